This is an optimization exercise on Yosys and OpenROAD, whose aim is small area, a short achievable clock period and few clock cycles, not a production implementation. Where RTL was checked, it was by simulation tests only, not by an equivalence proof against the original. Runs are listed by start time; runs that overlapped did not see each other's results, and the first one shown may already differ from the original design. Not every run is shown, and edits may drop behaviour that the tests do not exercise. Only the layout flow was run in runs 1, 4 to 7 and 12; the RTL was not checked for function there. Power and IR drop assume default switching activity.

File: flow/design.v
`timescale 1ns / 1ps
module ALU32Bit(ALUControl, A, B, ALUResult, Zero);
	input [3:0] ALUControl;  
	input [31:0] A, B;	     
    output reg [31:0] ALUResult;	 
	output reg Zero;	     
	reg [5:0] count; 
    integer i;
    reg flag;
always @ (*)
begin 
    count = 6'd0;
    flag = 1'b1;
    case (ALUControl)
        4'b0000: ALUResult = A+B;
        4'b0001: ALUResult = A-B;
        4'b0010: ALUResult = A*B;
        4'b0011: ALUResult = A&B;
        4'b0100: ALUResult = A|B;
        4'b0101: ALUResult = (A<B);
        4'b0110: ALUResult = (A==B);
        4'b0111: ALUResult = (A!=B);
        4'b1000: ALUResult = A<<B;
        4'b1001: ALUResult = A>>B;
        4'b1010: ALUResult = (A >> B);
        4'b1011: begin  
            for (i = 31; i >= 0; i = i - 1) begin
                if (flag && A[i] == 1'b1)
                    count = count + 6'd1;
                else
                    flag = 1'b0;
            end
            ALUResult = {26'b0, count};
        end
        4'b1100: begin  
            for (i = 31; i >= 0; i = i - 1) begin
                if (flag && A[i] == 1'b0)
                    count = count + 6'd1;
                else
                    flag = 1'b0;
            end
            ALUResult = {26'b0, count};
        end
        default: ALUResult = 32'b0;
     endcase
 if (ALUResult==1&&ALUControl==4'b0111)
    Zero = 1;
 else 
    Zero = 0;
end
endmodule
`timescale 1ns / 1ps
module Mux32Bit2To1(out, inA, inB, sel);
    output reg [31:0] out;
    input [31:0] inA;
    input [31:0] inB;
    input sel;
always @(*) 
begin 
    if (sel==0) 
    out <= inA;
    else 
    out <= inB;
end
endmodule
`timescale 1ns / 1ps
module PCAdder(PCResult, PCAddResult);
    input [31:0] PCResult;
    output reg [31:0] PCAddResult;
    always@(PCResult)
    begin
    PCAddResult <= PCResult + 4 ;
end
endmodule
`timescale 1ns / 1ps
module ProgramCounter(Address, PCResult, Reset, Clk);
	input [31:0] Address;
	input Reset, Clk;
	output reg [31:0] PCResult;
always @ (posedge Clk) 
begin 
    if (Reset==1)
    PCResult <= 32'b0;
    else 
    PCResult <= Address;
end
endmodule
`timescale 1ns / 1ps
module RegisterFile(ReadRegister1, ReadRegister2, WriteRegister, WriteData, RegWrite, Clk, ReadData1, ReadData2,debug_Reg8, debug_Reg16, debug_Reg17, debug_Reg18, 
      debug_Reg19);
input [4:0] ReadRegister1;
input [4:0] ReadRegister2;
input [4:0] WriteRegister;
input  [31:0] WriteData;
input RegWrite, Clk;
output reg [31:0] ReadData1;
output reg [31:0] ReadData2;
 output [31:0] debug_Reg8, debug_Reg16, debug_Reg17,    
   debug_Reg18, debug_Reg19;
  (* mark_debug = "true" *) reg [31:0] RegFile [0:31];
always @ (*)
begin
   ReadData1 <= (ReadRegister1 == 5'd0) ? 32'b0 : RegFile[ReadRegister1]; 
   ReadData2 <= (ReadRegister2 == 5'd0) ? 32'b0 : RegFile[ReadRegister2];
end
always @ (posedge Clk)
begin
    if ( RegWrite == 1 && WriteRegister != 5'd0) begin
        RegFile[WriteRegister] <= WriteData;
                        end
end
assign debug_Reg8 = RegFile[8];
    assign debug_Reg16 = RegFile[16];
    assign debug_Reg17 = RegFile[17];
    assign debug_Reg18 = RegFile[18];
    assign debug_Reg19 = RegFile[19];
endmodule
`timescale 1ns / 1ps
module SignExtension(in, out);
    input [15:0] in;
    output reg [31:0] out;    
always @ (*) 
begin 
    if (in[15]==1)
    begin
    out[15:0] <= in;
    out[31:16] <= 16'hffff;
    end
    else 
    begin
    out[15:0] <= in;
    out[31:16] <= 16'h0000;
    end
end
endmodule
`timescale 1ns / 1ps
module adder(in1,in2,out);
input [31:0] in1,in2;
output reg [31:0] out;
always@(*)begin
out<=in1+in2;
end
endmodule
`timescale 1ns / 1ps
module controller_finalr(Opcode,func,ALUsrc,RegDst,rst,RegWrite,ALUop,MemRead,MemWrite,MemtoReg,PCsrc,sel_a,sel_b);
input [5:0] Opcode;
input [5:0] func;
input rst;
output reg ALUsrc,RegDst,RegWrite,MemRead,MemWrite,MemtoReg,PCsrc,sel_a,sel_b;
output reg [3:0] ALUop;
always @(*)
if ( rst == 1'b1)
begin
ALUsrc <= 1'b0;
RegDst <= 1'b0;
RegWrite <= 1'b0;
ALUop <= 4'b0000;
MemRead <= 1'b0;
MemWrite <= 1'b0;
MemtoReg <= 1'b0;
PCsrc <= 1'b0;
sel_a<=1'b0;
sel_b<=1'b0;
end
else begin
ALUsrc <= 1'b0;
RegDst <= 1'b0;
RegWrite <= 1'b0;
ALUop <= 4'b0000;
MemRead <= 1'b0;
MemWrite <= 1'b0;
MemtoReg <= 1'b0;
PCsrc <= 1'b0;
sel_a<=1'b0;
sel_b<=1'b0;
case(Opcode)
6'b000000: begin 
if (func == 6'b100000 ) 
begin
ALUsrc <= 1'b0;
RegDst <= 1'b1;
RegWrite <= 1'b1;
ALUop <= 4'b0000;
MemRead <= 1'b0;
MemWrite <= 1'b0;
MemtoReg <= 1'b0;
PCsrc <= 1'b0;
sel_a<=1'b0;
sel_b<=1'b0;
end
if (func == 6'b100010 )  
begin
ALUsrc <= 1'b0;
RegDst <= 1'b1;
RegWrite <= 1'b1;
ALUop <= 4'b0001;
MemRead <= 1'b0;
MemWrite <= 1'b0;
MemtoReg <= 1'b0;
PCsrc <= 1'b0;
sel_a<=1'b0;
sel_b<=1'b0;
end
if (func == 6'b100100 )  
begin
ALUsrc <= 1'b0;
RegDst <= 1'b1;
RegWrite <= 1'b1;
ALUop <= 4'b0011;
MemRead <= 1'b0;
MemWrite <= 1'b0;
MemtoReg <= 1'b0;
PCsrc <= 1'b0;
sel_a<=1'b0;
sel_b<=1'b0;
end
if (func == 6'b100101 )  
begin
ALUsrc <= 1'b0;
RegDst <= 1'b1;
RegWrite <= 1'b1;
ALUop <= 4'b0100;
MemRead <= 1'b0;
MemWrite <= 1'b0;
MemtoReg <= 1'b0;
PCsrc <= 1'b0;
sel_a<=1'b0;
sel_b<=1'b0;
end
if (func == 6'b101010 )  
begin
ALUsrc <= 1'b0;
RegDst <= 1'b1;
RegWrite <= 1'b1;
ALUop <= 4'b0101;
MemRead <= 1'b0;
MemWrite <= 1'b0;
MemtoReg <= 1'b0;
PCsrc <= 1'b0;
sel_a<=1'b0;
sel_b<=1'b0;
end
if (func == 6'b000000 )  
begin
ALUsrc <= 1'b1;
RegDst <= 1'b1;
RegWrite <= 1'b1;
ALUop <= 4'b1000;
MemRead <= 1'b0;
MemWrite <= 1'b0;
MemtoReg <= 1'b0;
PCsrc <= 1'b0;
sel_a<=1'b1;
sel_b<=1'b1;
end
if (func == 6'b000010 )  
begin
ALUsrc <= 1'b0;
RegDst <= 1'b1;
RegWrite <= 1'b1;
ALUop <= 4'b1010;
MemRead <= 1'b0;
MemWrite <= 1'b0;
MemtoReg <= 1'b0;
PCsrc <= 1'b0;
sel_a<=1'b1;
sel_b<=1'b1;
end
end
6'b011100: begin 
if (func == 6'b100001 )  
begin
ALUsrc <= 1'b0;
RegDst <= 1'b1;
RegWrite <= 1'b1;
ALUop <= 4'b1011;
MemRead <= 1'b0;
MemWrite <= 1'b0;
MemtoReg <= 1'b0;
PCsrc <= 1'b0;
sel_a<=1'b0;
sel_b<=1'b0;
end
if (func == 6'b100000 )  
begin
ALUsrc <= 1'b0;
RegDst <= 1'b1;
RegWrite <= 1'b1;
ALUop <= 4'b1100;
MemRead <= 1'b0;
MemWrite <= 1'b0;
MemtoReg <= 1'b0;
PCsrc <= 1'b0;
sel_a<=1'b0;
sel_b<=1'b0;
end
if (func == 6'b000010 )  
begin
ALUsrc <= 1'b0;
RegDst <= 1'b1;
RegWrite <= 1'b1;
ALUop <= 4'b0010;
MemRead <= 1'b0;
MemWrite <= 1'b0;
MemtoReg <= 1'b0;
PCsrc <= 1'b0;
sel_a<=1'b0;
sel_b<=1'b0;
end
end
6'b001000: begin 
ALUsrc <= 1'b1;
RegDst <= 1'b0;
RegWrite <= 1'b1;
ALUop <= 4'b0000;
MemRead <= 1'b0;
MemWrite <= 1'b0;
MemtoReg <= 1'b0;
PCsrc <= 1'b0;
sel_a<=1'b0; 
sel_b<=1'b0;
end
6'b001101: begin 
ALUsrc <= 1'b1;
RegDst <= 1'b0;
RegWrite <= 1'b1;
ALUop <= 4'b0100;
MemRead <= 1'b0;
MemWrite <= 1'b0;
MemtoReg <= 1'b0;
PCsrc <= 1'b0; 
sel_a<=1'b0;
sel_b<=1'b0;
end
6'b100011: begin 
ALUsrc <= 1'b1;
RegDst <= 1'b0;
RegWrite <= 1'b1;
ALUop <= 4'b0000;
MemRead <= 1'b1;
MemWrite <= 1'b0;
MemtoReg <= 1'b1;
PCsrc <= 1'b0; 
sel_a<=1'b0;
sel_b<=1'b0;
end
6'b101011: begin 
ALUsrc <= 1'b1;
RegDst <= 1'b1;
RegWrite <= 1'b0;
ALUop <= 4'b0000;
MemRead <= 1'b0;
MemWrite <= 1'b1;
MemtoReg <= 1'b1;
PCsrc <= 1'b1; 
sel_a<=1'b0;
sel_b<=1'b0;
end
6'b000101: begin 
ALUsrc <= 1'b0;
RegDst <= 1'b0;
RegWrite <= 1'b0;
ALUop <= 4'b0111;
MemRead <= 1'b0;
MemWrite <= 1'b0;
MemtoReg <= 1'b0;
PCsrc <= 1'b1; 
sel_a<=1'b0;
sel_b<=1'b0;
end
default: begin
ALUsrc <= 1'b0;
RegDst <= 1'b0;
RegWrite <= 1'b0;
ALUop <= 4'b0000;
MemRead <= 1'b0;
MemWrite <= 1'b0;
MemtoReg <= 1'b0;
PCsrc <= 1'b0;
sel_a<=1'b0;
sel_b<=1'b0;
end
 endcase
 end
endmodule
`timescale 1ns / 1ps
module datapath(Clk,Rst,imem_addr,imem_rdata,dmem_addr,dmem_wdata,dmem_we,dmem_re,dmem_rdata);
input Clk,Rst;
output [31:0] imem_addr;
input  [31:0] imem_rdata;
output [31:0] dmem_addr;
output [31:0] dmem_wdata;
output dmem_we;
output dmem_re;
input  [31:0] dmem_rdata;
wire [31:0] Out;
wire [31:0] PCAddResult,Instruction,ReadData1,ReadData2,ALUIn,SignExtOut,SignExtOut2,ALUResult,ReadData,ALUADDResult,PCMuxResult,PCResult,ALURealIn,addtopOut,readDataMuxOut;
wire RegWrite,RegDstMux,ALUSrc,Zero,MemWrite,MemRead,MemToReg,PCSrc,sel_a,sel_b;
wire [31:0] RegMuxOut;
wire andOut;
wire [3:0] ALUOp;
wire [31:0] debug_Reg8, 	debug_Reg16, debug_Reg17, debug_Reg18, debug_Reg19;
assign imem_addr = PCResult;
assign Instruction = imem_rdata;
controller_finalr my_controller(Instruction[31:26],Instruction[5:0],ALUSrc,RegDstMux,Rst,RegWrite,ALUOp,MemRead,MemWrite,MemToReg,PCSrc,sel_a,sel_b);
ProgramCounter my_programcounter(PCMuxResult,PCResult,Rst,Clk);
PCAdder my_PCAdder(PCResult,PCAddResult);
Mux32Bit2To1 my_RegDst(RegMuxOut,{27'b0,Instruction[20:16]},{27'b0,Instruction[15:11]},RegDstMux);
RegisterFile my_registerFile(Instruction[25:21],Instruction[20:16],RegMuxOut[4:0],Out,RegWrite,Clk,ReadData1,ReadData2,debug_Reg8, debug_Reg16, debug_Reg17, debug_Reg18, 
      debug_Reg19);
SignExtension my_signExt(Instruction[15:0],SignExtOut);
Mux32Bit2To1 my_ALUSrc(ALUIn,ReadData2,SignExtOut,ALUSrc);
ALU32Bit my_ALU(ALUOp,readDataMuxOut,ALURealIn,ALUResult,Zero);
assign dmem_addr = ALUResult;
assign dmem_wdata = ReadData2;
assign dmem_we = MemWrite;
assign dmem_re = MemRead;
assign ReadData = dmem_rdata;
Mux32Bit2To1 my_finalMux(Out,ALUResult,ReadData,MemToReg);
Mux32Bit2To1 my_mux(PCMuxResult,addtopOut,PCAddResult,andOut);
adder addtop(SignExtOut<<2,PCAddResult,addtopOut);
nand andgate(andOut,Zero,PCSrc);
Mux32Bit2To1 my_signExtMux(ALURealIn,ALUIn,{27'b0,Instruction[10:6]},sel_b);
Mux32Bit2To1 my_readdataMux(readDataMuxOut,ReadData1,ReadData2,sel_a);
endmodule
File: flow/run.sh
#!/bin/bash
# synth_recipe.tcl (not shown) runs the flow's synth.tcl, then flattens the netlist and writes it again
# the make line also repeats each setting of config.mk as NAME=value (left out here)
make -C /OpenROAD-flow-scripts/flow DESIGN_CONFIG=/design/flow/config.mk WORK_HOME=/design/flow/orfs CLKGATE_MAP_FILE= SYNTH_SCRIPT=/design/flow/synth_recipe.tcl finish
File: flow/config.mk
export PLATFORM = sky130hd
export DESIGN_NAME = datapath
export DESIGN_NICKNAME = datapath
export VERILOG_FILES = /design/flow/design.v
export SDC_FILE = /design/flow/constraint.sdc
export NUM_CORES = 8
export LEC_CHECK = 0
export CAP_MARGIN = 20
export CORE_MARGIN = 2
export CORE_UTILIZATION = 40
export SETUP_SLACK_MARGIN = 3
export SLEW_MARGIN = 20
File: flow/constraint.sdc
create_clock -name core_clock -period 35.0 [get_ports {Clk}]
set_input_delay 7.0000 -clock core_clock [delete_from_list [all_inputs] [get_ports {Clk}]]
set_output_delay 7.0000 -clock core_clock [all_outputs]
set_load 0.01 [all_outputs]
==> impl_metrics.csv, run 1 <==
group,metric,value,unit
finish,final_nets,8136,
setup_path,crit_fanout,6,
synthesis,ys_types,120,
die,die_x,455,µm
drt,routed_via_density,6.24,
finish,syn2layout_area_growth,12.6,%
status,outcome,"complete, no violations",
placement,place_congestion,0.995,
sta,rsz0062_at_grt,"yes",
setup_path,arrival,25.94,ns
placement,place_area,86900,µm²
setup_path,regToRegEndpoint,"my_registerFile.RegFile[2][1]",
synthesis,netlist_instances,7148,
sta,finClkSkew,0.0417,ns
finish,drive_above_1_share,0.182,
drt,drt_wl_total,309000,µm
synthesis,syn_avg_cell_area,11.4,µm²
hold_path,min-delay-start,"my_programcounter.PCResult[2]",
synthesis,syn-cell-area,81500,µm²
sta,finalSetupViolCount,0,
die,num_io_pins,164,
sta,fin_crit_sh,0.941,
setup_path,r2r_start,"my_registerFile.RegFile[0][31]",
sta,maxSlewViolCount,0,
sta,setup_slack,2.06,ns
sta,fmax,0.0304,GHz
placement,place_inst,9788,
placement,port-buffer-count,161,
grt,grt_pass1_wl,444000,µm
clock_tree,clkTransAtPathRegs,0.09,ns
drt,firstDrtPassIters,6,
die,die_h,455,µm
placement,dp_slack,0.0722,ns
grt,grt_start_max_net_pins,100,
finish,final_cells,10100,
drt,wl_per_cell,30.6,µm
die,die_area,207000,µm²
setup_path,r2r_setup_slack,15.08,ns
finish,design_area,91800,µm²
clock_tree,hold_buffers,0,
setup_path,cpMaxStageDelayCell,"mux4_4",
hold_path,worst_hold_path.num_cells,1,
clock_tree,cts_max_level,3,
clock_tree,cts-buffers-inserted,100,
setup_path,crit_family,"adder cells",
clock_tree,tritoncts,"yes",
hold_path,min_path_type,"flop to flop",
drt,drc,0,
sta,min_period,32.94,ns
setup_path,path_class,"input port to output port",
grt,antenna_found_initial,9,
synthesis,synth_seq_cells,1054,
setup_path,critical_path.max_stage_delay,0.62,ns
clock_tree,cts.sinks,1054,
sta,tightest_slew,1.23,ns
synthesis,synthArstFlopShare,0,
setup_path,crit_top_cell,"ha_1",
hold_path,hold_end,"my_programcounter.PCResult[2]",
sta,hold_violations,0,
synthesis,yosys.area.top_type,"edfxtp_1",
setup_path,cp.required,28.00,ns
placement,post-dp-hpwl,210000,µm
drt,ant_nets,0,
flow_run,cap_violations,0,
die,core.rowCount,165,
grt,grtUsageTotal,0.293,
sta,setup_tns,0,ns
clock_tree,clock_path_buffers,3,
setup_path,end_kind,"output port",
synthesis,yosys_warnings,8,
synthesis,synth-edff-count,1024,
synthesis,synth_most_common_cell,"edfxtp_1",
grt,grt-ovfl-total,0,
synthesis,synth.area.top_cells,"edfxtp_1, mux4_2, fa_1, ha_1, nand2_1",
drt,dr.first_iter.drc_count,7704,
finish,fillers,18500,
synthesis,yosys-top-cells-count,"edfxtp_1, nand2_1, inv_1, nor2_1, mux4_2",
setup_path,cp_num_buf_inv,11,
setup_path,startpoint_type,"input port",
synthesis,synth-seq-area-share,0.385,
clock_tree,ctsRootBufferMaster,"clkbuf_16",
synthesis,synth_flop_cell,"edfxtp_1",
synthesis,synth_top_area_share,0.377,
grt,grt_pass1_vias,62800,
die,start_util,0.403,
drt,vias,63100,
die,core_area,202000,µm²
clock_tree,insertion_delay,0.75,ns
sta,relSlewSlack,0.177,
setup_path,reg2reg_depth,112,
-- area by class of cell --
cell class / count / area, µm² / area share
clock buffers: 115 / 2560 / 0.0279
clock inverters: 67 / 604 / 0.00658
multi-input cells: 4978 / 46800 / 0.509
inverters: 704 / 2650 / 0.0289
flip-flops and latches: 1054 / 31400 / 0.341
diodes: 8 / 20.0 / 0.000218
well taps: 2672 / 3340 / 0.0364
repair buffers: 512 / 4510 / 0.0491
-- cells in the final DEF (no fill, tap or decap), drive strengths merged, types with 36 or more instances in the layout --
cell           Yosys  layout
a211oi            47      47
a21o              39      39
a21oi            326     326
a221oi            37      37
a22oi             71      71
a31oi             43      43
buf              207     358
clkbuf           238     118
clkdlybuf4s50      0     136
clkinv            10      53
edfxtp          1024    1024
fa               411     411
ha               309     309
inv              694     703
mux2              74      74
mux2i            243     243
mux4             483     483
nand2            784     784
nand2b            44      44
nand3            122     122
nand4             37      37
nor2             630     630
nor2b             36      36
nor3             112     112
o211ai            37      37
o21ai            229     229
o21bai            39      39
o221ai            40      40
o22ai             71      71
xnor2            171     171
xor2              75      75
-- worst max path at each step --
stage	from	end	cells after the start
6_report	imem_rdata[21]	dmem_addr[5]	106
3_3_place_gp	imem_rdata[26]	dmem_addr[5]	102
5_1_grt	imem_rdata[21]	dmem_addr[5]	102
2_1_floorplan	imem_rdata[21]	dmem_addr[5]	107
4_1_cts	imem_rdata[21]	dmem_addr[5]	103
3_5_place_dp	imem_rdata[30]	dmem_addr[5]	105
-- routing by layer --
metal	track usage	vias to the layer above	wire, µm
li1	-	26400	-
met1	0.380	32300	116000
met2	0.472	3675	143000
met3	0.0541	728	31600
met4	0.143	12	17700
met5	0	-	126
-- metrics by stage --
step                       util  hold WS (ns)
after global routing      0.454         0.726
after CTS                 0.452         0.661
after floorplan               -         0.606
after detailed placement  0.430         0.637
after global placement    0.430         0.646
final                     0.454         0.663
-- cells by family (layout without fill, tap and decap cells) --
kind of cell / after synthesis / count (layout) / synth area share
other: 1 / 42 / 0.0000460
AND/OR/NAND/NOR: 1973 / 1973 / 0.107
multiplexers: 800 / 800 / 0.174
adder cells (fa/ha/maj): 720 / 720 / 0.148
flip-flops: 1054 / 1054 / 0.385
XOR/XNOR: 262 / 262 / 0.0319
buffers and inverters: 1149 / 1398 / 0.0577
AO/OA/AOI/OAI: 1189 / 1189 / 0.0961
-- flip-flops by register name (all words and copies together), names as in the netlist --
signal	cells
my_registerFile.RegFile	1024
my_programcounter.PCResult	30
-- timing repair --
| action | in CTS | in global routing |
|---|---|---|
| gates resized for setup | 137 | 40 |
| pin swaps | 125 | 95 |
| gates cloned | 7 | 0 |
| hold endpoints to repair | 0 | 0 |
| setup buffers | 95 | 29 |
| endpoints found under the setup margin | 5 | 5 |
Power of run 1 is left out: the tool's default activity adds up to more than one toggle a clock period on the data nets, which glitch-free logic cannot reach.
==> run 2, diff against run 1 <==
==> flow/design.v (replaced) <==
`timescale 1ns / 1ps
module datapath(Clk,Rst,imem_addr,imem_rdata,dmem_addr,dmem_wdata,dmem_we,dmem_re,dmem_rdata);
input Clk,Rst;
output [31:0] imem_addr;
input  [31:0] imem_rdata;
output [31:0] dmem_addr;
output [31:0] dmem_wdata;
output dmem_we;
output dmem_re;
input  [31:0] dmem_rdata;
reg  [9:0]  pc;           
reg  [31:0] ir;           
reg         xv;           
reg         xpred;        
reg  [9:0]  xpc1;         
reg  [1:0]  mstep;        
reg  [31:0] m_res;        
reg  [9:0]  m_addr;       
reg  [4:0]  m_rd;         
reg         m_lw, m_sw;
reg  [31:0] rf [1:31];
assign imem_addr  = {20'b0, pc, 2'b0};
assign dmem_addr  = {20'b0, m_addr, 2'b0};
assign dmem_wdata = m_res;
assign dmem_we    = m_sw;
assign dmem_re    = m_lw;
wire [9:0] pc1      = pc + 10'd1;
wire       f_pred   = (imem_rdata[31:26] == 6'h05) & imem_rdata[15];
wire [9:0] f_target = pc1 + imem_rdata[9:0];
wire [5:0] op = ir[31:26];
wire [5:0] fn = ir[5:0];
wire [4:0] rs = ir[25:21];
wire [4:0] rt = ir[20:16];
wire [4:0] rd = ir[15:11];
wire [4:0] sh = ir[10:6];
wire op_r   = (op == 6'h00);
wire op_s2  = (op == 6'h1c);
wire i_add  = op_r  & (fn == 6'h20);
wire i_sub  = op_r  & (fn == 6'h22);
wire i_and  = op_r  & (fn == 6'h24);
wire i_or   = op_r  & (fn == 6'h25);
wire i_slt  = op_r  & (fn == 6'h2a);
wire i_sll  = op_r  & (fn == 6'h00);
wire i_srl  = op_r  & (fn == 6'h02);
wire i_mul  = op_s2 & (fn == 6'h02);
wire i_clz  = op_s2 & (fn == 6'h20);
wire i_clo  = op_s2 & (fn == 6'h21);
wire i_addi = (op == 6'h08);
wire i_ori  = (op == 6'h0d);
wire i_lw   = (op == 6'h23);
wire i_sw   = (op == 6'h2b);
wire i_bne  = (op == 6'h05);
wire wr_rd  = i_add | i_sub | i_and | i_or | i_slt | i_sll | i_srl | i_mul | i_clz | i_clo;
wire wr_rt  = i_addi | i_ori | i_lw;
wire [4:0] dest = (xv & wr_rd) ? rd : (xv & wr_rt) ? rt : 5'd0;
wire [31:0] rf_a = (rs == 5'd0) ? 32'd0 : rf[rs];
wire [31:0] rf_b = (rt == 5'd0) ? 32'd0 : rf[rt];
wire fwd_a = (m_rd != 5'd0) & (m_rd == rs);
wire fwd_b = (m_rd != 5'd0) & (m_rd == rt);
wire [31:0] a = fwd_a ? m_res : rf_a;
wire [31:0] b = fwd_b ? m_res : rf_b;
wire [31:0] imm = {{16{ir[15]}}, ir[15:0]};
wire use_imm = i_addi | i_ori | i_lw | i_sw;
wire [31:0] bo  = use_imm ? imm : b;
wire        subt = i_sub | i_slt;
wire [32:0] sum  = {1'b0, a} + {1'b0, subt ? ~b : bo} + {32'd0, subt};
wire        ltu  = ~sum[32];
wire [31:0] lz_in = i_clo ? ~a : a;
reg  [5:0]  lz;
integer k;
always @(*) begin
    lz = 6'd32;
    for (k = 0; k < 32; k = k + 1)
        if (lz_in[k]) lz = 6'd31 - k[5:0];
end
wire [7:0]  mchunk = (mstep == 2'd0) ? b[31:24] :
                     (mstep == 2'd1) ? b[23:16] :
                     (mstep == 2'd2) ? b[15:8]  : b[7:0];
wire [31:0] macc   = (mstep == 2'd0) ? 32'd0 : {m_res[23:0], 8'd0};
wire [31:0] mout   = macc + a * mchunk;
reg [31:0] res;
always @(*) begin
    res = sum[31:0];
    if (i_and)         res = a & b;
    if (i_or | i_ori)  res = a | bo;
    if (i_slt)         res = {31'd0, ltu};
    if (i_sll)         res = b << sh;
    if (i_srl)         res = b >> sh;
    if (i_clz | i_clo) res = {26'd0, lz};
    if (i_mul)         res = mout;
    if (i_sw)          res = b;
end
wire ldstall  = xv & m_lw & (m_rd != 5'd0) & ((m_rd == rs) | (m_rd == rt));
wire mul_go   = xv & i_mul & ~ldstall;
wire mulstall = mul_go & (mstep != 2'd3);
wire stall    = ldstall | mulstall;
wire taken    = i_bne & (a != b);
wire redirect = xv & i_bne & ~ldstall & (taken != xpred);
wire [9:0] x_target = xpc1 + ir[9:0];
always @(posedge Clk) begin
    if (Rst) begin
        pc    <= 10'd0;
        xv    <= 1'b0;
        mstep <= 2'd0;
        m_rd  <= 5'd0;
        m_lw  <= 1'b0;
        m_sw  <= 1'b0;
    end else begin
        if (redirect) begin
            pc <= taken ? x_target : xpc1;
            xv <= 1'b0;
        end else if (!stall) begin
            pc    <= f_pred ? f_target : pc1;
            xv    <= 1'b1;
        end
        if (mul_go) mstep <= mstep + 2'd1;
        if (stall) begin
            m_rd <= 5'd0;
            m_lw <= 1'b0;
            m_sw <= 1'b0;
        end else begin
            m_rd <= dest;
            m_lw <= xv & i_lw;
            m_sw <= xv & i_sw;
        end
    end
end
always @(posedge Clk) begin
    if (!stall && !redirect) begin
        ir    <= imem_rdata;
        xpred <= f_pred;
        xpc1  <= pc1;
    end
    m_res  <= res;
    m_addr <= sum[11:2];
    if (m_rd != 5'd0)
        rf[m_rd] <= m_lw ? dmem_rdata : m_res;
end
endmodule
==> run 2 against run 1 <==
  * Die area shrank 17%
  * Final area fell by 18%
  * Flip-flop and latch count increased by 53
  * Global-route usage decreased by 1.4 points
  * Worst setup slack improved by 21 ns
  * Routed wire length down 21%
  * Core utilization fell by 0.35 points
  * Register-to-register slack better by 8.4 ns
  * Largest cell class unchanged
  * Maximum frequency increased to 2.9 times the previous value
  * Area after synthesis down 17%
  * Non-clock buffer count down 208
  * First-iteration DRC count is 18% lower
==> impl_metrics.csv, run 2 <==
group,metric,value,unit
status,outcome,"complete, no violations",
setup_path,end_kind,"flop",
die,num_io_pins,164,
clock_tree,post-cts-setup-buffer-count,0,
pwr,powerDensity,66.3,nW/µm²
grt,grtUsageTotal,0.278,
sta,min_period,11.50,ns
synthesis,syn-cell-area,67700,µm²
drt,vias,47500,
drt,ant_nets,0,
setup_path,critical_path.max_stage_delay,0.82,ns
clock_tree,cts-resized-gates,0,
finish,largestRegisters,"rf: 992 flops, ir: 32 flops, m_res: 32 flops",
die,core_area,168000,µm²
grt,grt_start_max_net_pins,122,
pwr,power_leakage,0.0264,µW
synthesis,yosys-top-cells-count,"edfxtp_1, mux4_2, nand2_1, nor2_1, mux2i_1",
synthesis,yosys_warnings,1,
synthesis,netlist_instances,5007,
sta,setup_tns,0,ns
synthesis,synth_top_area_share,0.459,
setup_path,reg2reg_depth,32,
setup_path,path_class,"flop to flop",
setup_path,cp.required,35.52,ns
synthesis,synth-edff-count,1035,
synthesis,syn_avg_cell_area,13.5,µm²
clock_tree,tritoncts,"yes",
drt,drc,0,
hold_path,min_path_type,"flop to flop",
die,start_util,0.404,
drt,firstDrtPassIters,6,
setup_path,startpoint_type,"flop",
setup_path,crit_family,"buffers and inverters",
sta,finClkSkew,0.0927,ns
pwr,peakVddDrop,0.0908,mV
clock_tree,clock_path_buffers,3,
pwr,combPwrFrac,0.404,
synthesis,synthArstFlopShare,0,
placement,port-buffer-count,119,
drt,routed_via_density,6.44,
finish,final_nets,5453,
drt,drt_wl_total,243000,µm
finish,final_util,0.450,
synthesis,ys_types,96,
grt,grt_pass1_wl,346000,µm
sta,relSlewSlack,0.200,
clock_tree,clkTransAtPathRegs,0.07,ns
placement,place_congestion,1.03,
synthesis,synth-seq-area-share,0.481,
finish,regMostFlops,"rf",
clock_tree,insertion_delay,0.79,ns
grt,grt_pass1_vias,46500,
sta,finalSetupViolCount,0,
finish,final_common_cell,"edfxtp_1",
die,core.rowCount,150,
pwr,intPower,3130,µW
placement,post-dp-hpwl,153000,µm
clock_tree,cts.sinks,1107,
setup_path,arrival,12.02,ns
setup_path,crit_fanout,44,
synthesis,yosys.area.top_type,"edfxtp_1",
drt,wl_per_cell,33.0,µm
pwr,power.switching,1870,µW
sta,hold_violations,0,
synthesis,synth.area.top_cells,"edfxtp_1, mux4_2, fa_1, mux2i_1, ha_1",
drt,dr.first_iter.drc_count,6300,
pwr,p_clk_frac,0.257,
finish,largest_reg_flops,992,
synthesis,synth_seq_cells,1107,
finish,syn2layout_area_growth,11.5,%
finish,layout_common_cells,"edfxtp_1, mux4_2, nand2_1",
hold_path,worst_hold_path.num_cells,2,
clock_tree,cts-buffers-inserted,118,
setup_path,cp_num_buf_inv,7,
clock_tree,hold_buffers,0,
sta,fmax,0.0870,GHz
setup_path,cp.depth,32,
pwr,seqPwrFrac,0.340,
clock_tree,cts_max_level,3,
sta,setup_slack,23.50,ns
grt,antenna_found_initial,7,
setup_path,cpMaxStageDelayCell,"buf_4",
die,die_area,173000,µm²
sta,tightest_slew,1.18,ns
sta,rsz0062_at_grt,"no",
die,die_h,415,µm
sta,maxSlewViolCount,0,
grt,grt-ovfl-total,0,
pwr,swShare,0.375,
placement,dp_slack,23.48,ns
flow_run,cap_violations,0,
synthesis,synth_flop_cell,"edfxtp_1",
finish,drive_above_1_share,0.204,
setup_path,crit_top_cell,"buf_4",
die,die_x,415,µm
clock_tree,ctsRootBufferMaster,"clkbuf_16",
synthesis,synth_most_common_cell,"edfxtp_1",
sta,fin_crit_sh,0.329,
run 2: routing by layer:
metal | share of wire | global-route usage
met5 | 0.00032 | 0
met3 | 0.10 | 0.0608
met4 | 0.060 | 0.142
met1 | 0.38 | 0.366
met2 | 0.46 | 0.435
run 2: logic make-up after synthesis:
kind of cell,share of synthesized area
simple gates,0.0774
flops,0.481
compound gates,0.0868
mux,0.222
buf+inv,0.0430
fa+ha+maj,0.0782
xor+xnor,0.0124
other cells,0.0000554
run 2: stage by stage:
step / std cells / hold slack, ns / instance area (µm²) / power (µW)
6_report: 7385 / 0.540 / 75500 / 5000
4_1_cts: 7382 / 0.540 / 75400 / 4990
3_5_place_dp: 7158 / 0.531 / 71500 / 3710
3_3_place_gp: 7157 / 0.534 / 71500 / 3700
5_1_grt: 7382 / 0.595 / 75400 / 5250
2_1_floorplan: 5050 / 0.489 / 67800 / 3020
run 2: worst register-to-register path: cells and delay by family, from the launching register on:
kind,cells,cell delay (ns)
compound gates,10,1.48
xor+xnor,1,0.16
fa+ha+maj,5,2.28
buf+inv,7,3.09
flops,1,0.63
mux,3,1.76
simple gates,6,1.91
run 2: area by class of cell:
| type | instances | area, µm² |
|---|---|---|
| sequential | 1107 | 32600 |
| clock buffer | 138 | 3050 |
| multi-input combinational | 3319 | 32700 |
| clock inverter | 86 | 890 |
| antenna | 3 | 7.51 |
| fill | 14900 | 92100 |
| tap | 2204 | 2760 |
| inverter | 224 | 841 |
| timing repair buffer | 304 | 2630 |
run 2: final timing paths:
check / startpoint / end / slack, ns
worst max-delay path: flop / m_res[29] / 23.50
worst min-delay path: pc[8] / pc[8] / 0.54
worst max register to register: flop / m_res[29] / 23.50
worst min register to register: pc[8] / pc[8] / 0.54
run 2: power groups by stage:
stage | Combinational [µW] | Clock (µW) | Sequential, µW
finish | 2020 | 1280 | 1700
global route | 2200 | 1350 | 1700
CTS | 2000 | 1300 | 1700
detailed placement | 1990 | 0 | 1730
global placement | 1970 | 0 | 1730
floorplan | 1310 | 0 | 1710
Testbench counts for the RTL of run 2, summed over its fixed seeds: cycles 213,222.
==> run 3, diff against run 2 <==
==> flow/flow/run.sh (new file) <==
#!/bin/bash
# Standard ORFS layout, with repair_timing asked to leave a setup margin so
# that the resizer works on the paths that set the achieved period.
set -euo pipefail
bash standard.sh SETUP_SLACK_MARGIN=26 finish > make_finish.log 2>&1
==> flow/standard.sh (new file) <==
#!/bin/bash
# synth_recipe.tcl (not shown) runs the flow's synth.tcl, then flattens the netlist and writes it again
# the make line also repeats each setting of config.mk as NAME=value (left out here)
make -C /OpenROAD-flow-scripts/flow DESIGN_CONFIG=/design/flow/config.mk WORK_HOME=/design/flow/orfs CLKGATE_MAP_FILE= SYNTH_SCRIPT=/design/flow/synth_recipe.tcl "${@:-finish}"
removed: flow/run.sh
==> run 3 against run 2 <==
  * Combinational power grew 3%
  * Core utilization rose by 0.96 points
  * Critical path depth shrank 30
  * Count of clock-buffer cells in the layout did not move
  * Worst hold slack got worse by 0.0018 ns
  * Critical endpoint is now dmem_wdata[18]
  * Worst setup slack gained 2.5 ns
  * Via count rose by 2.0%
  * Clock power about the same
  * Area after synthesis stayed put
==> impl_metrics.csv, run 3 <==
group,metric,value,unit
die,start_util,0.404,
synthesis,ys_types,96,
clock_tree,clock_path_buffers,3,
synthesis,synth_most_common_cell,"edfxtp_1",
synthesis,synth.area.top_cells,"edfxtp_1, mux4_2, fa_1, mux2i_1, ha_1",
clock_tree,cts_max_level,3,
synthesis,synthArstFlopShare,0,
pwr,power_leakage,0.0271,µW
sta,fmax,0.111,GHz
finish,largestRegisters,"rf: 992 flops, ir: 32 flops, m_res: 32 flops",
synthesis,synth-edff-count,1035,
drt,dr.first_iter.drc_count,6389,
die,die_x,415,µm
finish,regMostFlops,"rf",
synthesis,yosys.area.top_type,"edfxtp_1",
grt,grt_pass1_vias,47000,
clock_tree,clkTransAtPathRegs,0.07,ns
sta,tightest_slew,1.16,ns
sta,finClkSkew,0.0907,ns
finish,fillers,14700,
sta,setup_tns,0,ns
clock_tree,tritoncts,"yes",
setup_path,cp.required,28.00,ns
finish,syn2layout_area_growth,13.9,%
setup_path,path_class,"flop to output port",
drt,drc,0,
finish,layout_common_cells,"edfxtp_1, mux4_2, nand2_1",
sta,relSlewSlack,0.218,
flow_run,cap_violations,0,
die,die_h,415,µm
sta,min_period,8.99,ns
setup_path,reg2reg_depth,29,
synthesis,synth_top_area_share,0.459,
sta,finalSetupViolCount,0,
status,outcome,"complete, no violations",
setup_path,arrival,1.99,ns
sta,hold_violations,0,
sta,fin_crit_sh,0.257,
placement,post-dp-hpwl,153000,µm
drt,drt_wl_total,252000,µm
drt,wl_per_cell,33.8,µm
clock_tree,cts.sinks,1107,
clock_tree,hold_buffers,0,
finish,drive_above_1_share,0.226,
clock_tree,cts-buffers-inserted,118,
setup_path,end_kind,"output port",
drt,routed_via_density,6.50,
sta,maxSlewViolCount,0,
finish,final_common_cell,"edfxtp_1",
synthesis,yosys_warnings,1,
finish,final_nets,5524,
setup_path,crit_fanout,5,
die,num_io_pins,164,
finish,final_util,0.460,
synthesis,syn_avg_cell_area,13.5,µm²
sta,rsz0062_at_grt,"yes",
drt,firstDrtPassIters,7,
setup_path,startpoint_type,"flop",
hold_path,worst_hold_path.num_cells,2,
pwr,peakVddDrop,0.0911,mV
die,die_area,173000,µm²
grt,grtUsageTotal,0.284,
synthesis,synth_seq_cells,1107,
die,core_area,168000,µm²
die,core.rowCount,150,
grt,grt-ovfl-total,0,
placement,place_congestion,1.03,
drt,ant_nets,0,
pwr,powerDensity,65.8,nW/µm²
synthesis,synth_flop_cell,"edfxtp_1",
grt,grt_start_max_net_pins,109,
finish,largest_reg_flops,992,
clock_tree,insertion_delay,0.79,ns
drt,vias,48500,
synthesis,syn-cell-area,67700,µm²
grt,grt_pass1_wl,352000,µm
synthesis,netlist_instances,5007,
clock_tree,ctsRootBufferMaster,"clkbuf_16",
placement,port-buffer-count,119,
hold_path,min_path_type,"flop to flop",
pwr,power.total,5070,µW
synthesis,yosys-top-cells-count,"edfxtp_1, mux4_2, nand2_1, nor2_1, mux2i_1",
grt,antenna_found_initial,11,
synthesis,synth-seq-area-share,0.481,
-- run 3: cell counts after synthesis --
No cell type changed its count.
-- run 3: metal layers --
layer / GRT usage / share of wire / vias to the layer above
li1: - / - / 19600
met1: 0.371 / 0.37 / 25000
met2: 0.444 / 0.46 / 3132
met3: 0.0637 / 0.10 / 706
met4: 0.152 / 0.063 / 8
met5: 0 / 0.00023 / -
-- run 3: final cells by class --
cell class	instances	area [µm²]	area share
clock inverters	86	890	0.0115
flip-flops and latches	1107	32600	0.423
well taps	2204	2760	0.0358
repair buffers	374	3970	0.0515
multi-input cells	3320	33000	0.428
diodes	5	12.5	0.000162
clock buffers	138	3050	0.0395
inverters	224	848	0.0110
-- run 3: kinds of logic (layout without fill, tap and decap cells) --
family / count (synthesis) / in the layout / share of synthesized area
AOI/OAI and AO/OA: 875 / 875 / 0.0868
xor gates and xnor gates: 94 / 94 / 0.0124
adders and majority gates: 313 / 313 / 0.0782
buffers and inverters: 624 / 822 / 0.0430
DFF: 1107 / 1107 / 0.481
muxes: 839 / 839 / 0.222
other: 1 / 49 / 0.0000554
and+or+nand+nor: 1154 / 1155 / 0.0774
-- run 3: where the power goes --
| group | switching (µW) | total [µW] | internal [µW] |
|---|---|---|---|
| logic | 1290 | 2080 | 789 |
| registers | 49.2 | 1700 | 1650 |
| clock network | 559 | 1290 | 727 |
-- run 3: path summary, 6_finish.rpt --
| kind | startpoint | to | slack, ns |
|---|---|---|---|
| max | m_res[18] | dmem_wdata[18] | 26.01 |
| min reg2reg | pc[8] | pc[8] | 0.54 |
| max reg2reg | m_rd[3] | m_res[31] | 26.20 |
| min | pc[8] | pc[8] | 0.54 |
-- run 3: what timing repair did --
item | 4_1_cts | 5_1_grt
pin swaps | 2 | 11
buffers inserted | 20 | 34
gates resized for setup | 124 | 39
gates cloned | 9 | 8
hold endpoints to repair | 0 | 0
endpoints found under the setup margin | 36 | 13
-- run 3: worst max-delay path, cell delays in order (launching register included) --
cell	delay, ns
dfxtp_1	0.47
buf_6	0.22
clkdlybuf4s50_1	0.57
-- run 3: through the flow --
stage / hold WS (ns) / instances / setup slack [ns] / instance area [µm²]
after CTS: 0.540 / 7411 / 25.97 / 76400
after floorplan: 0.489 / 5050 / 26.00 / 67800
after detailed placement: 0.531 / 7158 / 23.48 / 71500
after global placement: 0.534 / 7157 / 23.67 / 71500
after global routing: 0.594 / 7454 / 25.98 / 77100
final: 0.538 / 7458 / 26.01 / 77100
==> run 4, diff against run 3 <==
--- a/flow/design.v
+++ b/flow/design.v
@@ -10,9 +10,11 @@
 input  [31:0] dmem_rdata;
 reg  [9:0]  pc;           
 reg  [31:0] ir;           
+reg  [31:1] oh_rs;        
+reg  [31:1] oh_rt;        
 reg         xv;           
 reg         xpred;        
-reg  [9:0]  xpc1;         
+reg         mbusy;        
 reg  [1:0]  mstep;        
 reg  [31:0] m_res;        
 reg  [9:0]  m_addr;       
@@ -53,8 +55,16 @@
 wire wr_rd  = i_add | i_sub | i_and | i_or | i_slt | i_sll | i_srl | i_mul | i_clz | i_clo;
 wire wr_rt  = i_addi | i_ori | i_lw;
 wire [4:0] dest = (xv & wr_rd) ? rd : (xv & wr_rt) ? rt : 5'd0;
-wire [31:0] rf_a = (rs == 5'd0) ? 32'd0 : rf[rs];
-wire [31:0] rf_b = (rt == 5'd0) ? 32'd0 : rf[rt];
+reg  [31:0] rf_a, rf_b;
+integer q;
+always @(*) begin
+    rf_a = 32'd0;
+    rf_b = 32'd0;
+    for (q = 1; q < 32; q = q + 1) begin
+        rf_a = rf_a | (rf[q] & {32{oh_rs[q]}});
+        rf_b = rf_b | (rf[q] & {32{oh_rt[q]}});
+    end
+end
 wire fwd_a = (m_rd != 5'd0) & (m_rd == rs);
 wire fwd_b = (m_rd != 5'd0) & (m_rd == rt);
 wire [31:0] a = fwd_a ? m_res : rf_a;
@@ -62,9 +72,10 @@
 wire [31:0] imm = {{16{ir[15]}}, ir[15:0]};
 wire use_imm = i_addi | i_ori | i_lw | i_sw;
 wire [31:0] bo  = use_imm ? imm : b;
-wire        subt = i_sub | i_slt;
+wire        subt = i_sub | i_slt | i_bne;
 wire [32:0] sum  = {1'b0, a} + {1'b0, subt ? ~b : bo} + {32'd0, subt};
 wire        ltu  = ~sum[32];
+wire        ne   = |sum[31:0];
 wire [31:0] lz_in = i_clo ? ~a : a;
 reg  [5:0]  lz;
 integer k;
@@ -73,47 +84,82 @@
     for (k = 0; k < 32; k = k + 1)
         if (lz_in[k]) lz = 6'd31 - k[5:0];
 end
-wire [7:0]  mchunk = (mstep == 2'd0) ? b[31:24] :
-                     (mstep == 2'd1) ? b[23:16] :
-                     (mstep == 2'd2) ? b[15:8]  : b[7:0];
-wire [31:0] macc   = (mstep == 2'd0) ? 32'd0 : {m_res[23:0], 8'd0};
-wire [31:0] mout   = macc + a * mchunk;
+wire        i_sh   = i_sll | i_srl;
+wire        m_op   = i_mul | i_sh;
+wire [31:0] b_rev;
+genvar g;
+generate for (g = 0; g < 32; g = g + 1) begin : rev
+    assign b_rev[g]    = b[31-g];
+    assign mout_rev[g] = mout[31-g];
+end endgenerate
+wire [31:0] mx     = i_mul ? a : i_srl ? b_rev : b;
+wire [1:0]  mslice = mbusy ? mstep : (i_mul ? 2'd3 : sh[4:3]);
+wire [8:0]  bc     = (mslice == 2'd3) ? b[31:23] :
+                     (mslice == 2'd2) ? b[23:15] :
+                     (mslice == 2'd1) ? b[15:7]  : {b[7:0], 1'b0};
+wire [31:0] macc   = mbusy ? {m_res[23:0], 8'd0} : 32'd0;
+reg  [31:0] pp [0:3];
+reg  [3:0]  ng;
+reg  [2:0]  bt;
+reg         one, two;
+integer j;
+always @(*) begin
+    for (j = 0; j < 4; j = j + 1) begin
+        bt    = bc[2*j +: 3];
+        if (i_mul) begin
+            ng[j] = bt[2] & ~(bt[1] & bt[0]);
+            one   = bt[0] ^ bt[1];
+            two   = (bt[2] & ~bt[1] & ~bt[0]) | (~bt[2] & bt[1] & bt[0]);
+        end else begin
+            ng[j] = 1'b0;
+            one   = ~mbusy & (sh[2:1] == j) & ~sh[0];
+            two   = ~mbusy & (sh[2:1] == j) &  sh[0];
+        end
+        pp[j] = (({32{one}} & mx) | ({32{two}} & {mx[30:0], 1'b0})) ^ {32{ng[j]}};
+    end
+end
+wire [31:0] mout_rev;
+wire [31:0] mout = macc + pp[0] + {pp[1][29:0], 2'b0} + {pp[2][27:0], 4'b0} + {pp[3][25:0], 6'b0}
+                 + {25'd0, ng[3], 1'b0, ng[2], 1'b0, ng[1], 1'b0, ng[0]};
+wire ldstall  = xv & m_lw & (m_rd != 5'd0) & ((m_rd == rs) | (m_rd == rt));
+wire m_go     = xv & m_op & ~ldstall;
+wire mulstall = m_go & (mslice != 2'd0);
+wire stall    = ldstall | mulstall;
 reg [31:0] res;
 always @(*) begin
     res = sum[31:0];
     if (i_and)         res = a & b;
     if (i_or | i_ori)  res = a | bo;
     if (i_slt)         res = {31'd0, ltu};
-    if (i_sll)         res = b << sh;
-    if (i_srl)         res = b >> sh;
     if (i_clz | i_clo) res = {26'd0, lz};
-    if (i_mul)         res = mout;
+    if (m_op)          res = (i_srl & ~mulstall) ? mout_rev : mout;
     if (i_sw)          res = b;
 end
-wire ldstall  = xv & m_lw & (m_rd != 5'd0) & ((m_rd == rs) | (m_rd == rt));
-wire mul_go   = xv & i_mul & ~ldstall;
-wire mulstall = mul_go & (mstep != 2'd3);
-wire stall    = ldstall | mulstall;
-wire taken    = i_bne & (a != b);
+wire taken    = i_bne & ne;
 wire redirect = xv & i_bne & ~ldstall & (taken != xpred);
-wire [9:0] x_target = xpc1 + ir[9:0];
+wire [9:0] x_redir = pc + (xpred ? (~ir[9:0] + 10'd1) : ir[9:0]);
+wire [4:0] n_rs = stall ? rs : imem_rdata[25:21];
+wire [4:0] n_rt = stall ? rt : imem_rdata[20:16];
 always @(posedge Clk) begin
     if (Rst) begin
         pc    <= 10'd0;
         xv    <= 1'b0;
-        mstep <= 2'd0;
+        mbusy <= 1'b0;
         m_rd  <= 5'd0;
         m_lw  <= 1'b0;
         m_sw  <= 1'b0;
     end else begin
         if (redirect) begin
-            pc <= taken ? x_target : xpc1;
+            pc <= x_redir;
             xv <= 1'b0;
         end else if (!stall) begin
-            pc    <= f_pred ? f_target : pc1;
-            xv    <= 1'b1;
+            pc <= f_pred ? f_target : pc1;
+            xv <= 1'b1;
         end
-        if (mul_go) mstep <= mstep + 2'd1;
+        if (m_go) begin
+            mbusy <= mulstall;
+            mstep <= mslice - 2'd1;
+        end
         if (stall) begin
             m_rd <= 5'd0;
             m_lw <= 1'b0;
@@ -125,11 +171,15 @@
         end
     end
 end
+integer r;
 always @(posedge Clk) begin
-    if (!stall && !redirect) begin
+    if (!stall) begin
         ir    <= imem_rdata;
         xpred <= f_pred;
-        xpc1  <= pc1;
+    end
+    for (r = 1; r < 32; r = r + 1) begin
+        oh_rs[r] <= (n_rs == r);
+        oh_rt[r] <= (n_rt == r);
     end
     m_res  <= res;
     m_addr <= sum[11:2];
==> flow/flow/run.sh (replaced) <==
#!/bin/bash
# Standard ORFS layout, with repair_timing asked to leave a setup margin so
# that the resizer works on the paths that set the achieved period.
set -euo pipefail
bash standard.sh SETUP_SLACK_MARGIN=26.5 finish > make_finish.log 2>&1
==> run 4 against run 3 <==
  * Final cell count shrank 2.4%
  * Area after synthesis shrank 12%
  * Still clean
  * Highest routed layer unchanged
  * Sequential share of layout area grew 5.7 points
  * Critical path type is now flop to flop
  * Synthesized cell count shrank 0.34%
  * Global-route usage grew 11 points
==> impl_metrics.csv, run 4 <==
group,metric,value,unit
status,outcome,"complete, no violations",
clock_tree,clock_path_buffers,3,
synthesis,syn_avg_cell_area,12.0,µm²
sta,relSlewSlack,0.181,
clock_tree,insertion_delay,0.80,ns
clock_tree,tritoncts,"yes",
sta,setup_tns,0,ns
synthesis,synth_flop_cell,"edfxtp_1",
grt,grt_pass1_vias,50100,
pwr,powerDensity,57.8,nW/µm²
finish,final_nets,5460,
sta,finClkSkew,0.0697,ns
grt,antenna_found_initial,21,
synthesis,synth_seq_cells,1150,
clock_tree,ctsRootBufferMaster,"clkbuf_16",
clock_tree,clkTransAtPathRegs,0.07,ns
grt,grt_pass1_wl,411000,µm
finish,final_common_cell,"edfxtp_1",
sta,min_period,8.60,ns
clock_tree,cts.sinks,1150,
synthesis,synth.area.top_cells,"edfxtp_1, a22oi_1, dfxtp_1, a221oi_1, fa_1",
placement,place_congestion,0.980,
finish,regMostFlops,"rf",
finish,layout_common_cells,"edfxtp_1, a22oi_1, nor2_1",
pwr,power_leakage,0.0239,µW
die,core_area,148000,µm²
synthesis,synth_most_common_cell,"edfxtp_1",
drt,wl_per_cell,42.2,µm
die,core.rowCount,141,
drt,drt_wl_total,307000,µm
finish,fillers,13200,
synthesis,netlist_instances,4990,
die,die_area,152000,µm²
synthesis,yosys_warnings,2,
placement,port-buffer-count,119,
drt,vias,54300,
die,num_io_pins,164,
sta,fin_crit_sh,0.246,
sta,rsz0062_at_grt,"yes",
setup_path,arrival,9.25,ns
drt,ant_nets,0,
die,start_util,0.404,
finish,syn2layout_area_growth,17.0,%
setup_path,crit_fanout,17,
synthesis,synth-seq-area-share,0.558,
synthesis,yosys-top-cells-count,"edfxtp_1, a22oi_1, nor2_1, clkbuf_1, nand2_1",
placement,dp_slack,24.94,ns
placement,post-dp-hpwl,175000,µm
drt,drc,0,
clock_tree,cts_max_level,3,
synthesis,syn-cell-area,59700,µm²
finish,final_cells,7277,
synthesis,synth-edff-count,1027,
drt,routed_via_density,7.46,
sta,tightest_slew,1.22,ns
sta,finalSetupViolCount,0,
sta,fmax,0.116,GHz
setup_path,critical_path.max_stage_delay,1.01,ns
finish,largestRegisters,"rf: 992 flops, ir: 32 flops, m_res: 32 flops",
clock_tree,cts-buffers-inserted,115,
drt,firstDrtPassIters,12,
die,die_x,390,µm
synthesis,ys_types,96,
setup_path,cpMaxStageDelayCell,"dfxtp_2",
finish,largest_reg_flops,992,
setup_path,startpoint_type,"flop",
placement,place_inst,6922,
grt,grt_start_max_net_pins,76,
synthesis,synth_top_area_share,0.517,
die,die_h,390,µm
flow_run,cap_violations,0,
hold_path,min_path_type,"flop to flop",
grt,grt-ovfl-total,0,
setup_path,end_kind,"flop",
grt,grtUsageTotal,0.390,
setup_path,cp.required,35.65,ns
synthesis,synthArstFlopShare,0,
sta,hold_violations,0,
sta,setup_slack,26.40,ns
finish,drive_above_1_share,0.155,
sta,maxSlewViolCount,0,
setup_path,path_class,"flop to flop",
synthesis,yosys.area.top_type,"edfxtp_1",
pwr,peakVddDrop,0.0492,mV
drt,dr.first_iter.drc_count,12700,
==> run 4: timing repair <==
item | 4_1_cts | 5_1_grt
buffers inserted | 47 | 52
hold buffers | 0 | 0
pin swaps | 22 | 44
resized for setup | 267 | 125
endpoints found under the setup margin | 97 | 41
cloned | 2 | 5
==> run 4: kinds of logic (layout without fill, tap and decap cells) <==
family | Yosys count | count (layout) | synth area share
AND/OR/NAND/NOR | 1132 | 1133 | 0.0931
adder cells (fa/ha/maj) | 179 | 179 | 0.0477
buffers and inverters | 525 | 803 | 0.0375
AO/OA/AOI/OAI | 1670 | 1671 | 0.210
flip-flops | 1150 | 1150 | 0.558
XOR/XNOR | 212 | 212 | 0.0317
other | 1 | 78 | 0.0000628
multiplexers | 121 | 121 | 0.0215
==> run 4: worst max-delay path: cells and delay by family (launching register included) <==
family | cells | cell delay, ns
AOI/OAI and AO/OA | 16 | 3.43
adders and majority gates | 4 | 1.53
and+or+nand+nor | 6 | 1.39
DFF | 1 | 1.01
buffers and inverters | 2 | 0.64
xor gates and xnor gates | 2 | 0.40
==> run 4: power by group <==
group | total (µW) | switching [µW] | internal [µW]
combinational | 1000 | 692 | 310
sequential | 1750 | 43.6 | 1700
clock | 1290 | 571 | 718
==> run 4: metrics by stage <==
step | area (µm²) | power, µW | util | hold WS (ns)
floorplan | 60100 | 2200 | - | 0.506
global placement | 64000 | 2640 | 0.433 | 0.565
detailed placement | 64000 | 2640 | 0.433 | 0.569
CTS | 68700 | 3970 | 0.465 | 0.554
global route | 69700 | 4120 | 0.472 | 0.585
finish | 69800 | 4040 | 0.472 | 0.551
==> run 4: worst paths after layout <==
kind / startpoint / to / slack (ns) / cells after the start
worst min-delay path: pc[8] / pc[8] / 0.55 / 2
worst min register to register: pc[8] / pc[8] / 0.55 / 2
worst max register to register: oh_rs[22] / m_res[31] / 26.40 / 30
worst max-delay path: oh_rs[22] / m_res[31] / 26.40 / 30
==> run 4: final cells by class <==
class	instances	area, µm²	area share
Multi-Input combinational cell	3360	25300	0.362
Inverter	151	574	0.00822
Antenna cell	34	85.1	0.00122
Tap cell	1930	2410	0.0346
Sequential cell	1150	33500	0.480
Clock buffer	146	3150	0.0451
Clock inverter	69	708	0.0101
Timing Repair Buffer	437	4120	0.0590
==> run 4: layer usage <==
| layer | wire [µm] | vias to the layer above | global-route usage | part of all wire |
|---|---|---|---|---|
| met5 | 254 | - | 0.0108 | 0.00083 |
| met4 | 30300 | 18 | 0.282 | 0.099 |
| met3 | 53200 | 1859 | 0.199 | 0.17 |
| met2 | 123000 | 5830 | 0.548 | 0.40 |
| met1 | 101000 | 26200 | 0.454 | 0.33 |
| li1 | - | 20400 | - | - |
==> run 5, diff against run 4 <==
--- a/flow/design.v
+++ b/flow/design.v
@@ -12,8 +12,11 @@
 reg  [31:0] ir;           
 reg  [31:1] oh_rs;        
 reg  [31:1] oh_rt;        
+reg         fw_rs;        
+reg         fw_rt;        
 reg         xv;           
 reg         xpred;        
+reg  [1:0]  fctr;         
 reg         mbusy;        
 reg  [1:0]  mstep;        
 reg  [31:0] m_res;        
@@ -27,7 +30,7 @@
 assign dmem_we    = m_sw;
 assign dmem_re    = m_lw;
 wire [9:0] pc1      = pc + 10'd1;
-wire       f_pred   = (imem_rdata[31:26] == 6'h05) & imem_rdata[15];
+wire       f_pred   = (imem_rdata[31:26] == 6'h05) & (imem_rdata[15] | fctr[1]);
 wire [9:0] f_target = pc1 + imem_rdata[9:0];
 wire [5:0] op = ir[31:26];
 wire [5:0] fn = ir[5:0];
@@ -65,16 +68,16 @@
         rf_b = rf_b | (rf[q] & {32{oh_rt[q]}});
     end
 end
-wire fwd_a = (m_rd != 5'd0) & (m_rd == rs);
-wire fwd_b = (m_rd != 5'd0) & (m_rd == rt);
-wire [31:0] a = fwd_a ? m_res : rf_a;
-wire [31:0] b = fwd_b ? m_res : rf_b;
+wire [31:0] a = rf_a | (m_res & {32{fw_rs}});
+wire [31:0] b = rf_b | (m_res & {32{fw_rt}});
 wire [31:0] imm = {{16{ir[15]}}, ir[15:0]};
 wire use_imm = i_addi | i_ori | i_lw | i_sw;
 wire [31:0] bo  = use_imm ? imm : b;
 wire        subt = i_sub | i_slt | i_bne;
 wire [32:0] sum  = {1'b0, a} + {1'b0, subt ? ~b : bo} + {32'd0, subt};
-wire        ltu  = ~sum[32];
+wire [31:0] ca = (m_lw & fw_rs) ? dmem_rdata : a;
+wire [31:0] cb = (m_lw & fw_rt) ? dmem_rdata : b;
+wire        ltu  = ca < cb;
 wire        ne   = |sum[31:0];
 wire [31:0] lz_in = i_clo ? ~a : a;
 reg  [5:0]  lz;
@@ -121,7 +124,7 @@
 wire [31:0] mout_rev;
 wire [31:0] mout = macc + pp[0] + {pp[1][29:0], 2'b0} + {pp[2][27:0], 4'b0} + {pp[3][25:0], 6'b0}
                  + {25'd0, ng[3], 1'b0, ng[2], 1'b0, ng[1], 1'b0, ng[0]};
-wire ldstall  = xv & m_lw & (m_rd != 5'd0) & ((m_rd == rs) | (m_rd == rt));
+wire ldstall  = xv & ~i_slt & m_lw & (fw_rs | fw_rt);
 wire m_go     = xv & m_op & ~ldstall;
 wire mulstall = m_go & (mslice != 2'd0);
 wire stall    = ldstall | mulstall;
@@ -140,11 +143,15 @@
 wire [9:0] x_redir = pc + (xpred ? (~ir[9:0] + 10'd1) : ir[9:0]);
 wire [4:0] n_rs = stall ? rs : imem_rdata[25:21];
 wire [4:0] n_rt = stall ? rt : imem_rdata[20:16];
+wire [4:0] n_rd = stall ? 5'd0 : dest;
+wire       n_fs = (n_rd != 5'd0) & (n_rd == n_rs);
+wire       n_ft = (n_rd != 5'd0) & (n_rd == n_rt);
 always @(posedge Clk) begin
     if (Rst) begin
         pc    <= 10'd0;
         xv    <= 1'b0;
         mbusy <= 1'b0;
+        fctr  <= 2'b01;
         m_rd  <= 5'd0;
         m_lw  <= 1'b0;
         m_sw  <= 1'b0;
@@ -156,6 +163,9 @@
             pc <= f_pred ? f_target : pc1;
             xv <= 1'b1;
         end
+        if (xv & i_bne & ~ldstall & ~ir[15])
+            fctr <= taken ? (fctr == 2'b11 ? 2'b11 : fctr + 2'b01)
+                          : (fctr == 2'b00 ? 2'b00 : fctr - 2'b01);
         if (m_go) begin
             mbusy <= mulstall;
             mstep <= mslice - 2'd1;
@@ -165,7 +175,7 @@
             m_lw <= 1'b0;
             m_sw <= 1'b0;
         end else begin
-            m_rd <= dest;
+            m_rd <= n_rd;
             m_lw <= xv & i_lw;
             m_sw <= xv & i_sw;
         end
@@ -178,9 +188,11 @@
         xpred <= f_pred;
     end
     for (r = 1; r < 32; r = r + 1) begin
-        oh_rs[r] <= (n_rs == r);
-        oh_rt[r] <= (n_rt == r);
-    end
+        oh_rs[r] <= (n_rs == r) & ~n_fs;
+        oh_rt[r] <= (n_rt == r) & ~n_ft;
+    end
+    fw_rs <= n_fs;
+    fw_rt <= n_ft;
     m_res  <= res;
     m_addr <= sum[11:2];
     if (m_rd != 5'd0)
==> run 5 against run 4 <==
  * Via count is 4.9% higher
  * Still clean
  * Largest cell class unchanged
  * Critical path depth decreased by 22
  * Clock skew rose by 0.038 ns
  * Final cell count up 4.6%
  * Area after synthesis rose by 2.1%
  * Largest power group unchanged
  * Worst setup slack worse by 0.034 ns
  * Maximum frequency decreased by 0.40%
==> impl_metrics.csv, run 5 <==
group,metric,value,unit
status,outcome,"complete, no violations",
setup_path,cp.depth,8,
drt,ant_nets,0,
pwr,intPower,2730,µW
die,num_io_pins,164,
sta,min_period,8.63,ns
clock_tree,tritoncts,"yes",
synthesis,synth_flop_cell,"edfxtp_1",
setup_path,crit_fanout,3,
drt,vias,56900,
drt,drc,0,
finish,layout_common_cells,"edfxtp_1, a22oi_1, nand2_1",
clock_tree,hold_buffers,0,
sta,fin_crit_sh,0.247,
sta,rsz0062_at_grt,"yes",
drt,firstDrtPassIters,10,
placement,port-buffer-count,119,
finish,syn2layout_area_growth,16.0,%
setup_path,path_cells,"dlygate4sd2_1 > o21ai_0 > ha_1 > nand4_1 > or4_4 > a41oi_2 > a22o_1 > a21oi_2",
synthesis,yosys.area.top_type,"edfxtp_1",
sta,finalSetupViolCount,0,
synthesis,synthArstFlopShare,0,
sta,maxSlewViolCount,0,
pwr,peakVddDrop,0.0426,mV
setup_path,path_class,"input port to flop",
drt,routed_via_density,7.47,
synthesis,ys_types,103,
setup_path,crit_end,"m_res[0]",
finish,final_nets,5732,
setup_path,regToRegEndpoint,"m_res[30]",
synthesis,synth_seq_cells,1154,
grt,grt_start_max_net_pins,69,
finish,ff_latch_area,33600,µm²
grt,grt_pass1_vias,52000,
pwr,p_clk_frac,0.320,
placement,place_congestion,1.02,
sta,tightest_slew,1.20,ns
setup_path,arrival,9.19,ns
pwr,seqPwrFrac,0.434,
synthesis,synth_most_common_cell,"edfxtp_1",
synthesis,netlist_instances,5276,
setup_path,crit_family,"simple AND/OR/NAND/NOR gates",
setup_path,r2r_setup_slack,26.53,ns
die,core.rowCount,143,
hold_path,worst_hold_path.num_cells,2,
clock_tree,clkTransAtPathRegs,0.07,ns
synthesis,synth_top_area_share,0.506,
pwr,combPwrFrac,0.246,
sta,setup_slack,26.37,ns
die,die_area,155000,µm²
synthesis,syn_avg_cell_area,11.5,µm²
grt,grtUsageTotal,0.388,
finish,regMostFlops,"rf",
setup_path,reg2reg_depth,27,
clock_tree,cts.sinks,1154,
die,die_x,394,µm
setup_path,critical_path.max_stage_delay,0.53,ns
grt,antenna_found_initial,30,
placement,dp_slack,24.93,ns
setup_path,startpoint_type,"input port",
finish,final_common_cell,"edfxtp_1",
clock_tree,cts-buffers-inserted,118,
synthesis,synth-edff-count,1027,
drt,highest_layer,"met5",
finish,largest_reg_flops,992,
sta,fmax,0.116,GHz
drt,dr_wl_met2,124000,µm
finish,largestRegisters,"rf: 992 flops, ir: 32 flops, m_res: 32 flops",
drt,drt_wl_total,316000,µm
synthesis,synth.area.top_cells,"edfxtp_1, a22oi_1, dfxtp_1, nand4_1, fa_1",
synthesis,synth-seq-area-share,0.548,
pwr,powerDensity,57.9,nW/µm²
pwr,power.switching,1360,µW
clock_tree,insertion_delay,0.81,ns
die,core_area,152000,µm²
setup_path,end_kind,"flop",
clock_tree,ctsRootBufferMaster,"clkbuf_16",
finish,multiInputGateArea,26200,µm²
sta,hold_violations,0,
synthesis,syn-cell-area,60900,µm²
grt,grt-ovfl-total,0,
sta,relSlewSlack,0.203,
synthesis,yosys_warnings,2,
grt,grt_pass1_wl,420000,µm
setup_path,cp_num_buf_inv,1,
pwr,swShare,0.333,
drt,wl_met1,103000,µm
sta,finClkSkew,0.108,ns
pwr,power_leakage,0.0239,µW
die,start_util,0.402,
flow_run,cap_violations,0,
setup_path,cpMaxStageDelayCell,"dlygate4sd2_1",
sta,setup_tns,0,ns
drt,wl_met3,58100,µm
clock_tree,cts_max_level,3,
synthesis,yosys-top-cells-count,"edfxtp_1, a22oi_1, nand2_1, nor2_1, nand4_1",
setup_path,startpoint,"dmem_rdata[4]",
setup_path,cp.required,35.56,ns
setup_path,r2r_start,"oh_rs[10]",
finish,drive_above_1_share,0.155,
hold_path,min_path_type,"flop to flop",
die,die_h,394,µm
drt,dr.first_iter.drc_count,12800,
placement,post-dp-hpwl,178000,µm
drt,wl_per_cell,41.6,µm
finish,fillers,13700,
clock_tree,clock_path_buffers,3,
[run 5: how the worst min path moves through the flow]
stage / start / endpoint / slack (ns)
finish: fctr[1] / fctr[1] / 0.50
global route: fctr[1] / fctr[1] / 0.51
CTS: fctr[1] / fctr[1] / 0.49
detailed placement: fctr[1] / fctr[1] / 0.48
global placement: fctr[1] / fctr[1] / 0.48
floorplan: fctr[1] / fctr[1] / 0.46
[run 5: logic make-up (layout without fill, tap and decap cells)]
group | count (synthesis) | in the layout | synth area share
adders and majority gates | 209 | 209 | 0.0529
buffers and inverters | 574 | 812 | 0.0421
xor gates and xnor gates | 210 | 210 | 0.0308
muxes | 57 | 57 | 0.0103
AOI/OAI and AO/OA | 1866 | 1866 | 0.212
other | 1 | 70 | 0.0000615
and+or+nand+nor | 1205 | 1205 | 0.104
DFF | 1154 | 1154 | 0.548
[run 5: metal layers]
| layer | vias to the layer above | global-route usage |
|---|---|---|
| li1 | 21300 | - |
| met1 | 27100 | 0.457 |
| met2 | 6355 | 0.537 |
| met3 | 2100 | 0.200 |
| met4 | 48 | 0.279 |
| met5 | - | 0.0142 |
[run 5: power by group through the flow]
stage	clock [µW]	combinational, µW	sequential, µW
2_1_floorplan	0	458	1770
3_5_place_dp	0	868	1810
6_report	1310	1010	1780
5_1_grt	1350	1030	1780
4_1_cts	1300	927	1770
3_3_place_gp	0	860	1810
[run 5: tightest hold or removal path, cell delays in order (launching register included)]
cell,delay (ns)
dfxtp_1,0.34
nand2_1,0.06
a21oi_1,0.05
[run 5: per-stage QoR]
stage / utilization / hold slack [ns] / power (µW) / instance area (µm²) / std cells
6_report: 0.467 / 0.502 / 4100 / 70700 / 7613
5_1_grt: 0.466 / 0.512 / 4160 / 70600 / 7587
4_1_cts: 0.461 / 0.494 / 4010 / 69900 / 7545
3_5_place_dp: 0.429 / 0.481 / 2680 / 65100 / 7280
3_3_place_gp: 0.429 / 0.477 / 2670 / 65100 / 7280
2_1_floorplan: - / 0.460 / 2230 / 61200 / 5319
[run 5: layout make-up]
type | count | area share
clock buffer | 141 | 0.0443
multi-input combinational | 3591 | 0.370
inverter | 184 | 0.00993
antenna | 26 | 0.000920
tap | 2030 | 0.0359
sequential | 1154 | 0.475
timing repair buffer | 408 | 0.0522
clock inverter | 79 | 0.0114
[run 5: what timing repair did]
action                     CTS  global route
pin swaps                   13            74
buffers inserted            45            39
setup endpoints to repair   97            32
gates resized for setup    294           179
cloned                       0             3
==> run 6, diff against run 5 <==
--- a/flow/config.mk
+++ b/flow/config.mk
@@ -7,6 +7,5 @@
 export LEC_CHECK = 0
 export CAP_MARGIN = 20
 export CORE_MARGIN = 2
-export CORE_UTILIZATION = 40
-export SETUP_SLACK_MARGIN = 3
+export CORE_UTILIZATION = 55
 export SLEW_MARGIN = 20
==> run 6 against run 5 <==
  * Still clean on timing, DRC and antenna
  * Count of clock-buffer cells in the layout is the same
  * Die area shrank 27%
  * Power increased by 0.45%
  * First-iteration DRC count rose by 1.8%
  * Worst setup slack improved by 0.11 ns
  * Core utilization increased by 17 points
  * Non-clock buffer count is 5 higher
  * Final area decreased by 0.82%
==> impl_metrics.csv, run 6 <==
group,metric,value,unit
pwr,peakVddDrop,0.0510,mV
sta,rsz0062_at_grt,"no",
sta,finalSetupViolCount,0,
clock_tree,clock_path_buffers,3,
hold_path,hold_end,"fctr[1]",
synthesis,yosys.area.top_type,"edfxtp_1",
setup_path,path_class,"flop to output port",
synthesis,synth_top_area_share,0.506,
clock_tree,cts_max_level,3,
drt,firstDrtPassIters,12,
die,start_util,0.553,
die,core.rowCount,122,
sta,fin_crit_sh,0.243,
finish,final_cells,7074,
drt,vias,56700,
sta,setup_tns,0,ns
drt,wl_per_cell,43.7,µm
placement,post-dp-hpwl,179000,µm
clock_tree,cts.sinks,1154,
setup_path,regToRegEndpoint,"m_res[31]",
setup_path,r2r_setup_slack,26.52,ns
clock_tree,insertion_delay,0.76,ns
synthesis,netlist_instances,5276,
synthesis,syn-cell-area,60900,µm²
sta,hold_violations,0,
hold_path,min_path_type,"flop to flop",
pwr,power_leakage,0.0240,µW
placement,dp_slack,25.04,ns
die,die_x,337,µm
clock_tree,clkTransAtPathRegs,0.07,ns
sta,finClkSkew,0.0430,ns
setup_path,crit_family,"buffers and inverters",
synthesis,synth-seq-area-share,0.548,
sta,setup_slack,26.48,ns
drt,routed_via_density,8.02,
grt,grt_pass1_vias,51700,
hold_path,worst_hold_path.num_cells,2,
drt,drc,0,
synthesis,synth_seq_cells,1154,
status,outcome,"complete, no violations",
sta,maxSlewViolCount,0,
synthesis,ys_types,103,
grt,grt_pass1_wl,413000,µm
setup_path,arrival,1.52,ns
setup_path,path_cells,"buf_8 > clkdlybuf4s15_2",
setup_path,cp_num_buf_inv,2,
flow_run,cap_violations,0,
finish,drive_above_1_share,0.159,
clock_tree,tritoncts,"yes",
sta,whs,0.504,ns
finish,final_nets,5736,
die,core_area,110000,µm²
die,num_io_pins,164,
drt,drt_wl_total,309000,µm
sta,fmax,0.117,GHz
sta,relSlewSlack,0.175,
synthesis,yosys-top-cells-count,"edfxtp_1, a22oi_1, nand2_1, nor2_1, nand4_1",
finish,final_common_cell,"edfxtp_1",
setup_path,end_kind,"output port",
grt,antenna_found_initial,23,
finish,layout_common_cells,"edfxtp_1, a22oi_1, nand2_1",
synthesis,synth.area.top_cells,"edfxtp_1, a22oi_1, dfxtp_1, nand4_1, fa_1",
sta,tightest_slew,1.23,ns
finish,largestRegisters,"rf: 992 flops, ir: 32 flops, m_res: 32 flops",
grt,grtUsageTotal,0.531,
synthesis,yosys_warnings,2,
synthesis,syn_avg_cell_area,11.5,µm²
placement,place_inst,6756,
setup_path,r2r_start,"oh_rt[30]",
setup_path,cp.depth,2,
finish,regMostFlops,"rf",
setup_path,crit_fanout,5,
grt,grt_start_max_net_pins,69,
placement,port-buffer-count,119,
finish,largest_reg_flops,992,
setup_path,critical_path.max_stage_delay,0.37,ns
setup_path,startpoint_type,"flop",
setup_path,cpMaxStageDelayCell,"dfxtp_2",
die,die_h,337,µm
die,die_area,113000,µm²
drt,ant_nets,0,
synthesis,synthArstFlopShare,0,
setup_path,cp.required,28.00,ns
grt,grt-ovfl-total,0,
clock_tree,cts-buffers-inserted,116,
pwr,powerDensity,58.7,nW/µm²
drt,dr.first_iter.drc_count,13000,
synthesis,synth_flop_cell,"edfxtp_1",
clock_tree,ctsRootBufferMaster,"clkbuf_16",
finish,syn2layout_area_growth,15.1,%
synthesis,synth-edff-count,1027,
sta,min_period,8.52,ns
setup_path,reg2reg_depth,32,
synthesis,synth_most_common_cell,"edfxtp_1",
hold_path,min-delay-start,"fctr[1]",
placement,place_congestion,1.03,
## run 6: cell count changes in the layout (fill, tap and decap cells not counted), moves of 8 or more
cell,previous run,this run
dfxtp_4,37,29
bufinv_16,12,20
buf_12,21,11
clkinv_1,32,21
buf_4,237,249
dlygate4sd2_1,42,55
## run 6: logic make-up after synthesis
logic type,after synthesis,synth area share
xor gates and xnor gates,210,0.0308
muxes,57,0.0103
DFF,1154,0.548
AOI/OAI and AO/OA,1866,0.212
and+or+nand+nor,1205,0.104
buffers and inverters,574,0.0421
adders and majority gates,209,0.0529
other,1,0.0000615
## run 6: repair_timing
| item | 4_1_cts | 5_1_grt |
|---|---|---|
| buffers inserted | 36 | 32 |
| pin swaps | 28 | 60 |
| gates cloned | 0 | 5 |
| setup endpoints to repair | 97 | 34 |
| resized for setup | 265 | 171 |
| hold buffers | 0 | 0 |
## run 6: worst max-delay path by stage
stage | startpoint | slack (ns) | endpoint
global route | ir[4] | 26.45 | m_res[31]
floorplan | imem_rdata[0] | 26.12 | pc[8]
global placement | ir[31] | 25.15 | m_res[1]
finish | m_res[31] | 26.48 | dmem_wdata[31]
detailed placement | ir[31] | 25.04 | m_res[1]
CTS | oh_rt[30] | 26.50 | m_res[31]
## run 6: area by class of cell
cell class              count  area, µm²
diodes                     22       55.1
clock buffers             141       3080
clock inverters            80        997
fillers                  8684      40100
inverters                 184        698
multi-input cells        3592      26300
flip-flops and latches   1154      33600
well taps                1488       1860
repair buffers            413       3550
## run 6: per-stage QoR
step	utilization	power (µW)	area [µm²]
2_1_floorplan	-	2230	61200
3_3_place_gp	0.586	2660	64600
3_5_place_dp	0.586	2670	64600
4_1_cts	0.629	4010	69300
5_1_grt	0.636	4180	70100
6_report	0.636	4110	70100
## run 6: where the power goes
part	internal (µW)	switching [µW]
Sequential	1710	60.5
Combinational	279	711
Clock	777	572
## run 6: tightest hold or removal path, cell delays in order (launching register included)
cell and delay (ns):
dfxtp_1 0.34, nand2_1 0.06, a21oi_1 0.06
## run 6: layer usage
layer / share of wire / up-vias / global-route usage / wire length [µm]
li1: - / 21300 / - / -
met1: 0.31 / 26800 / 0.625 / 96900
met2: 0.39 / 6558 / 0.721 / 120000
met3: 0.19 / 2116 / 0.281 / 58000
met4: 0.11 / 45 / 0.406 / 32700
met5: 0.0046 / - / 0.0685 / 1440
==> run 7, diff against run 6 <==
==> flow/flow/run.sh (replaced) <==
#!/bin/bash
# Standard ORFS layout, with repair_timing asked to leave a setup margin so
# that the resizer works on the paths that set the achieved period, and the
# port buffers made with a plain buffer cell.
set -euo pipefail
bash standard.sh SETUP_SLACK_MARGIN=26.5 'BUFFER_PORTS_ARGS=-buffer_cell sky130_fd_sc_hd__buf_2' finish > make_finish.log 2>&1
--- a/flow/config.mk
+++ b/flow/config.mk
@@ -7,5 +7,6 @@
 export LEC_CHECK = 0
 export CAP_MARGIN = 20
 export CORE_MARGIN = 2
-export CORE_UTILIZATION = 55
+export CORE_UTILIZATION = 40
+export SETUP_SLACK_MARGIN = 3
 export SLEW_MARGIN = 20
==> run 7 against run 6 <==
  * Non-clock buffer count fell by 33
  * Global-route usage down 14 points
  * Count of clock-buffer cells in the layout grew 2
  * Largest cell class unchanged
  * Critical path depth increased by 10
  * Largest power group unchanged
  * Combinational power is 6.7% lower
  * Core utilization decreased by 17 points
  * Sequential share of layout area down 0.086 points
  * Critical endpoint is now m_res[0]
  * Synthesized cell count unchanged
  * Worst setup slack lost 0.014 ns
  * Clock power about the same
  * Die area increased by 37%
  * Final area is 0.13% higher
==> impl_metrics.csv, run 7 <==
group,metric,value,unit
status,outcome,"complete, no violations",
finish,regMostFlops,"rf",
synthesis,synth-seq-area-share,0.548,
finish,syn2layout_area_growth,15.2,%
synthesis,synth-edff-count,1027,
synthesis,ys_types,103,
synthesis,synth_compound_area_frac,0.212,
grt,grt_pass1_vias,51500,
sta,fin_crit_sh,0.244,
setup_path,path_class,"input port to flop",
setup_path,crit_fanout,3,
synthesis,synthXorXnorAreaFrac,0.0308,
grt,antenna_found_initial,20,
finish,layout_common_cells,"edfxtp_1, a22oi_1, nand2_1",
die,die_h,394,µm
synthesis,synth_top_area_share,0.506,
clock_tree,insertion_delay,0.80,ns
sta,hold_violations,0,
synthesis,synthSimpleGateAreaFrac,0.104,
sta,relSlewSlack,0.155,
placement,place_inst,7277,
pwr,peakVddDrop,0.0488,mV
sta,setup_tns,0,ns
drt,wl_per_cell,42.0,µm
drt,routed_via_density,7.42,
hold_path,min_path_type,"flop to flop",
sta,finalSetupViolCount,0,
finish,largestRegisters,"rf: 992 flops, ir: 32 flops, m_res: 32 flops",
finish,final_nets,5708,
drt,dr.first_iter.drc_count,12500,
synthesis,synth_fa_ha_area_frac,0.0529,
sta,min_period,8.54,ns
drt,drc,0,
synthesis,synth_mux_area_frac,0.0103,
clock_tree,cts-buffers-inserted,121,
synthesis,synth_top_family_by_area,"compound AO/OA/AOI/OAI gates",
synthesis,syn_avg_cell_area,11.5,µm²
drt,drt_wl_total,319000,µm
setup_path,arrival,9.19,ns
setup_path,cp.required,35.66,ns
drt,ant_nets,0,
grt,grt-ovfl-total,0,
synthesis,synth.area.top_cells,"edfxtp_1, a22oi_1, dfxtp_1, nand4_1, fa_1",
clock_tree,cts.sinks,1154,
placement,port-buffer-count,119,
clock_tree,clock_path_buffers,3,
grt,grtUsageTotal,0.393,
finish,final_util,0.463,
die,start_util,0.402,
sta,maxSlewViolCount,0,
finish,final_common_cell,"edfxtp_1",
synthesis,synth_flop_cell,"edfxtp_1",
synthesis,yosys.area.top_type,"edfxtp_1",
synthesis,synth_seq_cells,1154,
clock_tree,tritoncts,"yes",
pwr,power_leakage,0.0237,µW
clock_tree,clkTransAtPathRegs,0.06,ns
drt,firstDrtPassIters,10,
clock_tree,hold_buffers,0,
grt,grt_start_max_net_pins,69,
drt,vias,56300,
setup_path,end_kind,"flop",
synthesis,netlist_instances,5276,
die,core_area,152000,µm²
grt,grt_pass1_wl,425000,µm
sta,tightest_slew,1.26,ns
finish,final_cells,7586,
sta,finClkSkew,0.0754,ns
synthesis,syn-cell-area,60900,µm²
synthesis,yosys-top-cells-count,"edfxtp_1, a22oi_1, nand2_1, nor2_1, nand4_1",
pwr,powerDensity,58.1,nW/µm²
die,core.rowCount,143,
die,num_io_pins,164,
synthesis,synthArstFlopShare,0,
synthesis,synth_most_common_cell,"edfxtp_1",
sta,rsz0062_at_grt,"yes",
synthesis,yosys_warnings,2,
die,die_x,394,µm
placement,post-dp-hpwl,185000,µm
setup_path,startpoint_type,"input port",
clock_tree,ctsRootBufferMaster,"clkbuf_16",
flow_run,cap_violations,0,
placement,place_congestion,1.00,
die,die_area,155000,µm²
finish,drive_above_1_share,0.168,
clock_tree,cts_max_level,3,
finish,largest_reg_flops,992,
sta,fmax,0.117,GHz
run 7: logic make-up (layout without fill, tap and decap cells):
| logic type | after synthesis | in the layout |
|---|---|---|
| other | 1 | 61 |
| and+or+nand+nor | 1205 | 1205 |
| adders and majority gates | 209 | 209 |
| muxes | 57 | 57 |
| AOI/OAI and AO/OA | 1866 | 1867 |
| buffers and inverters | 574 | 793 |
| DFF | 1154 | 1154 |
| xor gates and xnor gates | 210 | 210 |
run 7: stage by stage:
stage | worst slack (ns) | hold slack (ns) | total power [µW] | area (µm²)
finish | 26.46 | 0.511 | 4080 | 70200
global route | 26.41 | 0.523 | 4160 | 70200
CTS | 26.50 | 0.513 | 4010 | 69200
detailed placement | 25.23 | 0.504 | 2670 | 64500
global placement | 25.32 | 0.480 | 2660 | 64500
floorplan | 26.12 | 0.460 | 2230 | 61200
run 7: cell type report:
class | count | area, µm²
Clock buffer | 143 | 3190
Timing Repair Buffer | 380 | 3080
Tap cell | 2030 | 2540
Clock inverter | 86 | 925
Fill cell | 13700 | 81300
Sequential cell | 1154 | 33600
Inverter | 184 | 699
Antenna cell | 17 | 42.5
Multi-Input combinational cell | 3592 | 26200
run 7: worst max-delay path, cell delays in order:
cell and delay, ns:
buf_2 0.14, mux2_2 0.27, ha_1 0.19, a21o_1 0.19, a21o_1 0.20, a21oi_2 0.13, o211ai_1 0.18, a21oi_2 0.22
buf_4 0.14, a41oi_2 0.12, a22o_1 0.27, a21oi_1 0.14
run 7: final timing paths:
kind                                      from  depth (start not counted)  slack [ns]        to
worst max-delay path            dmem_rdata[24]                         12       26.46  m_res[0]
worst min-delay path                   fctr[1]                          2        0.51   fctr[1]
worst max register to register       oh_rt[30]                         31       26.52  m_res[2]
worst min register to register         fctr[1]                          2        0.51   fctr[1]
run 7: repair_timing:
action                                  in CTS  in global routing
hold endpoints to repair                     0                  0
resized for setup                          140                132
cloned                                       1                  5
endpoints found under the setup margin      69                 31
setup buffers                               17                 39
pin swaps                                   15                 62
run 7: metal layers:
metal / vias up / part of all wire / global-route usage
li1: 21200 / - / -
met2: 6202 / 0.40 / 0.554
met3: 1886 / 0.18 / 0.176
met1: 26900 / 0.33 / 0.477
met4: 22 / 0.095 / 0.277
met5: - / 0.00098 / 0.00616
run 7: power breakdown:
group          internal, µW  switching, µW  total, µW  leakage [µW]
Clock                   752            590       1340       0.00198
Sequential             1710            101       1810        0.0104
Combinational           263            662        925        0.0113
==> run 8, diff against run 7 <==
--- a/flow/design.v
+++ b/flow/design.v
@@ -96,11 +96,19 @@
     assign mout_rev[g] = mout[31-g];
 end endgenerate
 wire [31:0] mx     = i_mul ? a : i_srl ? b_rev : b;
-wire [1:0]  mslice = mbusy ? mstep : (i_mul ? 2'd3 : sh[4:3]);
+wire [1:0]  mslice = mbusy ? mstep : (i_mul ? 2'd0 : sh[4:3]);
+wire [31:0] xs     = (mslice == 2'd0) ? mx :
+                     (mslice == 2'd1) ? {mx[23:0], 8'd0} :
+                     (mslice == 2'd2) ? {mx[15:0], 16'd0} : {mx[7:0], 24'd0};
 wire [8:0]  bc     = (mslice == 2'd3) ? b[31:23] :
                      (mslice == 2'd2) ? b[23:15] :
                      (mslice == 2'd1) ? b[15:7]  : {b[7:0], 1'b0};
-wire [31:0] macc   = mbusy ? {m_res[23:0], 8'd0} : 32'd0;
+wire [31:0] macc   = mbusy ? m_res : 32'd0;
+wire [31:0] b_eq   = ~(b ^ {32{b[31]}});
+wire        m_done = ~i_mul | (mslice == 2'd3) |
+                     ((mslice == 2'd2) & (&b_eq[30:23])) |
+                     ((mslice == 2'd1) & (&b_eq[30:15])) |
+                     ((mslice == 2'd0) & (&b_eq[30:7]));
 reg  [31:0] pp [0:3];
 reg  [3:0]  ng;
 reg  [2:0]  bt;
@@ -118,7 +126,7 @@
             one   = ~mbusy & (sh[2:1] == j) & ~sh[0];
             two   = ~mbusy & (sh[2:1] == j) &  sh[0];
         end
-        pp[j] = (({32{one}} & mx) | ({32{two}} & {mx[30:0], 1'b0})) ^ {32{ng[j]}};
+        pp[j] = (({32{one}} & xs) | ({32{two}} & {xs[30:0], 1'b0})) ^ {32{ng[j]}};
     end
 end
 wire [31:0] mout_rev;
@@ -126,7 +134,7 @@
                  + {25'd0, ng[3], 1'b0, ng[2], 1'b0, ng[1], 1'b0, ng[0]};
 wire ldstall  = xv & ~i_slt & m_lw & (fw_rs | fw_rt);
 wire m_go     = xv & m_op & ~ldstall;
-wire mulstall = m_go & (mslice != 2'd0);
+wire mulstall = m_go & ~m_done;
 wire stall    = ldstall | mulstall;
 reg [31:0] res;
 always @(*) begin
@@ -168,7 +176,7 @@
                           : (fctr == 2'b00 ? 2'b00 : fctr - 2'b01);
         if (m_go) begin
             mbusy <= mulstall;
-            mstep <= mslice - 2'd1;
+            mstep <= mslice + 2'd1;
         end
         if (stall) begin
             m_rd <= 5'd0;
==> run 8 against run 7 <==
  * First-iteration DRC count is 2.9% higher
  * Non-clock buffer count is 29 higher
  * Flip-flop and latch count stayed put
  * Highest routed layer unchanged
==> impl_metrics.csv, run 8 <==
group,metric,value,unit
setup_path,end_kind,"flop",
synthesis,synth-edff-count,1027,
setup_path,crit_family,"compound AO/OA/AOI/OAI gates",
synthesis,synth-seq-area-share,0.537,
synthesis,synth.area.top_cells,"edfxtp_1, a22oi_1, dfxtp_1, ha_1, fa_1",
setup_path,crit_fanout,18,
setup_path,cp.required,35.63,ns
pwr,power_leakage,0.0241,µW
synthesis,syn-cell-area,62100,µm²
synthesis,netlist_instances,5349,
synthesis,synthArstFlopShare,0,
grt,grt_pass1_wl,437000,µm
sta,finalSetupViolCount,0,
die,die_x,398,µm
placement,post-dp-hpwl,195000,µm
pwr,power.total,4070,µW
finish,final_util,0.461,
setup_path,crit_top_cell,"buf_4",
synthesis,synth_top_area_share,0.496,
clock_tree,hold_buffers,0,
synthesis,yosys.area.top_type,"edfxtp_1",
sta,maxSlewViolCount,0,
sta,fmax,0.114,GHz
clock_tree,clkTransAtPathRegs,0.07,ns
finish,largest_reg_flops,992,
drt,routed_via_density,7.50,
die,core_area,154000,µm²
finish,final_cells,7691,
synthesis,ys_types,99,
drt,wl_per_cell,42.6,µm
clock_tree,cts_max_level,3,
clock_tree,cts.sinks,1154,
synthesis,synth_flop_cell,"edfxtp_1",
sta,finClkSkew,0.0971,ns
placement,place_inst,7393,
clock_tree,ctsRootBufferMaster,"clkbuf_16",
placement,place_area,65800,µm²
synthesis,synth_most_common_cell,"a22oi_1",
synthesis,synth_seq_cells,1154,
sta,min_period,8.73,ns
setup_path,cpMaxStageDelayCell,"or4_4",
sta,relSlewSlack,0.0817,
placement,port-buffer-count,119,
die,start_util,0.403,
finish,largestRegisters,"rf: 992 flops, ir: 32 flops, m_res: 32 flops",
drt,vias,57700,
grt,grt_start_max_net_pins,55,
drt,drc,0,
sta,tightest_slew,1.36,ns
finish,drive_above_1_share,0.166,
setup_path,arrival,9.36,ns
drt,drt_wl_total,328000,µm
sta,hold_violations,0,
finish,syn2layout_area_growth,14.4,%
grt,grt_pass1_vias,53100,
clock_tree,tritoncts,"yes",
grt,antenna_found_initial,27,
synthesis,syn_avg_cell_area,11.6,µm²
finish,final_nets,5831,
placement,place_congestion,1.03,
pwr,powerDensity,57.3,nW/µm²
clock_tree,clock_path_buffers,3,
flow_run,cap_violations,0,
drt,dr.first_iter.drc_count,12800,
finish,layout_common_cells,"a22oi_1, edfxtp_1, nand4_1",
sta,rsz0062_at_grt,"yes",
die,core.rowCount,144,
clock_tree,cts-buffers-inserted,116,
setup_path,cp_num_buf_inv,9,
clock_tree,insertion_delay,0.82,ns
setup_path,critical_path.max_stage_delay,0.66,ns
sta,setup_tns,0,ns
status,outcome,"complete, no violations",
finish,design_area,71100,µm²
setup_path,path_class,"flop to flop",
grt,grtUsageTotal,0.399,
die,die_area,159000,µm²
drt,firstDrtPassIters,11,
drt,ant_nets,0,
die,die_h,398,µm
sta,fin_crit_sh,0.250,
finish,regMostFlops,"rf",
finish,final_common_cell,"a22oi_1",
finish,fillers,14000,
synthesis,yosys_warnings,2,
setup_path,startpoint_type,"flop",
hold_path,min_path_type,"flop to flop",
die,num_io_pins,164,
grt,grt-ovfl-total,0,
synthesis,yosys-top-cells-count,"a22oi_1, edfxtp_1, nor2_1, nand4_1, nand2_1",
pwr,peakVddDrop,0.0521,mV
-- run 8: layer usage --
layer	wire [µm]	track usage	vias up
met5	1000	0.0278	-
met4	30600	0.273	38
met3	59700	0.207	2004
met2	129000	0.557	6490
met1	107000	0.473	27500
li1	-	-	21600
-- run 8: final timing paths --
path | startpoint | end | slack, ns | cells past startpoint
worst max-delay path | oh_rs[10] | m_res[31] | 26.27 | 33
worst min register to register | fctr[1] | fctr[1] | 0.50 | 2
worst max register to register | oh_rs[10] | m_res[31] | 26.27 | 33
worst min-delay path | fctr[1] | fctr[1] | 0.50 | 2
-- run 8: layout make-up --
cell class                 instances  area [µm²]  area share
inverter                         236         908      0.0128
tap                             2044        2560      0.0360
sequential                      1154       33600       0.472
timing repair buffer             409        3090      0.0435
antenna                           25        62.6    0.000880
multi-input combinational       3609       26900       0.379
clock inverter                    71         815      0.0115
clock buffer                     143        3160      0.0444
-- run 8: per-stage QoR --
| stage | hold slack [ns] | setup slack [ns] |
|---|---|---|
| after detailed placement | 0.483 | 24.97 |
| final | 0.496 | 26.27 |
| after global placement | 0.476 | 25.17 |
| after floorplan | 0.459 | 25.96 |
| after CTS | 0.493 | 26.31 |
| after global routing | 0.512 | 26.21 |
-- run 8: cell families (layout without fill, tap and decap cells) --
kind of cell,count (synthesis),count (layout),share of synthesized area
compound gates,1900,1900,0.217
other cells,1,69,0.0000604
flops,1154,1154,0.537
simple gates,1155,1155,0.0999
fa+ha+maj,239,239,0.0588
buf+inv,629,859,0.0460
xor+xnor,205,205,0.0294
mux,66,66,0.0115
-- run 8: power by group --
| group | internal (µW) | switching, µW |
|---|---|---|
| Sequential | 1710 | 83.0 |
| Clock | 739 | 586 |
| Combinational | 270 | 684 |
| Total | 2720 | 1350 |
-- run 8: worst min-delay path: stages, from the launching register on --
cell and delay [ns]:
dfxtp_1 0.33, nand2_1 0.06, a21oi_1 0.06
-- run 8: what timing repair did --
| action | in CTS | in global routing |
|---|---|---|
| hold endpoints to repair | 0 | 0 |
| setup endpoints to repair | 69 | 55 |
| setup buffers | 21 | 38 |
| pin swaps | 24 | 17 |
| gates resized for setup | 135 | 66 |
Testbench counts for the RTL of run 8, summed over its fixed seeds: cycles 194,651.
==> run 9, diff against run 8 <==
--- a/flow/design.v
+++ b/flow/design.v
@@ -12,6 +12,8 @@
 reg  [31:0] ir;           
 reg  [31:1] oh_rs;        
 reg  [31:1] oh_rt;        
+reg  [31:1] ol_rs;        
+reg  [31:1] ol_rt;        
 reg         fw_rs;        
 reg         fw_rt;        
 reg         xv;           
@@ -64,12 +66,12 @@
     rf_a = 32'd0;
     rf_b = 32'd0;
     for (q = 1; q < 32; q = q + 1) begin
-        rf_a = rf_a | (rf[q] & {32{oh_rs[q]}});
-        rf_b = rf_b | (rf[q] & {32{oh_rt[q]}});
-    end
-end
-wire [31:0] a = rf_a | (m_res & {32{fw_rs}});
-wire [31:0] b = rf_b | (m_res & {32{fw_rt}});
+        rf_a = rf_a | (rf[q] & {{16{oh_rs[q]}}, {16{ol_rs[q]}}});
+        rf_b = rf_b | (rf[q] & {{16{oh_rt[q]}}, {16{ol_rt[q]}}});
+    end
+end
+wire [31:0] a = {rf_a[31:16] | (m_res[31:16] & {16{fw_rs}}), fw_rs ? m_res[15:0] : rf_a[15:0]};
+wire [31:0] b = {rf_b[31:16] | (m_res[31:16] & {16{fw_rt}}), fw_rt ? m_res[15:0] : rf_b[15:0]};
 wire [31:0] imm = {{16{ir[15]}}, ir[15:0]};
 wire use_imm = i_addi | i_ori | i_lw | i_sw;
 wire [31:0] bo  = use_imm ? imm : b;
@@ -141,7 +143,7 @@
     res = sum[31:0];
     if (i_and)         res = a & b;
     if (i_or | i_ori)  res = a | bo;
-    if (i_slt)         res = {31'd0, ltu};
+    if (i_slt)         res = 32'd0;
     if (i_clz | i_clo) res = {26'd0, lz};
     if (m_op)          res = (i_srl & ~mulstall) ? mout_rev : mout;
     if (i_sw)          res = b;
@@ -198,10 +200,12 @@
     for (r = 1; r < 32; r = r + 1) begin
         oh_rs[r] <= (n_rs == r) & ~n_fs;
         oh_rt[r] <= (n_rt == r) & ~n_ft;
+        ol_rs[r] <= (n_rs == r);
+        ol_rt[r] <= (n_rt == r);
     end
     fw_rs <= n_fs;
     fw_rt <= n_ft;
-    m_res  <= res;
+    m_res  <= {res[31:1], i_slt ? ltu : res[0]};
     m_addr <= sum[11:2];
     if (m_rd != 5'd0)
         rf[m_rd] <= m_lw ? dmem_rdata : m_res;
==> run 9 against run 8 <==
  * Still clean
  * Count of clock-buffer cells in the layout grew 5
  * Critical path depth shrank 32
  * Non-clock buffer count grew 4
  * Critical path type is now flop to output port
  * Critical endpoint is now dmem_wdata[19]
  * Largest cell class unchanged
  * Largest power group unchanged
  * Highest routed layer unchanged
==> impl_metrics.csv, run 9 <==
group,metric,value,unit
status,outcome,"complete, no violations",
setup_path,r2r_setup_slack,26.55,ns
synthesis,yosys.area.top_type,"edfxtp_1",
setup_path,critical_path.max_stage_delay,0.58,ns
hold_path,worst_hold_path.num_cells,2,
synthesis,synth-seq-area-share,0.543,
setup_path,path_cells,"buf_2",
hold_path,min_path_type,"flop to flop",
synthesis,synth_top_area_share,0.484,
drt,routed_via_density,7.38,
placement,post-dp-hpwl,197000,µm
setup_path,cp_num_buf_inv,1,
grt,grtUsageTotal,0.384,
setup_path,r2r_start,"fw_rt",
clock_tree,cts-buffers-inserted,120,
sta,setup_tns,0,ns
finish,final_nets,5950,
grt,grt_pass1_wl,435000,µm
drt,drc,0,
placement,place_inst,7551,
finish,regMostFlops,"rf",
synthesis,synth_most_common_cell,"edfxtp_1",
finish,largest_reg_flops,992,
clock_tree,clkTransAtPathRegs,0.06,ns
synthesis,syn-cell-area,63800,µm²
finish,multiInputGateArea,27600,µm²
sta,maxSlewViolCount,0,
setup_path,cpMaxStageDelayCell,"dfxtp_2",
setup_path,regToRegEndpoint,"pc[9]",
die,die_h,403,µm
setup_path,arrival,1.53,ns
pwr,power_leakage,0.0253,µW
finish,final_cells,7847,
sta,hold_violations,0,
finish,fillers,14400,
finish,final_common_cell,"edfxtp_1",
finish,syn2layout_area_growth,14.1,%
finish,layout_common_cells,"edfxtp_1, a22oi_1, nor2_1",
grt,grt_pass1_vias,53300,
sta,whs,0.552,ns
grt,grtUsageMet1,0.459,
synthesis,synth_flop_cell,"edfxtp_1",
synthesis,syn_avg_cell_area,11.5,µm²
drt,vias,58000,
finish,drive_above_1_share,0.156,
finish,design_area,72700,µm²
die,core.rowCount,146,
synthesis,ys_types,97,
setup_path,crit_fanout,5,
setup_path,reg2reg_depth,27,
die,die_area,163000,µm²
grt,antenna_found_initial,33,
flow_run,cap_violations,0,
synthesis,yosys-top-cells-count,"edfxtp_1, a22oi_1, clkbuf_1, nor2_1, a21oi_1",
placement,place_congestion,1.04,
synthesis,synth-edff-count,1027,
clock_tree,insertion_delay,0.81,ns
sta,min_period,8.53,ns
pwr,peakVddDrop,0.0434,mV
die,start_util,0.403,
clock_tree,ctsRootBufferMaster,"clkbuf_16",
clock_tree,cts_max_level,3,
synthesis,synth.area.top_cells,"edfxtp_1, a22oi_1, dfxtp_1, ha_1, fa_1",
sta,relSlewSlack,0.121,
setup_path,path_class,"flop to output port",
placement,port-buffer-count,119,
setup_path,startpoint_type,"flop",
grt,use_met2,0.545,
synthesis,netlist_instances,5563,
sta,finalSetupViolCount,0,
sta,fin_crit_sh,0.244,
grt,top_usage_layer,"met2",
clock_tree,hold_buffers,0,
placement,dp_slack,25.00,ns
sta,fmax,0.117,GHz
die,num_io_pins,164,
setup_path,end_kind,"output port",
clock_tree,clock_path_buffers,3,
drt,dr.first_iter.drc_count,12400,
grt,use_met3,0.179,
clock_tree,tritoncts,"yes",
die,die_x,403,µm
pwr,powerDensity,56.5,nW/µm²
sta,finClkSkew,0.0881,ns
synthesis,synth_seq_cells,1216,
clock_tree,cts.sinks,1216,
sta,tightest_slew,1.32,ns
synthesis,synthArstFlopShare,0,
hold_path,min-delay-start,"fctr[1]",
finish,largestRegisters,"rf: 992 flops, ir: 32 flops, m_res: 32 flops",
setup_path,crit_family,"flip-flops",
drt,wl_per_cell,41.3,µm
finish,ff_latch_area,34700,µm²
synthesis,yosys_warnings,2,
sta,setup_slack,26.47,ns
hold_path,hold_end,"fctr[1]",
placement,place_area,67500,µm²
grt,grt-ovfl-total,0,
drt,firstDrtPassIters,10,
drt,drt_wl_total,324000,µm
setup_path,cp.required,28.00,ns
die,core_area,158000,µm²
sta,rsz0062_at_grt,"yes",
drt,ant_nets,0,
grt,grt_start_max_net_pins,66,
==> run 9: changes by cell type after synthesis, sizes merged, moves of 45 or more <==
cell,delta
a21oi,+69
a221oi,+169
a22o,+177
a22oi,-395
buf,-138
clkbuf,+243
dfxtp,+62
inv,-48
nand3,+45
nand4,-98
nor2,+58
==> run 9: logic make-up after synthesis <==
logic type                 after synthesis  share of synthesized area
xor gates and xnor gates               217                     0.0302
adders and majority gates              239                     0.0573
muxes                                   98                     0.0166
AOI/OAI and AO/OA                     1890                      0.213
buffers and inverters                  686                     0.0435
other                                    1                  0.0000588
DFF                                   1216                      0.543
and+or+nand+nor                       1216                     0.0962
==> run 9: worst max path at each step <==
stage,from,to,cells after the start
finish,m_res[19],dmem_wdata[19],1
global route,imem_rdata[1],pc[9],15
CTS,ir[31],m_res[2],35
detailed placement,ir[0],m_res[2],33
global placement,ir[28],m_res[2],32
floorplan,imem_rdata[1],pc[9],14
==> run 9: timing repair <==
item                       in CTS  in global routing
resized for setup             103                 90
pin swaps                      24                 33
setup buffers                  23                 14
setup endpoints to repair      70                 47
gates cloned                    3                  3
==> run 9: cell type report <==
cell class | count | share of cell area
well taps | 2072 | 0.0356
multi-input cells | 3706 | 0.379
flip-flops and latches | 1216 | 0.477
diodes | 26 | 0.000894
repair buffers | 413 | 0.0425
inverters | 188 | 0.00999
clock inverters | 78 | 0.0113
clock buffers | 148 | 0.0437
==> run 9: worst register-to-register path: stages, from the launching register on <==
cell,delay [ns]
dfxtp_4,0.69
buf_6,0.42
clkinvlp_4,0.24
buf_12,0.19
nor2_1,0.16
a21o_2,0.32
nor2_1,0.09
a21oi_1,0.26
mux2i_1,0.16
fa_1,0.50
inv_1,0.11
fa_1,0.26
nor2b_4,0.07
o31ai_4,0.29
a211oi_2,0.19
o31ai_1,0.50
a211oi_1,0.16
buf_4,0.22
a21boi_0,0.24
xnor2_1,0.28
or4_1,0.86
nor4b_2,0.32
nand4_1,0.44
or4_4,0.65
a21oi_4,0.16
buf_12,0.17
nor2_2,0.09
a221oi_2,0.31
==> run 9: per-layer routing <==
layer	wire length (µm)	up-vias	share of wire
met5	570	-	0.0018
li1	-	22000	-
met1	107000	27800	0.33
met3	56600	1944	0.17
met2	130000	6249	0.40
met4	29800	28	0.092
==> run 9: metrics by stage <==
stage / utilization / power (µW)
2_1_floorplan: - / 2300
3_3_place_gp: 0.426 / 2700
3_5_place_dp: 0.426 / 2710
4_1_cts: 0.455 / 4030
5_1_grt: 0.459 / 4190
6_report: 0.459 / 4110
==> run 9: power by group <==
group | switching, µW | total, µW | internal (µW)
clock | 610 | 1340 | 732
sequential | 80.8 | 1860 | 1780
combinational | 643 | 902 | 259
Testbench counts for the RTL of run 9, summed over its fixed seeds: cycles 194,651.
==> run 10, diff against run 9 <==
--- a/flow/design.v
+++ b/flow/design.v
@@ -12,8 +12,6 @@
 reg  [31:0] ir;           
 reg  [31:1] oh_rs;        
 reg  [31:1] oh_rt;        
-reg  [31:1] ol_rs;        
-reg  [31:1] ol_rt;        
 reg         fw_rs;        
 reg         fw_rt;        
 reg         xv;           
@@ -66,12 +64,12 @@
     rf_a = 32'd0;
     rf_b = 32'd0;
     for (q = 1; q < 32; q = q + 1) begin
-        rf_a = rf_a | (rf[q] & {{16{oh_rs[q]}}, {16{ol_rs[q]}}});
-        rf_b = rf_b | (rf[q] & {{16{oh_rt[q]}}, {16{ol_rt[q]}}});
-    end
-end
-wire [31:0] a = {rf_a[31:16] | (m_res[31:16] & {16{fw_rs}}), fw_rs ? m_res[15:0] : rf_a[15:0]};
-wire [31:0] b = {rf_b[31:16] | (m_res[31:16] & {16{fw_rt}}), fw_rt ? m_res[15:0] : rf_b[15:0]};
+        rf_a = rf_a | (rf[q] & {32{oh_rs[q]}});
+        rf_b = rf_b | (rf[q] & {32{oh_rt[q]}});
+    end
+end
+wire [31:0] a = rf_a | (m_res & {32{fw_rs}});
+wire [31:0] b = rf_b | (m_res & {32{fw_rt}});
 wire [31:0] imm = {{16{ir[15]}}, ir[15:0]};
 wire use_imm = i_addi | i_ori | i_lw | i_sw;
 wire [31:0] bo  = use_imm ? imm : b;
@@ -143,7 +141,7 @@
     res = sum[31:0];
     if (i_and)         res = a & b;
     if (i_or | i_ori)  res = a | bo;
-    if (i_slt)         res = 32'd0;
+    if (i_slt)         res = {31'd0, ltu};
     if (i_clz | i_clo) res = {26'd0, lz};
     if (m_op)          res = (i_srl & ~mulstall) ? mout_rev : mout;
     if (i_sw)          res = b;
@@ -200,12 +198,10 @@
     for (r = 1; r < 32; r = r + 1) begin
         oh_rs[r] <= (n_rs == r) & ~n_fs;
         oh_rt[r] <= (n_rt == r) & ~n_ft;
-        ol_rs[r] <= (n_rs == r);
-        ol_rt[r] <= (n_rt == r);
     end
     fw_rs <= n_fs;
     fw_rt <= n_ft;
-    m_res  <= {res[31:1], i_slt ? ltu : res[0]};
+    m_res  <= res;
     m_addr <= sum[11:2];
     if (m_rd != 5'd0)
         rf[m_rd] <= m_lw ? dmem_rdata : m_res;
==> flow/flow/run.sh (replaced) <==
#!/bin/bash
# Standard ORFS layout, with repair_timing asked to leave a setup margin so
# that the resizer works on the paths that set the achieved period, and the
# port buffers made with a plain buffer cell.
set -euo pipefail
bash standard.sh SETUP_SLACK_MARGIN=27.5 'BUFFER_PORTS_ARGS=-buffer_cell sky130_fd_sc_hd__buf_2' finish > make_finish.log 2>&1
==> run 10 against run 9 <==
  * Still clean on timing, DRC and antenna
  * Core utilization up 0.47 points
  * Die area decreased by 2.5%
  * Global-route usage up 1.5 points
  * Via count is 0.67% lower
  * Power fell by 1.2%
  * Clock skew shrank 0.025 ns
  * Area after synthesis down 2.6%
  * Sequential power shrank 5%
  * Synthesized cell count fell by 3.8%
  * Worst hold slack lost 0.053 ns
  * Combinational power grew about 10%
  * Highest routed layer unchanged
==> impl_metrics.csv, run 10 <==
group,metric,value,unit
pwr,swShare,0.334,
sta,setup_tns,0,ns
pwr,power.switching,1350,µW
finish,design_area,71600,µm²
setup_path,arrival,9.46,ns
finish,layout_common_cells,"a22oi_1, edfxtp_1, nand4_1",
setup_path,r2r_start,"oh_rs[11]",
sta,tightest_slew,1.29,ns
synthesis,synth_seq_cells,1154,
die,core_area,154000,µm²
sta,finalSetupViolCount,0,
grt,grtUsageTotal,0.399,
finish,syn2layout_area_growth,15.2,%
clock_tree,clock_path_buffers,3,
placement,post-dp-hpwl,189000,µm
synthesis,synthArstFlopShare,0,
synthesis,synth-edff-count,1027,
pwr,peakVddDrop,0.0447,mV
setup_path,end_kind,"flop",
pwr,seqPwrFrac,0.437,
sta,fin_crit_sh,0.251,
synthesis,yosys.area.top_type,"edfxtp_1",
hold_path,hold_end,"fctr[1]",
synthesis,syn_avg_cell_area,11.6,µm²
finish,drive_above_1_share,0.175,
synthesis,synth.area.top_cells,"edfxtp_1, a22oi_1, dfxtp_1, ha_1, fa_1",
sta,finClkSkew,0.0628,ns
clock_tree,tritoncts,"yes",
die,num_io_pins,164,
grt,grt_start_max_net_pins,57,
pwr,combPwrFrac,0.244,
setup_path,reg2reg_depth,31,
finish,fillers,14100,
finish,final_nets,5831,
hold_path,min_path_type,"flop to flop",
sta,fmax,0.114,GHz
clock_tree,insertion_delay,0.80,ns
flow_run,cap_violations,0,
pwr,power_leakage,0.0243,µW
die,core.rowCount,144,
die,die_x,398,µm
finish,largest_reg_flops,992,
placement,port-buffer-count,119,
clock_tree,ctsRootBufferMaster,"clkbuf_16",
grt,grt-ovfl-total,0,
clock_tree,cts-buffers-inserted,117,
sta,rsz0062_at_grt,"yes",
hold_path,min-delay-start,"fctr[1]",
sta,min_period,8.80,ns
hold_path,worst_hold_path.num_cells,2,
drt,firstDrtPassIters,12,
setup_path,r2r_setup_slack,26.55,ns
setup_path,startpoint_type,"input port",
grt,antenna_found_initial,28,
finish,final_common_cell,"a22oi_1",
synthesis,ys_types,99,
clock_tree,hold_buffers,0,
drt,ant_nets,0,
pwr,powerDensity,56.7,nW/µm²
die,start_util,0.403,
synthesis,synth_most_common_cell,"a22oi_1",
clock_tree,clkTransAtPathRegs,0.07,ns
drt,drt_wl_total,327000,µm
setup_path,crit_fanout,3,
pwr,intPower,2710,µW
placement,place_area,65900,µm²
synthesis,synth_top_area_share,0.496,
grt,grt_pass1_wl,436000,µm
drt,dr.first_iter.drc_count,12600,
synthesis,synth-seq-area-share,0.537,
sta,hold_violations,0,
finish,largestRegisters,"rf: 992 flops, ir: 32 flops, m_res: 32 flops",
die,die_area,159000,µm²
setup_path,path_class,"input port to flop",
die,die_h,398,µm
setup_path,regToRegEndpoint,"m_res[22]",
sta,relSlewSlack,0.142,
pwr,p_clk_frac,0.319,
synthesis,yosys-top-cells-count,"a22oi_1, edfxtp_1, nor2_1, nand4_1, nand2_1",
pwr,power.total,4060,µW
drt,drc,0,
setup_path,cp.required,35.66,ns
synthesis,syn-cell-area,62100,µm²
sta,maxSlewViolCount,0,
drt,vias,57600,
status,outcome,"complete, no violations",
clock_tree,cts.sinks,1154,
drt,wl_per_cell,42.4,µm
synthesis,netlist_instances,5349,
clock_tree,cts_max_level,3,
grt,grt_pass1_vias,53000,
synthesis,synth_flop_cell,"edfxtp_1",
synthesis,yosys_warnings,2,
finish,regMostFlops,"rf",
placement,place_congestion,0.984,
drt,routed_via_density,7.47,
[run 10: logic make-up after synthesis]
group,Yosys count,synth area share
compound gates,1900,0.217
simple gates,1155,0.0999
flops,1154,0.537
buf+inv,629,0.0460
fa+ha+maj,239,0.0588
xor+xnor,205,0.0294
mux,66,0.0115
other cells,1,0.0000604
[run 10: worst max-delay path, cell delays in order]
cell and delay (ns):
buf_12 0.12, nor2_4 0.08, a21oi_2 0.04, ha_1 0.32, a21o_1 0.19, a21o_1 0.17, a21o_1 0.16, a21oi_2 0.13
nor2b_1 0.06, o21ai_1 0.11, nand2b_1 0.10, a21oi_2 0.24, o221a_2 0.24, a22oi_2 0.07, o21ai_1 0.13, nand2_1 0.08
o221ai_2 0.20
[run 10: how the worst max path moves through the flow]
stage | end | slack, ns | startpoint
2_1_floorplan | pc[9] | 25.96 | imem_rdata[1]
3_3_place_gp | m_res[0] | 25.38 | dmem_rdata[17]
3_5_place_dp | m_res[0] | 25.33 | dmem_rdata[17]
4_1_cts | m_res[0] | 26.29 | dmem_rdata[17]
5_1_grt | m_res[0] | 26.14 | dmem_rdata[17]
6_report | m_res[0] | 26.20 | dmem_rdata[17]
[run 10: layout make-up]
type                    instances  area (µm²)  share of cell area
flip-flops and latches       1154       33600               0.470
well taps                    2044        2560              0.0357
diodes                         31        77.6             0.00108
multi-input cells            3610       27300               0.381
clock buffers                 140        3130              0.0437
inverters                     236         903              0.0126
repair buffers                407        3280              0.0458
clock inverters                79         744              0.0104
[run 10: stage by stage]
stage | setup slack, ns | cells | util | hold slack (ns)
finish | 26.20 | 7701 | 0.464 | 0.499
global route | 26.14 | 7673 | 0.464 | 0.557
CTS | 26.29 | 7655 | 0.461 | 0.504
detailed placement | 25.33 | 7377 | 0.428 | 0.494
global placement | 25.38 | 7377 | 0.428 | 0.495
floorplan | 25.96 | 5392 | - | 0.456
[run 10: timing repair]
item | CTS | global route
buffers inserted | 56 | 12
cloned | 3 | 0
pin swaps | 34 | 12
endpoints found under the hold margin | 0 | 0
endpoints found under the setup margin | 104 | 144
resized for setup | 238 | 46
[run 10: power groups by stage]
stage / sequential [µW] / clock [µW] / combinational [µW]
4_1_cts: 1770 / 1290 / 928
2_1_floorplan: 1760 / 0 / 453
3_3_place_gp: 1820 / 0 / 820
6_report: 1770 / 1290 / 992
5_1_grt: 1770 / 1340 / 1020
3_5_place_dp: 1820 / 0 / 827
[run 10: per-layer routing]
layer	GRT usage	part of all wire	wire (µm)
met5	0.0245	0.0024	774
met2	0.551	0.39	129000
met1	0.472	0.33	109000
met3	0.208	0.18	57600
met4	0.280	0.093	30400
Testbench counts for the RTL of run 10, summed over its fixed seeds: cycles 194,651.
==> run 11, diff against run 10 <==
--- a/flow/design.v
+++ b/flow/design.v
@@ -12,6 +12,8 @@
 reg  [31:0] ir;           
 reg  [31:1] oh_rs;        
 reg  [31:1] oh_rt;        
+reg  [31:1] ol_rs;        
+reg  [31:1] ol_rt;        
 reg         fw_rs;        
 reg         fw_rt;        
 reg         xv;           
@@ -64,12 +66,12 @@
     rf_a = 32'd0;
     rf_b = 32'd0;
     for (q = 1; q < 32; q = q + 1) begin
-        rf_a = rf_a | (rf[q] & {32{oh_rs[q]}});
-        rf_b = rf_b | (rf[q] & {32{oh_rt[q]}});
-    end
-end
-wire [31:0] a = rf_a | (m_res & {32{fw_rs}});
-wire [31:0] b = rf_b | (m_res & {32{fw_rt}});
+        rf_a = rf_a | (rf[q] & {{16{oh_rs[q]}}, {16{ol_rs[q]}}});
+        rf_b = rf_b | (rf[q] & {{16{oh_rt[q]}}, {16{ol_rt[q]}}});
+    end
+end
+wire [31:0] a = {rf_a[31:16] | (m_res[31:16] & {16{fw_rs}}), fw_rs ? m_res[15:0] : rf_a[15:0]};
+wire [31:0] b = {rf_b[31:16] | (m_res[31:16] & {16{fw_rt}}), fw_rt ? m_res[15:0] : rf_b[15:0]};
 wire [31:0] imm = {{16{ir[15]}}, ir[15:0]};
 wire use_imm = i_addi | i_ori | i_lw | i_sw;
 wire [31:0] bo  = use_imm ? imm : b;
@@ -141,7 +143,7 @@
     res = sum[31:0];
     if (i_and)         res = a & b;
     if (i_or | i_ori)  res = a | bo;
-    if (i_slt)         res = {31'd0, ltu};
+    if (i_slt)         res = 32'd0;
     if (i_clz | i_clo) res = {26'd0, lz};
     if (m_op)          res = (i_srl & ~mulstall) ? mout_rev : mout;
     if (i_sw)          res = b;
@@ -198,10 +200,12 @@
     for (r = 1; r < 32; r = r + 1) begin
         oh_rs[r] <= (n_rs == r) & ~n_fs;
         oh_rt[r] <= (n_rt == r) & ~n_ft;
+        ol_rs[r] <= (n_rs == r);
+        ol_rt[r] <= (n_rt == r);
     end
     fw_rs <= n_fs;
     fw_rt <= n_ft;
-    m_res  <= res;
+    m_res  <= {res[31:1], i_slt ? ltu : res[0]};
     m_addr <= sum[11:2];
     if (m_rd != 5'd0)
         rf[m_rd] <= m_lw ? dmem_rdata : m_res;
==> flow/flow/run.sh (replaced) <==
#!/bin/bash
# Standard ORFS layout, with repair_timing asked to leave a setup margin so
# that the resizer works on the paths that set the achieved period, and the
# port buffers made with a plain buffer cell.
set -euo pipefail
bash standard.sh SETUP_SLACK_MARGIN=26.5 'BUFFER_PORTS_ARGS=-buffer_cell sky130_fd_sc_hd__buf_2' finish > make_finish.log 2>&1
==> flow/config.mk (replaced) <==
export PLATFORM = sky130hd
export DESIGN_NAME = datapath
export DESIGN_NICKNAME = datapath
export VERILOG_FILES = /design/flow/design.v
export SDC_FILE = /design/flow/constraint.sdc
export NUM_CORES = 8
export LEC_CHECK = 0
export CAP_MARGIN = 5
export CORE_MARGIN = 2
export CORE_UTILIZATION = 40
export CTS_BUF_LIST = sky130_fd_sc_hd__clkbuf_8
export CTS_CLUSTER_DIAMETER = 50
export CTS_CLUSTER_SIZE = 16
export SLEW_MARGIN = 5
==> run 11 against run 10 <==
  * Core utilization fell by 1.3 points
  * Critical path depth fell by 15
  * Combinational power fell by 2.5%
  * Critical endpoint is now dmem_wdata[6]
==> impl_metrics.csv, run 11 <==
group,metric,value,unit
drt,dr.first_iter.drc_count,12100,
pwr,p_clk_frac,0.251,
synthesis,syn_avg_cell_area,11.5,µm²
die,core.rowCount,146,
die,core_area,158000,µm²
setup_path,end_kind,"output port",
pwr,power_leakage,0.0248,µW
sta,fmax,0.118,GHz
synthesis,syn-cell-area,63800,µm²
die,start_util,0.403,
placement,post-dp-hpwl,197000,µm
sta,hold_violations,0,
sta,maxSlewViolCount,0,
pwr,intPower,2440,µW
die,num_io_pins,164,
finish,largest_reg_flops,992,
sta,fin_crit_sh,0.243,
clock_tree,hold_buffers,0,
finish,final_cells,7881,
clock_tree,ctsRootBufferMaster,"clkbuf_8",
setup_path,arrival,1.51,ns
clock_tree,cts-buffers-inserted,110,
synthesis,synth.area.top_cells,"edfxtp_1, a22oi_1, dfxtp_1, ha_1, fa_1",
synthesis,synth_top_area_share,0.484,
placement,port-buffer-count,119,
finish,syn2layout_area_growth,12.1,%
finish,layout_common_cells,"edfxtp_1, a22oi_1, buf_4",
sta,tightest_slew,1.39,ns
sta,setup_tns,0,ns
status,outcome,"complete, no violations",
synthesis,synth_flop_cell,"edfxtp_1",
grt,grt_start_max_net_pins,66,
die,die_area,163000,µm²
setup_path,critical_path.max_stage_delay,0.35,ns
sta,finClkSkew,0.0787,ns
sta,finalSetupViolCount,0,
pwr,seqPwrFrac,0.491,
drt,ant_nets,0,
clock_tree,clkTransAtPathRegs,0.10,ns
pwr,power.switching,1300,µW
grt,grt-ovfl-total,0,
synthesis,yosys.area.top_type,"edfxtp_1",
synthesis,yosys_warnings,2,
clock_tree,cts_max_level,3,
synthesis,synth-seq-area-share,0.543,
sta,rsz0062_at_grt,"yes",
die,die_h,403,µm
setup_path,path_cells,"buf_12 > buf_6",
die,die_x,403,µm
clock_tree,cts.sinks,1216,
grt,antenna_found_initial,42,
placement,place_inst,7550,
finish,drive_above_1_share,0.163,
synthesis,synthArstFlopShare,0,
synthesis,synth_most_common_cell,"edfxtp_1",
drt,drt_wl_total,325000,µm
synthesis,ys_types,97,
pwr,combPwrFrac,0.258,
flow_run,cap_violations,0,
synthesis,yosys-top-cells-count,"edfxtp_1, a22oi_1, clkbuf_1, nor2_1, a21oi_1",
sta,min_period,8.51,ns
placement,place_congestion,1.04,
finish,final_nets,5988,
drt,wl_per_cell,41.2,µm
finish,regMostFlops,"rf",
setup_path,path_class,"flop to output port",
clock_tree,insertion_delay,0.93,ns
drt,drc,0,
setup_path,cpMaxStageDelayCell,"dfxtp_2",
pwr,powerDensity,52.4,nW/µm²
grt,grtUsageTotal,0.384,
setup_path,cp.required,28.00,ns
pwr,peakVddDrop,0.0352,mV
hold_path,min_path_type,"flop to flop",
drt,routed_via_density,7.37,
synthesis,netlist_instances,5563,
sta,relSlewSlack,0.0627,
finish,largestRegisters,"rf: 992 flops, ir: 32 flops, m_res: 32 flops",
drt,firstDrtPassIters,10,
synthesis,synth-edff-count,1027,
setup_path,startpoint_type,"flop",
grt,grt_pass1_wl,435000,µm
pwr,swShare,0.348,
setup_path,crit_fanout,3,
finish,final_common_cell,"edfxtp_1",
grt,grt_pass1_vias,52800,
synthesis,synth_seq_cells,1216,
clock_tree,tritoncts,"yes",
clock_tree,clock_path_buffers,3,
drt,vias,58100,
run 11: changes by cell type after synthesis, sizes merged, moves of 69 or more:
cell    delta
a22o     +177
buf      -138
a221oi   +169
clkbuf   +243
a21oi     +69
a22oi    -395
nand4     -98
run 11: kinds of logic after synthesis:
logic type      after synthesis  synth area share
compound gates             1890             0.213
xor+xnor                    217            0.0302
fa+ha+maj                   239            0.0573
buf+inv                     686            0.0435
flops                      1216             0.543
mux                          98            0.0166
other cells                   1         0.0000588
simple gates               1216            0.0962
run 11: worst paths after layout:
check / startpoint / endpoint / slack, ns / cells after the start
worst max-delay path: m_res[6] / dmem_wdata[6] / 26.49 / 2
worst min-delay path: fctr[1] / fctr[1] / 0.54 / 2
worst max register to register: ol_rt[24] / m_res[2] / 26.60 / 29
worst min register to register: fctr[1] / fctr[1] / 0.54 / 2
run 11: power groups by stage:
stage	clock network (µW)	logic [µW]	registers, µW
after floorplan	0	455	1840
after global placement	0	813	1890
after detailed placement	0	820	1890
after CTS	931	906	1840
after global routing	981	999	1840
final	939	967	1840
run 11: metrics by stage:
step                      hold WS [ns]  setup slack (ns)  cell area, µm²  total power (µW)  utilization
after floorplan                  0.486             26.06           64100              2300            -
after global placement           0.509             24.98           67400              2700        0.426
after detailed placement         0.521             24.96           67400              2710        0.426
after CTS                        0.537             26.44           70800              3670        0.447
after global routing             0.574             26.43           71400              3820        0.451
final                            0.537             26.49           71500              3750        0.451
run 11: repair_timing:
item                                   CTS  global route
pin swaps                               14            25
cloned                                   5             2
setup endpoints to repair               84            44
resized for setup                      140            75
endpoints found under the hold margin    0             0
buffers inserted                        51            35
run 11: per-layer routing:
layer	part of all wire	track usage	wire length, µm	vias up
met4	0.092	0.264	29800	48
li1	-	-	-	22000
met2	0.40	0.545	131000	6243
met5	0.0026	0.0199	853	-
met3	0.17	0.183	56400	1869
met1	0.33	0.458	107000	27900
run 11: layout make-up:
class	instances	area (µm²)
antenna	40	100
clock buffer	112	1540
clock inverter	86	832
fill	14400	86900
inverter	188	742
multi-input combinational	3707	27400
sequential	1216	34800
tap	2072	2590
timing repair buffer	460	3460
run 11: critical path: cells and delay by family, from the launching register on:
kind                   cells  cell delay [ns]
buffers and inverters      2             0.25
flip-flops                 1             0.35
Testbench counts for the RTL of run 11, summed over its fixed seeds: cycles 194,651.
==> run 12, diff against run 11 <==
--- a/flow/design.v
+++ b/flow/design.v
@@ -1,3 +1,19 @@
+`timescale 1ns / 1ps
+module add10(in1, in2, out);
+input  [9:0] in1, in2;
+output [9:0] out;
+assign out = in1 + in2;
+endmodule
+module add32(in1, in2, out);
+input  [31:0] in1, in2;
+output [31:0] out;
+assign out = in1 + in2;
+endmodule
+module ltu32(in1, in2, lt);
+input  [31:0] in1, in2;
+output lt;
+assign lt = in1 < in2;
+endmodule
 `timescale 1ns / 1ps
 module datapath(Clk,Rst,imem_addr,imem_rdata,dmem_addr,dmem_wdata,dmem_we,dmem_re,dmem_rdata);
 input Clk,Rst;
@@ -33,7 +49,8 @@
 assign dmem_re    = m_lw;
 wire [9:0] pc1      = pc + 10'd1;
 wire       f_pred   = (imem_rdata[31:26] == 6'h05) & (imem_rdata[15] | fctr[1]);
-wire [9:0] f_target = pc1 + imem_rdata[9:0];
+wire [9:0] f_target;
+add10 u_ftgt(pc1, imem_rdata[9:0], f_target);
 wire [5:0] op = ir[31:26];
 wire [5:0] fn = ir[5:0];
 wire [4:0] rs = ir[25:21];
@@ -79,7 +96,8 @@
 wire [32:0] sum  = {1'b0, a} + {1'b0, subt ? ~b : bo} + {32'd0, subt};
 wire [31:0] ca = (m_lw & fw_rs) ? dmem_rdata : a;
 wire [31:0] cb = (m_lw & fw_rt) ? dmem_rdata : b;
-wire        ltu  = ca < cb;
+wire        ltu;
+ltu32 u_lt(ca, cb, ltu);
 wire        ne   = |sum[31:0];
 wire [31:0] lz_in = i_clo ? ~a : a;
 reg  [5:0]  lz;
@@ -132,8 +150,22 @@
     end
 end
 wire [31:0] mout_rev;
-wire [31:0] mout = macc + pp[0] + {pp[1][29:0], 2'b0} + {pp[2][27:0], 4'b0} + {pp[3][25:0], 6'b0}
-                 + {25'd0, ng[3], 1'b0, ng[2], 1'b0, ng[1], 1'b0, ng[0]};
+wire [31:0] t0 = macc;
+wire [31:0] t1 = pp[0];
+wire [31:0] t2 = {pp[1][29:0], 2'b0};
+wire [31:0] t3 = {pp[2][27:0], 4'b0};
+wire [31:0] t4 = {pp[3][25:0], 6'b0};
+wire [31:0] t5 = {25'd0, ng[3], 1'b0, ng[2], 1'b0, ng[1], 1'b0, ng[0]};
+wire [31:0] s1 = t0 ^ t1 ^ t2;
+wire [31:0] c1 = {(t0[30:0] & t1[30:0]) | (t0[30:0] & t2[30:0]) | (t1[30:0] & t2[30:0]), 1'b0};
+wire [31:0] s2 = t3 ^ t4 ^ t5;
+wire [31:0] c2 = {(t3[30:0] & t4[30:0]) | (t3[30:0] & t5[30:0]) | (t4[30:0] & t5[30:0]), 1'b0};
+wire [31:0] s3 = s1 ^ c1 ^ s2;
+wire [31:0] c3 = {(s1[30:0] & c1[30:0]) | (s1[30:0] & s2[30:0]) | (c1[30:0] & s2[30:0]), 1'b0};
+wire [31:0] s4 = s3 ^ c3 ^ c2;
+wire [31:0] c4 = {(s3[30:0] & c3[30:0]) | (s3[30:0] & c2[30:0]) | (c3[30:0] & c2[30:0]), 1'b0};
+wire [31:0] mout;
+add32 u_madd(s4, c4, mout);
 wire ldstall  = xv & ~i_slt & m_lw & (fw_rs | fw_rt);
 wire m_go     = xv & m_op & ~ldstall;
 wire mulstall = m_go & ~m_done;
--- a/flow/config.mk
+++ b/flow/config.mk
@@ -12,3 +12,4 @@
 export CTS_CLUSTER_DIAMETER = 50
 export CTS_CLUSTER_SIZE = 16
 export SLEW_MARGIN = 5
+export SYNTH_HIERARCHICAL = 1
==> run 12 against run 11 <==
  * Still clean
  * Non-clock buffer count shrank 39
  * Final area increased by 0.59%
  * Clock power grew 6.1%
  * Via count increased by 1.0%
  * Final cell count up 0.66%
  * Largest cell class unchanged
==> impl_metrics.csv, run 12 <==
group,metric,value,unit
setup_path,critical_path.max_stage_delay,0.51,ns
setup_path,crit_fanout,2,
finish,syn2layout_area_growth,11.3,%
synthesis,yosys_warnings,8,
finish,drive_above_1_share,0.171,
flow_run,cap_violations,0,
grt,use_met3,0.194,
drt,wl_per_cell,41.0,µm
sta,hold_violations,0,
clock_tree,ctsRootBufferMaster,"clkbuf_8",
grt,grt_start_max_net_pins,74,
sta,rsz0062_at_grt,"yes",
setup_path,startpoint_type,"flop",
sta,setup_slack,26.44,ns
sta,tightest_slew,1.32,ns
pwr,peakVddDrop,0.0356,mV
grt,top_usage_layer,"met2",
setup_path,path_class,"flop to output port",
sta,relSlewSlack,0.121,
pwr,power.total,3820,µW
placement,place_congestion,1.00,
sta,fmax,0.117,GHz
clock_tree,cts-buffers-inserted,117,
placement,dp_slack,25.38,ns
synthesis,netlist_instances,5586,
grt,grt_pass1_wl,434000,µm
sta,maxSlewViolCount,0,
drt,ant_nets,0,
finish,final_util,0.448,
drt,dr.first_iter.drc_count,12800,
grt,grtUsageMet1,0.455,
synthesis,synth_seq_cells,1216,
die,die_h,406,µm
finish,final_nets,5972,
synthesis,yosys.area.top_type,"edfxtp_1",
synthesis,synth_most_common_cell,"edfxtp_1",
setup_path,cpMaxStageDelayCell,"dfxtp_4",
synthesis,synth_top_area_share,0.477,
die,die_x,406,µm
finish,design_area,71900,µm²
grt,grt_pass1_vias,53500,
synthesis,yosys-top-cells-count,"edfxtp_1, a22oi_1, clkbuf_1, nor2_1, a21oi_1",
synthesis,synth-seq-area-share,0.536,
grt,grt-ovfl-total,0,
pwr,power_leakage,0.0250,µW
synthesis,syn-cell-area,64600,µm²
clock_tree,cts.sinks,1216,
drt,firstDrtPassIters,13,
placement,port-buffer-count,119,
setup_path,end_kind,"output port",
synthesis,synthArstFlopShare,0,
drt,routed_via_density,7.40,
sta,min_period,8.56,ns
finish,largestRegisters,"rf: 992 flops, ir: 32 flops, m_res: 32 flops",
grt,grtUsageTotal,0.382,
synthesis,syn_avg_cell_area,11.6,µm²
grt,antenna_found_initial,28,
die,die_area,165000,µm²
sta,fin_crit_sh,0.245,
die,core_area,160000,µm²
sta,setup_tns,0,ns
setup_path,arrival,1.56,ns
hold_path,min_path_type,"flop to flop",
synthesis,synth.area.top_cells,"edfxtp_1, a22oi_1, dfxtp_1, ha_1, fa_1",
clock_tree,tritoncts,"yes",
setup_path,cp_num_buf_inv,1,
clock_tree,cts_max_level,3,
grt,use_met2,0.537,
die,num_io_pins,164,
clock_tree,clock_path_buffers,3,
sta,finClkSkew,0.114,ns
sta,finalSetupViolCount,0,
synthesis,synth_flop_cell,"edfxtp_1",
status,outcome,"complete, no violations",
placement,post-dp-hpwl,194000,µm
setup_path,crit_family,"flip-flops",
setup_path,cp.required,28.00,ns
finish,layout_common_cells,"edfxtp_1, a22oi_1, buf_4",
synthesis,ys_types,112,
finish,largest_reg_flops,992,
drt,drc,0,
pwr,powerDensity,53.1,nW/µm²
clock_tree,insertion_delay,0.96,ns
drt,vias,58700,
finish,regMostFlops,"rf",
drt,drt_wl_total,325000,µm
setup_path,path_cells,"buf_6",
die,start_util,0.403,
die,core.rowCount,147,
clock_tree,clkTransAtPathRegs,0.10,ns
finish,final_common_cell,"edfxtp_1",
synthesis,synth-edff-count,1027,
placement,place_area,68100,µm²
## run 12: final cells by class
type                    count  area [µm²]
clock inverters            89         953
inverters                 156         606
clock buffers             122        1680
flip-flops and latches   1216       34800
multi-input cells        3750       28000
repair buffers            421        3060
diodes                     19        47.5
well taps                2160        2700
fillers                 14800       88500
## run 12: timing repair
item,in CTS,in global routing
hold buffers,0,0
setup buffers,41,21
resized for setup,140,58
setup endpoints to repair,75,57
pin swaps,2,10
gates cloned,0,0
## run 12: worst reg2reg max path: cells and delay by family (launching register included)
family | cells | cell delay [ns]
compound gates | 12 | 2.80
fa+ha+maj | 4 | 1.79
buf+inv | 6 | 1.13
flops | 1 | 1.09
simple gates | 3 | 0.70
mux | 1 | 0.45
xor+xnor | 2 | 0.28
## run 12: where the power goes
group | internal (µW) | leakage [µW] | total [µW] | switching, µW
clock | 407 | 0.00135 | 996 | 590
combinational | 284 | 0.0128 | 981 | 697
sequential | 1790 | 0.0109 | 1840 | 55.4
total | 2480 | 0.0250 | 3820 | 1340
## run 12: modules after synthesis (local to each module, per instance)
module	area (µm²)	flops+latches
add32	1740	0
ltu32	777	0
datapath	61700	1216
add10	385	0
## run 12: final timing paths
path,depth (start not counted),from,end,slack (ns)
setup / recovery,1,m_res[15],dmem_wdata[15],26.44
setup reg to reg,28,ol_rs[20],m_res[23],26.53
hold / removal,2,fctr[1],fctr[1],0.53
hold reg to reg,2,fctr[1],fctr[1],0.53
## run 12: routing by layer
layer	share of wire	vias to the layer above
met5	0.0030	-
met4	0.089	34
met3	0.18	1881
met2	0.40	6391
met1	0.33	28200
li1	-	22100
## run 12: cells by family (layout without fill, tap and decap cells)
family                   after synthesis  in the layout  share of synthesized area
other                                  1             66                  0.0000581
adder cells (fa/ha/maj)              244            244                     0.0574
flip-flops                          1216           1216                      0.536
XOR/XNOR                             219            219                     0.0297
AND/OR/NAND/NOR                     1167           1167                     0.0930
AO/OA/AOI/OAI                       1939           1939                      0.218
buffers and inverters                666            788                     0.0435
multiplexers                         134            134                     0.0225
## run 12: stage by stage
stage                     instances  hold slack, ns
after floorplan                5632           0.477
after global placement         7640           0.502
after detailed placement       7641           0.524
after CTS                      7893           0.540
after global routing           7919           0.576
final                          7933           0.532
==> run 13, diff against run 12 <==
==> flow/design.v: back to that of run 8 <==
--- a/flow/config.mk
+++ b/flow/config.mk
@@ -12,4 +12,3 @@
 export CTS_CLUSTER_DIAMETER = 50
 export CTS_CLUSTER_SIZE = 16
 export SLEW_MARGIN = 5
-export SYNTH_HIERARCHICAL = 1
==> run 13 against run 12 <==
  * Still clean
  * Clock skew grew 0.0088 ns
  * Final area shrank 2.6%
  * Final cell count shrank 2.7%
  * Register-to-register slack lost 0.35 ns
  * First-iteration DRC count grew 1.5%
  * Critical path depth grew 25
  * Flip-flop and latch count shrank 62
  * Area after synthesis shrank 3.8%
  * Count of clock-buffer cells in the layout shrank 7
  * Die area shrank 3.8%
  * Global-route usage grew 1.9 points
  * Worst setup slack lost 0.26 ns
  * Critical path type is now flop to flop
  * Critical endpoint is now m_res[12]
==> impl_metrics.csv, run 13 <==
group,metric,value,unit
finish,fillers,14200,
synthesis,yosys.area.top_type,"edfxtp_1",
die,num_io_pins,164,
grt,grt_start_max_net_pins,55,
finish,final_common_cell,"a22oi_1",
synthesis,synthArstFlopShare,0,
synthesis,synth.area.top_cells,"edfxtp_1, a22oi_1, dfxtp_1, ha_1, fa_1",
finish,final_cells,7717,
clock_tree,tritoncts,"yes",
sta,setup_slack,26.18,ns
synthesis,yosys-top-cells-count,"a22oi_1, edfxtp_1, nor2_1, nand4_1, nand2_1",
sta,min_period,8.82,ns
clock_tree,clkTransAtPathRegs,0.10,ns
finish,drive_above_1_share,0.172,
clock_tree,cts-buffers-inserted,112,
clock_tree,cts_max_level,3,
synthesis,synth-edff-count,1027,
drt,routed_via_density,7.56,
sta,rsz0062_at_grt,"yes",
synthesis,netlist_instances,5349,
placement,dp_slack,24.99,ns
status,outcome,"complete, no violations",
drt,drt_wl_total,330000,µm
finish,syn2layout_area_growth,12.7,%
die,die_area,159000,µm²
placement,port-buffer-count,119,
grt,grtUsageTotal,0.401,
finish,final_nets,5851,
sta,whs,0.496,ns
finish,final_util,0.454,
finish,largest_reg_flops,992,
sta,hold_violations,0,
synthesis,syn-cell-area,62100,µm²
setup_path,cp.required,35.76,ns
synthesis,synth_top_area_share,0.496,
placement,post-dp-hpwl,195000,µm
hold_path,min_path_type,"flop to flop",
finish,layout_common_cells,"a22oi_1, edfxtp_1, buf_4",
drt,ant_nets,0,
placement,place_congestion,1.03,
synthesis,syn_avg_cell_area,11.6,µm²
drt,drc,0,
grt,grt_pass1_wl,438000,µm
setup_path,startpoint_type,"flop",
clock_tree,clock_path_buffers,3,
sta,relSlewSlack,0.0355,
pwr,power_leakage,0.0237,µW
finish,largestRegisters,"rf: 992 flops, ir: 32 flops, m_res: 32 flops",
clock_tree,ctsRootBufferMaster,"clkbuf_8",
synthesis,synth_flop_cell,"edfxtp_1",
sta,finClkSkew,0.122,ns
sta,fin_crit_sh,0.252,
drt,dr.first_iter.drc_count,13000,
pwr,peakVddDrop,0.0517,mV
setup_path,crit_fanout,23,
sta,tightest_slew,1.44,ns
clock_tree,insertion_delay,0.96,ns
die,core.rowCount,144,
sta,setup_tns,0,ns
placement,place_inst,7392,
die,start_util,0.403,
drt,wl_per_cell,42.8,µm
sta,maxSlewViolCount,0,
flow_run,cap_violations,0,
synthesis,synth-seq-area-share,0.537,
die,die_x,398,µm
clock_tree,cts.sinks,1154,
setup_path,end_kind,"flop",
setup_path,arrival,9.57,ns
grt,grt_pass1_vias,53000,
synthesis,synth_seq_cells,1154,
drt,firstDrtPassIters,11,
synthesis,synth_most_common_cell,"a22oi_1",
finish,regMostFlops,"rf",
setup_path,path_class,"flop to flop",
sta,fmax,0.113,GHz
sta,finalSetupViolCount,0,
die,die_h,398,µm
grt,antenna_found_initial,28,
grt,grt-ovfl-total,0,
die,core_area,154000,µm²
synthesis,ys_types,99,
drt,vias,58300,
synthesis,yosys_warnings,2,
pwr,powerDensity,54.4,nW/µm²
## run 13: stage by stage
stage | total power (µW) | area [µm²]
after global placement | 2650 | 65800
after global routing | 3870 | 69900
after CTS | 3720 | 69500
final | 3810 | 70000
after detailed placement | 2650 | 65800
after floorplan | 2200 | 62400
## run 13: layout make-up
cell class / instances / area (µm²) / share of cell area
clock buffers: 115 / 1580 / 0.0226
inverters: 236 / 908 / 0.0130
flip-flops and latches: 1154 / 33600 / 0.480
clock inverters: 86 / 1030 / 0.0147
well taps: 2044 / 2560 / 0.0365
repair buffers: 433 / 3370 / 0.0481
multi-input cells: 3609 / 26900 / 0.384
diodes: 40 / 100 / 0.00143
## run 13: worst max-delay path, cell delays in order, from the launching register on
cell	delay (ns)
dfxtp_2	0.75
buf_4	0.78
a22oi_1	0.21
nand4_1	0.16
nor4_2	0.08
buf_4	0.18
inv_1	0.30
o221ai_1	0.45
o22ai_1	0.72
inv_1	0.23
o22ai_1	0.21
xnor2_1	0.11
fa_1	0.52
inv_1	0.05
fa_1	0.46
fa_1	0.50
inv_1	0.04
ha_1	0.34
nand4_1	0.22
nor2_1	0.25
a21boi_4	0.10
a21oi_1	0.33
nand2_1	0.11
xor2_1	0.18
o21ai_0	0.78
a221oi_1	0.27
a21oi_1	0.22
## run 13: kinds of logic after synthesis
logic type,share of synthesized area
AOI/OAI and AO/OA,0.217
and+or+nand+nor,0.0999
DFF,0.537
buffers and inverters,0.0460
adders and majority gates,0.0588
xor gates and xnor gates,0.0294
muxes,0.0115
other,0.0000604
## run 13: timing repair
| item | 4_1_cts | 5_1_grt |
|---|---|---|
| endpoints found under the setup margin | 78 | 52 |
| hold buffers | 0 | 0 |
| hold endpoints to repair | 0 | 0 |
| pin swaps | 15 | 17 |
| gates resized for setup | 183 | 49 |
| setup buffers | 51 | 32 |
| cloned | 0 | 1 |
## run 13: per-layer routing
layer  up-vias  wire (µm)  GRT usage
met5         -        228    0.00545
met4        24      31500      0.281
met3      2130      60600      0.213
met2      6727     129000      0.555
met1     27800     108000      0.473
li1      21600          -          -
## run 13: power by group
| group | switching (µW) | leakage, µW | internal, µW |
|---|---|---|---|
| clock | 557 | 0.00132 | 439 |
| sequential | 55.1 | 0.0104 | 1710 |
| combinational | 748 | 0.0120 | 302 |
| total | 1360 | 0.0237 | 2450 |
## run 13: path summary, 6_finish.rpt
path | end | depth (start not counted) | slack (ns) | startpoint
max reg2reg | m_res[12] | 26 | 26.18 | oh_rs[19]
min reg2reg | fctr[1] | 2 | 0.50 | fctr[1]
min | fctr[1] | 2 | 0.50 | fctr[1]
max | m_res[12] | 26 | 26.18 | oh_rs[19]
Testbench counts for the RTL of run 13, summed over its fixed seeds: cycles 194,651.
==> run 14, diff against run 13 <==
--- a/flow/design.v
+++ b/flow/design.v
@@ -12,6 +12,8 @@
 reg  [31:0] ir;           
 reg  [31:1] oh_rs;        
 reg  [31:1] oh_rt;        
+reg  [31:1] ol_rs;        
+reg  [31:1] ol_rt;        
 reg         fw_rs;        
 reg         fw_rt;        
 reg         xv;           
@@ -64,12 +66,12 @@
     rf_a = 32'd0;
     rf_b = 32'd0;
     for (q = 1; q < 32; q = q + 1) begin
-        rf_a = rf_a | (rf[q] & {32{oh_rs[q]}});
-        rf_b = rf_b | (rf[q] & {32{oh_rt[q]}});
-    end
-end
-wire [31:0] a = rf_a | (m_res & {32{fw_rs}});
-wire [31:0] b = rf_b | (m_res & {32{fw_rt}});
+        rf_a = rf_a | (rf[q] & {{16{oh_rs[q]}}, {16{ol_rs[q]}}});
+        rf_b = rf_b | (rf[q] & {{16{oh_rt[q]}}, {16{ol_rt[q]}}});
+    end
+end
+wire [31:0] a = {rf_a[31:16] | (m_res[31:16] & {16{fw_rs}}), fw_rs ? m_res[15:0] : rf_a[15:0]};
+wire [31:0] b = {rf_b[31:16] | (m_res[31:16] & {16{fw_rt}}), fw_rt ? m_res[15:0] : rf_b[15:0]};
 wire [31:0] imm = {{16{ir[15]}}, ir[15:0]};
 wire use_imm = i_addi | i_ori | i_lw | i_sw;
 wire [31:0] bo  = use_imm ? imm : b;
@@ -141,7 +143,7 @@
     res = sum[31:0];
     if (i_and)         res = a & b;
     if (i_or | i_ori)  res = a | bo;
-    if (i_slt)         res = {31'd0, ltu};
+    if (i_slt)         res = 32'd0;
     if (i_clz | i_clo) res = {26'd0, lz};
     if (m_op)          res = (i_srl & ~mulstall) ? mout_rev : mout;
     if (i_sw)          res = b;
@@ -198,10 +200,12 @@
     for (r = 1; r < 32; r = r + 1) begin
         oh_rs[r] <= (n_rs == r) & ~n_fs;
         oh_rt[r] <= (n_rt == r) & ~n_ft;
+        ol_rs[r] <= (n_rs == r);
+        ol_rt[r] <= (n_rt == r);
     end
     fw_rs <= n_fs;
     fw_rt <= n_ft;
-    m_res  <= res;
+    m_res  <= {res[31:1], i_slt ? ltu : res[0]};
     m_addr <= sum[11:2];
     if (m_rd != 5'd0)
         rf[m_rd] <= m_lw ? dmem_rdata : m_res;
--- a/flow/config.mk
+++ b/flow/config.mk
@@ -7,7 +7,7 @@
 export LEC_CHECK = 0
 export CAP_MARGIN = 5
 export CORE_MARGIN = 2
-export CORE_UTILIZATION = 40
+export CORE_UTILIZATION = 50
 export CTS_BUF_LIST = sky130_fd_sc_hd__clkbuf_8
 export CTS_CLUSTER_DIAMETER = 50
 export CTS_CLUSTER_SIZE = 16
==> run 14 against run 13 <==
  * Now fails the layout checks on capacitance limit, slew limit
  * Area after synthesis is 2.6% higher
  * Final cell count shrank 3.5%
  * Clock skew fell by 0.062 ns
  * Worst hold slack better by 0.032 ns
  * Count of clock-buffer cells in the layout grew 5
  * Non-clock buffer count up 14
  * Synthesized cell count rose by 4.0%
  * Routed wire length shrank 2.8%
  * Critical path type is now flop to output port
  * Largest cell class unchanged
==> impl_metrics.csv, run 14 <==
group,metric,value,unit
synthesis,synth_most_common_cell,"edfxtp_1",
die,core.rowCount,131,
setup_path,end_kind,"output port",
die,die_h,361,µm
die,core_area,127000,µm²
synthesis,synthArstFlopShare,0,
placement,port-buffer-count,119,
synthesis,syn-cell-area,63800,µm²
finish,fillers,10600,
finish,drive_above_1_share,0.163,
die,num_io_pins,164,
grt,antenna_found_initial,21,
synthesis,netlist_instances,5563,
drt,wl_per_cell,43.0,µm
setup_path,r2r_setup_slack,26.64,ns
sta,finClkSkew,0.0605,ns
setup_path,crit_fanout,3,
hold_path,min-delay-start,"fctr[1]",
setup_path,cp.required,28.00,ns
finish,regMostFlops,"rf",
grt,grtUsageTotal,0.474,
sta,fin_crit_sh,0.244,
grt,grt_pass1_vias,52500,
sta,whs,0.529,ns
drt,vias,58200,
drt,drc,0,
placement,place_congestion,1.04,
synthesis,synth_flop_cell,"edfxtp_1",
drt,drt_wl_total,321000,µm
synthesis,synth_seq_cells,1216,
hold_path,worst_hold_path.num_cells,2,
hold_path,hold_end,"fctr[1]",
die,die_area,130000,µm²
pwr,power.total,3810,µW
synthesis,synth-seq-area-share,0.543,
finish,final_nets,5979,
synthesis,ys_types,97,
die,die_x,361,µm
clock_tree,clock_path_buffers,3,
clock_tree,cts_max_level,3,
clock_tree,insertion_delay,0.92,ns
drt,dr.first_iter.drc_count,12000,
finish,largest_reg_flops,992,
sta,finalSetupViolCount,0,
clock_tree,hold_buffers,0,
sta,fmax,0.117,GHz
setup_path,regToRegEndpoint,"m_res[2]",
synthesis,yosys.area.top_type,"edfxtp_1",
finish,final_common_cell,"edfxtp_1",
synthesis,synth_top_area_share,0.484,
clock_tree,clkTransAtPathRegs,0.09,ns
clock_tree,cts.sinks,1216,
die,start_util,0.502,
drt,firstDrtPassIters,11,
pwr,powerDensity,53.6,nW/µm²
flow_run,cap_violations,1,
setup_path,arrival,1.56,ns
drt,ant_nets,0,
sta,rsz0062_at_grt,"yes",
grt,grt_start_max_net_pins,66,
setup_path,path_class,"flop to output port",
synthesis,syn_avg_cell_area,11.5,µm²
sta,min_period,8.56,ns
grt,grt-ovfl-total,0,
synthesis,yosys-top-cells-count,"edfxtp_1, a22oi_1, clkbuf_1, nor2_1, a21oi_1",
pwr,peakVddDrop,0.0373,mV
finish,largestRegisters,"rf: 992 flops, ir: 32 flops, m_res: 32 flops",
clock_tree,cts-buffers-inserted,116,
drt,routed_via_density,7.81,
setup_path,startpoint_type,"flop",
sta,maxSlewViolCount,2,
setup_path,reg2reg_depth,29,
finish,layout_common_cells,"edfxtp_1, a22oi_1, nor2_1",
pwr,power_leakage,0.0249,µW
finish,final_util,0.559,
status,outcome,"failed layout checks",
clock_tree,tritoncts,"yes",
clock_tree,ctsRootBufferMaster,"clkbuf_8",
sta,setup_tns,0,ns
status,violations,"capacitance limit, slew limit",
setup_path,r2r_start,"ol_rs[13]",
synthesis,yosys_warnings,2,
placement,post-dp-hpwl,185000,µm
synthesis,synth-edff-count,1027,
hold_path,min_path_type,"flop to flop",
sta,hold_violations,0,
sta,tightest_slew,1.56,ns
grt,grt_pass1_wl,427000,µm
synthesis,synth.area.top_cells,"edfxtp_1, a22oi_1, dfxtp_1, ha_1, fa_1",
sta,relSlewSlack,-0.0472,
finish,syn2layout_area_growth,11.4,%
-- run 14: cell families (layout without fill, tap and decap cells) --
kind of cell    after synthesis  after routing  share of synthesized area
mux                          98             98                     0.0166
xor+xnor                    217            217                     0.0302
flops                      1216           1216                      0.543
buf+inv                     686            846                     0.0435
fa+ha+maj                   239            239                     0.0573
compound gates             1890           1890                      0.213
simple gates               1216           1217                     0.0962
other cells                   1             65                  0.0000588
-- run 14: worst max-delay path by stage --
stage / endpoint / from / cells after the start
after floorplan: pc[9] / imem_rdata[1] / 14
after detailed placement: m_res[2] / ir[31] / 33
after global routing: pc[9] / imem_rdata[1] / 15
final: dmem_wdata[4] / m_res[4] / 2
after global placement: m_res[2] / ir[0] / 33
after CTS: m_res[2] / ir[31] / 34
-- run 14: power breakdown --
part	switching [µW]	internal (µW)	total (µW)
Clock	586	413	999
Combinational	691	270	960
Sequential	58.9	1790	1850
Total	1340	2470	3810
-- run 14: what timing repair did --
item                                    4_1_cts  5_1_grt
gates resized for setup                     125       69
endpoints found under the setup margin       86       46
pin swaps                                     4       30
setup buffers                                36       43
gates cloned                                  1        5
-- run 14: through the flow --
| stage | cells | cell area [µm²] | worst slack (ns) |
|---|---|---|---|
| 3_3_place_gp | 7133 | 66900 | 25.22 |
| 4_1_cts | 7381 | 70200 | 26.41 |
| 5_1_grt | 7434 | 71000 | 26.40 |
| 2_1_floorplan | 5606 | 64100 | 26.06 |
| 3_5_place_dp | 7133 | 66900 | 25.12 |
| 6_report | 7450 | 71100 | 26.44 |
-- run 14: layer usage --
metal,wire [µm],vias up,track usage
li1,-,22000,-
met1,104000,27800,0.568
met2,125000,6365,0.646
met3,59400,1974,0.245
met4,31500,32,0.349
met5,708,-,0.00740
-- run 14: worst max-delay path, stage by stage (launching register included) --
cell and delay (ns):
dfxtp_2 0.37, buf_12 0.16, buf_6 0.12
-- run 14: cell type report --
| cell class | instances | area (µm²) | share of cell area |
|---|---|---|---|
| Timing Repair Buffer | 447 | 3340 | 0.0470 |
| Tap cell | 1662 | 2080 | 0.0293 |
| Clock inverter | 91 | 978 | 0.0138 |
| Multi-Input combinational cell | 3705 | 27500 | 0.386 |
| Sequential cell | 1216 | 34800 | 0.489 |
| Clock buffer | 120 | 1650 | 0.0232 |
| Inverter | 188 | 718 | 0.0101 |
| Antenna cell | 21 | 52.6 | 0.000740 |
Testbench counts for the RTL of run 14, summed over its fixed seeds: cycles 194,651.
==> run 15, diff against run 14 <==
==> flow/flow/run.sh (replaced) <==
#!/bin/bash
# Standard ORFS layout, with repair_timing asked to leave a setup margin so
# that the resizer works on the paths that set the achieved period, and the
# port buffers made with a plain buffer cell.
set -euo pipefail
bash standard.sh SETUP_SLACK_MARGIN=27.0 'BUFFER_PORTS_ARGS=-buffer_cell sky130_fd_sc_hd__buf_2' finish > make_finish.log 2>&1
--- a/flow/config.mk
+++ b/flow/config.mk
@@ -7,7 +7,7 @@
 export LEC_CHECK = 0
 export CAP_MARGIN = 5
 export CORE_MARGIN = 2
-export CORE_UTILIZATION = 50
+export CORE_UTILIZATION = 40
 export CTS_BUF_LIST = sky130_fd_sc_hd__clkbuf_8
 export CTS_CLUSTER_DIAMETER = 50
 export CTS_CLUSTER_SIZE = 16
==> run 15 against run 14 <==
  * Now clean on timing, DRC and antenna
  * Clock power is 5.4% lower
  * Register-to-register slack better by 0.04 ns
  * Flip-flop and latch count stayed put
  * Sequential share of layout area is 1.3 points lower
  * Maximum frequency hardly changed
  * First-iteration DRC count is 6.9% higher
  * Combinational power is 5% higher
  * Worst hold slack better by 0.014 ns
  * Synthesized cell count stayed put
  * Power is 0.14% lower
  * Routed wire length is 0.62% higher
  * Largest power group unchanged
==> impl_metrics.csv, run 15 <==
group,metric,value,unit
status,outcome,"complete, no violations",
grt,grt-ovfl-total,0,
drt,drc,0,
sta,setup_slack,26.45,ns
finish,design_area,73100,µm²
grt,top_usage_layer,"met2",
drt,ant_nets,0,
sta,relSlewSlack,0.131,
pwr,power_leakage,0.0254,µW
setup_path,reg2reg_depth,31,
clock_tree,cts_max_level,3,
finish,syn2layout_area_growth,14.6,%
setup_path,regToRegEndpoint,"m_res[2]",
setup_path,cp.required,28.00,ns
placement,post-dp-hpwl,189000,µm
placement,dp_slack,25.39,ns
setup_path,end_kind,"output port",
sta,maxSlewViolCount,0,
hold_path,hold_end,"fctr[1]",
sta,whs,0.542,ns
sta,rsz0062_at_grt,"yes",
die,die_h,403,µm
synthesis,synth-seq-area-share,0.543,
synthesis,synth_seq_cells,1216,
sta,fin_crit_sh,0.244,
grt,use_met3,0.194,
setup_path,path_class,"flop to output port",
finish,drive_above_1_share,0.187,
setup_path,r2r_setup_slack,26.68,ns
clock_tree,ctsRootBufferMaster,"clkbuf_8",
finish,regMostFlops,"rf",
grt,grtUsageMet1,0.446,
clock_tree,insertion_delay,0.91,ns
finish,final_nets,6037,
setup_path,path_cells,"buf_6",
finish,largest_reg_flops,992,
drt,wl_per_cell,40.8,µm
drt,dr.first_iter.drc_count,12900,
grt,grt_pass1_vias,53800,
synthesis,synth.area.top_cells,"edfxtp_1, a22oi_1, dfxtp_1, ha_1, fa_1",
synthesis,synth_top_area_share,0.484,
die,num_io_pins,164,
synthesis,yosys_warnings,2,
sta,tightest_slew,1.29,ns
synthesis,synth-edff-count,1027,
sta,setup_tns,0,ns
clock_tree,cts.sinks,1216,
setup_path,startpoint_type,"flop",
die,die_x,403,µm
clock_tree,clock_path_buffers,3,
setup_path,crit_family,"flip-flops",
flow_run,cap_violations,0,
drt,routed_via_density,7.42,
setup_path,r2r_start,"ol_rt[26]",
die,start_util,0.403,
clock_tree,cts-buffers-inserted,111,
grt,grt_start_max_net_pins,66,
synthesis,yosys.area.top_type,"edfxtp_1",
hold_path,min-delay-start,"fctr[1]",
setup_path,crit_fanout,2,
setup_path,arrival,1.55,ns
finish,final_cells,7913,
placement,place_congestion,1.05,
finish,layout_common_cells,"edfxtp_1, a22oi_1, buf_4",
die,core_area,158000,µm²
finish,final_common_cell,"edfxtp_1",
die,die_area,163000,µm²
sta,finClkSkew,0.0581,ns
drt,vias,58700,
sta,finalSetupViolCount,0,
synthesis,synth_flop_cell,"edfxtp_1",
synthesis,yosys-top-cells-count,"edfxtp_1, a22oi_1, clkbuf_1, nor2_1, a21oi_1",
grt,grt_pass1_wl,431000,µm
grt,antenna_found_initial,25,
clock_tree,tritoncts,"yes",
sta,hold_violations,0,
sta,min_period,8.55,ns
placement,port-buffer-count,119,
pwr,powerDensity,52.0,nW/µm²
synthesis,ys_types,97,
setup_path,cp_num_buf_inv,1,
pwr,peakVddDrop,0.0362,mV
hold_path,worst_hold_path.num_cells,2,
synthesis,syn-cell-area,63800,µm²
placement,place_inst,7536,
setup_path,cpMaxStageDelayCell,"dfxtp_4",
synthesis,syn_avg_cell_area,11.5,µm²
placement,place_area,67500,µm²
clock_tree,clkTransAtPathRegs,0.09,ns
finish,largestRegisters,"rf: 992 flops, ir: 32 flops, m_res: 32 flops",
drt,drt_wl_total,323000,µm
grt,grtUsageTotal,0.380,
grt,use_met2,0.529,
drt,firstDrtPassIters,11,
clock_tree,hold_buffers,0,
sta,fmax,0.117,GHz
synthesis,synth_most_common_cell,"edfxtp_1",
hold_path,min_path_type,"flop to flop",
synthesis,synthArstFlopShare,0,
setup_path,critical_path.max_stage_delay,0.52,ns
die,core.rowCount,146,
synthesis,netlist_instances,5563,
[run 15: cell counts after synthesis]
Identical to the previous run, type by type.
[run 15: worst max path at each step]
stage / startpoint / end / slack, ns / cells after the start
4_1_cts: m_res[0] / dmem_wdata[0] / 26.46 / 1
6_report: m_res[0] / dmem_wdata[0] / 26.45 / 1
3_3_place_gp: ir[0] / m_res[2] / 25.51 / 33
2_1_floorplan: imem_rdata[1] / pc[9] / 26.06 / 14
3_5_place_dp: ir[0] / m_res[2] / 25.39 / 33
5_1_grt: m_res[0] / dmem_wdata[0] / 26.48 / 1
[run 15: final cells by class]
cell class,instances,area [µm²]
Inverter,188,729
Antenna cell,23,57.6
Tap cell,2072,2590
Fill cell,14300,85300
Timing Repair inverter,1,8.76
Timing Repair Buffer,509,4370
Sequential cell,1216,34800
Clock inverter,85,837
Multi-Input combinational cell,3705,28100
Clock buffer,114,1570
[run 15: what timing repair did]
| item | 4_1_cts | 5_1_grt |
|---|---|---|
| pin swaps | 42 | 59 |
| resized for setup | 258 | 151 |
| buffers inserted | 92 | 49 |
| gates cloned | 6 | 8 |
| endpoints found under the setup margin | 99 | 97 |
[run 15: kinds of logic (layout without fill, tap and decap cells)]
kind of cell,after synthesis,count (layout),share of synthesized area
compound gates,1890,1890,0.213
simple gates,1216,1217,0.0962
buf+inv,686,897,0.0435
other cells,1,67,0.0000588
xor+xnor,217,217,0.0302
fa+ha+maj,239,239,0.0573
mux,98,98,0.0166
flops,1216,1216,0.543
[run 15: tightest hold or removal path: cells and delay by family (launching register included)]
family,cells,cell delay [ns]
flip-flops,1,0.35
AO/OA/AOI/OAI,2,0.15
[run 15: per-stage QoR]
step	util	total power (µW)
floorplan	-	2300
global placement	0.426	2680
detailed placement	0.426	2680
CTS	0.453	3690
global route	0.461	3870
finish	0.461	3800
[run 15: metal layers]
metal | vias to the layer above | share of wire
li1 | 22100 | -
met1 | 28100 | 0.32
met2 | 6455 | 0.40
met3 | 2056 | 0.18
met4 | 16 | 0.097
met5 | - | 0.0014
[run 15: where the power goes]
| part | total (µW) | switching, µW | leakage [µW] | internal, µW |
|---|---|---|---|---|
| logic | 1010 | 706 | 0.0133 | 308 |
| registers | 1840 | 54.0 | 0.0109 | 1790 |
| clock network | 945 | 566 | 0.00129 | 379 |
==> run 16, diff against run 15 <==
==> flow/flow/run.sh (replaced) <==
#!/bin/bash
# Standard ORFS layout, with repair_timing asked to leave a setup margin so
# that the resizer works on the paths that set the achieved period, and the
# port buffers made with a plain buffer cell.
set -euo pipefail
bash standard.sh SETUP_SLACK_MARGIN=26.5 MATCH_CELL_FOOTPRINT=0 'BUFFER_PORTS_ARGS=-buffer_cell sky130_fd_sc_hd__buf_2' finish > make_finish.log 2>&1
==> run 16 against run 15 <==
  * Core utilization decreased by 1.0 points
  * Final cell count decreased by 0.54%
  * Sequential share of layout area increased by 1.1 points
  * Flip-flop and latch count unchanged
  * Die area unchanged
  * Worst hold slack got worse by 0.0089 ns
  * First-iteration DRC count decreased by 6.9%
  * Non-clock buffer count decreased by 60
  * Area after synthesis unchanged
  * Power decreased by 0.53%
  * Clock power increased by 3.8%
  * Register-to-register slack got worse by 0.18 ns
==> impl_metrics.csv, run 16 <==
group,metric,value,unit
drt,vias,57900,
synthesis,synth_most_common_cell,"edfxtp_1",
drt,drc,0,
pwr,power.switching,1320,µW
finish,final_cells,7870,
die,num_io_pins,164,
setup_path,crit_family,"compound AO/OA/AOI/OAI gates",
placement,dp_slack,24.94,ns
placement,post-dp-hpwl,191000,µm
clock_tree,hold_buffers,0,
finish,final_nets,5980,
pwr,power.total,3780,µW
grt,grt-ovfl-total,0,
grt,grt_start_max_net_pins,66,
setup_path,reg2reg_depth,28,
placement,place_congestion,1.03,
sta,fmax,0.118,GHz
setup_path,end_kind,"flop",
synthesis,yosys_warnings,2,
synthesis,yosys.area.top_type,"edfxtp_1",
pwr,power_leakage,0.0249,µW
finish,largest_reg_flops,992,
drt,dr.first_iter.drc_count,12000,
sta,setup_tns,0,ns
synthesis,ys_types,97,
clock_tree,cts_max_level,3,
pwr,intPower,2460,µW
sta,relSlewSlack,0.136,
status,outcome,"complete, no violations",
pwr,combPwrFrac,0.254,
hold_path,min_path_type,"flop to flop",
clock_tree,cts.sinks,1216,
finish,regMostFlops,"rf",
drt,ant_nets,0,
finish,fillers,14500,
grt,grt_pass1_vias,53400,
sta,maxSlewViolCount,0,
pwr,p_clk_frac,0.260,
synthesis,netlist_instances,5563,
clock_tree,clkTransAtPathRegs,0.10,ns
synthesis,synth_flop_cell,"edfxtp_1",
pwr,powerDensity,52.9,nW/µm²
synthesis,synth_seq_cells,1216,
synthesis,synth_top_area_share,0.484,
setup_path,startpoint_type,"flop",
sta,hold_violations,0,
clock_tree,tritoncts,"yes",
grt,grtUsageTotal,0.384,
drt,routed_via_density,7.36,
setup_path,crit_fanout,9,
die,die_area,163000,µm²
finish,largestRegisters,"rf: 992 flops, ir: 32 flops, m_res: 32 flops",
finish,drive_above_1_share,0.160,
placement,port-buffer-count,119,
drt,firstDrtPassIters,11,
sta,finalSetupViolCount,0,
setup_path,path_class,"flop to flop",
synthesis,syn-cell-area,63800,µm²
setup_path,critical_path.max_stage_delay,0.81,ns
setup_path,cp_num_buf_inv,3,
clock_tree,ctsRootBufferMaster,"clkbuf_8",
sta,fin_crit_sh,0.243,
finish,syn2layout_area_growth,12.1,%
drt,drt_wl_total,324000,µm
pwr,peakVddDrop,0.0340,mV
setup_path,cp.required,35.72,ns
die,die_h,403,µm
placement,place_inst,7548,
pwr,seqPwrFrac,0.486,
hold_path,worst_hold_path.num_cells,2,
flow_run,cap_violations,0,
clock_tree,cts-buffers-inserted,116,
clock_tree,insertion_delay,0.95,ns
finish,layout_common_cells,"edfxtp_1, a22oi_1, nor2_1",
setup_path,arrival,9.22,ns
synthesis,synth-edff-count,1027,
sta,finClkSkew,0.100,ns
clock_tree,clock_path_buffers,3,
sta,setup_slack,26.50,ns
die,core_area,158000,µm²
grt,grt_pass1_wl,434000,µm
pwr,swShare,0.350,
sta,min_period,8.50,ns
sta,rsz0062_at_grt,"yes",
die,die_x,403,µm
synthesis,synth-seq-area-share,0.543,
die,core.rowCount,146,
setup_path,cpMaxStageDelayCell,"dfxtp_1",
synthesis,syn_avg_cell_area,11.5,µm²
synthesis,yosys-top-cells-count,"edfxtp_1, a22oi_1, clkbuf_1, nor2_1, a21oi_1",
finish,final_common_cell,"edfxtp_1",
drt,wl_per_cell,41.1,µm
synthesis,synth.area.top_cells,"edfxtp_1, a22oi_1, dfxtp_1, ha_1, fa_1",
synthesis,synthArstFlopShare,0,
grt,antenna_found_initial,34,
die,start_util,0.403,
sta,tightest_slew,1.29,ns
setup_path,cp.depth,28,
-- run 16: cell counts after synthesis --
No cell type changed its count.
-- run 16: power groups by stage --
stage | clock network [µW] | registers [µW] | logic, µW
CTS | 974 | 1840 | 902
global route | 1030 | 1840 | 994
floorplan | 0 | 1840 | 455
global placement | 0 | 1900 | 790
finish | 981 | 1840 | 961
detailed placement | 0 | 1900 | 796
-- run 16: what timing repair did --
action                                  in CTS  in global routing
gates resized for setup                    133                 68
buffers inserted                            50                 27
gates cloned                                 0                  4
hold endpoints to repair                     0                  0
endpoints found under the setup margin      87                 41
pin swaps                                    6                 28
-- run 16: cells by family after synthesis --
family / share of synthesized area
DFF: 0.543
muxes: 0.0166
other: 0.0000588
xor gates and xnor gates: 0.0302
buffers and inverters: 0.0435
adders and majority gates: 0.0573
AOI/OAI and AO/OA: 0.213
and+or+nand+nor: 0.0962
-- run 16: worst paths after layout --
| path | start | endpoint | slack, ns |
|---|---|---|---|
| worst max-delay path | ol_rs[26] | m_res[2] | 26.50 |
| worst min-delay path | fctr[1] | fctr[1] | 0.53 |
| worst max register to register | ol_rs[26] | m_res[2] | 26.50 |
| worst min register to register | fctr[1] | fctr[1] | 0.53 |
-- run 16: layout make-up --
class                           count  area, µm²  share of cell area
Clock buffer                      116       1600              0.0223
Sequential cell                  1216      34800               0.487
Clock inverter                     99        980              0.0137
Tap cell                         2072       2590              0.0363
Timing Repair Buffer              449       3350              0.0468
Multi-Input combinational cell   3704      27400               0.383
Inverter                          188        722              0.0101
Antenna cell                       26       65.1            0.000910
-- run 16: tightest hold or removal path: stages, from the launching register on --
cell	delay, ns
dfxtp_1	0.35
o21ai_0	0.08
a21oi_1	0.06
-- run 16: metal layers --
metal,vias to the layer above,share of wire,GRT usage
li1,22000,-,-
met1,27900,0.33,0.452
met2,6160,0.40,0.540
met3,1778,0.18,0.193
met4,32,0.090,0.269
met5,-,0.0023,0.0172
-- run 16: through the flow --
stage	utilization	hold slack [ns]	cell area, µm²
floorplan	-	0.486	64100
CTS	0.447	0.531	70800
global placement	0.426	0.509	67400
detailed placement	0.426	0.515	67400
global route	0.451	0.580	71400
finish	0.451	0.533	71500
==> run 17, diff against run 16 <==
==> flow/flow/run.sh (replaced) <==
#!/bin/bash
# Standard ORFS layout, with repair_timing asked to leave a setup margin so
# that the resizer works on the paths that set the achieved period, and the
# port buffers made with a plain buffer cell.
set -euo pipefail
bash standard.sh SETUP_SLACK_MARGIN=27.0 MATCH_CELL_FOOTPRINT=0 'BUFFER_PORTS_ARGS=-buffer_cell sky130_fd_sc_hd__buf_2' finish > make_finish.log 2>&1
==> run 17 against run 16 <==
  * Still clean
  * Synthesized cell count unchanged
  * Final area up 2.6%
  * Count of clock-buffer cells in the layout increased by 7
  * Via count grew 0.96%
  * Critical path depth decreased by 26
  * Non-clock buffer count up 68
  * Worst hold slack better by 0.018 ns
  * Core utilization rose by 1.2 points
==> impl_metrics.csv, run 17 <==
group,metric,value,unit
status,outcome,"complete, no violations",
sta,setup_slack,26.46,ns
clock_tree,ctsRootBufferMaster,"clkbuf_8",
finish,layout_common_cells,"edfxtp_1, a22oi_1, buf_4",
setup_path,cp.required,28.00,ns
grt,grt_pass1_wl,439000,µm
clock_tree,tritoncts,"yes",
synthesis,syn-cell-area,63800,µm²
pwr,power.switching,1370,µW
placement,place_congestion,1.02,
grt,grt_pass1_vias,53400,
setup_path,end_kind,"output port",
pwr,combPwrFrac,0.266,
placement,place_inst,7547,
die,die_area,163000,µm²
finish,multiInputGateArea,28100,µm²
sta,fin_crit_sh,0.244,
clock_tree,cts-buffers-inserted,116,
pwr,seqPwrFrac,0.479,
synthesis,yosys_warnings,2,
synthesis,ys_types,97,
finish,drive_above_1_share,0.192,
clock_tree,cts.sinks,1216,
sta,finClkSkew,0.0788,ns
clock_tree,hold_buffers,0,
setup_path,crit_fanout,2,
setup_path,r2r_setup_slack,27.00,ns
placement,dp_slack,25.12,ns
synthesis,synth_seq_cells,1216,
drt,drt_wl_total,328000,µm
grt,antenna_found_initial,32,
drt,ant_nets,0,
pwr,swShare,0.355,
drt,firstDrtPassIters,10,
pwr,p_clk_frac,0.254,
clock_tree,clock_path_buffers,3,
setup_path,path_class,"flop to output port",
clock_tree,insertion_delay,0.96,ns
sta,setup_tns,0,ns
hold_path,min_path_type,"flop to flop",
synthesis,synthArstFlopShare,0,
sta,finalSetupViolCount,0,
setup_path,r2r_start,"fw_rs",
sta,maxSlewViolCount,0,
die,start_util,0.403,
sta,relSlewSlack,0.100,
clock_tree,cts_max_level,3,
pwr,peakVddDrop,0.0429,mV
synthesis,synth-seq-area-share,0.543,
grt,grt-ovfl-total,0,
finish,fillers,14300,
grt,grtUsageTotal,0.388,
finish,ff_latch_area,34800,µm²
setup_path,arrival,1.54,ns
grt,grt_start_max_net_pins,65,
die,num_io_pins,164,
finish,largest_reg_flops,992,
die,core.rowCount,146,
placement,post-dp-hpwl,197000,µm
sta,min_period,8.54,ns
die,die_h,403,µm
synthesis,synth.area.top_cells,"edfxtp_1, a22oi_1, dfxtp_1, ha_1, fa_1",
synthesis,syn_avg_cell_area,11.5,µm²
pwr,powerDensity,52.6,nW/µm²
pwr,power_leakage,0.0255,µW
drt,routed_via_density,7.36,
sta,fmax,0.117,GHz
finish,final_nets,6048,
synthesis,synth_most_common_cell,"edfxtp_1",
setup_path,startpoint,"m_res[14]",
drt,dr.first_iter.drc_count,12200,
drt,drc,0,
synthesis,yosys.area.top_type,"edfxtp_1",
die,die_x,403,µm
clock_tree,clkTransAtPathRegs,0.10,ns
sta,tightest_slew,1.34,ns
synthesis,synth_flop_cell,"edfxtp_1",
drt,wl_per_cell,41.3,µm
setup_path,startpoint_type,"flop",
synthesis,netlist_instances,5563,
finish,regMostFlops,"rf",
pwr,intPower,2480,µW
synthesis,synth-edff-count,1027,
hold_path,min-delay-start,"fctr[1]",
finish,syn2layout_area_growth,15.0,%
synthesis,synth_top_area_share,0.484,
finish,largestRegisters,"rf: 992 flops, ir: 32 flops, m_res: 32 flops",
finish,final_common_cell,"edfxtp_1",
placement,port-buffer-count,119,
synthesis,yosys-top-cells-count,"edfxtp_1, a22oi_1, clkbuf_1, nor2_1, a21oi_1",
finish,final_cells,7940,
drt,vias,58400,
sta,hold_violations,0,
die,core_area,158000,µm²
sta,rsz0062_at_grt,"yes",
flow_run,cap_violations,0,
run 17: changes by cell type in the layout (fill, tap and decap cells not counted), moves of 10 or more:
cell     delta
a21oi_1    -18
a21oi_2    +11
buf_2      -42
buf_4      +35
buf_6      +56
inv_1      -11
nand2_1    -10
nor2_1     -10
o21ai_2    +10
run 17: cell families (layout without fill, tap and decap cells):
group	Yosys count	after routing	synth area share
xor gates and xnor gates	217	217	0.0302
DFF	1216	1216	0.543
and+or+nand+nor	1216	1216	0.0962
adders and majority gates	239	239	0.0573
buffers and inverters	686	917	0.0435
AOI/OAI and AO/OA	1890	1890	0.213
muxes	98	98	0.0166
other	1	75	0.0000588
run 17: final timing paths:
| kind | cells after the start | to |
|---|---|---|
| min reg2reg | 2 | fctr[1] |
| min | 2 | fctr[1] |
| max | 2 | dmem_wdata[14] |
| max reg2reg | 31 | m_res[0] |
run 17: per-layer routing:
metal / routed length (µm) / GRT usage / vias up
li1: - / - / 22100
met1: 108000 / 0.464 / 28200
met2: 133000 / 0.548 / 6387
met3: 56900 / 0.183 / 1757
met4: 30000 / 0.270 / 28
met5: 379 / 0.00149 / -
run 17: cell type report:
cell class                 instances  area share
antenna                           31     0.00106
clock buffer                     123      0.0231
clock inverter                    89      0.0120
inverter                         188     0.00998
multi-input combinational       3704       0.384
sequential                      1216       0.475
tap                             2072      0.0354
timing repair buffer             517      0.0600
run 17: stage by stage:
stage	hold slack, ns	total power [µW]	utilization	area, µm²
CTS	0.544	3760	0.455	72000
detailed placement	0.529	2710	0.427	67600
finish	0.551	3850	0.463	73300
floorplan	0.486	2300	-	64300
global route	0.568	3930	0.463	73300
global placement	0.515	2700	0.427	67600
run 17: timing repair:
action | in CTS | in global routing
setup buffers | 84 | 56
gates resized for setup | 290 | 162
setup endpoints to repair | 98 | 95
gates cloned | 6 | 4
pin swaps | 45 | 78
run 17: power by group through the flow:
stage / clock network, µW / logic (µW) / registers [µW]
2_1_floorplan: 0 / 458 / 1840
6_report: 981 / 1030 / 1850
4_1_cts: 967 / 948 / 1840
3_5_place_dp: 0 / 808 / 1900
5_1_grt: 1020 / 1060 / 1850
3_3_place_gp: 0 / 799 / 1900
run 17: critical path, stage by stage (launching register included):
cell and delay [ns]:
dfxtp_2 0.34, buf_12 0.16, buf_6 0.12

[port drivers added, routing unchanged]
The flow's constraints put no driver on any port. The routed layouts listed below were extracted and timed again, unchanged, in two steps.
Step 1 sets driving cells, clkbuf_16 on the clock port and buf_2 on the other inputs (assumed; they add their load-dependent delay and slew).
Step 2 also shifts input and output timing later by t, the mid clock arrival at the registers, as if the neighbouring blocks saw the same clock.
Three values: ideal, step 1, step 2; two values: the first two.
run	t, ns	setup slack, ns	worst register clock-pin slew, ns
run 1	0.809	2.061 / 1.736 / 1.736	0.09 / 0.09
run 2	0.830	23.500 / 23.500 / 23.500	0.07 / 0.07
run 3	0.836	26.006 / 25.914 / 25.398	0.07 / 0.07
run 4	0.848	26.404 / 26.404 / 25.703	0.07 / 0.07
run 5	0.834	26.370 / 26.424 / 25.596	0.07 / 0.07
run 6	0.823	26.479 / 26.399 / 25.693	0.07 / 0.07
run 7	0.847	26.465 / 26.414 / 25.602	0.07 / 0.07
run 8	0.857	26.265 / 26.265 / 25.514	0.07 / 0.07
run 9	0.846	26.471 / 26.389 / 25.714	0.08 / 0.08
run 10	0.851	26.201 / 26.240 / 25.389	0.09 / 0.09
run 11	0.971	26.492 / 26.415 / 25.660	0.11 / 0.11
run 12	0.982	26.442 / 26.355 / 25.647	0.11 / 0.11
run 13	0.980	26.184 / 26.155 / 25.449	0.11 / 0.11
run 14	0.967	26.443 / 26.373 / 25.598	0.11 / 0.11
run 15	0.957	26.448 / 26.367 / 25.694	0.11 / 0.11
run 16	0.985	26.504 / 26.427 / 25.637	0.11 / 0.11
run 17	0.996	26.456 / 26.377 / 25.720	0.12 / 0.12
The setup slack of run 16, which loses most, moves by -0.077 ns with the drivers and by -0.867 ns with both steps.
